Background: an optimization exercise with open tools, aiming at small area. Do not read the settings as production practice.
Where RTL was checked, it was by simulation tests only, not by an equivalence proof against the original.
The runs stand in the order in which they began. Some may have run side by side, so a run need not build on the results above it, and the first need not be the original design.
The series may have gaps, and a smaller design here may also do less where the tests do not look.
Function not checked in runs 9 and 10: the RTL went through the layout flow alone.
The clock cells of runs 9 to 17 come from the design's own scripts or RTL, not from TritonCTS.
The clock port is modelled as an ideal driver, which makes a skipped or thinned clock tree look cheaper than it is; a real chip needs a root buffer or a tree.
Power and IR drop assume default switching activity.

[flow/run.sh]
#!/bin/bash
# synth_recipe.tcl (not shown) runs the flow's synth.tcl, then flattens the netlist and writes it again
# the make line also repeats each setting of config.mk as NAME=value (left out here)
make -C /OpenROAD-flow-scripts/flow DESIGN_CONFIG=/design/flow/config.mk WORK_HOME=/design/flow/orfs CLKGATE_MAP_FILE= SYNTH_SCRIPT=/design/flow/synth_recipe.tcl finish
[flow/config.mk]
export PLATFORM = sky130hd
export DESIGN_NAME = Security_Top
export DESIGN_NICKNAME = Security_Top
export VERILOG_FILES = /design/flow/design.v
export SDC_FILE = /design/flow/constraint.sdc
export NUM_CORES = 4
export LEC_CHECK = 0
export CAP_MARGIN = 20
export CORE_MARGIN = 2
export CORE_UTILIZATION = 40
export SLEW_MARGIN = 20
[flow/constraint.sdc]
create_clock -name core_clock -period 30.0 [get_ports {CLK}]
set_input_delay 6.0000 -clock core_clock [delete_from_list [all_inputs] [get_ports {CLK}]]
set_output_delay 6.0000 -clock core_clock [all_outputs]
set_load 0.01 [all_outputs]
[flow/design.v]
module BCD (input [3:0] BINARY,
				output reg [6:0] SEGMENTS);
always@(*)
	case(BINARY)
		0:SEGMENTS=7'b1000000;
		1:SEGMENTS=7'b1111001;
		2:SEGMENTS=7'b0100100;
		3:SEGMENTS=7'b0110000;
		4:SEGMENTS=7'b0011001;
		5:SEGMENTS=7'b0010010;
		6:SEGMENTS=7'b0000010;
		7:SEGMENTS=7'b1111000;
		8:SEGMENTS=7'b0000000;
		9:SEGMENTS=7'b0010000;
		10:SEGMENTS=7'b0001000;
		11:SEGMENTS=7'b0000011;
		12:SEGMENTS=7'b1000110;
		13:SEGMENTS=7'b0100001;
		14:SEGMENTS=7'b0000110;
		15:SEGMENTS=7'b0001110;
		default:SEGMENTS=7'b1111111;
	endcase
endmodule 
module Digit_Converter (input [7:0] Distance_Raw,		 
								output [13:0] Distance);		 
wire [3:0] Distance_Tens, Distance_Units;
assign Distance_Units = (Distance_Raw < 100) ? (Distance_Raw % 10) : 9;
assign Distance_Tens = (Distance_Raw < 100) ? ((Distance_Raw - Distance_Units) / 10) : 9;
BCD DUT1(.BINARY(Distance_Tens),
			.SEGMENTS(Distance[13:7]));
BCD DUT2(.BINARY(Distance_Units),
			.SEGMENTS(Distance[6:0]));
endmodule 
module CLK_Divider (input CLK,				 
						  input RST,				 
						  output reg T_CLK,		 
						  output T_Tick);			 
reg [11:0] Counter;
assign T_Tick = (Counter == 4) && !T_CLK;
always@(posedge CLK)
	if(!RST)
		begin
			T_CLK <= 0;
			Counter <= 0;
		end
	else
		if(Counter == 4)
			begin
				T_CLK <= !T_CLK;
				Counter <= 0;
			end
		else
			Counter <= Counter + 1;
endmodule
module Sensor_Controller (input CLK,							 
								  input EN,								 
								  input RST,							 
								  input Echo,							 
								  output reg Trigger,				 
								  output reg [7:0] Distance);		 
reg [19:0] Counter;
always@(posedge CLK)
	if(!RST)
		begin
			Counter <= 0;
			Trigger <= 0;
			Distance <= 0;
		end
	else if(EN)
		begin
			if(Counter == 99999)		 
				begin
					Counter <= 0;
					Trigger <= 1;
				end
			else
				begin
					Trigger <= 0;
					Counter <= Counter + 1;
				end
			if(Echo)						 
				Distance <= Counter * 10 / 58;
		end
endmodule
module Sound_Generator (input CLK,					 
								input RST,					 
								input [7:0] Distance,	 
								output Sound_Data,		 
								output XCLK,				 
								output BCLK,				 
								output DACLRCK);			 
reg [15:0] Counter;
always@(posedge CLK)
	if(!RST)
		Counter <= 0;
	else
		Counter <= Counter + 1;
assign Sound_Data = (Distance < 100) ? Counter[12] : 1'b0;		 
assign XCLK = Counter[1];
assign BCLK = Counter[3];
assign DACLRCK = Counter[8];
endmodule
module I2CTxLogic
(
	input CLK,
	input reset,
	input inTick,
	input [7:0] inData,
	input [1:0] mode,  
	output sdaLow,
	output sclLow,
	output reg ack,
	output reg ready
);
	reg sdaPullDown, sclPullDown;
	reg [3:0] state;
	reg [1:0] bitState;
	wire sda = ~sdaPullDown;
	assign sdaLow = sdaPullDown;
	assign sclLow = sclPullDown;
	always @(posedge CLK)
	begin
		if (reset)
		begin
			ack <= 1'b0;
			state <= 1'b0;
			ready <= 1'b0;
			bitState <= 1'b0;
			sclPullDown <= 1'b0;
			sdaPullDown <= 1'b0;
		end
		else if (inTick)
		begin
			case(mode)
				0: begin 
					case(state)
						0: begin
							sclPullDown <= 1'b0;
							ready <= 1'b0;
						end
						1: sdaPullDown <= 1'b1;
						2: begin
							sclPullDown <= 1'b1;
							ready <= 1'b1;
						end
					endcase
					if (state == 2'd2) state <= 1'b0;
					else state <= state + 1'b1;
				end
				1: begin
					if (state == 4'd0 && bitState == 2'd0)
					begin
						ready <= 1'b0;
						ack <= 1'b0;
					end
					if (state != 4'd8)
					begin
						case(bitState)
							0: sdaPullDown <= ~(inData >> (3'd7 - state));
							1: sclPullDown <= 1'b0;	
							3: begin
								sclPullDown <= 1'b1;
								state <= state + 1'b1;
							end
						endcase
					end
					else
					begin
						case(bitState)
							0: sdaPullDown <= 1'b0;
							1: sclPullDown <= 1'b0;
							2: ack <= ~sda;
							3: begin
								sclPullDown <= 1'b1;
								state <= 1'b0;
								ready <= 1'b1;
							end
						endcase
					end
					bitState <= bitState + 1'b1;
				end
				2: begin
					case(state)
						0: begin
							sdaPullDown <= 1'b1;
							ready <= 1'b0;
						end
						1: sclPullDown <= 1'b0;
						2: begin
							sdaPullDown <= 1'b0;
							ready <= 1'b1;
						end
					endcase
					if (state == 2'd2) state <= 1'b0;
					else state <= state + 1'b1;
				end
			endcase
		end
	end			
endmodule
module I2CMaster
(
	input CLK,
	input reset,
	input inTick,
	input [23:0] inData,
	output sdaLow,
	output sclLow,
	output reg ack,  
	output reg ready
);
	reg [1:0] txState, bytesCounter, ackNum;
	reg [7:0] txData;
	wire txReady, txAck;
	reg txReadyPrev;
	always @*
	begin
		case(bytesCounter)
			0: txData <= inData[23:16];
			1: txData <= inData[15:8];
			2: txData <= inData[7:0];
			default: txData <= 1'b0;
		endcase
	end
	always @(posedge CLK)
		if (reset) txReadyPrev <= 1'b0;
		else txReadyPrev <= txReady;
	always @(posedge CLK)
	begin
		if (reset)
		begin
			txState <= 1'b0;
			bytesCounter <= 1'b0;
			ready <= 1'b0;
			ackNum <= 1'b0;
			ack <= 1'b0;
		end
		else if (txReady && !txReadyPrev)
		begin
			case(txState)
				0: begin
					txState <= 2'd1;
					ready <= 1'b1;
					ackNum <= 1'b0;
				end
				1: begin
					if (bytesCounter == 2'd2)
					begin
						bytesCounter <= 1'b0;
						txState <= 2'd2;
					end
					else bytesCounter <= bytesCounter + 1'b1;
					ackNum = ackNum + txAck;
					ack <= (ackNum == 2'd3);
				end
				2: begin
					txState <= 2'd0;
					ready <= 1'b0;
				end
			endcase
		end
	end
	I2CTxLogic txLogic
	(
		.CLK(CLK),
		.reset(reset),
		.inTick(inTick),
		.inData(txData),
		.mode(txState),
		.sdaLow(sdaLow),
		.sclLow(sclLow),
		.ack(txAck),
		.ready(txReady)
	);
endmodule
module CodecConfigurator
(
	input CLK,
	input reset,
	input inTick,
	output sdaLow,
	output sclLow,
	output reg ready,
	output reg [3:0] ackNum
);
	localparam DEVICE_ADDR = 8'h35;
	reg i2cClockDisable;
	reg [23:0] data;
	reg [2:0] state;
	wire txReady, ack;
	reg txReadyPrev;
	I2CMaster i2cm1
	(
		.CLK(CLK),
		.reset(reset),
		.inTick(i2cClockDisable ? 1'b0 : inTick),
		.inData(data),
		.sdaLow(sdaLow),
		.sclLow(sclLow),
		.ready(txReady),
		.ack(ack)
	);
	always @(posedge CLK)
		if (reset) txReadyPrev <= 1'b0;
		else txReadyPrev <= txReady;
	always @(posedge CLK)
	begin
		if (reset)
		begin
			i2cClockDisable <= 1'b0;
			state <= 1'b0;
			ready <= 1'b0;
			data <= 8'h00;
			ackNum <= 1'b0;
		end
		else if (txReady && !txReadyPrev)
		begin
			case(state)	
				3'h0: data <= {DEVICE_ADDR, 7'h04, 9'b0_0000_0100};
				3'h1: data <= {DEVICE_ADDR, 7'h07, 9'b0_0100_0010};
				3'h2: data <= {DEVICE_ADDR, 7'h09, 9'b0_0000_0001};
				3'h3: data <= {DEVICE_ADDR, 7'h06, 9'b0_0011_1001};
				3'h4: data <= {DEVICE_ADDR, 7'h00, 9'b0_0001_0111};
				3'h5: data <= {DEVICE_ADDR, 7'h01, 9'b0_0001_0111};
			endcase
			if (state == 3'h6)
			begin
				ready <= 1'b1;
				i2cClockDisable <= 1'b1;
			end
			else state <= state + 1'b1;
			ackNum <= ackNum + ack; 
		end
	end
endmodule
module Security_Top (input CLK,						 
							input RST,						 
							output XCLK,					 
							output BCLK,					 
							output DACLRCK,				 
							input Echo_Sig,				 
							output Trigger_Sig,			 
							output [13:0] Distance,		 
							output Sound_Data,			 
							output I2C_Data_Low,			 
							output I2C_Clock_Low);		 
wire T_Tick;					 
wire [7:0] Distance_Raw;	 
CLK_Divider DUT1(.CLK(CLK),
					  .RST(RST),
					  .T_CLK(),
					  .T_Tick(T_Tick));
Sensor_Controller DUT2(.CLK(CLK),
							  .EN(T_Tick),
							  .RST(RST),
							  .Trigger(Trigger_Sig),
							  .Echo(Echo_Sig),
							  .Distance(Distance_Raw));
Digit_Converter DUT3(.Distance_Raw(Distance_Raw),
							.Distance(Distance));
Sound_Generator DUT5(.CLK(CLK),
							.RST(RST),
							.Distance(Distance_Raw),
							.Sound_Data(Sound_Data),
							.XCLK(XCLK),
							.BCLK(BCLK),
							.DACLRCK(DACLRCK));
CodecConfigurator DUT6(.CLK(CLK),
							  .reset(!RST),
							  .inTick((Distance_Raw < 100) ? T_Tick : 1'b0),
							  .sdaLow(I2C_Data_Low),
							  .sclLow(I2C_Clock_Low),
							  .ready(),
							  .ackNum());
endmodule
==> metrics.cfg, run 1 <==
[status]
status = timing/DRC/antenna clean

[run]
cap_violations = 0

[finish]
finalCoreUtilization_pct = 42.1
multi_input_area_um2 = 14800
final_common_cell = nor2_1
fin_area_um2 = 18100
nNetsFinal = 2439
drive_gt1_share_pct = 9.60
fill_cells = 4499
antennaDiodeCount = 0
syn2layout_area_growth_pct = 3.84
layout.cells.non_filler = 2949
regArea_um2 = 1720
layout_common_cells = nor2_1 (254), nand2_1 (238), a21oi_1 (170), xnor2_1 (129), o21ai_0 (118)

[power]
finalPower_mw = 0.273
powerDensity_nw_per_um2 = 15.1
seqPwrFrac_pct = 42.7
clkPwrFrac_pct = 42.8
vdd_ir_drop_max_uv = 25.8
switching_share_pct = 28.2
internal-power_mw = 0.196
switchingPower_mw = 0.0772
p_leak_nw = 6.66
power_frac_comb_pct = 14.5

[cts]
cts_buffer_depth = 2
post_cts_resized = 0
holdBufCountCts = 0
cts_made_buffers = 9
cts.clk_slew.worst_paths_ns = 0.07
cts_sinks = 86
root_buffer = clkbuf_16
cts_tree = built
clk-insertion-delay-late_ns = 0.34
htreeDepth = 3
postCtsSetupBuffers = 0

[place]
post-dp-hpwl_um = 42200
pre_cts_slack_ns = 8.02
dpl.cell_count = 2933
gp_congestion = 0.949
port-buffer-count = 23
post_dp_cell_area_um2 = 17800

[hold_path]
hp-class = reg2reg
worstHoldStart = DUT5.Counter[0]$_SDFF_PN0_
min_path_cells = 1

[sta]
tightest_slew_ns = 1.16
grt_setup_unrepaired = no
whs_ns = 0.435
worst_slack_ns = 7.44
finalSetupViolCount = 0
fin_crit_ns = 22.56
setup-tns-final_ns = 0
min_period_over_period_pct = 75.2
max_freq_mhz = 44.3
slew_violations = 0
hold_viol_final = 0
skew_ns = 0.0128
relSlewSlack_pct = 22.9

[critical_path]
cp_slowest_stage_delay_ns = 0.91
startpoint = DUT2.Counter[0]$_SDFFE_PN0P_
endpoint_kind = flop
critical_path.max_fanout = 18
r2r_cells = 62
critical_path_class = reg2reg
cp_slowest_cell = o221ai_1
arrival_ns = 22.75
startpoint_type = flop
required_ns = 30.19
r2r_start = DUT2.Counter[0]$_SDFFE_PN0P_

[logic_synthesis]
synth_edf_count = 0
synthesis.nets = 2499
synth-warning-count = 7
synthTopCellsByArea = dfxtp_1 (9.9%), xnor2_1 (6.5%), nor2_1 (5.5%)
synthFlopType = dfxtp_1
async_flop_share_pct = 0
ys_ff_latch = 86
synth.top_cell.area_share_pct = 9.89
synth_top_area_cell = dfxtp_1
yosysSeqAreaShare_pct = 9.89
yosysUniqueCellTypes = 162
synthCells = 2419
netlist_area_um2 = 17400
postSynthAreaPerCell_um2 = 7.20

[drt]
drtIter0Drc = 1732
wl_um = 53700
post_drt_wl_per_cell_um = 18.2
firstDrtPassIters = 6
drcViolationCount = 0
viasPerCell = 6.32
vias = 18600
ant_nets = 0

[floorplan]
fp.dieH_um = 213
die_x_um = 213
ioPinCount = 24
dieArea_um2 = 45200
rows = 76
initial_core_util_pct = 40.5
core_area_um2 = 43000

[global_routing]
antenna_found_initial = 0
grt_max_degree = 44
grt_remaining_overflow = 0
grt_pass1_wl_um = 87500
first_global_vias = 17100
grt_usage_pct = 22.9

## state kept, by name (all words and copies together) (netlist names), 2 cells and up
register	flops
DUT6.data	11
DUT2.Counter	20
DUT6.i2cm1.txLogic.bitState	2
DUT2.Distance	8
DUT5.Counter	13
DUT6.state	3
DUT6.i2cm1.txState	2
DUT1.Counter	12
DUT6.i2cm1.txLogic.state	4
DUT6.i2cm1.bytesCounter	2
## cell type report
type | instances | area share, %
Inverter | 58 | 1.23
Tap cell | 585 | 4.05
Timing Repair Buffer | 37 | 1.86
Clock buffer | 10 | 1.32
Multi-Input combinational cell | 2167 | 81.6
Sequential cell | 86 | 9.52
Clock inverter | 6 | 0.408
## path summary, 6_finish.rpt
check	endpoint	slack [ns]
setup / recovery	DUT2.Distance[0]$_SDFFE_PN0P_	7.44
hold / removal	DUT5.Counter[0]$_SDFF_PN0_	0.44
setup reg to reg	DUT2.Distance[0]$_SDFFE_PN0P_	7.44
hold reg to reg	DUT5.Counter[0]$_SDFF_PN0_	0.44
## metal layers
layer / track usage, % / part of all wire [%] / vias to the layer above
li1: - / - / 9061
met1: 31.9 / 47 / 8830
met2: 38.3 / 46 / 666
met3: 2.11 / 5.7 / 76
met4: 4.73 / 1.8 / 0
met5: 0 / 0 / -
## kinds of logic (layout without fill, tap and decap cells)
family | Yosys count | in the layout | share of synthesized area, %
XOR/XNOR | 199 | 199 | 10.8
buffers and inverters | 166 | 111 | 5.41
AND/OR/NAND/NOR | 1057 | 1057 | 31.8
flip-flops | 86 | 86 | 9.89
adder cells (fa/ha/maj) | 81 | 81 | 5.81
multiplexers | 38 | 38 | 2.39
AO/OA/AOI/OAI | 792 | 792 | 33.8
## critical path: cells and delay by family, from the launching register on
kind | cells | cell delay, ns
muxes | 3 | 0.91
xor gates and xnor gates | 4 | 1.45
and+or+nand+nor | 22 | 7.67
DFF | 1 | 0.50
AOI/OAI and AO/OA | 29 | 10.90
adders and majority gates | 3 | 0.84
buffers and inverters | 1 | 0.06
## cell usage after synthesis (30+ instances only)
library cell  number
nor2_1           254
nand2_1          238
a21oi_1          170
xnor2_1          129
o21ai_0          118
nand3_1          108
nor3_1            89
dfxtp_1           86
ha_1              76
xor2_1            56
inv_1             55
a31oi_1           45
and3_1            45
nand4_1           38
and2_1            36
clkbuf_1          35
a211oi_1          33
nor4_1            32
a21o_1            30
## power by group through the flow
stage	combinational (mW)	sequential, mW	clock, mW
CTS	0.0385	0.117	0.119
global route	0.0426	0.117	0.124
floorplan	0.0285	0.119	0
finish	0.0396	0.117	0.117
global placement	0.0379	0.119	0
detailed placement	0.0382	0.119	0
==> inputs of run 2 (changes only) <==
==> flow/design.v (replaced) <==
module BCD (input [3:0] BINARY,
				output reg [6:0] SEGMENTS);
always@(*)
	case(BINARY)
		0:SEGMENTS=7'b1000000;
		1:SEGMENTS=7'b1111001;
		2:SEGMENTS=7'b0100100;
		3:SEGMENTS=7'b0110000;
		4:SEGMENTS=7'b0011001;
		5:SEGMENTS=7'b0010010;
		6:SEGMENTS=7'b0000010;
		7:SEGMENTS=7'b1111000;
		8:SEGMENTS=7'b0000000;
		9:SEGMENTS=7'b0010000;
		default:SEGMENTS=7'bxxxxxxx;
	endcase
endmodule
module Digit_Converter (input Far,						 
								input [3:0] Tens,				 
								input [3:0] Units,			 
								output [13:0] Distance);		 
BCD DUT1(.BINARY(Far ? 4'd9 : Tens),
			.SEGMENTS(Distance[13:7]));
BCD DUT2(.BINARY(Far ? 4'd9 : Units),
			.SEGMENTS(Distance[6:0]));
endmodule
module CLK_Divider (input CLK,				 
						  input RST,				 
						  input Cycle_Odd,		 
						  output T_Tick);			 
reg [2:0] Counter;		 
assign T_Tick = Counter[2] && !Cycle_Odd;
always@(posedge CLK)
	if(!RST)
		Counter <= 0;
	else
		if(Counter[2])
			Counter <= 0;
		else
			Counter <= Counter + 1;
endmodule
module Sensor_Controller (input CLK,							 
								  input EN,								 
								  input RST,							 
								  input Echo,							 
								  output reg Trigger,				 
								  output reg Far,					 
								  output reg [3:0] Tens,			 
								  output reg [3:0] Units);		 
reg [4:0] R;
reg [6:0] Q_Hi;
reg [1:0] H;
reg [3:0] T, U;
wire Q_Inc   = R[4] & R[3];								 
wire U_Nine  = U[3] & U[0];
wire T_Nine  = T[3] & T[0];
wire Q_Wrap  = H[1] & T[2] & T[0] & U[2] & U[0];		 
wire C_Last  = Q_Hi[6] & Q_Hi[1] & Q_Hi[0] & T[3] & U[3] & U[0] & R[2];	 
always@(posedge CLK)
	if(!RST)
		begin
			R <= 0; Q_Hi <= 0; H <= 0; T <= 0; U <= 0;
			Trigger <= 0;
			Far <= 0; Tens <= 0; Units <= 0;
		end
	else if(EN)
		begin
			Trigger <= C_Last;
			if(Echo)
				begin
					Far <= H != 0;
					Tens <= T;
					Units <= U;
				end
			if(C_Last)
				begin
					R <= 0; Q_Hi <= 0; H <= 0; T <= 0; U <= 0;
				end
			else
				begin
					R <= Q_Inc ? {2'b00, R[2:0]} : R + 5'd5;
					if(Q_Inc)
						begin
							if(Q_Wrap)
								begin
									H <= 0; T <= 0; U <= 0;
									Q_Hi <= Q_Hi + 1;
								end
							else if(U_Nine)
								begin
									U <= 0;
									if(T_Nine)
										begin
											T <= 0;
											H <= H + 1;
										end
									else
										T <= T + 1;
								end
							else
								U <= U + 1;
						end
				end
		end
endmodule
module Sound_Generator (input CLK,					 
								input RST,					 
								input Far,					 
								output Sound_Data,		 
								output XCLK,				 
								output BCLK,				 
								output DACLRCK,			 
								output Cycle_Odd);		 
reg [12:0] Counter;
always@(posedge CLK)
	if(!RST)
		Counter <= 0;
	else
		Counter <= Counter + 1;
assign Sound_Data = Far ? 1'b0 : Counter[12];
assign XCLK = Counter[1];
assign BCLK = Counter[3];
assign DACLRCK = Counter[8];
assign Cycle_Odd = Counter[0];
endmodule
module CodecConfigurator
(
	input CLK,
	input RST,				 
	input inTick,
	output sdaLow,
	output sclLow
);
	reg [6:0] pos;			 
	reg [2:0] write;		 
	wire [4:0] slot = pos[6:2];
	wire [1:0] phase = pos[1:0];
	wire gapEnd = slot[4] & slot[3] & slot[2] & phase[0];		 
	wire bytesEnd = (pos == 7'd107);
	wire done = write[2] & write[1] & gapEnd;
	always @(posedge CLK)
		if (!RST)
		begin
			pos <= 7'd110;
			write <= 3'd0;
		end
		else if (inTick && !done)
		begin
			pos <= gapEnd ? 7'd0 : pos + 1'b1;
			if (bytesEnd) write <= write + 1'b1;
		end
	reg [26:0] lowBits;
	always @*
		case (write)
			3'd0: lowBits = 27'b011011111011101111001010011;
			3'd1: lowBits = 27'b010111101010001111001010011;
			3'd2: lowBits = 27'b001111111010110111001010011;
			3'd3: lowBits = 27'b001100011011001111001010011;
			3'd4: lowBits = 27'b000010111011111111001010011;
			3'd5: lowBits = 27'b000010111010111111001010011;
			default: lowBits = 27'bx;
		endcase
	wire inGap = slot[4] & slot[3] & (slot[2] | (slot[1] & slot[0]));	 
	assign sdaLow = inGap ? (~slot[0] | ~phase[1]) : lowBits[slot];
	assign sclLow = inGap ? ((slot[0] ^ phase[0]) & ~phase[1]) : ~(phase[0] ^ phase[1]);
endmodule
module Security_Top (input CLK,						 
							input RST,						 
							output XCLK,					 
							output BCLK,					 
							output DACLRCK,				 
							input Echo_Sig,				 
							output Trigger_Sig,			 
							output [13:0] Distance,		 
							output Sound_Data,			 
							output I2C_Data_Low,			 
							output I2C_Clock_Low);		 
wire T_Tick;					 
wire Cycle_Odd;				 
wire Far;						 
wire [3:0] Tens, Units;		 
Sound_Generator DUT5(.CLK(CLK),
							.RST(RST),
							.Far(Far),
							.Sound_Data(Sound_Data),
							.XCLK(XCLK),
							.BCLK(BCLK),
							.DACLRCK(DACLRCK),
							.Cycle_Odd(Cycle_Odd));
CLK_Divider DUT1(.CLK(CLK),
					  .RST(RST),
					  .Cycle_Odd(Cycle_Odd),
					  .T_Tick(T_Tick));
Sensor_Controller DUT2(.CLK(CLK),
							  .EN(T_Tick),
							  .RST(RST),
							  .Trigger(Trigger_Sig),
							  .Echo(Echo_Sig),
							  .Far(Far),
							  .Tens(Tens),
							  .Units(Units));
Digit_Converter DUT3(.Far(Far),
							.Tens(Tens),
							.Units(Units),
							.Distance(Distance));
CodecConfigurator DUT6(.CLK(CLK),
							  .RST(RST),
							  .inTick(T_Tick & ~Far),
							  .sdaLow(I2C_Data_Low),
							  .sclLow(I2C_Clock_Low));
endmodule
==> run 2 against run 1 <==
  * Still clean on timing, DRC and antenna
  * Sequential share of layout area up 21 points
  * Synthesized cell count down 84%
  * Worst setup slack improved by 14 ns
  * Register-to-register slack better by 20 ns
  * Utilization grew 4.9 points
  * Area after synthesis shrank 81%
==> metrics.cfg, run 2 <==
[status]
status = timing/DRC/antenna clean  ; unchanged

[critical_path]
startpoint = DUT6.write[1]$_SDFFE_PN0P_  ; was DUT2.Counter[0]$_SDFFE_PN0P_
r2r_cells = 5  ; was 62
required_ns = 24.00  ; was 30.19 ns
critical_path_class = reg2out  ; was reg2reg
startpoint_type = flop  ; unchanged
endpoint_kind = output pin  ; was flop
arrival_ns = 2.90  ; was 22.75 ns
critical_path.max_fanout = 8  ; was 18
r2r_start = DUT2.U[0]$_SDFFE_PN0P_  ; was DUT2.Counter[0]$_SDFFE_PN0P_

[finish]
antennaDiodeCount = 0  ; unchanged
drive_gt1_share_pct = 7.00  ; was 9.60%
largest_reg_flops = 13  ; was 20
fin_area_um2 = 3840  ; was 18,100 um2
layout_common_cells = dfxtp_1 (58), nand2_1 (40), nor2_1 (24), ha_1 (23), clkdlybuf4s50_1 (23)  ; was nor2_1 (254), nand2_1 (238), a21oi_1 (170), xnor2_1 (129), o21ai_0 (118)
syn2layout_area_growth_pct = 14.2  ; was 3.84%
nNetsFinal = 435  ; was 2,439
reg.largest.list = DUT5.Counter x13, DUT2.Q_Hi x7, DUT6.pos x7  ; was DUT2.Counter x20, DUT5.Counter x13, DUT1.Counter x12
final_common_cell = dfxtp_1  ; was nor2_1
top_register = DUT5.Counter  ; was DUT2.Counter

[drt]
drtIter0Drc = 98  ; was 1,732
firstDrtPassIters = 4  ; was 6
post_drt_wl_per_cell_um = 12.6  ; was 18.2 um
viasPerCell = 5.26  ; was 6.32
drcViolationCount = 0  ; unchanged
ant_nets = 0  ; unchanged
vias = 2731  ; was 18.6k
wl_um = 6560  ; was 53,700 um

[global_routing]
grt_usage_pct = 16.0  ; was 22.9%
grt_max_degree = 58  ; was 44
grt_pass1_wl_um = 11600  ; was 87,500 um
antenna_found_initial = 0  ; unchanged
first_global_vias = 2564  ; was 17.1k
grt_remaining_overflow = 0  ; unchanged

[sta]
finalSetupViolCount = 0  ; unchanged
slew_violations = 0  ; unchanged
worst_slack_ns = 21.10  ; was 7.44 ns
relSlewSlack_pct = 33.3  ; was 22.9%
grt_setup_unrepaired = no  ; unchanged
min_period_over_period_pct = 29.7  ; was 75.2%
tightest_slew_ns = 0.999  ; was 1.16 ns
hold_viol_final = 0  ; unchanged
fin_crit_ns = 8.90  ; was 22.56 ns
max_freq_mhz = 112  ; was 44.3 MHz
skew_ns = 0.00436  ; was 0.0128 ns
setup-tns-final_ns = 0  ; unchanged

[logic_synthesis]
synthFlopType = dfxtp_1  ; unchanged
synth.top_cell.area_share_pct = 34.6  ; was 9.89%
postSynthAreaPerCell_um2 = 8.46  ; was 7.20 um2
ys_ff_latch = 58  ; was 86
async_flop_share_pct = 0  ; unchanged
synthTopCellsByArea = dfxtp_1 (35%), ha_1 (8.6%), nand2_1 (4.5%)  ; was dfxtp_1 (9.9%), xnor2_1 (6.5%), nor2_1 (5.5%)
yosysUniqueCellTypes = 56  ; was 162
synthesis.nets = 423  ; was 2,499
netlist_area_um2 = 3360  ; was 17,400 um2
synth_edf_count = 0  ; unchanged
synth_top_area_cell = dfxtp_1  ; unchanged
synth-warning-count = 5  ; was 7
yosysSeqAreaShare_pct = 34.6  ; was 9.89%
synth_common_cells = dfxtp_1 (58), nand2_1 (40), nor2_1 (24)  ; was nor2_1 (254), nand2_1 (238), a21oi_1 (170)
synthCells = 397  ; was 2,419
synth_most_common_cell = dfxtp_1  ; was nor2_1

[power]
vdd_ir_drop_max_uv = 26.7  ; was 25.8 uV
p_leak_nw = 1.56  ; was 6.66 nW
seqPwrFrac_pct = 49.6  ; was 42.7%
powerDensity_nw_per_um2 = 41.4  ; was 15.1 nW/um2
power_frac_comb_pct = 3.5  ; was 14.5%
internal-power_mw = 0.123  ; was 0.196 mW
switching_share_pct = 22.3  ; was 28.2%
switchingPower_mw = 0.0354  ; was 0.0772 mW
clkPwrFrac_pct = 46.8  ; was 42.8%

[hold_path]
worstHoldStart = DUT1.Counter[0]$_SDFF_PP0_  ; was DUT5.Counter[0]$_SDFF_PN0_
hp-class = reg2reg  ; unchanged
min_path_cells = 1  ; unchanged

[place]
port-buffer-count = 23  ; unchanged
post_dp_cell_area_um2 = 3630  ; was 17,800 um2
post-dp-hpwl_um = 4520  ; was 42,200 um
pre_cts_slack_ns = 21.46  ; was 8.02 ns
gp_congestion = 0.793  ; was 0.949

[cts]
holdBufCountCts = 0  ; unchanged
cts.clk_slew.worst_paths_ns = 0.07  ; about the same
cts_buffer_depth = 2  ; unchanged
cts_tree = built  ; unchanged
root_buffer = clkbuf_8  ; was clkbuf_16
htreeDepth = 3  ; unchanged
post_cts_resized = 0  ; unchanged
cts_made_buffers = 9  ; unchanged
cts_sinks = 58  ; was 86
postCtsSetupBuffers = 0  ; unchanged
clk-insertion-delay-late_ns = 0.34  ; about the same

[floorplan]
dieArea_um2 = 9150  ; was 45,200 um2
rows = 33  ; was 76
core_area_um2 = 8180  ; was 43,000 um2
die_x_um = 95.6  ; was 213 um
initial_core_util_pct = 41.1  ; was 40.5%
fp.dieH_um = 95.6  ; was 213 um
ioPinCount = 24  ; unchanged

[run]
cap_violations = 0  ; unchanged

[run 2: critical path, cell delays in order, from the launching register on]
cell and delay, ns:
dfxtp_1 0.46, inv_1 0.13, ha_1 0.43, and3b_1 0.21
a311oi_1 0.28, a211oi_1 0.08, a211oi_1 0.28, o32a_1 0.17
clkdlybuf4s50_1 0.53
[run 2: metal layers]
metal	vias up	GRT usage (%)	wire [um]
li1	1418	-	-
met1	1261	20.7	3340
met2	42	25.8	2910
met3	10	5.06	239
met4	0	4.29	75
met5	-	0	0
[run 2: area by class of cell]
type	count	area, um2
fill	820	4340
multi-input combinational	302	2050
sequential	58	1160
timing repair buffer	24	238
clock buffer	12	155
tap	105	131
inverter	14	52.6
clock inverter	4	50.0
[run 2: cell families (layout without fill, tap and decap cells)]
| group | after synthesis | in the layout | synth area share, % |
|---|---|---|---|
| adder cells (fa/ha/maj) | 23 | 23 | 8.57 |
| buffers and inverters | 37 | 54 | 4.47 |
| multiplexers | 6 | 6 | 1.79 |
| AND/OR/NAND/NOR | 168 | 168 | 27.3 |
| flip-flops | 58 | 58 | 34.6 |
| AO/OA/AOI/OAI | 80 | 80 | 16.8 |
| XOR/XNOR | 25 | 25 | 6.52 |
[run 2: final timing paths]
path,to,slack (ns)
max,I2C_Data_Low,21.10
min reg2reg,DUT1.Counter[0]$_SDFF_PP0_,0.43
max reg2reg,DUT2.U[0]$_SDFFE_PN0P_,27.60
min,DUT1.Counter[0]$_SDFF_PP0_,0.43
[run 2: stage by stage]
step	power [mW]	hold WS [ns]	utilization, %	cells
finish	0.159	0.426	46.9	519
detailed placement	0.0861	0.420	44.4	503
floorplan	0.0840	0.405	-	397
global placement	0.0860	0.416	44.4	503
global route	0.165	0.454	46.9	519
CTS	0.161	0.430	46.9	519
[run 2: power groups by stage]
stage,logic (mW),registers (mW),clock network [mW]
after CTS,0.00571,0.0787,0.0768
after detailed placement,0.00566,0.0805,0
after global routing,0.00639,0.0788,0.0800
after floorplan,0.00378,0.0803,0
final,0.00563,0.0787,0.0743
after global placement,0.00559,0.0804,0
==> inputs of run 3 (changes only) <==
--- a/flow/config.mk
+++ b/flow/config.mk
@@ -5,7 +5,11 @@
 export SDC_FILE = /design/flow/constraint.sdc
 export NUM_CORES = 4
 export LEC_CHECK = 0
+export ABC_AREA = 1
 export CAP_MARGIN = 20
 export CORE_MARGIN = 2
 export CORE_UTILIZATION = 40
+export CTS_BUF_LIST = sky130_fd_sc_hd__clkbuf_8
+export CTS_CLUSTER_DIAMETER = 500
+export CTS_CLUSTER_SIZE = 60
 export SLEW_MARGIN = 20
==> run 3 against run 2 <==
  * Register-to-register slack better by 0.75 ns
  * Combinational power is 62% higher
  * Largest power group unchanged
  * Sequential power is 0.5% higher
  * Still clean
  * Highest routed layer unchanged
  * Global-route usage is 0.093 points lower
  * Critical endpoint unchanged
  * Routed wire length is 7.5% higher
  * Die area is 2.4% higher
==> metrics.cfg, run 3 <==
[status]
status = timing/DRC/antenna clean  ; unchanged

[critical_path]
endpoint_kind = output pin  ; unchanged
required_ns = 24.00  ; about the same
startpoint_type = flop  ; unchanged
critical_path.max_fanout = 7  ; was 8
critical_path_class = reg2out  ; unchanged
arrival_ns = 2.36  ; was 2.90 ns
r2r_cells = 8  ; was 5

[drt]
viasPerCell = 4.84  ; was 5.26
vias = 3089  ; was 2,731
post_drt_wl_per_cell_um = 11.1  ; was 12.6 um
wl_um = 7050  ; was 6560 um
ant_nets = 0  ; unchanged
drtIter0Drc = 100  ; was 98
firstDrtPassIters = 4  ; unchanged
drcViolationCount = 0  ; unchanged

[finish]
fill_cells = 874  ; was 820
regArea_um2 = 1160  ; unchanged
largest_reg_flops = 13  ; unchanged
drive_gt1_share_pct = 7.50  ; was 7.00%
antennaDiodeCount = 0  ; unchanged
nNetsFinal = 555  ; was 435
reg.largest.list = DUT5.Counter x13, DUT2.Q_Hi x7, DUT6.pos x7  ; unchanged
layout_common_cells = nand2_1 (120), inv_1 (66), dfxtp_1 (58), nor2_1 (58), a21oi_1 (52)  ; was dfxtp_1 (58), nand2_1 (40), nor2_1 (24), ha_1 (23), clkdlybuf4s50_1 (23)
finalCoreUtilization_pct = 47.6  ; was 46.9%
fin_area_um2 = 3950  ; was 3840 um2
layout.cells.non_filler = 638  ; was 519
final_common_cell = nand2_1  ; was dfxtp_1
syn2layout_area_growth_pct = 14.7  ; was 14.2%
multi_input_area_um2 = 1950  ; was 2050 um2
top_register = DUT5.Counter  ; unchanged

[place]
dpl.cell_count = 623  ; was 503
port-buffer-count = 23  ; unchanged
gp_congestion = 0.853  ; was 0.793
post_dp_cell_area_um2 = 3740  ; was 3630 um2
post-dp-hpwl_um = 5050  ; was 4520 um

[global_routing]
first_global_vias = 2898  ; was 2,564
grt_usage_pct = 15.9  ; was 16.0%
grt_pass1_wl_um = 12600  ; was 11,600 um
grt_remaining_overflow = 0  ; unchanged
antenna_found_initial = 0  ; unchanged
grt_max_degree = 31  ; was 58

[cts]
clk-insertion-delay-late_ns = 0.34  ; about the same
root_buffer = clkbuf_8  ; unchanged
cts_sinks = 58  ; unchanged
cts_tree = built  ; unchanged
cts_buffer_depth = 2  ; unchanged
cts.clk_slew.worst_paths_ns = 0.06  ; was 0.07 ns
htreeDepth = 3  ; unchanged
post_cts_resized = 0  ; unchanged
holdBufCountCts = 0  ; unchanged
postCtsSetupBuffers = 0  ; unchanged
cts_made_buffers = 9  ; unchanged

[floorplan]
fp.dieH_um = 96.8  ; was 95.6 um
ioPinCount = 24  ; unchanged
dieArea_um2 = 9360  ; was 9150 um2
initial_core_util_pct = 41.5  ; was 41.1%
die_x_um = 96.8  ; was 95.6 um
rows = 33  ; unchanged
core_area_um2 = 8300  ; was 8180 um2

[logic_synthesis]
synth_top_family_by_area = simple AND/OR/NAND/NOR gates  ; unchanged
ys_ff_latch = 58  ; unchanged
synth_common_cells = nand2_1 (120), inv_1 (65), dfxtp_1 (58), nor2_1 (58), a21oi_1 (52)  ; was dfxtp_1 (58), nand2_1 (40), nor2_1 (24)
synth.top_cell.area_share_pct = 33.7  ; was 34.6%
synth_compound_gate_area_share_pct = 12.4  ; was 16.8%
synth_most_common_cell = nand2_1  ; was dfxtp_1
async_flop_share_pct = 0  ; unchanged
yosysSeqAreaShare_pct = 33.7  ; was 34.6%
synth-warning-count = 5  ; unchanged
yosysUniqueCellTypes = 33  ; was 56
synthFlopType = dfxtp_1  ; unchanged
synth.area.mux_share_pct = 0  ; was 1.79%
postSynthAreaPerCell_um2 = 6.80  ; was 8.46 um2
netlist_area_um2 = 3440  ; was 3360 um2
synth_edf_count = 0  ; unchanged
synthXorXnorAreaFrac_pct = 2.29  ; was 6.52%
synth_top_area_cell = dfxtp_1  ; unchanged
yosys.area_share.adder_pct = 8.36  ; was 8.57%
synth_simple_gate_area_share_pct = 33.7  ; was 27.3%
synthTopCellsByArea = dfxtp_1 (34%), nand2_1 (13%), ha_1 (8.4%)  ; was dfxtp_1 (35%), ha_1 (8.6%), nand2_1 (4.5%)
synthesis.nets = 532  ; was 423
synthCells = 506  ; was 397

[sta]
setup-tns-final_ns = 0  ; unchanged
fin_crit_ns = 8.36  ; was 8.90 ns
finalSetupViolCount = 0  ; unchanged
relSlewSlack_pct = 49.2  ; was 33.3%
slew_violations = 0  ; unchanged
min_period_over_period_pct = 27.9  ; was 29.7%
hold_viol_final = 0  ; unchanged
grt_setup_unrepaired = no  ; unchanged
skew_ns = 0.00923  ; was 0.00436 ns
max_freq_mhz = 120  ; was 112 MHz
tightest_slew_ns = 0.757  ; was 0.999 ns

[power]
finalPower_mw = 0.162  ; was 0.159 mW
powerDensity_nw_per_um2 = 41.0  ; was 41.4 nW/um2
p_leak_nw = 1.73  ; was 1.56 nW
vdd_ir_drop_max_uv = 25.2  ; was 26.7 uV

[hold_path]
min_path_cells = 1  ; unchanged
hp-class = reg2reg  ; unchanged

[run]
cap_violations = 0  ; unchanged

## run 3: cell count changes in the layout (fill, tap and decap cells not counted), moves of 7 or more
cell      change
o21ai_0      +10
a21boi_0     -12
a21oi_1      +34
and3_1        -8
xnor2_1      -13
nor2b_1      -12
inv_1        +52
nor2_1       +34
nand2_1      +80
nand2b_1     -11
and2_1       -20
nor3_1        +7
nand3_1      +26
## run 3: layout make-up
type | count | area share, %
clock buffers | 12 | 4.18
clock inverters | 3 | 0.983
inverters | 69 | 6.56
multi-input cells | 367 | 49.5
flip-flops and latches | 58 | 29.4
well taps | 105 | 3.33
repair buffers | 24 | 6.02
## run 3: critical path: stages (launching register included)
cell             delay, ns
dfxtp_1               0.45
inv_1                 0.12
ha_1                  0.36
inv_1                 0.07
nand2_1               0.04
nand3_1               0.07
nand2_1               0.05
inv_1                 0.06
nand2_1               0.04
a21oi_1               0.11
nand2_1               0.07
nand2_1               0.06
clkdlybuf4s50_1       0.52
## run 3: cells by family after synthesis
logic type / count (synthesis)
compound gates: 80
xor+xnor: 9
fa+ha+maj: 23
buf+inv: 81
flops: 58
simple gates: 255
## run 3: per-layer routing
| layer | GRT usage (%) | vias up | routed length [um] |
|---|---|---|---|
| li1 | - | 1667 | - |
| met1 | 21.1 | 1368 | 3640 |
| met2 | 25.7 | 42 | 3070 |
| met3 | 2.38 | 12 | 193 |
| met4 | 7.26 | 0 | 151 |
| met5 | 0 | - | 0 |
## run 3: path summary, 6_finish.rpt
kind	startpoint	endpoint	slack, ns
hold / removal	DUT1.Counter[0]$_SDFF_PP0_	DUT1.Counter[0]$_SDFF_PP0_	0.42
hold reg to reg	DUT1.Counter[0]$_SDFF_PP0_	DUT1.Counter[0]$_SDFF_PP0_	0.42
setup / recovery	DUT6.write[1]$_SDFFE_PN0P_	I2C_Data_Low	21.64
setup reg to reg	DUT5.Counter[0]$_SDFF_PN0_	DUT5.Counter[12]$_SDFF_PN0_	28.35
## run 3: power breakdown
group | total, mW | internal, mW | switching [mW]
registers | 0.0791 | 0.0781 | 0.00103
logic | 0.00913 | 0.00374 | 0.00539
clock network | 0.0735 | 0.0442 | 0.0292
## run 3: per-stage QoR
step	worst slack (ns)	hold WS [ns]
detailed placement	22.01	0.421
global placement	22.04	0.408
CTS	21.63	0.430
floorplan	22.62	0.399
global route	21.41	0.448
finish	21.64	0.420
==> inputs of run 4 (changes only) <==
--- a/flow/config.mk
+++ b/flow/config.mk
@@ -9,7 +9,7 @@
 export CAP_MARGIN = 20
 export CORE_MARGIN = 2
 export CORE_UTILIZATION = 40
-export CTS_BUF_LIST = sky130_fd_sc_hd__clkbuf_8
+export CTS_BUF_LIST = sky130_fd_sc_hd__clkbuf_4
 export CTS_CLUSTER_DIAMETER = 500
 export CTS_CLUSTER_SIZE = 60
 export SLEW_MARGIN = 20
==> run 4 against run 3 <==
  * Power shrank 13%
  * Combinational power hardly changed
  * Area after synthesis unchanged
  * Synthesized cell count is the same
  * Sequential cell count did not move
  * Critical path depth is the same
  * Non-clock buffer count is the same
==> metrics.cfg, run 4 <==
[cts]
root_buffer = clkbuf_4  ; was clkbuf_8
post_cts_resized = 0  ; unchanged
cts_buffer_depth = 2  ; unchanged
cts_tree = built  ; unchanged
holdBufCountCts = 0  ; unchanged
clk-insertion-delay-late_ns = 0.39  ; was 0.34 ns
postCtsSetupBuffers = 0  ; unchanged
cts_sinks = 58  ; unchanged
htreeDepth = 3  ; unchanged
cts_made_buffers = 9  ; unchanged
cts.clk_slew.worst_paths_ns = 0.09  ; was 0.06 ns

[finish]
drive_gt1_share_pct = 7.13  ; was 7.50%
largest_reg_flops = 13  ; unchanged
top_register = DUT5.Counter  ; unchanged
final_common_cell = nand2_1  ; unchanged
layout_common_cells = nand2_1 (120), inv_1 (65), dfxtp_1 (58), nor2_1 (58), a21oi_1 (52)  ; was nand2_1 (120), inv_1 (66), dfxtp_1 (58), nor2_1 (58), a21oi_1 (52)
reg.largest.list = DUT5.Counter x13, DUT2.Q_Hi x7, DUT6.pos x7  ; unchanged
antennaDiodeCount = 0  ; unchanged
fin_area_um2 = 3860  ; was 3950 um2
syn2layout_area_growth_pct = 12.3  ; was 14.7%
fill_cells = 888  ; was 874
nNetsFinal = 555  ; unchanged

[logic_synthesis]
yosysSeqAreaShare_pct = 33.7  ; unchanged
synth_simple_gate_area_share_pct = 33.7  ; unchanged
ys_ff_latch = 58  ; unchanged
synth_top_family_by_area = simple AND/OR/NAND/NOR gates  ; unchanged
synth.area.mux_share_pct = 0  ; unchanged
synthesis.nets = 532  ; unchanged
synth.top_cell.area_share_pct = 33.7  ; unchanged
yosys.area_share.adder_pct = 8.36  ; unchanged
synth_most_common_cell = nand2_1  ; unchanged
synth_top_area_cell = dfxtp_1  ; unchanged
netlist_area_um2 = 3440  ; unchanged
async_flop_share_pct = 0  ; unchanged
synthCells = 506  ; unchanged
yosysUniqueCellTypes = 33  ; unchanged
synth_edf_count = 0  ; unchanged
synthXorXnorAreaFrac_pct = 2.29  ; unchanged
postSynthAreaPerCell_um2 = 6.80  ; unchanged
synth-warning-count = 5  ; unchanged
synthFlopType = dfxtp_1  ; unchanged
synth_compound_gate_area_share_pct = 12.4  ; unchanged
synthTopCellsByArea = dfxtp_1 (34%), nand2_1 (13%), ha_1 (8.4%)  ; unchanged
synth_common_cells = nand2_1 (120), inv_1 (65), dfxtp_1 (58), nor2_1 (58), a21oi_1 (52)  ; unchanged

[sta]
relSlewSlack_pct = 49.2  ; about the same
setup-tns-final_ns = 0  ; unchanged
skew_ns = 0.0142  ; was 0.00923 ns
hold_viol_final = 0  ; unchanged
worst_slack_ns = 21.57  ; was 21.64 ns
tightest_slew_ns = 0.757  ; about the same
min_period_over_period_pct = 28.1  ; was 27.9%
finalSetupViolCount = 0  ; unchanged
grt_setup_unrepaired = no  ; unchanged
whs_ns = 0.424  ; was 0.420 ns
fin_crit_ns = 8.43  ; was 8.36 ns
max_freq_mhz = 119  ; was 120 MHz
slew_violations = 0  ; unchanged

[drt]
drcViolationCount = 0  ; unchanged
ant_nets = 0  ; unchanged
vias = 3093  ; was 3,089
drtIter0Drc = 110  ; was 100
firstDrtPassIters = 5  ; was 4
wl_um = 6970  ; was 7050 um
viasPerCell = 4.85  ; was 4.84
post_drt_wl_per_cell_um = 10.9  ; was 11.1 um

[place]
gp_congestion = 0.853  ; unchanged
port-buffer-count = 23  ; unchanged
post_dp_cell_area_um2 = 3740  ; unchanged
post-dp-hpwl_um = 5050  ; unchanged
pre_cts_slack_ns = 22.01  ; unchanged

[critical_path]
arrival_ns = 2.43  ; was 2.36 ns
critical_path.max_fanout = 7  ; unchanged
critical_path_class = reg2out  ; unchanged
startpoint_type = flop  ; unchanged
startpoint = DUT6.write[1]$_SDFFE_PN0P_  ; unchanged
required_ns = 24.00  ; about the same
endpoint_kind = output pin  ; unchanged
r2r_start = DUT5.Counter[0]$_SDFF_PN0_  ; unchanged

[power]
vdd_ir_drop_max_uv = 22.5  ; was 25.2 uV
powerDensity_nw_per_um2 = 36.2  ; was 41.0 nW/um2
p_leak_nw = 1.68  ; was 1.73 nW

[global_routing]
grt_usage_pct = 15.8  ; was 15.9%
grt_pass1_wl_um = 12600  ; about the same
antenna_found_initial = 0  ; unchanged
first_global_vias = 2877  ; was 2,898
grt_remaining_overflow = 0  ; unchanged
grt_max_degree = 31  ; unchanged

[floorplan]
dieArea_um2 = 9360  ; unchanged
ioPinCount = 24  ; unchanged
fp.dieH_um = 96.8  ; unchanged
initial_core_util_pct = 41.5  ; unchanged
rows = 33  ; unchanged
core_area_um2 = 8300  ; unchanged
die_x_um = 96.8  ; unchanged

[run]
cap_violations = 0  ; unchanged

[hold_path]
hp-class = reg2reg  ; unchanged
worstHoldStart = DUT1.Counter[0]$_SDFF_PP0_  ; unchanged

[status]
status = timing/DRC/antenna clean  ; unchanged

run 4: cell counts after synthesis:
No cell type changed its count.
run 4: cell type report:
class / count / area (um2) / area share, %
flip-flops and latches: 58 / 1160 / 30.0
clock inverters: 5 / 46.3 / 1.20
inverters: 69 / 259 / 6.70
well taps: 105 / 131 / 3.40
repair buffers: 24 / 238 / 6.15
multi-input cells: 367 / 1950 / 50.6
clock buffers: 10 / 75.1 / 1.94
run 4: worst paths after layout:
| path | to | slack [ns] | depth (start not counted) |
|---|---|---|---|
| setup reg to reg | DUT2.U[2]$_SDFFE_PN0P_ | 28.34 | 6 |
| setup / recovery | I2C_Data_Low | 21.57 | 12 |
| hold / removal | DUT1.Counter[0]$_SDFF_PP0_ | 0.42 | 1 |
| hold reg to reg | DUT1.Counter[0]$_SDFF_PP0_ | 0.42 | 1 |
run 4: worst max-delay path, cell delays in order (launching register included):
cell	delay, ns
dfxtp_1	0.47
inv_1	0.12
ha_1	0.36
inv_1	0.07
nand2_1	0.04
nand3_1	0.07
nand2_1	0.05
inv_1	0.06
nand2_1	0.04
a21oi_1	0.11
nand2_1	0.07
nand2_1	0.06
clkdlybuf4s50_1	0.52
run 4: logic make-up after synthesis:
logic type                 Yosys count
buffers and inverters               81
xor gates and xnor gates             9
and+or+nand+nor                    255
DFF                                 58
adders and majority gates           23
AOI/OAI and AO/OA                   80
run 4: where the power goes:
group          leakage (nW)  internal, mW  switching [mW]
Sequential            0.469        0.0780         0.00102
Combinational          1.15       0.00374         0.00539
Clock                0.0688        0.0250          0.0268
run 4: layer usage:
layer  wire length, um  vias to the layer above  global-route usage, %
met5                 0                        -                      0
met4               101                        0                   6.18
met3               195                        9                   2.82
met2              3020                       48                   25.5
met1              3660                     1364                   21.0
li1                  -                     1672                      -
run 4: per-stage QoR:
stage | total power [mW] | util [%] | instances
3_5_place_dp | 0.0900 | 45.1 | 623
2_1_floorplan | 0.0867 | - | 506
6_report | 0.140 | 46.6 | 638
5_1_grt | 0.147 | 46.6 | 638
4_1_cts | 0.143 | 46.6 | 638
3_3_place_gp | 0.0899 | 45.1 | 623
==> inputs of run 5 (changes only) <==
==> flow/flow/run.sh (new file) <==
#!/bin/bash
# Own layout flow: the standard synthesis, then the combinational logic
# between the registers is mapped again by ABC for area (the registers, their
# names and cell types stay as the standard synthesis made them), then
# the standard layout steps from floorplan to finish.
set -euo pipefail
W=$PWD
R=$W/orfs/results/$FLOW_PLATFORM/Security_Top/base
YOSYS=yosys
if [[ -x $FLOW_HOME/../tools/install/yosys/bin/yosys ]]; then YOSYS=$FLOW_HOME/../tools/install/yosys/bin/yosys; fi
LIB=$FLOW_HOME/platforms/$FLOW_PLATFORM/lib/sky130_fd_sc_hd__tt_025C_1v80.lib

MAKE_VARS=(
  "BUFFER_PORTS_ARGS=-buffer_cell sky130_fd_sc_hd__buf_1"
  "CTS_ARGS=-sink_clustering_enable -repair_clock_nets -dont_use_dummy_load -buf_list sky130_fd_sc_hd__clkbuf_4"
)

# 1. standard synthesis (netlist only)
bash standard.sh "$R/1_2_yosys.v" > "$W/1_standard_synth.log" 2>&1
cp "$R/1_2_yosys.v" "$W/standard_netlist.v"

# 2. area re-mapping of the combinational logic
sed -e "s|@LIB@|$LIB|g" -e "s|@IN@|$W/standard_netlist.v|g" -e "s|@OUT@|$W/remapped_netlist.v|g" \
    -e "s|@SCRIPT@|$W/flow/area.abc|g" -e "s|@TOP@|$FLOW_TOP|g" "$W/flow/remap.ys" > "$W/remap.ys"
"$YOSYS" -s "$W/remap.ys" > "$W/2_remap.log" 2>&1
cp "$W/remapped_netlist.v" "$R/1_2_yosys.v"
touch "$R/1_2_yosys.v"

# 3. standard layout from the remapped netlist
bash standard.sh "${MAKE_VARS[@]}" finish > "$W/3_layout.log" 2>&1
==> flow/flow/area.abc (new file) <==
strash
&get -n
&deepsyn -T 20
&put
dch -f
map -a
topo
==> flow/flow/remap.ys (new file) <==
# Re-map the combinational cells of the standard netlist for area.
read_liberty -ignore_miss_func @LIB@
read_verilog @IN@
# registers and tie cells stay as they are
blackbox sky130_fd_sc_hd__dfxtp_1 sky130_fd_sc_hd__dfxtp_2 sky130_fd_sc_hd__dfxtp_4 sky130_fd_sc_hd__dfrtp_1 sky130_fd_sc_hd__dfstp_1 sky130_fd_sc_hd__edfxtp_1 sky130_fd_sc_hd__dfxbp_1 sky130_fd_sc_hd__dfrbp_1 sky130_fd_sc_hd__dfsbp_1 sky130_fd_sc_hd__conb_1
hierarchy -top @TOP@
flatten
opt_clean -purge
abc -liberty @LIB@ -script @SCRIPT@ -dont_use sky130_fd_sc_hd__lpflow* -dont_use sky130_fd_sc_hd__probe*
opt_clean -purge
hilomap -singleton -hicell sky130_fd_sc_hd__conb_1 HI -locell sky130_fd_sc_hd__conb_1 LO
splitnets
opt_clean -purge
insbuf -buf sky130_fd_sc_hd__buf_4 A X
opt_clean -purge
stat -liberty @LIB@
select @TOP@
write_verilog -noattr -noexpr -nohex -nodec -selected @OUT@
==> flow/standard.sh (new file) <==
#!/bin/bash
# synth_recipe.tcl (not shown) runs the flow's synth.tcl, then flattens the netlist and writes it again
# the make line also repeats each setting of config.mk as NAME=value (left out here)
make -C /OpenROAD-flow-scripts/flow DESIGN_CONFIG=/design/flow/config.mk WORK_HOME=/design/flow/orfs CLKGATE_MAP_FILE= SYNTH_SCRIPT=/design/flow/synth_recipe.tcl "${@:-finish}"
==> flow/config.mk (replaced) <==
export PLATFORM = sky130hd
export DESIGN_NAME = Security_Top
export DESIGN_NICKNAME = Security_Top
export VERILOG_FILES = /design/flow/design.v
export SDC_FILE = /design/flow/constraint.sdc
export NUM_CORES = 4
export LEC_CHECK = 0
export CAP_MARGIN = 20
export CORE_MARGIN = 2
export CORE_UTILIZATION = 40
export SLEW_MARGIN = 20
removed: flow/run.sh
==> run 5 against run 4 <==
  * Final cell count decreased by 26%
  * Global-route usage fell by 0.31 points
  * Clock skew increased by 0.024 ns
  * Sequential share of layout area grew 12 points
  * First-iteration DRC count is 0.91% lower
  * Routed wire length down 30%
  * Sequential power up 1%
  * Non-clock buffer count stayed put
  * Critical path type unchanged
==> metrics.cfg, run 5 <==
[cts]
root_buffer = clkbuf_4  ; unchanged
cts.clk_slew.worst_paths_ns = 0.11  ; was 0.09 ns
cts_made_buffers = 9  ; unchanged
clk-insertion-delay-late_ns = 0.41  ; was 0.39 ns
post_cts_resized = 0  ; unchanged
postCtsSetupBuffers = 0  ; unchanged
cts_sinks = 58  ; unchanged
holdBufCountCts = 0  ; unchanged
cts_buffer_depth = 2  ; unchanged
cts_tree = built  ; unchanged
htreeDepth = 3  ; unchanged

[finish]
nNetsFinal = 402  ; was 555
reg.largest.list = DUT5.Counter x13, DUT2.Q_Hi x7, DUT6.pos x7  ; unchanged
fill_cells = 614  ; was 888
finalCoreUtilization_pct = 46.1  ; was 46.6%
antennaDiodeCount = 0  ; unchanged
largest_reg_flops = 13  ; unchanged
final_common_cell = nor2_1  ; was nand2_1
drive_gt1_share_pct = 2.52  ; was 7.13%
syn2layout_area_growth_pct = 10.2  ; was 12.3%
layout_common_cells = nor2_1 (71), clkinv_1 (68), dfxtp_1 (58), nand2_1 (57), o21ai_0 (31)  ; was nand2_1 (120), inv_1 (65), dfxtp_1 (58), nor2_1 (58), a21oi_1 (52)
top_register = DUT5.Counter  ; unchanged

[critical_path]
critical_path_class = reg2out  ; unchanged
cp_slowest_cell = dfxtp_1  ; was clkdlybuf4s50_1
endpoint_kind = output pin  ; unchanged
cp_slowest_stage_delay_ns = 0.42  ; was 0.52 ns
path_delay_family = buffers and inverters  ; unchanged
worstPathCellList = clkinv_1 > nor2_1 > clkinv_1 > nor2_1 > a21oi_1 > xor2_1 > a31oi_1 > buf_1  ; was inv_1 > ha_1 > inv_1 > nand2_1 > nand3_1 > nand2_1 > inv_1 > nand2_1 > a21oi_1 > nand2_1 > nand2_1 > clkdlybuf4s50_1
critical_path.max_fanout = 5  ; was 7
startpoint_type = flop  ; unchanged
required_ns = 24.00  ; about the same
arrival_ns = 2.08  ; was 2.43 ns
path_buf_inv = 3  ; was 4

[drt]
firstDrtPassIters = 4  ; was 5
wl_um = 4890  ; was 6970 um
ant_nets = 0  ; unchanged
drtIter0Drc = 109  ; was 110
viasPerCell = 4.86  ; was 4.85
post_drt_wl_per_cell_um = 10.4  ; was 10.9 um
vias = 2293  ; was 3,093
drcViolationCount = 0  ; unchanged

[sta]
grt_setup_unrepaired = no  ; unchanged
slew_violations = 0  ; unchanged
skew_ns = 0.0382  ; was 0.0142 ns
finalSetupViolCount = 0  ; unchanged
fin_crit_ns = 8.08  ; was 8.43 ns
max_freq_mhz = 124  ; was 119 MHz
tightest_slew_ns = 0.629  ; was 0.757 ns
relSlewSlack_pct = 57.7  ; was 49.2%
setup-tns-final_ns = 0  ; unchanged
worst_slack_ns = 21.92  ; was 21.57 ns
min_period_over_period_pct = 26.9  ; was 28.1%
hold_viol_final = 0  ; unchanged

[logic_synthesis]
synthesis.nets = 367  ; was 532
postSynthAreaPerCell_um2 = 6.88  ; was 6.80 um2
synthCells = 364  ; was 506
synth-warning-count = 5  ; unchanged
netlist_area_um2 = 2500  ; was 3440 um2

[status]
status = timing/DRC/antenna clean  ; unchanged

[floorplan]
fp.dieH_um = 83.1  ; was 96.8 um
dieArea_um2 = 6910  ; was 9360 um2
core_area_um2 = 5990  ; was 8300 um2
initial_core_util_pct = 41.8  ; was 41.5%
die_x_um = 83.1  ; was 96.8 um
ioPinCount = 24  ; unchanged
rows = 28  ; was 33

[global_routing]
grt_usage_pct = 15.5  ; was 15.8%
grt_pass1_wl_um = 8830  ; was 12,600 um
antenna_found_initial = 0  ; unchanged
first_global_vias = 2050  ; was 2,877
grt_remaining_overflow = 0  ; unchanged
grt_max_degree = 31  ; unchanged

[place]
pre_cts_slack_ns = 22.30  ; was 22.01 ns
port-buffer-count = 23  ; unchanged
gp_congestion = 0.837  ; was 0.853
post-dp-hpwl_um = 3640  ; was 5050 um

[run]
cap_violations = 0  ; unchanged

[power]
p_leak_nw = 0.963  ; was 1.68 nW
powerDensity_nw_per_um2 = 44.3  ; was 36.2 nW/um2
vdd_ir_drop_max_uv = 19.2  ; was 22.5 uV
finalPower_mw = 0.122  ; was 0.140 mW

[hold_path]
hp-class = reg2reg  ; unchanged

==> run 5: cell types whose count changed in the layout (fill, tap and decap cells not counted), moves of 6 or more <==
cell,delta
nor3_1,+13
clkinv_1,+63
a21oi_1,-32
ha_1,-23
clkdlybuf4s50_1,-23
nand2_1,-63
nand3_2,-6
nor2_1,+13
buf_1,+23
o21ai_0,+9
inv_1,-65
nand3_1,-28
==> run 5: metrics by stage <==
step	hold WS [ns]	std cells	area [um2]
after floorplan	0.413	364	2500
after global placement	0.426	463	2690
after detailed placement	0.432	463	2690
after CTS	0.442	472	2760
after global routing	0.478	472	2760
final	0.443	472	2760
==> run 5: layout make-up <==
class | count | area, um2 | area share, %
Sequential cell | 58 | 1160 | 42.1
Clock buffer | 9 | 67.6 | 2.45
Inverter | 68 | 255 | 9.25
Timing Repair Buffer | 24 | 93.8 | 3.40
Multi-Input combinational cell | 238 | 1090 | 39.4
Tap cell | 75 | 93.8 | 3.40
==> run 5: power breakdown <==
group          switching, mW  internal (mW)
combinational        0.00353        0.00165
sequential           0.00129         0.0786
clock                 0.0234         0.0139
==> run 5: path summary, 6_finish.rpt <==
kind | from | endpoint | slack (ns) | cells past startpoint
worst max register to register | DUT5.Counter[0]$_SDFF_PN0_ | DUT6.write[2]$_SDFFE_PN0P_ | 27.13 | 11
worst max-delay path | DUT6.pos[5]$_SDFFE_PN1P_ | I2C_Clock_Low | 21.92 | 8
worst min-delay path | DUT1.Counter[0]$_SDFF_PP0_ | DUT1.Counter[0]$_SDFF_PP0_ | 0.44 | 1
worst min register to register | DUT1.Counter[0]$_SDFF_PP0_ | DUT1.Counter[0]$_SDFF_PP0_ | 0.44 | 1
==> run 5: per-layer routing <==
layer	part of all wire [%]	track usage (%)	vias to the layer above
met5	0	0	-
met4	1.6	6.71	0
met2	43	23.8	39
met1	51	20.1	992
met3	3.9	4.87	6
li1	-	-	1256
==> run 5: worst register-to-register path, stage by stage (launching register included) <==
cell and delay (ns):
dfxtp_1 0.35, nor2_1 0.40, clkinv_1 0.27, nor4_1 0.59, nand2_1 0.20, nor2_1 0.15, clkinv_1 0.09, nor3_1 0.26
nand2_1 0.12, nor2_1 0.18, o21ai_0 0.09, a21oi_1 0.12
==> inputs of run 6 (changes only) <==
--- a/flow/flow/run.sh
+++ b/flow/flow/run.sh
@@ -12,7 +12,7 @@
 
 MAKE_VARS=(
   "BUFFER_PORTS_ARGS=-buffer_cell sky130_fd_sc_hd__buf_1"
-  "CTS_ARGS=-sink_clustering_enable -repair_clock_nets -dont_use_dummy_load -buf_list sky130_fd_sc_hd__clkbuf_4"
+  "CTS_ARGS=-sink_clustering_enable -repair_clock_nets -dont_use_dummy_load -sink_clustering_size 64 -sink_clustering_max_diameter 1000 -buf_list sky130_fd_sc_hd__clkbuf_4"
 )
 
 # 1. standard synthesis (netlist only)
==> flow/flow/area.abc (replaced) <==
strash
&get -n
&deepsyn -T 20
&put
dch -f
amap
topo
==> run 6 against run 5 <==
  * Still clean
  * Clock skew down 0.0021 ns
  * Clock power is essentially flat
  * Critical path depth is 3 higher
  * Via count decreased by 5.1%
  * Die area down 2.8%
==> metrics.cfg, run 6 <==
[cts]
post_cts_resized = 0  ; unchanged
root_buffer = clkbuf_4  ; unchanged
cts.clk_slew.worst_paths_ns = 0.07  ; was 0.11 ns
postCtsSetupBuffers = 0  ; unchanged
cts_tree = built  ; unchanged
cts_made_buffers = 9  ; unchanged
clk-insertion-delay-late_ns = 0.40  ; was 0.41 ns
cts_buffer_depth = 2  ; unchanged
holdBufCountCts = 0  ; unchanged
cts_sinks = 58  ; unchanged
htreeDepth = 3  ; unchanged

[floorplan]
core_area_um2 = 5890  ; was 5990 um2
dieArea_um2 = 6720  ; was 6910 um2
ioPinCount = 24  ; unchanged
fp.dieH_um = 82.0  ; was 83.1 um
die_x_um = 82.0  ; was 83.1 um
rows = 28  ; unchanged
initial_core_util_pct = 41.3  ; was 41.8%

[power]
p_leak_nw = 0.956  ; was 0.963 nW
vdd_ir_drop_max_uv = 18.8  ; was 19.2 uV
powerDensity_nw_per_um2 = 45.8  ; was 44.3 nW/um2
finalPower_mw = 0.123  ; was 0.122 mW

[finish]
reg.largest.list = DUT5.Counter x13, DUT2.Q_Hi x7, DUT6.pos x7  ; unchanged
largest_reg_flops = 13  ; unchanged
drive_gt1_share_pct = 2.54  ; was 2.52%
antennaDiodeCount = 0  ; unchanged
layout_common_cells = nor2_1 (68), dfxtp_1 (58), clkinv_1 (45), nor3_1 (36), buf_1 (23)  ; was nor2_1 (71), clkinv_1 (68), dfxtp_1 (58), nand2_1 (57), o21ai_0 (31)
top_register = DUT5.Counter  ; unchanged
final_common_cell = nor2_1  ; unchanged
syn2layout_area_growth_pct = 10.2  ; about the same
nNetsFinal = 360  ; was 402

[logic_synthesis]
postSynthAreaPerCell_um2 = 7.53  ; was 6.88 um2
synth-warning-count = 5  ; unchanged
synthesis.nets = 326  ; was 367
synthCells = 323  ; was 364
netlist_area_um2 = 2430  ; was 2500 um2

[global_routing]
first_global_vias = 1972  ; was 2,050
grt_max_degree = 21  ; was 31
grt_pass1_wl_um = 8600  ; was 8830 um
grt_remaining_overflow = 0  ; unchanged
grt_usage_pct = 16.7  ; was 15.5%
antenna_found_initial = 0  ; unchanged

[critical_path]
r2r_cells = 10  ; was 11
cp_slowest_stage_delay_ns = 0.37  ; was 0.42 ns
endpoint_kind = output pin  ; unchanged
required_ns = 24.00  ; about the same
startpoint_type = flop  ; unchanged
worstPathCellList = clkinv_1 > nor2_1 > clkinv_1 > nor2_1 > nor2b_1 > a211oi_1 > nor4_1 > nor4_1 > a31oi_1 > a31oi_1 > buf_1  ; was clkinv_1 > nor2_1 > clkinv_1 > nor2_1 > a21oi_1 > xor2_1 > a31oi_1 > buf_1
arrival_ns = 2.50  ; was 2.08 ns
critical_path_class = reg2out  ; unchanged
cp_slowest_cell = dfxtp_1  ; unchanged
critical_path.max_fanout = 4  ; was 5

[drt]
wl_um = 4760  ; was 4890 um
ant_nets = 0  ; unchanged
viasPerCell = 5.06  ; was 4.86
firstDrtPassIters = 4  ; unchanged
drcViolationCount = 0  ; unchanged
vias = 2176  ; was 2,293
drtIter0Drc = 118  ; was 109
post_drt_wl_per_cell_um = 11.1  ; was 10.4 um

[sta]
finalSetupViolCount = 0  ; unchanged
tightest_slew_ns = 0.848  ; was 0.629 ns
slew_violations = 0  ; unchanged
grt_setup_unrepaired = no  ; unchanged
skew_ns = 0.0361  ; was 0.0382 ns
fin_crit_ns = 8.50  ; was 8.08 ns
min_period_over_period_pct = 28.3  ; was 26.9%
max_freq_mhz = 118  ; was 124 MHz
setup-tns-final_ns = 0  ; unchanged
hold_viol_final = 0  ; unchanged
relSlewSlack_pct = 42.8  ; was 57.7%

[status]
status = timing/DRC/antenna clean  ; unchanged

[hold_path]
min_path_cells = 1  ; unchanged
hp-class = reg2reg  ; unchanged

[run]
cap_violations = 0  ; unchanged

[place]
port-buffer-count = 23  ; unchanged
post-dp-hpwl_um = 3530  ; was 3640 um
gp_congestion = 0.828  ; was 0.837

run 6: cell types whose count changed in the layout (fill, tap and decap cells not counted), moves of 5 or more:
cell      delta
nor3_1      +14
and2_0       +5
and3_1      +10
o21ai_0     -10
or2_0        +5
clkinv_1    -23
nand2_1     -37
a211oi_1     +9
a21oi_1     -13
run 6: layout make-up:
cell class / instances / area [um2]
sequential: 58 / 1160
tap: 75 / 93.8
fill: 604 / 3210
inverter: 45 / 169
timing repair buffer: 23 / 86.3
clock buffer: 9 / 67.6
multi-input combinational: 220 / 1100
run 6: layer usage:
layer / part of all wire [%] / vias to the layer above / GRT usage, %
li1: - / 1186 / -
met1: 51 / 938 / 21.9
met2: 42 / 46 / 24.6
met3: 4.9 / 6 / 4.18
met4: 1.5 / 0 / 9.83
met5: 0 / - / 0
run 6: path summary, 6_finish.rpt:
| path | slack, ns | startpoint | to |
|---|---|---|---|
| setup reg to reg | 27.23 | DUT5.Counter[0]$_SDFF_PN0_ | DUT2.Q_Hi[6]$_SDFFE_PN0P_ |
| hold / removal | 0.46 | DUT2.Q_Hi[6]$_SDFFE_PN0P_ | DUT2.Q_Hi[6]$_SDFFE_PN0P_ |
| setup / recovery | 21.50 | DUT6.write[1]$_SDFFE_PN0P_ | I2C_Data_Low |
| hold reg to reg | 0.46 | DUT2.Q_Hi[6]$_SDFFE_PN0P_ | DUT2.Q_Hi[6]$_SDFFE_PN0P_ |
run 6: worst max-delay path, delay by kind of cell (launching register included):
family	cells	cell delay, ns
buffers and inverters	3	0.43
DFF	1	0.37
and+or+nand+nor	5	0.80
AOI/OAI and AO/OA	3	0.53
run 6: stage by stage:
stage	utilization, %	cell area [um2]	hold slack, ns	instances	setup WS [ns]
floorplan	-	2430	0.415	323	22.21
global placement	44.4	2610	0.433	421	22.04
detailed placement	44.4	2610	0.439	421	21.93
CTS	45.5	2680	0.461	430	21.51
global route	45.5	2680	0.483	430	21.17
finish	45.5	2680	0.457	430	21.50
run 6: where the power goes:
part / leakage (nW) / total (mW) / internal, mW / switching (mW)
clock network: 0.0414 / 0.0376 / 0.0139 / 0.0237
logic: 0.446 / 0.00540 / 0.00192 / 0.00348
registers: 0.469 / 0.0799 / 0.0786 / 0.00122
==> inputs of run 7 (changes only) <==
--- a/flow/flow/run.sh
+++ b/flow/flow/run.sh
@@ -12,7 +12,7 @@
 
 MAKE_VARS=(
   "BUFFER_PORTS_ARGS=-buffer_cell sky130_fd_sc_hd__buf_1"
-  "CTS_ARGS=-sink_clustering_enable -repair_clock_nets -dont_use_dummy_load -sink_clustering_size 64 -sink_clustering_max_diameter 1000 -buf_list sky130_fd_sc_hd__clkbuf_4"
+  "CTS_ARGS=-sink_clustering_enable -repair_clock_nets -dont_use_dummy_load -sink_clustering_size 64 -sink_clustering_max_diameter 1000 -buf_list sky130_fd_sc_hd__clkbuf_8 -root_buf sky130_fd_sc_hd__clkbuf_8"
 )
 
 # 1. standard synthesis (netlist only)
==> run 7 against run 6 <==
  * Die area grew 0.15%
  * Clock power grew 39%
  * Combinational power grew 1%
  * Worst setup slack gained 0.26 ns
==> metrics.cfg, run 7 <==
[cts]
cts_buffer_depth = 2  ; unchanged
cts_sinks = 58  ; unchanged
post_cts_resized = 0  ; unchanged
htreeDepth = 3  ; unchanged
root_buffer = clkbuf_8  ; was clkbuf_4
cts_tree = built  ; unchanged
postCtsSetupBuffers = 0  ; unchanged
cts.clk_slew.worst_paths_ns = 0.06  ; was 0.07 ns
cts_made_buffers = 9  ; unchanged
holdBufCountCts = 0  ; unchanged
clk-insertion-delay-late_ns = 0.33  ; was 0.40 ns

[critical_path]
cp_num_cells = 8  ; was 11
r2r_cells = 10  ; unchanged
critical_path.max_fanout = 23  ; was 4
path_delay_family = simple AND/OR/NAND/NOR gates  ; unchanged
cp_common_cell = nor2_1
worstPathCellList = buf_1 > clkinv_1 > or2_0 > nor2_1 > nand2_1 > o21ai_0 > nor2_1 > o22a_1  ; was clkinv_1 > nor2_1 > clkinv_1 > nor2_1 > nor2b_1 > a211oi_1 > nor4_1 > nor4_1 > a31oi_1 > a31oi_1 > buf_1
arrival_ns = 8.46  ; was 2.50 ns
startpoint_type = input pin  ; was flop
required_ns = 30.22  ; was 24.00 ns
path_buf_inv = 2  ; was 3
critical_path_class = in2reg  ; was reg2out
endpoint_kind = flop  ; was output pin
cp_slowest_stage_delay_ns = 0.61  ; was 0.37 ns
cp_slowest_cell = or2_0  ; was dfxtp_1

[power]
internal-power_mw = 0.107  ; was 0.0945 mW
seqPwrFrac_pct = 58.2  ; was 65.0%
switching_share_pct = 22.1  ; was 23.1%
vdd_ir_drop_max_uv = 33.0  ; was 18.8 uV
power_frac_comb_pct = 4.0  ; was 4.4%
powerDensity_nw_per_um2 = 50.2  ; was 45.8 nW/um2
switchingPower_mw = 0.0304  ; was 0.0284 mW
p_leak_nw = 0.975  ; was 0.956 nW
clkPwrFrac_pct = 37.9  ; was 30.6%

[sta]
grt_setup_unrepaired = no  ; unchanged
finalSetupViolCount = 0  ; unchanged
max_freq_mhz = 121  ; was 118 MHz
min_period_over_period_pct = 27.5  ; was 28.3%
hold_viol_final = 0  ; unchanged
skew_ns = 0.0170  ; was 0.0361 ns
relSlewSlack_pct = 40.8  ; was 42.8%
setup-tns-final_ns = 0  ; unchanged
tightest_slew_ns = 0.879  ; was 0.848 ns
slew_violations = 0  ; unchanged
fin_crit_ns = 8.24  ; was 8.50 ns
whs_ns = 0.449  ; was 0.457 ns

[place]
dpl.cell_count = 414  ; was 421
port-buffer-count = 23  ; unchanged
post-dp-hpwl_um = 3580  ; was 3530 um
gp_congestion = 0.756  ; was 0.828
post_dp_cell_area_um2 = 2620  ; was 2610 um2

[finish]
largest_reg_flops = 13  ; unchanged
finalCoreUtilization_pct = 46.3  ; was 45.5%
syn2layout_area_growth_pct = 12.5  ; was 10.2%
reg.largest.list = DUT5.Counter x13, DUT2.Q_Hi x7, DUT6.pos x7  ; unchanged
nNetsFinal = 353  ; was 360
antennaDiodeCount = 0  ; unchanged
final_common_cell = nor2_1  ; unchanged
fill_cells = 621  ; was 604
multi_input_area_um2 = 1130  ; was 1100 um2
layout_common_cells = nor2_1 (64), dfxtp_1 (58), clkinv_1 (39), nor3_1 (34), buf_1 (23)  ; was nor2_1 (68), dfxtp_1 (58), clkinv_1 (45), nor3_1 (36), buf_1 (23)
top_register = DUT5.Counter  ; unchanged
fin_area_um2 = 2740  ; was 2680 um2
regArea_um2 = 1160  ; unchanged
layout.cells.non_filler = 423  ; was 430
drive_gt1_share_pct = 2.59  ; was 2.54%

[global_routing]
grt_usage_pct = 16.4  ; was 16.7%
grt_pass1_wl_um = 8460  ; was 8600 um
grt_remaining_overflow = 0  ; unchanged
antenna_found_initial = 0  ; unchanged
grt_max_degree = 24  ; was 21
first_global_vias = 1938  ; was 1,972

[floorplan]
die_x_um = 82.0  ; about the same
initial_core_util_pct = 41.1  ; was 41.3%
dieArea_um2 = 6730  ; was 6720 um2
rows = 28  ; unchanged
ioPinCount = 24  ; unchanged
fp.dieH_um = 82.0  ; about the same
core_area_um2 = 5920  ; was 5890 um2

[logic_synthesis]
synth-warning-count = 5  ; unchanged
synthCells = 316  ; was 323
synthesis.nets = 319  ; was 326
netlist_area_um2 = 2440  ; was 2430 um2
postSynthAreaPerCell_um2 = 7.71  ; was 7.53 um2

[hold_path]
min_path_cells = 1  ; unchanged
hp-class = reg2reg  ; unchanged

[drt]
m1WireLength_um = 2510  ; was 2440 um
drcViolationCount = 0  ; unchanged
vias = 2187  ; was 2,176
wl_met3_um = 160  ; was 232 um
routed-wl-met2_um = 2170  ; was 2020 um
post_drt_wl_per_cell_um = 11.6  ; was 11.1 um
routed.top_layer = met4  ; unchanged
ant_nets = 0  ; unchanged
drtIter0Drc = 66  ; was 118
viasPerCell = 5.17  ; was 5.06
firstDrtPassIters = 4  ; unchanged
wl_um = 4920  ; was 4760 um

[run]
cap_violations = 0  ; unchanged

[status]
status = timing/DRC/antenna clean  ; unchanged

[run 7: final cells by class]
| cell class | instances | area share, % |
|---|---|---|
| Clock buffer | 9 | 4.52 |
| Sequential cell | 58 | 42.4 |
| Timing Repair Buffer | 23 | 3.15 |
| Multi-Input combinational cell | 219 | 41.2 |
| Tap cell | 75 | 3.42 |
| Inverter | 39 | 5.34 |
[run 7: power groups by stage]
stage	clock [mW]	sequential [mW]	combinational (mW)
after floorplan	0	0.0814	0.00411
after global placement	0	0.0816	0.00545
after detailed placement	0	0.0816	0.00551
after CTS	0.0540	0.0800	0.00553
after global routing	0.0574	0.0802	0.00645
final	0.0522	0.0801	0.00546
[run 7: worst paths after layout]
path	from	to	slack [ns]
worst max-delay path	RST	DUT2.U[2]$_SDFFE_PN0P_	21.76
worst min-delay path	DUT5.Counter[0]$_SDFF_PN0_	DUT5.Counter[0]$_SDFF_PN0_	0.45
worst max register to register	DUT5.Counter[0]$_SDFF_PN0_	DUT2.U[3]$_SDFFE_PN0P_	27.06
worst min register to register	DUT5.Counter[0]$_SDFF_PN0_	DUT5.Counter[0]$_SDFF_PN0_	0.45
[run 7: through the flow]
| stage | total power [mW] | setup slack (ns) |
|---|---|---|
| 2_1_floorplan | 0.0855 | 22.23 |
| 3_3_place_gp | 0.0871 | 21.53 |
| 3_5_place_dp | 0.0871 | 21.42 |
| 4_1_cts | 0.140 | 21.75 |
| 5_1_grt | 0.144 | 21.41 |
| 6_report | 0.138 | 21.76 |
[run 7: worst reg2reg max path: cells and delay by family (launching register included)]
family,cells,cell delay [ns]
AND/OR/NAND/NOR,7,1.82
AO/OA/AOI/OAI,2,0.46
flip-flops,1,0.33
buffers and inverters,1,0.25
[run 7: per-layer routing]
layer	vias up	track usage [%]
li1	1170	-
met1	980	20.6
met2	26	25.5
met3	11	4.62
met4	0	8.17
met5	-	0
==> inputs of run 8 (changes only) <==
--- a/flow/design.v
+++ b/flow/design.v
@@ -1,27 +1,20 @@
 module BCD (input [3:0] BINARY,
-				output reg [6:0] SEGMENTS);
-always@(*)
-	case(BINARY)
-		0:SEGMENTS=7'b1000000;
-		1:SEGMENTS=7'b1111001;
-		2:SEGMENTS=7'b0100100;
-		3:SEGMENTS=7'b0110000;
-		4:SEGMENTS=7'b0011001;
-		5:SEGMENTS=7'b0010010;
-		6:SEGMENTS=7'b0000010;
-		7:SEGMENTS=7'b1111000;
-		8:SEGMENTS=7'b0000000;
-		9:SEGMENTS=7'b0010000;
-		default:SEGMENTS=7'bxxxxxxx;
-	endcase
-endmodule
-module Digit_Converter (input Far,						 
-								input [3:0] Tens,				 
+				output [6:0] SEGMENTS);
+wire d0 = BINARY[0], d1 = BINARY[1], d2 = BINARY[2], d3 = BINARY[3];
+assign SEGMENTS[0] = (d2 & ~d1 & ~d0) | (~d3 & ~d2 & ~d1 & d0);
+assign SEGMENTS[1] = (d2 & ~d1 & d0) | (d2 & d1 & ~d0);
+assign SEGMENTS[2] = (~d2 & d1 & ~d0);
+assign SEGMENTS[3] = (d2 & ~d1 & ~d0) | (~d3 & ~d2 & ~d1 & d0) | (~d3 & d2 & d1 & d0);
+assign SEGMENTS[4] = (d0) | (d2 & ~d1);
+assign SEGMENTS[5] = (~d2 & d1) | (~d3 & ~d2 & d0) | (~d3 & d1 & d0);
+assign SEGMENTS[6] = (~d3 & ~d2 & ~d1) | (~d3 & d2 & d1 & d0);
+endmodule
+module Digit_Converter (input [3:0] Tens,				 
 								input [3:0] Units,			 
 								output [13:0] Distance);		 
-BCD DUT1(.BINARY(Far ? 4'd9 : Tens),
+BCD DUT1(.BINARY(Tens),
 			.SEGMENTS(Distance[13:7]));
-BCD DUT2(.BINARY(Far ? 4'd9 : Units),
+BCD DUT2(.BINARY(Units),
 			.SEGMENTS(Distance[6:0]));
 endmodule
 module CLK_Divider (input CLK,				 
@@ -44,8 +37,7 @@
 								  input RST,							 
 								  input Echo,							 
 								  output reg Trigger,				 
-								  output reg Far,					 
-								  output reg [3:0] Tens,			 
+								  								  output reg [3:0] Tens,			 
 								  output reg [3:0] Units);		 
 reg [4:0] R;
 reg [6:0] Q_Hi;
@@ -61,16 +53,15 @@
 		begin
 			R <= 0; Q_Hi <= 0; H <= 0; T <= 0; U <= 0;
 			Trigger <= 0;
-			Far <= 0; Tens <= 0; Units <= 0;
+			Tens <= 0; Units <= 0;
 		end
 	else if(EN)
 		begin
 			Trigger <= C_Last;
 			if(Echo)
 				begin
-					Far <= H != 0;
-					Tens <= T;
-					Units <= U;
+					Tens <= T | {4{H != 0}};
+					Units <= U | {4{H != 0}};
 				end
 			if(C_Last)
 				begin
@@ -196,11 +187,10 @@
 							  .RST(RST),
 							  .Trigger(Trigger_Sig),
 							  .Echo(Echo_Sig),
-							  .Far(Far),
 							  .Tens(Tens),
 							  .Units(Units));
-Digit_Converter DUT3(.Far(Far),
-							.Tens(Tens),
+assign Far = Tens[3] & Tens[2];
+Digit_Converter DUT3(.Tens(Tens),
 							.Units(Units),
 							.Distance(Distance));
 CodecConfigurator DUT6(.CLK(CLK),
--- a/flow/flow/run.sh
+++ b/flow/flow/run.sh
@@ -12,7 +12,7 @@
 
 MAKE_VARS=(
   "BUFFER_PORTS_ARGS=-buffer_cell sky130_fd_sc_hd__buf_1"
-  "CTS_ARGS=-sink_clustering_enable -repair_clock_nets -dont_use_dummy_load -sink_clustering_size 64 -sink_clustering_max_diameter 1000 -buf_list sky130_fd_sc_hd__clkbuf_8 -root_buf sky130_fd_sc_hd__clkbuf_8"
+  "CTS_ARGS=-sink_clustering_enable -repair_clock_nets -dont_use_dummy_load -sink_clustering_size 64 -sink_clustering_max_diameter 1000 -buf_list sky130_fd_sc_hd__clkbuf_4"
 )
 
 # 1. standard synthesis (netlist only)
==> run 8 against run 7 <==
  * Clock-buffer cell count unchanged
  * Worst hold slack better by 0.0032 ns
  * Area after synthesis down 1.8%
==> metrics.cfg, run 8 <==
[status]
status = timing/DRC/antenna clean  ; unchanged

[drt]
wl_um = 4770  ; was 4920 um
drtIter0Drc = 93  ; was 66
viasPerCell = 5.17  ; about the same
drcViolationCount = 0  ; unchanged
vias = 2150  ; was 2,187
post_drt_wl_per_cell_um = 11.5  ; was 11.6 um
ant_nets = 0  ; unchanged
firstDrtPassIters = 4  ; unchanged

[finish]
syn2layout_area_growth_pct = 10.4  ; was 12.5%
reg.largest.list = DUT5.Counter x13, DUT2.Q_Hi x7, DUT6.pos x7  ; unchanged
top_register = DUT5.Counter  ; unchanged
largest_reg_flops = 13  ; unchanged
layout_common_cells = nor2_1 (71), dfxtp_1 (57), clkinv_1 (27), nor3_1 (27), buf_1 (23)  ; was nor2_1 (64), dfxtp_1 (58), clkinv_1 (39), nor3_1 (34), buf_1 (23)
nNetsFinal = 346  ; was 353
fin_area_um2 = 2640  ; was 2740 um2
final_common_cell = nor2_1  ; unchanged
fill_cells = 593  ; was 621
drive_gt1_share_pct = 2.64  ; was 2.59%
antennaDiodeCount = 0  ; unchanged

[power]
seqPwrFrac_pct = 65.3  ; was 58.2%
power_frac_comb_pct = 3.5  ; was 4.0%
vdd_ir_drop_max_uv = 21.7  ; was 33.0 uV
p_leak_nw = 0.938  ; was 0.975 nW
internal-power_mw = 0.0917  ; was 0.107 mW
powerDensity_nw_per_um2 = 44.8  ; was 50.2 nW/um2
finalPower_mw = 0.118  ; was 0.138 mW
clkPwrFrac_pct = 31.2  ; was 37.9%
switchingPower_mw = 0.0264  ; was 0.0304 mW
switching_share_pct = 22.4  ; was 22.1%

[critical_path]
cp_slowest_cell = clkinv_1  ; was or2_0
arrival_ns = 8.44  ; was 8.46 ns
endpoint_kind = flop  ; unchanged
path_buf_inv = 2  ; unchanged
r2r_end = DUT2.Q_Hi[6]$_SDFFE_PN0P_  ; was DUT2.U[3]$_SDFFE_PN0P_
required_ns = 30.30  ; was 30.22 ns
critical_path_class = in2reg  ; unchanged
startpoint_type = input pin  ; unchanged
r2r_start = DUT5.Counter[0]$_SDFF_PN0_  ; unchanged
r2r_cells = 12  ; was 10
path_delay_family = simple AND/OR/NAND/NOR gates  ; unchanged
rrSetupSlack_ns = 27.05  ; was 27.06 ns
critical_path.max_fanout = 29  ; was 23
cp_slowest_stage_delay_ns = 0.76  ; was 0.61 ns
worstPathCellList = buf_1 > clkinv_1 > or2_0 > or3_1 > a211oi_1  ; was buf_1 > clkinv_1 > or2_0 > nor2_1 > nand2_1 > o21ai_0 > nor2_1 > o22a_1

[place]
gp_congestion = 0.815  ; was 0.756
post_dp_cell_area_um2 = 2570  ; was 2620 um2
port-buffer-count = 23  ; unchanged
post-dp-hpwl_um = 3470  ; was 3580 um

[cts]
cts_sinks = 57  ; was 58
post_cts_resized = 0  ; unchanged
cts_tree = built  ; unchanged
holdBufCountCts = 0  ; unchanged
root_buffer = clkbuf_4  ; was clkbuf_8
htreeDepth = 3  ; unchanged
cts.clk_slew.worst_paths_ns = 0.08  ; was 0.06 ns
cts_buffer_depth = 2  ; unchanged
clk-insertion-delay-late_ns = 0.38  ; was 0.33 ns
cts_made_buffers = 9  ; unchanged
postCtsSetupBuffers = 0  ; unchanged

[global_routing]
first_global_vias = 1864  ; was 1,938
grt_usage_pct = 16.2  ; was 16.4%
antenna_found_initial = 0  ; unchanged
grt_pass1_wl_um = 8050  ; was 8460 um
grt_max_degree = 30  ; was 24
grt_remaining_overflow = 0  ; unchanged

[run]
cap_violations = 0  ; unchanged

[logic_synthesis]
synth-warning-count = 4  ; was 5
postSynthAreaPerCell_um2 = 7.74  ; was 7.71 um2
synthCells = 309  ; was 316
netlist_area_um2 = 2390  ; was 2440 um2
synthesis.nets = 312  ; was 319

[sta]
relSlewSlack_pct = 47.1  ; was 40.8%
setup-tns-final_ns = 0  ; unchanged
slew_violations = 0  ; unchanged
grt_setup_unrepaired = no  ; unchanged
skew_ns = 0.0217  ; was 0.0170 ns
max_freq_mhz = 123  ; was 121 MHz
min_period_over_period_pct = 27.1  ; was 27.5%
fin_crit_ns = 8.14  ; was 8.24 ns
finalSetupViolCount = 0  ; unchanged
tightest_slew_ns = 0.789  ; was 0.879 ns
hold_viol_final = 0  ; unchanged

[floorplan]
ioPinCount = 24  ; unchanged
fp.dieH_um = 81.3  ; was 82.0 um
initial_core_util_pct = 40.9  ; was 41.1%
rows = 28  ; unchanged
core_area_um2 = 5850  ; was 5920 um2
dieArea_um2 = 6610  ; was 6730 um2
die_x_um = 81.3  ; was 82.0 um

[hold_path]
hold-path-endpoint = DUT1.Counter[2]$_SDFF_PP0_  ; was DUT5.Counter[0]$_SDFF_PN0_
min_path_cells = 2  ; was 1
hp-class = reg2reg  ; unchanged
worstHoldStart = DUT1.Counter[1]$_SDFF_PP0_  ; was DUT5.Counter[0]$_SDFF_PN0_

-- run 8: tightest hold or removal path, delay by kind of cell (launching register included) --
kind             cells  cell delay, ns
DFF                  1            0.32
and+or+nand+nor      2            0.09
-- run 8: power groups by stage --
stage               combinational, mW  sequential [mW]  clock [mW]
floorplan                     0.00287           0.0788           0
global placement              0.00422           0.0788           0
detailed placement            0.00430           0.0789           0
CTS                           0.00430           0.0771      0.0390
global route                  0.00483           0.0772      0.0424
finish                        0.00419           0.0771      0.0368
-- run 8: how the worst max path moves through the flow --
| stage | startpoint | slack, ns | endpoint | cells after the start |
|---|---|---|---|---|
| 2_1_floorplan | RST | 22.41 | DUT2.U[2]$_SDFFE_PN0P_ | 4 |
| 3_3_place_gp | RST | 21.40 | DUT2.U[2]$_SDFFE_PN0P_ | 5 |
| 3_5_place_dp | RST | 21.36 | DUT2.U[2]$_SDFFE_PN0P_ | 5 |
| 4_1_cts | RST | 21.79 | DUT2.U[2]$_SDFFE_PN0P_ | 5 |
| 5_1_grt | RST | 21.65 | DUT2.U[2]$_SDFFE_PN0P_ | 5 |
| 6_report | RST | 21.86 | DUT2.U[2]$_SDFFE_PN0P_ | 5 |
-- run 8: cell type report --
cell class	count	area, um2	share of cell area (%)
clock buffer	9	67.6	2.56
timing repair buffer	23	86.3	3.27
inverter	27	101	3.84
sequential	57	1140	43.2
multi-input combinational	225	1150	43.5
tap	75	93.8	3.56
-- run 8: stage by stage --
| step | hold slack, ns | setup WS, ns | util (%) | cells |
|---|---|---|---|---|
| 2_1_floorplan | 0.415 | 22.41 | - | 309 |
| 3_3_place_gp | 0.434 | 21.40 | 43.9 | 407 |
| 3_5_place_dp | 0.444 | 21.36 | 43.9 | 407 |
| 4_1_cts | 0.457 | 21.79 | 45.1 | 416 |
| 5_1_grt | 0.481 | 21.65 | 45.1 | 416 |
| 6_report | 0.453 | 21.86 | 45.1 | 416 |
-- run 8: metal layers --
metal	up-vias	GRT usage (%)	routed length [um]
li1	1144	-	-
met4	0	6.10	57
met2	21	26.1	2260
met1	981	18.9	2310
met5	-	0	0
met3	4	7.33	145
==> inputs of run 9 (changes only) <==
--- a/flow/design.v
+++ b/flow/design.v
@@ -48,10 +48,40 @@
 wire T_Nine  = T[3] & T[0];
 wire Q_Wrap  = H[1] & T[2] & T[0] & U[2] & U[0];		 
 wire C_Last  = Q_Hi[6] & Q_Hi[1] & Q_Hi[0] & T[3] & U[3] & U[0] & R[2];	 
+wire Clr = !RST | (EN & C_Last);
+always@(posedge CLK)
+	if(Clr)
+		begin
+			R <= 0; Q_Hi <= 0; H <= 0; T <= 0; U <= 0;
+		end
+	else if(EN)
+		begin
+			R <= Q_Inc ? {2'b00, R[2:0]} : R + 5'd5;
+			if(Q_Inc)
+				begin
+					if(Q_Wrap)
+						begin
+							H <= 0; T <= 0; U <= 0;
+							Q_Hi <= Q_Hi + 1;
+						end
+					else if(U_Nine)
+						begin
+							U <= 0;
+							if(T_Nine)
+								begin
+									T <= 0;
+									H <= H + 1;
+								end
+							else
+								T <= T + 1;
+						end
+					else
+						U <= U + 1;
+				end
+		end
 always@(posedge CLK)
 	if(!RST)
 		begin
-			R <= 0; Q_Hi <= 0; H <= 0; T <= 0; U <= 0;
 			Trigger <= 0;
 			Tens <= 0; Units <= 0;
 		end
@@ -62,35 +92,6 @@
 				begin
 					Tens <= T | {4{H != 0}};
 					Units <= U | {4{H != 0}};
-				end
-			if(C_Last)
-				begin
-					R <= 0; Q_Hi <= 0; H <= 0; T <= 0; U <= 0;
-				end
-			else
-				begin
-					R <= Q_Inc ? {2'b00, R[2:0]} : R + 5'd5;
-					if(Q_Inc)
-						begin
-							if(Q_Wrap)
-								begin
-									H <= 0; T <= 0; U <= 0;
-									Q_Hi <= Q_Hi + 1;
-								end
-							else if(U_Nine)
-								begin
-									U <= 0;
-									if(T_Nine)
-										begin
-											T <= 0;
-											H <= H + 1;
-										end
-									else
-										T <= T + 1;
-								end
-							else
-								U <= U + 1;
-						end
 				end
 		end
 endmodule
@@ -127,7 +128,6 @@
 	wire [4:0] slot = pos[6:2];
 	wire [1:0] phase = pos[1:0];
 	wire gapEnd = slot[4] & slot[3] & slot[2] & phase[0];		 
-	wire bytesEnd = (pos == 7'd107);
 	wire done = write[2] & write[1] & gapEnd;
 	always @(posedge CLK)
 		if (!RST)
@@ -138,17 +138,17 @@
 		else if (inTick && !done)
 		begin
 			pos <= gapEnd ? 7'd0 : pos + 1'b1;
-			if (bytesEnd) write <= write + 1'b1;
+			if (gapEnd) write <= write + 1'b1;
 		end
 	reg [26:0] lowBits;
 	always @*
 		case (write)
-			3'd0: lowBits = 27'b011011111011101111001010011;
-			3'd1: lowBits = 27'b010111101010001111001010011;
-			3'd2: lowBits = 27'b001111111010110111001010011;
-			3'd3: lowBits = 27'b001100011011001111001010011;
-			3'd4: lowBits = 27'b000010111011111111001010011;
-			3'd5: lowBits = 27'b000010111010111111001010011;
+			3'd1: lowBits = 27'b011011111011101111001010011;
+			3'd2: lowBits = 27'b010111101010001111001010011;
+			3'd3: lowBits = 27'b001111111010110111001010011;
+			3'd4: lowBits = 27'b001100011011001111001010011;
+			3'd5: lowBits = 27'b000010111011111111001010011;
+			3'd6: lowBits = 27'b000010111010111111001010011;
 			default: lowBits = 27'bx;
 		endcase
 	wire inGap = slot[4] & slot[3] & (slot[2] | (slot[1] & slot[0]));	 
--- a/flow/flow/run.sh
+++ b/flow/flow/run.sh
@@ -12,18 +12,44 @@
 
 MAKE_VARS=(
   "BUFFER_PORTS_ARGS=-buffer_cell sky130_fd_sc_hd__buf_1"
-  "CTS_ARGS=-sink_clustering_enable -repair_clock_nets -dont_use_dummy_load -sink_clustering_size 64 -sink_clustering_max_diameter 1000 -buf_list sky130_fd_sc_hd__clkbuf_4"
+  "PRE_CTS_TCL=$W/flow/manual_cts.tcl"
+  "MANUAL_CTS_NET=CLK"
+  "MANUAL_CTS_BUF=sky130_fd_sc_hd__clkbuf_8"
+  "MANUAL_CTS_N=4"
 )
 
 # 1. standard synthesis (netlist only)
 bash standard.sh "$R/1_2_yosys.v" > "$W/1_standard_synth.log" 2>&1
 cp "$R/1_2_yosys.v" "$W/standard_netlist.v"
 
-# 2. area re-mapping of the combinational logic
-sed -e "s|@LIB@|$LIB|g" -e "s|@IN@|$W/standard_netlist.v|g" -e "s|@OUT@|$W/remapped_netlist.v|g" \
-    -e "s|@SCRIPT@|$W/flow/area.abc|g" -e "s|@TOP@|$FLOW_TOP|g" "$W/flow/remap.ys" > "$W/remap.ys"
-"$YOSYS" -s "$W/remap.ys" > "$W/2_remap.log" 2>&1
-cp "$W/remapped_netlist.v" "$R/1_2_yosys.v"
+# 2. area re-mapping of the combinational logic: several ABC runs (two
+#    mappers, four seeds), keeping the smallest result
+best=""
+best_area=""
+for batch in "1 2" "3 4"; do
+  for seed in $batch; do
+    for mapper in amap nf; do
+      tag=${mapper}_$seed
+      sed -e "s|@SEED@|$seed|g" "$W/flow/area_$mapper.abc" > "$W/area_$tag.abc"
+      sed -e "s|@LIB@|$LIB|g" -e "s|@IN@|$W/standard_netlist.v|g" -e "s|@OUT@|$W/remapped_$tag.v|g" \
+          -e "s|@SCRIPT@|$W/area_$tag.abc|g" -e "s|@TOP@|$FLOW_TOP|g" "$W/flow/remap.ys" > "$W/remap_$tag.ys"
+      "$YOSYS" -s "$W/remap_$tag.ys" > "$W/2_remap_$tag.log" 2>&1 &
+    done
+  done
+  wait
+done
+for log in "$W"/2_remap_*.log; do
+  tag=${log##*/2_remap_}
+  tag=${tag%.log}
+  area=$(grep "Chip area for module" "$log" | tail -1 | awk '{print $NF}')
+  [[ -n $area && -s $W/remapped_$tag.v ]] || continue
+  if [[ -z $best_area ]] || awk -v a="$area" -v b="$best_area" 'BEGIN { exit !(a < b) }'; then
+    best=$tag
+    best_area=$area
+  fi
+done
+echo "remap: kept $best, area $best_area" > "$W/2_remap_choice.log"
+cp "$W/remapped_$best.v" "$R/1_2_yosys.v"
 touch "$R/1_2_yosys.v"
 
 # 3. standard layout from the remapped netlist
==> flow/flow/area_amap.abc (new file) <==
strash
&get -n
&deepsyn -T 20 -S @SEED@
&put
dch -f
amap
topo
==> flow/flow/area_nf.abc (new file) <==
strash
&get -n
&deepsyn -T 20 -S @SEED@
&put
&get -n
&dch -f
&nf -R 1000
&put
topo
==> flow/flow/manual_cts.tcl (new file) <==
set block [ord::get_db_block]
set db [ord::get_db]
set clk_net [$block findNet $::env(MANUAL_CTS_NET)]
set master [$db findMaster $::env(MANUAL_CTS_BUF)]
set k $::env(MANUAL_CTS_N)

set sinks {}
foreach it [$clk_net getITerms] {
  set loc [[$it getInst] getLocation]
  lappend sinks [list $it [lindex $loc 0] [lindex $loc 1]]
}
set n [llength $sinks]
# initial centres: sinks spread along the sorted x order
set sorted [lsort -integer -index 1 $sinks]
set cx {}
set cy {}
for {set c 0} {$c < $k} {incr c} {
  set s [lindex $sorted [expr {int(($c + 0.5) * $n / $k)}]]
  lappend cx [lindex $s 1]
  lappend cy [lindex $s 2]
}
for {set iter 0} {$iter < 50} {incr iter} {
  set sumx [lrepeat $k 0]
  set sumy [lrepeat $k 0]
  set cnt [lrepeat $k 0]
  set assign {}
  foreach s $sinks {
    set best 0
    set bd -1
    for {set c 0} {$c < $k} {incr c} {
      set d [expr {abs([lindex $s 1] - [lindex $cx $c]) + abs([lindex $s 2] - [lindex $cy $c])}]
      if {$bd < 0 || $d < $bd} { set bd $d; set best $c }
    }
    lappend assign $best
    lset sumx $best [expr {[lindex $sumx $best] + [lindex $s 1]}]
    lset sumy $best [expr {[lindex $sumy $best] + [lindex $s 2]}]
    lset cnt $best [expr {[lindex $cnt $best] + 1}]
  }
  for {set c 0} {$c < $k} {incr c} {
    if {[lindex $cnt $c] > 0} {
      lset cx $c [expr {[lindex $sumx $c] / [lindex $cnt $c]}]
      lset cy $c [expr {[lindex $sumy $c] / [lindex $cnt $c]}]
    }
  }
}
set nets {}
for {set c 0} {$c < $k} {incr c} {
  set buf [odb::dbInst_create $block $master clkbuf_0_$c]
  set net [odb::dbNet_create $block clknet_0_$c]
  $net setSigType CLOCK
  [$buf findITerm X] connect $net
  $buf setLocation [lindex $cx $c] [lindex $cy $c]
  $buf setPlacementStatus PLACED
  lappend nets $net
  lappend bufs $buf
}
foreach s $sinks c $assign {
  set it [lindex $s 0]
  $it disconnect
  $it connect [lindex $nets $c]
}
foreach buf $bufs {
  [$buf findITerm A] connect $clk_net
}
global_connect
puts "manual CTS: $n clock sinks on $k [$master getName], cluster sizes $cnt"
proc clock_tree_synthesis { args } {
  set_propagated_clock [all_clocks]
}
removed: flow/flow/area.abc
==> run 9 against run 8 <==
  * Utilization down 0.30 points
  * Highest routed layer unchanged
  * Power shrank 5.5%
  * Die area is 0.20% lower
  * Critical path type is now reg2out
  * First-iteration DRC count is 25% higher
  * Critical path depth increased by 4
  * Maximum frequency up 1.8%
  * Still clean on timing, DRC and antenna
  * Register-to-register slack got worse by 0.04 ns
  * Final cell count down 0.48%
  * Sequential cell count did not move
==> metrics.cfg, run 9 <==
[place]
gp_congestion = 0.774  ; was 0.815
dpl.cell_count = 410  ; was 407
pre_cts_slack_ns = 22.21  ; was 21.36 ns
post-dp-hpwl_um = 3470  ; about the same
port-buffer-count = 23  ; unchanged

[floorplan]
dieArea_um2 = 6600  ; was 6610 um2
ioPinCount = 24  ; unchanged
fp.dieH_um = 81.2  ; was 81.3 um
initial_core_util_pct = 40.8  ; was 40.9%
die_x_um = 81.2  ; was 81.3 um
core_area_um2 = 5850  ; unchanged
rows = 28  ; unchanged

[power]
clkPwrFrac_pct = 27.2  ; was 31.2%
power_frac_comb_pct = 3.7  ; was 3.5%
p_leak_nw = 0.935  ; was 0.938 nW
switchingPower_mw = 0.0217  ; was 0.0264 mW
powerDensity_nw_per_um2 = 42.6  ; was 44.8 nW/um2
seqPwrFrac_pct = 69.0  ; was 65.3%
switching_share_pct = 19.4  ; was 22.4%
vdd_ir_drop_max_uv = 18.9  ; was 21.7 uV
internal-power_mw = 0.0900  ; was 0.0917 mW

[critical_path]
required_ns = 24.00  ; was 30.30 ns
critical_path.max_fanout = 7  ; was 29
startpoint_type = flop  ; was input pin
cp_slowest_stage_delay_ns = 0.44  ; was 0.76 ns
cp_slowest_cell = dfxtp_1  ; was clkinv_1
path_delay_family = compound AO/OA/AOI/OAI gates  ; was simple AND/OR/NAND/NOR gates
worstPathCellList = clkinv_1 > nor2_1 > o21ai_0 > a31oi_1 > nor2_1 > a221oi_1 > o21ai_0 > o22ai_1 > buf_1  ; was buf_1 > clkinv_1 > or2_0 > or3_1 > a211oi_1
path_buf_inv = 2  ; unchanged
arrival_ns = 2.00  ; was 8.44 ns
endpoint_kind = output pin  ; was flop
critical_path_class = reg2out  ; was in2reg

[global_routing]
grt_remaining_overflow = 0  ; unchanged
grt_pass1_wl_um = 8040  ; was 8050 um
antenna_found_initial = 0  ; unchanged
grt_max_degree = 29  ; was 30
first_global_vias = 1863  ; was 1,864
grt_usage_pct = 14.5  ; was 16.2%

[cts]
holdBufCountCts = 0  ; unchanged
post_cts_resized = 0  ; unchanged
clk-insertion-delay-late_ns = 0.15  ; was 0.38 ns
cts.clk_slew.worst_paths_ns = 0.09  ; was 0.08 ns
postCtsSetupBuffers = 0  ; unchanged

[sta]
hold_viol_final = 0  ; unchanged
finalSetupViolCount = 0  ; unchanged
max_freq_mhz = 125  ; was 123 MHz
tightest_slew_ns = 0.723  ; was 0.789 ns
setup-tns-final_ns = 0  ; unchanged
relSlewSlack_pct = 51.5  ; was 47.1%
worst_slack_ns = 22.00  ; was 21.86 ns
min_period_over_period_pct = 26.7  ; was 27.1%
fin_crit_ns = 8.00  ; was 8.14 ns
skew_ns = 0.0178  ; was 0.0217 ns
slew_violations = 0  ; unchanged
grt_setup_unrepaired = no  ; unchanged

[drt]
ant_nets = 0  ; unchanged
wl_um = 4620  ; was 4770 um
post_drt_wl_per_cell_um = 11.2  ; was 11.5 um
drcViolationCount = 0  ; unchanged
vias = 2117  ; was 2,150
firstDrtPassIters = 6  ; was 4
viasPerCell = 5.11  ; was 5.17
drtIter0Drc = 116  ; was 93

[logic_synthesis]
netlist_area_um2 = 2390  ; about the same
synthesis.nets = 315  ; was 312
synth-warning-count = 4  ; unchanged
synthCells = 312  ; was 309
postSynthAreaPerCell_um2 = 7.65  ; was 7.74 um2

[finish]
largest_reg_flops = 13  ; unchanged
layout_common_cells = nor2_1 (84), dfxtp_1 (57), nor3_1 (31), clkinv_1 (30), buf_1 (23)  ; was nor2_1 (71), dfxtp_1 (57), clkinv_1 (27), nor3_1 (27), buf_1 (23)
antennaDiodeCount = 0  ; unchanged
syn2layout_area_growth_pct = 9.86  ; was 10.4%
nNetsFinal = 344  ; was 346
final_common_cell = nor2_1  ; unchanged
drive_gt1_share_pct = 1.18  ; was 2.64%
top_register = DUT5.Counter  ; unchanged
fill_cells = 617  ; was 593
layout.cells.non_filler = 414  ; was 416
reg.largest.list = DUT5.Counter x13, DUT2.Q_Hi x7, DUT6.pos x7  ; unchanged

[status]
status = timing/DRC/antenna clean  ; unchanged

[hold_path]
hp-class = reg2reg  ; unchanged

[run]
cap_violations = 0  ; unchanged

run 9: through the flow:
step | instance area [um2] | hold WS [ns] | util, % | total power, mW
4_1_cts | 2620 | 0.451 | 44.8 | 0.113
6_report | 2620 | 0.451 | 44.8 | 0.112
2_1_floorplan | 2390 | 0.415 | - | 0.0817
3_5_place_dp | 2570 | 0.439 | 43.9 | 0.0831
5_1_grt | 2620 | 0.473 | 44.8 | 0.118
3_3_place_gp | 2570 | 0.436 | 43.9 | 0.0831
run 9: layout make-up:
| cell class | count | area [um2] | area share [%] |
|---|---|---|---|
| Inverter | 30 | 113 | 4.30 |
| Tap cell | 75 | 93.8 | 3.58 |
| Buffer | 4 | 55.1 | 2.10 |
| Sequential cell | 57 | 1140 | 43.5 |
| Multi-Input combinational cell | 225 | 1130 | 43.2 |
| Timing Repair Buffer | 23 | 86.3 | 3.29 |
run 9: worst min-delay path, cell delays in order, from the launching register on:
cell	delay (ns)
dfxtp_1	0.31
clkinv_1	0.05
a21oi_1	0.05
run 9: power by group through the flow:
stage	clock network, mW	logic [mW]	registers (mW)
CTS	0.0319	0.00426	0.0771
global route	0.0354	0.00491	0.0773
finish	0.0304	0.00416	0.0771
floorplan	0	0.00286	0.0788
detailed placement	0	0.00423	0.0789
global placement	0	0.00422	0.0788
run 9: final timing paths:
path,start,to,slack [ns],cells after the start
hold reg to reg,DUT2.Units[3]$_SDFFE_PN0P_,DUT2.Units[3]$_SDFFE_PN0P_,0.45,2
setup / recovery,DUT6.pos[4]$_SDFFE_PN0P_,I2C_Data_Low,22.00,9
hold / removal,DUT2.Units[3]$_SDFFE_PN0P_,DUT2.Units[3]$_SDFFE_PN0P_,0.45,2
setup reg to reg,DUT5.Counter[0]$_SDFF_PN0_,DUT2.Q_Hi[6]$_SDFFE_PP0P_,27.01,12
run 9: layer usage:
| layer | track usage [%] | routed length, um | vias up |
|---|---|---|---|
| li1 | - | - | 1142 |
| met2 | 25.1 | 1990 | 41 |
| met4 | 2.03 | 88 | 0 |
| met1 | 20.4 | 2390 | 926 |
| met3 | 0.778 | 149 | 8 |
| met5 | 0 | 0 | - |
==> inputs of run 10 (changes only) <==
--- a/flow/flow/run.sh
+++ b/flow/flow/run.sh
@@ -15,7 +15,7 @@
   "PRE_CTS_TCL=$W/flow/manual_cts.tcl"
   "MANUAL_CTS_NET=CLK"
   "MANUAL_CTS_BUF=sky130_fd_sc_hd__clkbuf_8"
-  "MANUAL_CTS_N=4"
+  "MANUAL_CTS_N=3"
 )
 
 # 1. standard synthesis (netlist only)
==> run 10 against run 9 <==
  * Clock power down 7.9%
  * Power is 2.1% lower
  * Global-route usage about the same
  * Sequential power about the same
  * Highest routed layer unchanged
  * Design area shrank 0.52%
  * Register-to-register slack lost 0.02 ns
  * Sequential share of layout area up 0.23 points
  * Via count increased by 0.14%
  * Worst setup slack got worse by 0.048 ns
  * Die area is the same
==> metrics.cfg, run 10 <==
[drt]
vias = 2120  ; was 2,117
routed.top_layer = met4  ; unchanged
firstDrtPassIters = 5  ; was 6
routed-wl-met2_um = 2030  ; was 1990 um
drcViolationCount = 0  ; unchanged
wl_um = 4640  ; was 4620 um
drtIter0Drc = 105  ; was 116
ant_nets = 0  ; unchanged
viasPerCell = 5.13  ; was 5.11
post_drt_wl_per_cell_um = 11.2  ; about the same
wl_met3_um = 141  ; was 149 um
m1WireLength_um = 2410  ; was 2390 um

[finish]
drive_gt1_share_pct = 0.888  ; was 1.18%
layout_common_cells = nor2_1 (84), dfxtp_1 (57), nor3_1 (31), clkinv_1 (30), buf_1 (23)  ; unchanged
reg.largest.list = DUT5.Counter x13, DUT2.Q_Hi x7, DUT6.pos x7  ; unchanged
top_register = DUT5.Counter  ; unchanged
syn2layout_area_growth_pct = 9.28  ; was 9.86%
fin_area_um2 = 2610  ; was 2620 um2
finalCoreUtilization_pct = 44.6  ; was 44.8%
layout.cells.non_filler = 413  ; was 414
final_common_cell = nor2_1  ; unchanged
antennaDiodeCount = 0  ; unchanged
fill_cells = 622  ; was 617
largest_reg_flops = 13  ; unchanged
nNetsFinal = 343  ; was 344

[power]
finalPower_mw = 0.109  ; was 0.112 mW
p_leak_nw = 0.927  ; was 0.935 nW
seqPwrFrac_pct = 70.6  ; was 69.0%
vdd_ir_drop_max_uv = 27.5  ; was 18.9 uV
power_frac_comb_pct = 3.8  ; was 3.7%
switchingPower_mw = 0.0222  ; was 0.0217 mW
powerDensity_nw_per_um2 = 41.9  ; was 42.6 nW/um2
internal-power_mw = 0.0871  ; was 0.0900 mW
clkPwrFrac_pct = 25.6  ; was 27.2%
switching_share_pct = 20.3  ; was 19.4%

[floorplan]
initial_core_util_pct = 40.8  ; unchanged
rows = 28  ; unchanged
fp.dieH_um = 81.2  ; unchanged
ioPinCount = 24  ; unchanged
die_x_um = 81.2  ; unchanged
core_area_um2 = 5850  ; unchanged
dieArea_um2 = 6600  ; unchanged

[sta]
skew_ns = 0.0103  ; was 0.0178 ns
slew_violations = 0  ; unchanged
finalSetupViolCount = 0  ; unchanged
fin_crit_ns = 8.04  ; was 8.00 ns
grt_setup_unrepaired = no  ; unchanged
max_freq_mhz = 124  ; was 125 MHz
setup-tns-final_ns = 0  ; unchanged
tightest_slew_ns = 0.734  ; was 0.723 ns
relSlewSlack_pct = 50.8  ; was 51.5%
hold_viol_final = 0  ; unchanged
min_period_over_period_pct = 26.8  ; was 26.7%

[global_routing]
antenna_found_initial = 0  ; unchanged
grt_max_degree = 29  ; unchanged
first_global_vias = 1876  ; was 1,863
grt_usage_pct = 14.5  ; about the same
grt_remaining_overflow = 0  ; unchanged
grt_pass1_wl_um = 8040  ; unchanged

[cts]
postCtsSetupBuffers = 0  ; unchanged
cts.clk_slew.worst_paths_ns = 0.11  ; was 0.09 ns
clk-insertion-delay-late_ns = 0.17  ; was 0.15 ns
holdBufCountCts = 0  ; unchanged
post_cts_resized = 0  ; unchanged

[critical_path]
critical_path.max_fanout = 7  ; unchanged
arrival_ns = 2.04  ; was 2.00 ns
startpoint_type = flop  ; unchanged
required_ns = 24.00  ; about the same
critical_path_class = reg2out  ; unchanged
endpoint_kind = output pin  ; unchanged
rrSetupSlack_ns = 26.99  ; was 27.01 ns

[place]
gp_congestion = 0.774  ; unchanged
port-buffer-count = 23  ; unchanged
post_dp_cell_area_um2 = 2570  ; unchanged
post-dp-hpwl_um = 3470  ; unchanged
dpl.cell_count = 410  ; unchanged

[run]
cap_violations = 0  ; unchanged

[logic_synthesis]
synth-warning-count = 4  ; unchanged
netlist_area_um2 = 2390  ; unchanged
postSynthAreaPerCell_um2 = 7.65  ; unchanged
synthesis.nets = 315  ; unchanged
synthCells = 312  ; unchanged

[status]
status = timing/DRC/antenna clean  ; unchanged

[hold_path]
hp-class = reg2reg  ; unchanged

## run 10: layer usage
metal	up-vias	global-route usage, %
met5	-	0
met4	0	1.36
met3	3	1.00
met2	32	25.6
met1	944	20.1
li1	1141	-
## run 10: power by group through the flow
stage                     clock, mW  combinational [mW]  sequential (mW)
after floorplan                   0             0.00286           0.0788
after global placement            0             0.00422           0.0788
after detailed placement          0             0.00423           0.0789
after CTS                    0.0293             0.00426           0.0772
after global routing         0.0320             0.00491           0.0773
final                        0.0280             0.00416           0.0771
## run 10: worst max-delay path, cell delays in order, from the launching register on
cell	delay (ns)
dfxtp_1	0.44
clkinv_1	0.19
nor2_1	0.20
o21ai_0	0.18
a31oi_1	0.25
nor2_1	0.06
a221oi_1	0.19
o21ai_0	0.10
o22ai_1	0.11
buf_1	0.16
## run 10: worst paths after layout
kind,endpoint,depth (start not counted),from
hold / removal,DUT2.Units[3]$_SDFFE_PN0P_,2,DUT2.Units[3]$_SDFFE_PN0P_
setup reg to reg,DUT2.Q_Hi[6]$_SDFFE_PP0P_,12,DUT5.Counter[0]$_SDFF_PN0_
setup / recovery,I2C_Data_Low,9,DUT6.pos[4]$_SDFFE_PN0P_
hold reg to reg,DUT2.Units[3]$_SDFFE_PN0P_,2,DUT2.Units[3]$_SDFFE_PN0P_
## run 10: per-stage QoR
step | setup WS [ns] | hold slack, ns
6_report | 21.96 | 0.456
5_1_grt | 21.79 | 0.478
4_1_cts | 22.01 | 0.456
3_5_place_dp | 22.21 | 0.439
3_3_place_gp | 22.24 | 0.436
2_1_floorplan | 22.44 | 0.415
## run 10: final cells by class
cell class	instances	area (um2)	area share (%)
buffer	3	41.3	1.58
inverter	30	113	4.32
multi-input combinational	225	1130	43.4
sequential	57	1140	43.8
tap	75	93.8	3.60
timing repair buffer	23	86.3	3.31
==> inputs of run 11 (changes only) <==
--- a/flow/design.v
+++ b/flow/design.v
@@ -1,13 +1,13 @@
 module BCD (input [3:0] BINARY,
 				output [6:0] SEGMENTS);
-wire d0 = BINARY[0], d1 = BINARY[1], d2 = BINARY[2], d3 = BINARY[3];
-assign SEGMENTS[0] = (d2 & ~d1 & ~d0) | (~d3 & ~d2 & ~d1 & d0);
-assign SEGMENTS[1] = (d2 & ~d1 & d0) | (d2 & d1 & ~d0);
-assign SEGMENTS[2] = (~d2 & d1 & ~d0);
-assign SEGMENTS[3] = (d2 & ~d1 & ~d0) | (~d3 & ~d2 & ~d1 & d0) | (~d3 & d2 & d1 & d0);
-assign SEGMENTS[4] = (d0) | (d2 & ~d1);
-assign SEGMENTS[5] = (~d2 & d1) | (~d3 & ~d2 & d0) | (~d3 & d1 & d0);
-assign SEGMENTS[6] = (~d3 & ~d2 & ~d1) | (~d3 & d2 & d1 & d0);
+wire [3:0] d = BINARY;
+assign SEGMENTS[0] = (d[2] & ~d[1] & ~d[0]) | (~d[3] & ~d[2] & ~d[1] & d[0]);
+assign SEGMENTS[1] = (d[2] & ~d[1] & d[0]) | (d[2] & d[1] & ~d[0]);
+assign SEGMENTS[2] = (~d[2] & d[1] & ~d[0]);
+assign SEGMENTS[3] = (d[2] & ~d[1] & ~d[0]) | (~d[3] & ~d[2] & ~d[1] & d[0]) | (~d[3] & d[2] & d[1] & d[0]);
+assign SEGMENTS[4] = (d[0]) | (d[2] & ~d[1]);
+assign SEGMENTS[5] = (~d[2] & d[1]) | (~d[3] & ~d[2] & d[0]) | (~d[3] & d[1] & d[0]);
+assign SEGMENTS[6] = (~d[3] & ~d[2] & ~d[1]) | (~d[3] & d[2] & d[1] & d[0]);
 endmodule
 module Digit_Converter (input [3:0] Tens,				 
 								input [3:0] Units,			 
@@ -37,17 +37,23 @@
 								  input RST,							 
 								  input Echo,							 
 								  output reg Trigger,				 
-								  								  output reg [3:0] Tens,			 
+								  output reg [3:0] Tens,			 
 								  output reg [3:0] Units);		 
 reg [4:0] R;
 reg [6:0] Q_Hi;
-reg [1:0] H;
+reg [1:0] H;			 
 reg [3:0] T, U;
+wire [3:0] U_Inc = {(U[3]) | (U[2] & U[1] & U[0]), (U[2] & ~U[0]) | (U[2] & ~U[1]) | (~U[2] & U[1] & U[0]), (~U[1] & U[0]) | (U[1] & ~U[0]), (~U[0])};	 
+wire [3:0] T_Inc = {(T[3]) | (T[2] & T[1] & T[0]), (T[2] & ~T[0]) | (T[2] & ~T[1]) | (~T[2] & T[1] & T[0]), (~T[1] & T[0]) | (T[1] & ~T[0]), (~T[0])};	 
+wire U_Nine  = (U[3] & U[0]);
+wire T_Nine  = (T[3] & T[0]);
+wire U_Five  = U[2] & U[0];				 
+wire T_Five  = T[2] & T[0];				 
+wire T_Eight = T[3];						 
 wire Q_Inc   = R[4] & R[3];								 
-wire U_Nine  = U[3] & U[0];
-wire T_Nine  = T[3] & T[0];
-wire Q_Wrap  = H[1] & T[2] & T[0] & U[2] & U[0];		 
-wire C_Last  = Q_Hi[6] & Q_Hi[1] & Q_Hi[0] & T[3] & U[3] & U[0] & R[2];	 
+wire Q_Wrap  = H[1] & T_Five & U_Five;					 
+wire C_Last  = Q_Hi[6] & Q_Hi[1] & Q_Hi[0] & T_Eight & U_Nine & R[2];	 
+wire Far_Now = H[0];
 wire Clr = !RST | (EN & C_Last);
 always@(posedge CLK)
 	if(Clr)
@@ -70,13 +76,13 @@
 							if(T_Nine)
 								begin
 									T <= 0;
-									H <= H + 1;
+									H <= {H[0], 1'b1};
 								end
 							else
-								T <= T + 1;
+								T <= T_Inc;
 						end
 					else
-						U <= U + 1;
+						U <= U_Inc;
 				end
 		end
 always@(posedge CLK)
@@ -90,8 +96,8 @@
 			Trigger <= C_Last;
 			if(Echo)
 				begin
-					Tens <= T | {4{H != 0}};
-					Units <= U | {4{H != 0}};
+					Tens <= T | {4{Far_Now}};
+					Units <= U | {4{Far_Now}};
 				end
 		end
 endmodule
@@ -140,19 +146,9 @@
 			pos <= gapEnd ? 7'd0 : pos + 1'b1;
 			if (gapEnd) write <= write + 1'b1;
 		end
-	reg [26:0] lowBits;
-	always @*
-		case (write)
-			3'd1: lowBits = 27'b011011111011101111001010011;
-			3'd2: lowBits = 27'b010111101010001111001010011;
-			3'd3: lowBits = 27'b001111111010110111001010011;
-			3'd4: lowBits = 27'b001100011011001111001010011;
-			3'd5: lowBits = 27'b000010111011111111001010011;
-			3'd6: lowBits = 27'b000010111010111111001010011;
-			default: lowBits = 27'bx;
-		endcase
+	wire romLow = (~slot[4] & ~slot[3] & ~slot[2] & ~slot[1]) | (~write[2] & slot[4] & ~slot[3] & ~slot[0]) | (~slot[4] & slot[3] & ~slot[2] & slot[1]) | (~slot[4] & ~slot[3] & slot[2] & ~slot[0]) | (~slot[4] & ~slot[2] & ~slot[1] & slot[0]) | (slot[4] & ~slot[3] & ~slot[2] & ~slot[0]) | (~write[1] & write[0] & slot[2] & ~slot[0]) | (~write[2] & write[1] & slot[4] & slot[2]) | (write[2] & write[1] & slot[2] & ~slot[0]) | (~write[1] & slot[3] & slot[1] & slot[0]) | (~write[1] & slot[4] & ~slot[2] & slot[1] & slot[0]) | (~write[0] & slot[3] & slot[2] & ~slot[1] & ~slot[0]) | (~write[2] & write[0] & slot[4] & ~slot[1] & ~slot[0]) | (~write[2] & slot[4] & slot[2] & ~slot[1]) | (write[2] & write[0] & slot[3] & slot[2]) | (write[0] & slot[2] & slot[1] & ~slot[0]) | (write[2] & write[1] & slot[3] & slot[2] & ~slot[1]) | (~write[2] & ~write[1] & slot[4] & slot[3] & slot[0]) | (~write[1] & ~write[0] & slot[4] & slot[1] & slot[0]) | (write[1] & write[0] & slot[4] & ~slot[3] & slot[1]) | (~write[2] & ~write[0] & slot[4] & slot[3] & slot[0]) | (write[2] & slot[4] & ~slot[3] & ~slot[2] & slot[1]) | (write[1] & write[0] & slot[3] & slot[2] & ~slot[1] & slot[0]) | (~write[1] & ~write[0] & slot[4] & slot[3] & ~slot[1] & ~slot[0]);
 	wire inGap = slot[4] & slot[3] & (slot[2] | (slot[1] & slot[0]));	 
-	assign sdaLow = inGap ? (~slot[0] | ~phase[1]) : lowBits[slot];
+	assign sdaLow = inGap ? (~slot[0] | ~phase[1]) : romLow;
 	assign sclLow = inGap ? ((slot[0] ^ phase[0]) & ~phase[1]) : ~(phase[0] ^ phase[1]);
 endmodule
 module Security_Top (input CLK,						 
--- a/flow/flow/run.sh
+++ b/flow/flow/run.sh
@@ -15,7 +15,7 @@
   "PRE_CTS_TCL=$W/flow/manual_cts.tcl"
   "MANUAL_CTS_NET=CLK"
   "MANUAL_CTS_BUF=sky130_fd_sc_hd__clkbuf_8"
-  "MANUAL_CTS_N=3"
+  "MANUAL_CTS_N=4"
 )
 
 # 1. standard synthesis (netlist only)
==> run 11 against run 10 <==
  * Still clean
  * Design area decreased by 1.4%
  * Utilization increased by 1.6 points
  * Synthesized cell count decreased by 11%
  * Sequential share of layout area increased by 0.62 points
  * Via count decreased by 6.7%
  * Critical path depth decreased by 2
  * Clock skew increased by 0.011 ns
  * Area after synthesis decreased by 2.3%
  * Global-route usage decreased by 0.15 points
  * Critical path type unchanged
==> metrics.cfg, run 11 <==
[drt]
post_drt_wl_per_cell_um = 11.7  ; was 11.2 um
vias = 1978  ; was 2,120
wl_um = 4420  ; was 4640 um
firstDrtPassIters = 4  ; was 5
viasPerCell = 5.25  ; was 5.13
drcViolationCount = 0  ; unchanged
ant_nets = 0  ; unchanged
drtIter0Drc = 89  ; was 105

[critical_path]
endpoint_kind = output pin  ; unchanged
critical_path_class = reg2out  ; unchanged
critical_path.max_fanout = 8  ; was 7
r2r_start = DUT5.Counter[0]$_SDFF_PN0_  ; unchanged
required_ns = 24.00  ; about the same
arrival_ns = 1.77  ; was 2.04 ns
startpoint_type = flop  ; unchanged
r2r_cells = 8  ; was 12
rrSetupSlack_ns = 27.49  ; was 26.99 ns
startpoint = DUT6.write[0]$_SDFFE_PN0P_  ; was DUT6.pos[4]$_SDFFE_PN0P_

[sta]
hold_viol_final = 0  ; unchanged
finalSetupViolCount = 0  ; unchanged
min_period_over_period_pct = 25.9  ; was 26.8%
max_freq_mhz = 129  ; was 124 MHz
fin_crit_ns = 7.77  ; was 8.04 ns
slew_violations = 0  ; unchanged
tightest_slew_ns = 0.559  ; was 0.734 ns
skew_ns = 0.0209  ; was 0.0103 ns
grt_setup_unrepaired = no  ; unchanged
relSlewSlack_pct = 62.7  ; was 50.8%
worst_slack_ns = 22.23  ; was 21.96 ns
setup-tns-final_ns = 0  ; unchanged

[power]
finalPower_mw = 0.113  ; was 0.109 mW
powerDensity_nw_per_um2 = 43.8  ; was 41.9 nW/um2
p_leak_nw = 0.958  ; was 0.927 nW
power_frac_comb_pct = 3.8  ; about the same
vdd_ir_drop_max_uv = 25.2  ; was 27.5 uV
internal-power_mw = 0.0901  ; was 0.0871 mW
clkPwrFrac_pct = 27.6  ; was 25.6%
switchingPower_mw = 0.0224  ; was 0.0222 mW
switching_share_pct = 19.9  ; was 20.3%
seqPwrFrac_pct = 68.6  ; was 70.6%

[logic_synthesis]
synthCells = 277  ; was 312
netlist_area_um2 = 2330  ; was 2390 um2
synth-warning-count = 4  ; unchanged
postSynthAreaPerCell_um2 = 8.42  ; was 7.65 um2
synthesis.nets = 280  ; was 315

[global_routing]
antenna_found_initial = 0  ; unchanged
grt_remaining_overflow = 0  ; unchanged
grt_pass1_wl_um = 7850  ; was 8040 um
grt_max_degree = 25  ; was 29
first_global_vias = 1725  ; was 1,876
grt_usage_pct = 14.3  ; was 14.5%

[floorplan]
rows = 27  ; was 28
dieArea_um2 = 6460  ; was 6600 um2
core_area_um2 = 5570  ; was 5850 um2
fp.dieH_um = 80.4  ; was 81.2 um
ioPinCount = 24  ; unchanged
initial_core_util_pct = 41.8  ; was 40.8%
die_x_um = 80.4  ; was 81.2 um

[hold_path]
min_path_cells = 2  ; unchanged
hp-class = reg2reg  ; unchanged
worstHoldStart = DUT1.Counter[0]$_SDFF_PP0_  ; was DUT2.Units[3]$_SDFFE_PN0P_

[finish]
drive_gt1_share_pct = 1.64  ; was 0.888%
final_common_cell = dfxtp_1  ; was nor2_1
antennaDiodeCount = 0  ; unchanged
top_register = DUT5.Counter  ; unchanged
nNetsFinal = 310  ; was 343
multi_input_area_um2 = 1170  ; was 1130 um2
finalCoreUtilization_pct = 46.1  ; was 44.6%
layout_common_cells = dfxtp_1 (57), nor2_1 (38), a21oi_1 (35), nand2_1 (32), buf_1 (23)  ; was nor2_1 (84), dfxtp_1 (57), nor3_1 (31), clkinv_1 (30), buf_1 (23)
fill_cells = 565  ; was 622
regArea_um2 = 1140  ; unchanged
layout.cells.non_filler = 377  ; was 413
reg.largest.list = DUT5.Counter x13, DUT2.Q_Hi x7, DUT6.pos x7  ; unchanged
syn2layout_area_growth_pct = 10.2  ; was 9.28%
largest_reg_flops = 13  ; unchanged

[status]
status = timing/DRC/antenna clean  ; unchanged

[place]
port-buffer-count = 23  ; unchanged
dpl.cell_count = 373  ; was 410
post-dp-hpwl_um = 3150  ; was 3470 um
gp_congestion = 0.896  ; was 0.774
pre_cts_slack_ns = 22.42  ; was 22.21 ns

[cts]
post_cts_resized = 0  ; unchanged
holdBufCountCts = 0  ; unchanged
postCtsSetupBuffers = 0  ; unchanged
clk-insertion-delay-late_ns = 0.16  ; was 0.17 ns
cts.clk_slew.worst_paths_ns = 0.10  ; was 0.11 ns

[run]
cap_violations = 0  ; unchanged

[run 11: power groups by stage]
stage	Clock, mW	Combinational [mW]	Sequential [mW]
2_1_floorplan	0	0.00261	0.0789
3_3_place_gp	0	0.00423	0.0789
3_5_place_dp	0	0.00428	0.0789
4_1_cts	0.0327	0.00429	0.0772
5_1_grt	0.0355	0.00484	0.0774
6_report	0.0311	0.00422	0.0772
[run 11: metal layers]
metal  wire length, um  share of wire [%]  vias to the layer above  global-route usage (%)
met2              1840                 42                       40                    23.2
met4                95                2.2                        0                    2.88
met1              2320                 53                      881                    21.0
li1                  -                  -                     1050                       -
met3               158                3.6                        7                    1.01
met5                 0                  0                        -                       0
[run 11: critical path: stages, from the launching register on]
cell      delay, ns
dfxtp_1        0.49
nor2_1         0.09
o311ai_0       0.37
o21ai_0        0.14
o21ai_0        0.09
a211oi_1       0.09
o21ai_0        0.17
buf_1          0.17
[run 11: worst paths after layout]
path | end
worst min-delay path | DUT1.Counter[2]$_SDFF_PP0_
worst max register to register | DUT2.Q_Hi[6]$_SDFFE_PP0P_
worst max-delay path | I2C_Data_Low
worst min register to register | DUT1.Counter[2]$_SDFF_PP0_
[run 11: area by class of cell]
class,instances,share of cell area (%)
Timing Repair Buffer,24,3.65
Multi-Input combinational cell,214,45.5
Tap cell,72,3.50
Sequential cell,57,44.4
Inverter,6,0.876
Buffer,4,2.14
[run 11: metrics by stage]
step                instance area, um2  hold slack [ns]
floorplan                         2330            0.414
global placement                  2520            0.423
detailed placement                2520            0.436
CTS                               2570            0.441
global route                      2570            0.461
finish                            2570            0.438
==> inputs of run 12 (changes only) <==
--- a/flow/design.v
+++ b/flow/design.v
@@ -40,7 +40,7 @@
 								  output reg [3:0] Tens,			 
 								  output reg [3:0] Units);		 
 reg [4:0] R;
-reg [6:0] Q_Hi;
+reg [3:0] E;
 reg [1:0] H;			 
 reg [3:0] T, U;
 wire [3:0] U_Inc = {(U[3]) | (U[2] & U[1] & U[0]), (U[2] & ~U[0]) | (U[2] & ~U[1]) | (~U[2] & U[1] & U[0]), (~U[1] & U[0]) | (U[1] & ~U[0]), (~U[0])};	 
@@ -49,16 +49,16 @@
 wire T_Nine  = (T[3] & T[0]);
 wire U_Five  = U[2] & U[0];				 
 wire T_Five  = T[2] & T[0];				 
-wire T_Eight = T[3];						 
 wire Q_Inc   = R[4] & R[3];								 
 wire Q_Wrap  = H[1] & T_Five & U_Five;					 
-wire C_Last  = Q_Hi[6] & Q_Hi[1] & Q_Hi[0] & T_Eight & U_Nine & R[2];	 
+wire E_Last  = ~R[2] & ~R[1] & ~R[0];					 
+wire C_Last  = E[3] & E[2] & E[0] & T[3] & U_Nine & ~R[3] & R[2] & R[1];
 wire Far_Now = H[0];
 wire Clr = !RST | (EN & C_Last);
 always@(posedge CLK)
 	if(Clr)
 		begin
-			R <= 0; Q_Hi <= 0; H <= 0; T <= 0; U <= 0;
+			R <= 0; E <= 0; H <= 0; T <= 0; U <= 0;
 		end
 	else if(EN)
 		begin
@@ -68,7 +68,8 @@
 					if(Q_Wrap)
 						begin
 							H <= 0; T <= 0; U <= 0;
-							Q_Hi <= Q_Hi + 1;
+							if(E_Last)
+								E <= E + 1;
 						end
 					else if(U_Nine)
 						begin
==> run 12 against run 11 <==
  * Still clean on timing, DRC and antenna
  * Die area fell by 2.4%
  * Register-to-register slack better by 0.27 ns
  * Utilization fell by 0.52 points
  * Clock skew rose by 0.012 ns
  * Sequential share of layout area shrank 1.3 points
  * First-iteration DRC count up 7.9%
  * Final cell count fell by 3.4%
  * Via count down 5.0%
  * Worst hold slack better by 0.0079 ns
  * Synthesized cell count fell by 4.7%
  * Sequential power decreased by 5.2%
  * Design area is 2.3% lower
  * Largest cell class unchanged
==> metrics.cfg, run 12 <==
[run]
cap_violations = 0  ; unchanged

[sta]
skew_ns = 0.0333  ; was 0.0209 ns
max_freq_mhz = 130  ; was 129 MHz
grt_setup_unrepaired = no  ; unchanged
min_period_over_period_pct = 25.6  ; was 25.9%
hold_viol_final = 0  ; unchanged
finalSetupViolCount = 0  ; unchanged
tightest_slew_ns = 0.461  ; was 0.559 ns
setup-tns-final_ns = 0  ; unchanged
relSlewSlack_pct = 69.2  ; was 62.7%
slew_violations = 0  ; unchanged
fin_crit_ns = 7.67  ; was 7.77 ns

[power]
powerDensity_nw_per_um2 = 42.5  ; was 43.8 nW/um2
switching_share_pct = 19.1  ; was 19.9%
vdd_ir_drop_max_uv = 28.0  ; was 25.2 uV
p_leak_nw = 0.913  ; was 0.958 nW
seqPwrFrac_pct = 68.7  ; was 68.6%
clkPwrFrac_pct = 27.6  ; about the same
power_frac_comb_pct = 3.7  ; was 3.8%
internal-power_mw = 0.0863  ; was 0.0901 mW
switchingPower_mw = 0.0204  ; was 0.0224 mW

[cts]
postCtsSetupBuffers = 0  ; unchanged
holdBufCountCts = 0  ; unchanged
cts.clk_slew.worst_paths_ns = 0.11  ; was 0.10 ns
clk-insertion-delay-late_ns = 0.16  ; about the same
post_cts_resized = 0  ; unchanged

[place]
port-buffer-count = 23  ; unchanged
gp_congestion = 0.825  ; was 0.896
post-dp-hpwl_um = 2960  ; was 3150 um
dpl.cell_count = 360  ; was 373

[critical_path]
r2r_start = DUT5.Counter[0]$_SDFF_PN0_  ; unchanged
required_ns = 24.00  ; about the same
startpoint_type = flop  ; unchanged
r2r_end = DUT6.pos[5]$_SDFFE_PN1P_  ; was DUT2.Q_Hi[6]$_SDFFE_PP0P_
r2r_cells = 10  ; was 8
rrSetupSlack_ns = 27.76  ; was 27.49 ns
arrival_ns = 1.67  ; was 1.77 ns
critical_path.max_fanout = 11  ; was 8
endpoint_kind = output pin  ; unchanged
critical_path_class = reg2out  ; unchanged

[logic_synthesis]
synthesis.nets = 267  ; was 280
netlist_area_um2 = 2270  ; was 2330 um2
synth-warning-count = 4  ; unchanged
synthCells = 264  ; was 277
postSynthAreaPerCell_um2 = 8.61  ; was 8.42 um2

[drt]
drtIter0Drc = 96  ; was 89
ant_nets = 0  ; unchanged
firstDrtPassIters = 4  ; unchanged
vias = 1880  ; was 1,978
wl_um = 4230  ; was 4420 um
post_drt_wl_per_cell_um = 11.6  ; was 11.7 um
drcViolationCount = 0  ; unchanged
viasPerCell = 5.16  ; was 5.25

[finish]
largest_reg_flops = 13  ; unchanged
layout_common_cells = dfxtp_1 (54), a21oi_1 (37), nor2_1 (29), nand2_1 (23), buf_1 (23)  ; was dfxtp_1 (57), nor2_1 (38), a21oi_1 (35), nand2_1 (32), buf_1 (23)
syn2layout_area_growth_pct = 10.5  ; was 10.2%
antennaDiodeCount = 0  ; unchanged
final_common_cell = dfxtp_1  ; unchanged
nNetsFinal = 297  ; was 310
multi_input_area_um2 = 1170  ; unchanged
fill_cells = 572  ; was 565
top_register = DUT5.Counter  ; unchanged
regArea_um2 = 1080  ; was 1140 um2
drive_gt1_share_pct = 1.71  ; was 1.64%
reg.largest.list = DUT5.Counter x13, DUT6.pos x7, DUT2.R x5  ; was DUT5.Counter x13, DUT2.Q_Hi x7, DUT6.pos x7
layout.cells.non_filler = 364  ; was 377

[hold_path]
min_path_cells = 1  ; was 2
hp-class = reg2reg  ; unchanged
worstHoldStart = DUT1.Counter[0]$_SDFF_PP0_  ; unchanged
hold-path-endpoint = DUT1.Counter[0]$_SDFF_PP0_  ; was DUT1.Counter[2]$_SDFF_PP0_

[floorplan]
ioPinCount = 24  ; unchanged
fp.dieH_um = 79.4  ; was 80.4 um
initial_core_util_pct = 41.3  ; was 41.8%
dieArea_um2 = 6300  ; was 6460 um2
rows = 27  ; unchanged
die_x_um = 79.4  ; was 80.4 um
core_area_um2 = 5510  ; was 5570 um2

[global_routing]
first_global_vias = 1724  ; was 1,725
grt_max_degree = 35  ; was 25
gr-usage-met3_pct = 1.24  ; was 1.01%
met2_usage_pct = 22.8  ; was 23.2%
grt_busiest_layer = met2  ; unchanged
antenna_found_initial = 0  ; unchanged
grt_pass1_wl_um = 7450  ; was 7850 um
grt_usage_pct = 13.7  ; was 14.3%
use_met1_pct = 19.5  ; was 21.0%
grt_remaining_overflow = 0  ; unchanged

[status]
status = timing/DRC/antenna clean  ; unchanged

[run 12: area by class of cell]
type,count,area share [%]
multi-input cells,204,46.5
repair buffers,24,3.74
well taps,72,3.59
inverters,6,0.897
plain buffers,4,2.19
flip-flops and latches,54,43.0
[run 12: worst max path at each step]
stage | start | endpoint | slack, ns | cells after the start
6_report | DUT6.write[1]$_SDFFE_PN0P_ | I2C_Data_Low | 22.33 | 7
5_1_grt | DUT6.write[1]$_SDFFE_PN0P_ | I2C_Data_Low | 22.13 | 7
4_1_cts | DUT6.write[1]$_SDFFE_PN0P_ | I2C_Data_Low | 22.33 | 7
3_5_place_dp | DUT6.pos[3]$_SDFFE_PN1P_ | I2C_Data_Low | 22.49 | 8
3_3_place_gp | DUT6.write[1]$_SDFFE_PN0P_ | I2C_Data_Low | 22.56 | 7
2_1_floorplan | DUT2.Units[1]$_SDFFE_PN0P_ | Distance[0] | 22.62 | 6
[run 12: power by group through the flow]
stage          Sequential, mW  Combinational, mW  Clock [mW]
2_1_floorplan          0.0748            0.00243           0
3_3_place_gp           0.0749            0.00395           0
3_5_place_dp           0.0749            0.00400           0
4_1_cts                0.0732            0.00403      0.0310
5_1_grt                0.0734            0.00453      0.0336
6_report               0.0732            0.00398      0.0295
[run 12: critical path: stages (launching register included)]
cell	delay, ns
dfxtp_1	0.54
o21ai_0	0.15
o211ai_1	0.18
a21oi_1	0.09
a31oi_1	0.16
o22ai_1	0.09
a21oi_1	0.15
buf_1	0.16
[run 12: per-stage QoR]
step	util, %	worst slack [ns]	hold WS [ns]	total power, mW	cell area (um2)
after floorplan	-	22.62	0.414	0.0772	2270
after global placement	44.6	22.56	0.424	0.0788	2460
after detailed placement	44.6	22.49	0.432	0.0789	2460
after CTS	45.6	22.33	0.446	0.108	2510
after global routing	45.6	22.13	0.466	0.112	2510
final	45.6	22.33	0.446	0.107	2510
[run 12: metal layers]
| metal | up-vias | part of all wire (%) |
|---|---|---|
| met2 | 33 | 43 |
| met1 | 816 | 52 |
| li1 | 1024 | - |
| met5 | - | 0 |
| met4 | 0 | 1.7 |
| met3 | 7 | 3.5 |
==> inputs of run 13 (changes only) <==
--- a/flow/design.v
+++ b/flow/design.v
@@ -41,24 +41,21 @@
 								  output reg [3:0] Units);		 
 reg [4:0] R;
 reg [3:0] E;
-reg [1:0] H;			 
-reg [3:0] T, U;
+reg [4:0] T;			 
+reg [3:0] U;			 
 wire [3:0] U_Inc = {(U[3]) | (U[2] & U[1] & U[0]), (U[2] & ~U[0]) | (U[2] & ~U[1]) | (~U[2] & U[1] & U[0]), (~U[1] & U[0]) | (U[1] & ~U[0]), (~U[0])};	 
-wire [3:0] T_Inc = {(T[3]) | (T[2] & T[1] & T[0]), (T[2] & ~T[0]) | (T[2] & ~T[1]) | (~T[2] & T[1] & T[0]), (~T[1] & T[0]) | (T[1] & ~T[0]), (~T[0])};	 
 wire U_Nine  = (U[3] & U[0]);
-wire T_Nine  = (T[3] & T[0]);
 wire U_Five  = U[2] & U[0];				 
-wire T_Five  = T[2] & T[0];				 
 wire Q_Inc   = R[4] & R[3];								 
-wire Q_Wrap  = H[1] & T_Five & U_Five;					 
+wire Q_Wrap  = T[4] & T[3] & T[0] & U_Five;				 
 wire E_Last  = ~R[2] & ~R[1] & ~R[0];					 
-wire C_Last  = E[3] & E[2] & E[0] & T[3] & U_Nine & ~R[3] & R[2] & R[1];
-wire Far_Now = H[0];
+wire C_Last  = E[3] & E[2] & E[0] & T[3] & U[3] & ~R[3] & R[2] & R[1] & ~R[0];
+wire Far_Now = T[4] | (T[3] & (T[2] | T[1]));			 
 wire Clr = !RST | (EN & C_Last);
 always@(posedge CLK)
 	if(Clr)
 		begin
-			R <= 0; E <= 0; H <= 0; T <= 0; U <= 0;
+			R <= 0; E <= 0; T <= 0; U <= 0;
 		end
 	else if(EN)
 		begin
@@ -67,20 +64,14 @@
 				begin
 					if(Q_Wrap)
 						begin
-							H <= 0; T <= 0; U <= 0;
+							T <= 0; U <= 0;
 							if(E_Last)
 								E <= E + 1;
 						end
 					else if(U_Nine)
 						begin
 							U <= 0;
-							if(T_Nine)
-								begin
-									T <= 0;
-									H <= {H[0], 1'b1};
-								end
-							else
-								T <= T_Inc;
+							T <= T + 1;
 						end
 					else
 						U <= U_Inc;
@@ -97,7 +88,7 @@
 			Trigger <= C_Last;
 			if(Echo)
 				begin
-					Tens <= T | {4{Far_Now}};
+					Tens <= T[3:0] | {4{Far_Now}};
 					Units <= U | {4{Far_Now}};
 				end
 		end
==> run 13 against run 12 <==
  * First-iteration DRC count rose by 4.2%
  * Sequential power fell by 2%
  * Largest power group unchanged
  * Combinational power barely moved
  * Worst hold slack improved by 0.0061 ns
  * Still clean
  * Clock skew fell by 0.014 ns
  * Critical path depth did not move
==> metrics.cfg, run 13 <==
[logic_synthesis]
netlist_area_um2 = 2250  ; was 2270 um2
postSynthAreaPerCell_um2 = 8.68  ; was 8.61 um2
synthesis.nets = 262  ; was 267
synthCells = 259  ; was 264
synth-warning-count = 4  ; unchanged

[drt]
drtIter0Drc = 100  ; was 96
firstDrtPassIters = 4  ; unchanged
drcViolationCount = 0  ; unchanged
ant_nets = 0  ; unchanged
vias = 1893  ; was 1,880
viasPerCell = 5.27  ; was 5.16
wl_um = 4230  ; about the same
post_drt_wl_per_cell_um = 11.8  ; was 11.6 um

[critical_path]
path_buf_inv = 1  ; unchanged
startpoint = DUT6.write[0]$_SDFFE_PN0P_  ; was DUT6.write[1]$_SDFFE_PN0P_
r2r_start = DUT5.Counter[0]$_SDFF_PN0_  ; unchanged
r2r_end = DUT2.E[3]$_SDFFE_PP0P_  ; was DUT6.pos[5]$_SDFFE_PN1P_
crit_path_end = I2C_Data_Low  ; unchanged
startpoint_type = flop  ; unchanged
required_ns = 24.00  ; about the same
worstPathCellList = a21oi_1 > and3b_1 > o21ai_0 > a21boi_0 > a2111oi_0 > a21oi_1 > buf_1  ; was o21ai_0 > o211ai_1 > a21oi_1 > a31oi_1 > o22ai_1 > a21oi_1 > buf_1
critical_path_class = reg2out  ; unchanged
endpoint_kind = output pin  ; unchanged
critical_path.max_fanout = 10  ; was 11
cp_slowest_stage_delay_ns = 0.39  ; was 0.54 ns
path_delay_family = compound AO/OA/AOI/OAI gates  ; unchanged
r2r_cells = 8  ; was 10
cp_num_cells = 7  ; unchanged
arrival_ns = 1.78  ; was 1.67 ns
cp_common_cell = a21oi_1  ; unchanged
cp_slowest_cell = dfxtp_1  ; unchanged
rrSetupSlack_ns = 27.63  ; was 27.76 ns

[status]
status = timing/DRC/antenna clean  ; unchanged

[finish]
drive_gt1_share_pct = 1.74  ; was 1.71%
fill_cells = 567  ; was 572
nNetsFinal = 292  ; was 297
antennaDiodeCount = 0  ; unchanged
syn2layout_area_growth_pct = 10.6  ; was 10.5%
fin_area_um2 = 2490  ; was 2510 um2
top_register = DUT5.Counter  ; unchanged
final_common_cell = dfxtp_1  ; unchanged
layout_common_cells = dfxtp_1 (53), a21oi_1 (31), nor2_1 (27), o21ai_0 (23), buf_1 (23)  ; was dfxtp_1 (54), a21oi_1 (37), nor2_1 (29), nand2_1 (23), buf_1 (23)
layout.cells.non_filler = 359  ; was 364
reg.largest.list = DUT5.Counter x13, DUT6.pos x7  ; was DUT5.Counter x13, DUT6.pos x7, DUT2.R x5
largest_reg_flops = 13  ; unchanged

[global_routing]
grt_max_degree = 36  ; was 35
grt_remaining_overflow = 0  ; unchanged
antenna_found_initial = 0  ; unchanged
grt_pass1_wl_um = 7450  ; unchanged
grt_usage_pct = 13.6  ; was 13.7%
first_global_vias = 1662  ; was 1,724

[power]
vdd_ir_drop_max_uv = 21.4  ; was 28.0 uV
p_leak_nw = 0.912  ; was 0.913 nW
internal-power_mw = 0.0849  ; was 0.0863 mW
switching_share_pct = 19.1  ; about the same
seqPwrFrac_pct = 68.5  ; was 68.7%
switchingPower_mw = 0.0200  ; was 0.0204 mW
powerDensity_nw_per_um2 = 42.2  ; was 42.5 nW/um2
clkPwrFrac_pct = 27.7  ; was 27.6%
power_frac_comb_pct = 3.8  ; was 3.7%
finalPower_mw = 0.105  ; was 0.107 mW

[sta]
relSlewSlack_pct = 67.6  ; was 69.2%
finalSetupViolCount = 0  ; unchanged
skew_ns = 0.0191  ; was 0.0333 ns
min_period_over_period_pct = 25.9  ; was 25.6%
grt_setup_unrepaired = no  ; unchanged
setup-tns-final_ns = 0  ; unchanged
fin_crit_ns = 7.78  ; was 7.67 ns
tightest_slew_ns = 0.485  ; was 0.461 ns
hold_viol_final = 0  ; unchanged
slew_violations = 0  ; unchanged
max_freq_mhz = 129  ; was 130 MHz

[place]
gp_congestion = 0.777  ; was 0.825
post_dp_cell_area_um2 = 2430  ; was 2460 um2
post-dp-hpwl_um = 2940  ; was 2960 um
dpl.cell_count = 355  ; was 360
port-buffer-count = 23  ; unchanged

[cts]
cts.clk_slew.worst_paths_ns = 0.10  ; was 0.11 ns
holdBufCountCts = 0  ; unchanged
clk-insertion-delay-late_ns = 0.15  ; was 0.16 ns
post_cts_resized = 0  ; unchanged
postCtsSetupBuffers = 0  ; unchanged

[hold_path]
hp-class = reg2reg  ; unchanged
min_path_cells = 1  ; unchanged

[floorplan]
dieArea_um2 = 6240  ; was 6300 um2
fp.dieH_um = 79.0  ; was 79.4 um
core_area_um2 = 5470  ; was 5510 um2
initial_core_util_pct = 41.1  ; was 41.3%
rows = 27  ; unchanged
ioPinCount = 24  ; unchanged
die_x_um = 79.0  ; was 79.4 um

[run]
cap_violations = 0  ; unchanged

run 13: cell count changes in the layout (fill, tap and decap cells not counted), moves of 3 or more:
cell      previous run  this run
a21oi_1             37        31
nand2b_1             9         5
and2_0              10         7
nor2b_1              8        11
o22ai_1              3         0
xnor2_1              1         4
run 13: power by group through the flow:
stage	Sequential [mW]	Combinational [mW]	Clock [mW]
final	0.0719	0.00401	0.0290
after global routing	0.0721	0.00455	0.0336
after CTS	0.0719	0.00408	0.0304
after floorplan	0.0734	0.00246	0
after detailed placement	0.0735	0.00405	0
after global placement	0.0735	0.00403	0
run 13: how the worst min path moves through the flow:
stage | from | end | slack [ns]
final | DUT1.Counter[0]$_SDFF_PP0_ | DUT1.Counter[0]$_SDFF_PP0_ | 0.45
after global routing | DUT1.Counter[0]$_SDFF_PP0_ | DUT1.Counter[0]$_SDFF_PP0_ | 0.46
after CTS | DUT1.Counter[0]$_SDFF_PP0_ | DUT1.Counter[0]$_SDFF_PP0_ | 0.46
after detailed placement | DUT1.Counter[0]$_SDFF_PP0_ | DUT1.Counter[0]$_SDFF_PP0_ | 0.44
after global placement | DUT1.Counter[0]$_SDFF_PP0_ | DUT1.Counter[0]$_SDFF_PP0_ | 0.43
after floorplan | DUT1.Counter[0]$_SDFF_PP0_ | DUT1.Counter[0]$_SDFF_PP0_ | 0.41
run 13: metal layers:
metal	vias up	global-route usage, %	routed length, um
li1	1008	-	-
met2	30	21.1	1730
met3	6	0.795	132
met4	0	2.07	66
met1	849	21.2	2300
met5	-	0	0
run 13: worst register-to-register path, stage by stage (launching register included):
cell	delay [ns]
dfxtp_1	0.37
nor2b_1	0.32
and4_1	0.40
nand3_1	0.15
nor4_1	0.31
and2_0	0.30
and3_1	0.23
xnor2_1	0.13
nor2_1	0.05
run 13: final cells by class:
class	instances	area, um2	share of cell area, %
plain buffers	4	55.1	2.21
repair buffers	24	93.8	3.77
well taps	72	90.1	3.62
flip-flops and latches	53	1060	42.7
multi-input cells	202	1170	47.1
inverters	4	15.0	0.604
run 13: per-stage QoR:
| step | setup slack, ns | hold WS [ns] | util [%] |
|---|---|---|---|
| 6_report | 22.22 | 0.452 | 45.5 |
| 5_1_grt | 21.80 | 0.461 | 45.5 |
| 4_1_cts | 22.19 | 0.458 | 45.5 |
| 3_5_place_dp | 22.37 | 0.439 | 44.4 |
| 3_3_place_gp | 22.39 | 0.430 | 44.4 |
| 2_1_floorplan | 22.59 | 0.414 | - |
==> inputs of run 14 (changes only) <==
--- a/flow/flow/run.sh
+++ b/flow/flow/run.sh
@@ -23,10 +23,10 @@
 cp "$R/1_2_yosys.v" "$W/standard_netlist.v"
 
 # 2. area re-mapping of the combinational logic: several ABC runs (two
-#    mappers, four seeds), keeping the smallest result
+#    mappers, eight seeds), keeping the smallest result
 best=""
 best_area=""
-for batch in "1 2" "3 4"; do
+for batch in "1 2" "3 4" "5 6" "7 8"; do
   for seed in $batch; do
     for mapper in amap nf; do
       tag=${mapper}_$seed
==> run 14 against run 13 <==
  * Sequential share of layout area is 0.13 points higher
  * First-iteration DRC count is 23% lower
  * Maximum frequency is 3.4% lower
  * Highest routed layer unchanged
  * Final cell count is 2.2% higher
  * Largest cell class unchanged
  * Utilization is 0.14 points lower
  * Still clean
  * Area after synthesis is 0.33% lower
==> metrics.cfg, run 14 <==
[cts]
cts.clk_slew.worst_paths_ns = 0.10  ; about the same
clk-insertion-delay-late_ns = 0.16  ; was 0.15 ns
postCtsSetupBuffers = 0  ; unchanged
holdBufCountCts = 0  ; unchanged
post_cts_resized = 0  ; unchanged

[critical_path]
r2r_end = DUT2.E[3]$_SDFFE_PP0P_  ; unchanged
required_ns = 24.00  ; about the same
critical_path_class = reg2out  ; unchanged
endpoint_kind = output pin  ; unchanged
rrSetupSlack_ns = 27.65  ; was 27.63 ns
r2r_cells = 9  ; was 8
critical_path.max_fanout = 7  ; was 10
startpoint = DUT6.write[1]$_SDFFE_PN0P_  ; was DUT6.write[0]$_SDFFE_PN0P_
startpoint_type = flop  ; unchanged
arrival_ns = 2.06  ; was 1.78 ns
r2r_start = DUT5.Counter[0]$_SDFF_PN0_  ; unchanged
crit_path_end = I2C_Data_Low  ; unchanged

[floorplan]
ioPinCount = 24  ; unchanged
dieArea_um2 = 6220  ; was 6240 um2
fp.dieH_um = 78.9  ; was 79.0 um
rows = 27  ; unchanged
die_x_um = 78.9  ; was 79.0 um
core_area_um2 = 5470  ; unchanged
initial_core_util_pct = 40.9  ; was 41.1%

[drt]
viasPerCell = 5.22  ; was 5.27
drcViolationCount = 0  ; unchanged
wl_um = 4210  ; was 4230 um
firstDrtPassIters = 4  ; unchanged
drtIter0Drc = 77  ; was 100
post_drt_wl_per_cell_um = 11.5  ; was 11.8 um
vias = 1915  ; was 1,893
ant_nets = 0  ; unchanged

[finish]
syn2layout_area_growth_pct = 10.7  ; was 10.6%
top_register = DUT5.Counter  ; unchanged
antennaDiodeCount = 0  ; unchanged
fin_area_um2 = 2480  ; was 2490 um2
nNetsFinal = 300  ; was 292
fill_cells = 564  ; was 567
reg.largest.list = DUT5.Counter x13, DUT6.pos x7  ; unchanged
layout_common_cells = dfxtp_1 (53), nor2_1 (36), a21oi_1 (32), o21ai_0 (29), buf_1 (23)  ; was dfxtp_1 (53), a21oi_1 (31), nor2_1 (27), o21ai_0 (23), buf_1 (23)
finalCoreUtilization_pct = 45.3  ; was 45.5%
layout.cells.non_filler = 367  ; was 359
final_common_cell = dfxtp_1  ; unchanged
drive_gt1_share_pct = 1.69  ; was 1.74%
largest_reg_flops = 13  ; unchanged

[place]
gp_congestion = 0.813  ; was 0.777
dpl.cell_count = 363  ; was 355
post_dp_cell_area_um2 = 2420  ; was 2430 um2
post-dp-hpwl_um = 3020  ; was 2940 um
port-buffer-count = 23  ; unchanged
pre_cts_slack_ns = 22.09  ; was 22.37 ns

[power]
finalPower_mw = 0.109  ; was 0.105 mW
vdd_ir_drop_max_uv = 23.7  ; was 21.4 uV
powerDensity_nw_per_um2 = 43.9  ; was 42.2 nW/um2
p_leak_nw = 0.949  ; was 0.912 nW

[global_routing]
grt_pass1_wl_um = 7330  ; was 7450 um
first_global_vias = 1704  ; was 1,662
grt_usage_pct = 13.5  ; was 13.6%
grt_remaining_overflow = 0  ; unchanged
antenna_found_initial = 0  ; unchanged
grt_max_degree = 34  ; was 36

[sta]
relSlewSlack_pct = 67.0  ; was 67.6%
grt_setup_unrepaired = no  ; unchanged
whs_ns = 0.443  ; was 0.452 ns
setup-tns-final_ns = 0  ; unchanged
hold_viol_final = 0  ; unchanged
slew_violations = 0  ; unchanged
worst_slack_ns = 21.94  ; was 22.22 ns
min_period_over_period_pct = 26.9  ; was 25.9%
max_freq_mhz = 124  ; was 129 MHz
tightest_slew_ns = 0.489  ; was 0.485 ns
skew_ns = 0.0281  ; was 0.0191 ns
fin_crit_ns = 8.06  ; was 7.78 ns
finalSetupViolCount = 0  ; unchanged

[logic_synthesis]
netlist_area_um2 = 2240  ; was 2250 um2
synthCells = 267  ; was 259
synth-warning-count = 4  ; unchanged
postSynthAreaPerCell_um2 = 8.39  ; was 8.68 um2
synthesis.nets = 270  ; was 262

[run]
cap_violations = 0  ; unchanged

[hold_path]
hp-class = reg2reg  ; unchanged
min_path_cells = 1  ; unchanged

[status]
status = timing/DRC/antenna clean  ; unchanged

-- run 14: worst max-delay path, cell delays in order (launching register included) --
cell       delay [ns]
dfxtp_1          0.45
clkinv_1         0.16
o311ai_0         0.49
a22oi_1          0.17
a311oi_1         0.26
a2111oi_0        0.11
a21oi_1          0.14
buf_1            0.16
-- run 14: how the worst min path moves through the flow --
stage	slack [ns]	start	end
CTS	0.45	DUT1.Counter[0]$_SDFF_PP0_	DUT1.Counter[0]$_SDFF_PP0_
finish	0.44	DUT1.Counter[0]$_SDFF_PP0_	DUT1.Counter[0]$_SDFF_PP0_
global route	0.46	DUT1.Counter[0]$_SDFF_PP0_	DUT1.Counter[0]$_SDFF_PP0_
floorplan	0.41	DUT1.Counter[0]$_SDFF_PP0_	DUT1.Counter[0]$_SDFF_PP0_
detailed placement	0.43	DUT1.Counter[0]$_SDFF_PP0_	DUT1.Counter[0]$_SDFF_PP0_
global placement	0.43	DUT1.Counter[0]$_SDFF_PP0_	DUT1.Counter[0]$_SDFF_PP0_
-- run 14: per-layer routing --
metal  part of all wire (%)  global-route usage, %  vias up  routed length, um
li1                       -                      -     1026                  -
met1                     53                   18.6      861               2210
met2                     44                   23.7       26               1830
met3                    2.9                   1.25        2                123
met4                   0.97                   1.55        0                 41
met5                      0                      0        -                  0
-- run 14: final cells by class --
class	instances	area, um2	share of cell area (%)
buffer	4	55.1	2.22
tap	72	90.1	3.63
timing repair buffer	24	93.8	3.78
multi-input combinational	206	1150	46.4
sequential	53	1060	42.8
inverter	8	30.0	1.21
-- run 14: where the power goes --
group	switching [mW]	total, mW	internal [mW]
Sequential	0.00215	0.0743	0.0722
Clock	0.0171	0.0293	0.0122
Combinational	0.00303	0.00516	0.00212
Total	0.0223	0.109	0.0865
==> inputs of run 15 (changes only) <==
--- a/flow/flow/run.sh
+++ b/flow/flow/run.sh
@@ -15,7 +15,7 @@
   "PRE_CTS_TCL=$W/flow/manual_cts.tcl"
   "MANUAL_CTS_NET=CLK"
   "MANUAL_CTS_BUF=sky130_fd_sc_hd__clkbuf_8"
-  "MANUAL_CTS_N=4"
+  "MANUAL_CTS_N=3"
 )
 
 # 1. standard synthesis (netlist only)
--- a/flow/flow/manual_cts.tcl
+++ b/flow/flow/manual_cts.tcl
@@ -19,22 +19,42 @@
   lappend cx [lindex $s 1]
   lappend cy [lindex $s 2]
 }
+# balanced k-means: each cluster takes at most ceil(n / k) sinks, the
+# sinks with the strongest preference choosing first
+set cap [expr {($n + $k - 1) / $k}]
 for {set iter 0} {$iter < 50} {incr iter} {
+  set order {}
+  set si 0
+  foreach s $sinks {
+    set ds {}
+    for {set c 0} {$c < $k} {incr c} {
+      lappend ds [expr {abs([lindex $s 1] - [lindex $cx $c]) + abs([lindex $s 2] - [lindex $cy $c])}]
+    }
+    set sd [lsort -integer $ds]
+    lappend order [list $si [expr {[lindex $sd 1] - [lindex $sd 0]}] $ds]
+    incr si
+  }
+  set order [lsort -integer -decreasing -index 1 $order]
+  set assign [lrepeat $n 0]
+  set cnt [lrepeat $k 0]
+  foreach o $order {
+    set si [lindex $o 0]
+    set ds [lindex $o 2]
+    set best -1
+    set bd -1
+    for {set c 0} {$c < $k} {incr c} {
+      if {[lindex $cnt $c] >= $cap} { continue }
+      set d [lindex $ds $c]
+      if {$bd < 0 || $d < $bd} { set bd $d; set best $c }
+    }
+    lset assign $si $best
+    lset cnt $best [expr {[lindex $cnt $best] + 1}]
+  }
   set sumx [lrepeat $k 0]
   set sumy [lrepeat $k 0]
-  set cnt [lrepeat $k 0]
-  set assign {}
-  foreach s $sinks {
-    set best 0
-    set bd -1
-    for {set c 0} {$c < $k} {incr c} {
-      set d [expr {abs([lindex $s 1] - [lindex $cx $c]) + abs([lindex $s 2] - [lindex $cy $c])}]
-      if {$bd < 0 || $d < $bd} { set bd $d; set best $c }
-    }
-    lappend assign $best
-    lset sumx $best [expr {[lindex $sumx $best] + [lindex $s 1]}]
-    lset sumy $best [expr {[lindex $sumy $best] + [lindex $s 2]}]
-    lset cnt $best [expr {[lindex $cnt $best] + 1}]
+  foreach s $sinks c $assign {
+    lset sumx $c [expr {[lindex $sumx $c] + [lindex $s 1]}]
+    lset sumy $c [expr {[lindex $sumy $c] + [lindex $s 2]}]
   }
   for {set c 0} {$c < $k} {incr c} {
     if {[lindex $cnt $c] > 0} {
==> run 15 against run 14 <==
  * Worst hold slack gained 0.0010 ns
  * Final cell count is 0.27% lower
  * Clock skew fell by 0.026 ns
  * First-iteration DRC count up 5.2%
  * Worst setup slack worse by 0.062 ns
  * Clock power fell by 8.2%
  * Sequential power about the same
  * Largest cell class unchanged
==> metrics.cfg, run 15 <==
[sta]
whs_ns = 0.444  ; was 0.443 ns
tightest_slew_ns = 0.506  ; was 0.489 ns
fin_crit_ns = 8.12  ; was 8.06 ns
slew_violations = 0  ; unchanged
setup-tns-final_ns = 0  ; unchanged
skew_ns = 0.00192  ; was 0.0281 ns
grt_setup_unrepaired = no  ; unchanged
max_freq_mhz = 123  ; was 124 MHz
hold_viol_final = 0  ; unchanged
relSlewSlack_pct = 65.8  ; was 67.0%
finalSetupViolCount = 0  ; unchanged
min_period_over_period_pct = 27.1  ; was 26.9%

[critical_path]
critical_path_class = reg2out  ; unchanged
path_delay_family = compound AO/OA/AOI/OAI gates  ; unchanged
required_ns = 24.00  ; about the same
cp_slowest_cell = o311ai_0  ; unchanged
critical_path.max_fanout = 7  ; unchanged
worstPathCellList = clkinv_1 > o311ai_0 > a311oi_1 > a2111oi_0 > a21oi_1 > buf_1  ; was clkinv_1 > o311ai_0 > a22oi_1 > a311oi_1 > a2111oi_0 > a21oi_1 > buf_1
cp_slowest_stage_delay_ns = 0.51  ; was 0.49 ns
arrival_ns = 2.12  ; was 2.06 ns
endpoint_kind = output pin  ; unchanged
startpoint_type = flop  ; unchanged
path_buf_inv = 2  ; unchanged

[drt]
post_drt_wl_per_cell_um = 11.4  ; was 11.5 um
firstDrtPassIters = 4  ; unchanged
drcViolationCount = 0  ; unchanged
vias = 1906  ; was 1,915
viasPerCell = 5.21  ; was 5.22
wl_um = 4190  ; was 4210 um
drtIter0Drc = 81  ; was 77
ant_nets = 0  ; unchanged

[finish]
final_common_cell = dfxtp_1  ; unchanged
multi_input_area_um2 = 1150  ; unchanged
largest_reg_flops = 13  ; unchanged
reg.largest.list = DUT5.Counter x13, DUT6.pos x7  ; unchanged
antennaDiodeCount = 0  ; unchanged
nNetsFinal = 299  ; was 300
fill_cells = 569  ; was 564
regArea_um2 = 1060  ; unchanged
layout_common_cells = dfxtp_1 (53), nor2_1 (36), a21oi_1 (32), o21ai_0 (29), buf_1 (23)  ; unchanged
layout.cells.non_filler = 366  ; was 367
syn2layout_area_growth_pct = 10.1  ; was 10.7%
top_register = DUT5.Counter  ; unchanged
drive_gt1_share_pct = 1.36  ; was 1.69%
finalCoreUtilization_pct = 45.1  ; was 45.3%

[power]
internal-power_mw = 0.0836  ; was 0.0865 mW
seqPwrFrac_pct = 69.9  ; was 68.3%
p_leak_nw = 0.942  ; was 0.949 nW
power_frac_comb_pct = 4.8  ; was 4.7%
switching_share_pct = 21.4  ; was 20.5%
clkPwrFrac_pct = 25.3  ; was 27.0%
vdd_ir_drop_max_uv = 23.5  ; was 23.7 uV
finalPower_mw = 0.106  ; was 0.109 mW
powerDensity_nw_per_um2 = 43.1  ; was 43.9 nW/um2
switchingPower_mw = 0.0227  ; was 0.0223 mW

[place]
post-dp-hpwl_um = 3020  ; unchanged
gp_congestion = 0.813  ; unchanged
dpl.cell_count = 363  ; unchanged
port-buffer-count = 23  ; unchanged

[logic_synthesis]
postSynthAreaPerCell_um2 = 8.39  ; unchanged
synthCells = 267  ; unchanged
synthesis.nets = 270  ; unchanged
netlist_area_um2 = 2240  ; unchanged
synth-warning-count = 4  ; unchanged

[global_routing]
grt_busiest_layer = met2  ; unchanged
grt_usage_pct = 13.5  ; about the same
grt_max_degree = 34  ; unchanged
met2_usage_pct = 23.6  ; was 23.7%
use_met1_pct = 18.8  ; was 18.6%
gr-usage-met3_pct = 0.909  ; was 1.25%
grt_remaining_overflow = 0  ; unchanged
grt_pass1_wl_um = 7300  ; was 7330 um
antenna_found_initial = 0  ; unchanged
first_global_vias = 1703  ; was 1,704

[floorplan]
ioPinCount = 24  ; unchanged
die_x_um = 78.9  ; unchanged
core_area_um2 = 5470  ; unchanged
fp.dieH_um = 78.9  ; unchanged
initial_core_util_pct = 40.9  ; unchanged
dieArea_um2 = 6220  ; unchanged
rows = 27  ; unchanged

[status]
status = timing/DRC/antenna clean  ; unchanged

[cts]
postCtsSetupBuffers = 0  ; unchanged
holdBufCountCts = 0  ; unchanged
post_cts_resized = 0  ; unchanged
cts.clk_slew.worst_paths_ns = 0.10  ; about the same
clk-insertion-delay-late_ns = 0.16  ; about the same

[hold_path]
hp-class = reg2reg  ; unchanged

[run]
cap_violations = 0  ; unchanged

[run 15: metal layers]
layer / routed length, um / up-vias
li1: - / 1027
met1: 2220 / 854
met2: 1810 / 21
met3: 99 / 4
met4: 53 / 0
met5: 0 / -
[run 15: power groups by stage]
stage | sequential [mW] | combinational [mW] | clock (mW)
6_report | 0.0743 | 0.00515 | 0.0269
5_1_grt | 0.0746 | 0.00591 | 0.0313
4_1_cts | 0.0743 | 0.00523 | 0.0283
3_5_place_dp | 0.0759 | 0.00522 | 0
3_3_place_gp | 0.0760 | 0.00522 | 0
2_1_floorplan | 0.0754 | 0.00352 | 0
[run 15: worst paths after layout]
check,startpoint,endpoint,slack [ns],depth (start not counted)
max,DUT6.write[1]$_SDFFE_PN0P_,I2C_Data_Low,21.88,6
min reg2reg,DUT1.Counter[0]$_SDFF_PP0_,DUT1.Counter[0]$_SDFF_PP0_,0.44,1
max reg2reg,DUT5.Counter[0]$_SDFF_PN0_,DUT2.E[3]$_SDFFE_PP0P_,27.71,9
min,DUT1.Counter[0]$_SDFF_PP0_,DUT1.Counter[0]$_SDFF_PP0_,0.44,1
[run 15: area by class of cell]
cell class / instances / share of cell area [%]
well taps: 72 / 3.65
repair buffers: 24 / 3.81
plain buffers: 3 / 1.67
multi-input cells: 206 / 46.6
inverters: 8 / 1.22
flip-flops and latches: 53 / 43.0
[run 15: worst reg2reg max path, delay by kind of cell, from the launching register on]
family                    cells  cell delay, ns
DFF                           1            0.37
xor gates and xnor gates      1            0.12
and+or+nand+nor               8            1.70
[run 15: through the flow]
| stage | setup WS [ns] | area (um2) |
|---|---|---|
| finish | 21.88 | 2470 |
| global route | 21.64 | 2470 |
| CTS | 21.89 | 2470 |
| detailed placement | 22.09 | 2420 |
| global placement | 22.21 | 2420 |
| floorplan | 22.40 | 2240 |
==> inputs of run 16 (changes only) <==
--- a/flow/flow/run.sh
+++ b/flow/flow/run.sh
@@ -15,7 +15,7 @@
   "PRE_CTS_TCL=$W/flow/manual_cts.tcl"
   "MANUAL_CTS_NET=CLK"
   "MANUAL_CTS_BUF=sky130_fd_sc_hd__clkbuf_8"
-  "MANUAL_CTS_N=3"
+  "MANUAL_CTS_N=4"
 )
 
 # 1. standard synthesis (netlist only)
==> run 16 against run 15 <==
  * Power is 2.4% higher
  * Maximum frequency is 0.45% higher
  * Combinational power hardly changed
  * Clock power is 9.7% higher
  * Via count is 1.4% higher
  * Still clean on timing, DRC and antenna
  * Critical path depth is 1 higher
  * Worst setup slack better by 0.036 ns
  * Final cell count is 0.27% higher
  * Sequential share of layout area is 0.24 points lower
==> metrics.cfg, run 16 <==
[cts]
post_cts_resized = 0  ; unchanged
cts.clk_slew.worst_paths_ns = 0.08  ; was 0.10 ns
holdBufCountCts = 0  ; unchanged
clk-insertion-delay-late_ns = 0.14  ; was 0.16 ns
postCtsSetupBuffers = 0  ; unchanged

[drt]
viasPerCell = 5.26  ; was 5.21
firstDrtPassIters = 4  ; unchanged
drcViolationCount = 0  ; unchanged
post_drt_wl_per_cell_um = 11.5  ; was 11.4 um
vias = 1932  ; was 1,906
wl_um = 4210  ; was 4190 um
ant_nets = 0  ; unchanged
drtIter0Drc = 56  ; was 81

[run]
cap_violations = 0  ; unchanged

[sta]
worst_slack_ns = 21.92  ; was 21.88 ns
slew_violations = 0  ; unchanged
setup-tns-final_ns = 0  ; unchanged
min_period_over_period_pct = 26.9  ; was 27.1%
max_freq_mhz = 124  ; was 123 MHz
finalSetupViolCount = 0  ; unchanged
fin_crit_ns = 8.08  ; was 8.12 ns
hold_viol_final = 0  ; unchanged
grt_setup_unrepaired = no  ; unchanged
skew_ns = 0.00860  ; was 0.00192 ns
tightest_slew_ns = 0.500  ; was 0.506 ns
relSlewSlack_pct = 66.3  ; was 65.8%

[logic_synthesis]
netlist_area_um2 = 2240  ; unchanged
synth-warning-count = 4  ; unchanged
synthCells = 267  ; unchanged
synthesis.nets = 270  ; unchanged
postSynthAreaPerCell_um2 = 8.39  ; unchanged

[finish]
top_register = DUT5.Counter  ; unchanged
antennaDiodeCount = 0  ; unchanged
largest_reg_flops = 13  ; unchanged
reg.largest.list = DUT5.Counter x13, DUT6.pos x7  ; unchanged
drive_gt1_share_pct = 1.69  ; was 1.36%
final_common_cell = dfxtp_1  ; unchanged
layout_common_cells = dfxtp_1 (53), nor2_1 (36), a21oi_1 (32), o21ai_0 (29), buf_1 (23)  ; unchanged
multi_input_area_um2 = 1150  ; unchanged
fill_cells = 566  ; was 569
nNetsFinal = 300  ; was 299
syn2layout_area_growth_pct = 10.7  ; was 10.1%
regArea_um2 = 1060  ; unchanged

[power]
power_frac_comb_pct = 4.7  ; was 4.8%
p_leak_nw = 0.949  ; was 0.942 nW
seqPwrFrac_pct = 68.2  ; was 69.9%
clkPwrFrac_pct = 27.1  ; was 25.3%
vdd_ir_drop_max_uv = 18.5  ; was 23.5 uV
switching_share_pct = 20.6  ; was 21.4%
switchingPower_mw = 0.0224  ; was 0.0227 mW
internal-power_mw = 0.0865  ; was 0.0836 mW
powerDensity_nw_per_um2 = 43.9  ; was 43.1 nW/um2

[critical_path]
critical_path.max_fanout = 7  ; unchanged
rrSetupSlack_ns = 27.67  ; was 27.71 ns
required_ns = 24.00  ; about the same
critical_path_class = reg2out  ; unchanged
endpoint_kind = output pin  ; unchanged
arrival_ns = 2.08  ; was 2.12 ns
startpoint_type = flop  ; unchanged

[global_routing]
grt_pass1_wl_um = 7330  ; was 7300 um
antenna_found_initial = 0  ; unchanged
first_global_vias = 1714  ; was 1,703
grt_remaining_overflow = 0  ; unchanged
grt_usage_pct = 13.4  ; was 13.5%
grt_max_degree = 34  ; unchanged

[place]
post-dp-hpwl_um = 3020  ; unchanged
pre_cts_slack_ns = 22.09  ; unchanged
gp_congestion = 0.813  ; unchanged
port-buffer-count = 23  ; unchanged

[floorplan]
core_area_um2 = 5470  ; unchanged
initial_core_util_pct = 40.9  ; unchanged
ioPinCount = 24  ; unchanged
die_x_um = 78.9  ; unchanged
fp.dieH_um = 78.9  ; unchanged
rows = 27  ; unchanged
dieArea_um2 = 6220  ; unchanged

[hold_path]
hp-class = reg2reg  ; unchanged

[status]
status = timing/DRC/antenna clean  ; unchanged

-- run 16: power groups by stage --
stage	clock [mW]	sequential, mW	combinational (mW)
floorplan	0	0.0754	0.00352
global placement	0	0.0760	0.00522
detailed placement	0	0.0759	0.00522
CTS	0.0308	0.0743	0.00523
global route	0.0338	0.0746	0.00591
finish	0.0295	0.0742	0.00517
-- run 16: path summary, 6_finish.rpt --
kind	startpoint	endpoint	cells after the start
worst max register to register	DUT5.Counter[0]$_SDFF_PN0_	DUT2.E[3]$_SDFFE_PP0P_	9
worst max-delay path	DUT6.write[1]$_SDFFE_PN0P_	I2C_Data_Low	7
worst min register to register	DUT1.Counter[0]$_SDFF_PP0_	DUT1.Counter[0]$_SDFF_PP0_	1
worst min-delay path	DUT1.Counter[0]$_SDFF_PP0_	DUT1.Counter[0]$_SDFF_PP0_	1
-- run 16: cell type report --
| cell class | count | area share [%] |
|---|---|---|
| Multi-Input combinational cell | 206 | 46.4 |
| Sequential cell | 53 | 42.8 |
| Tap cell | 72 | 3.63 |
| Timing Repair Buffer | 24 | 3.78 |
| Buffer | 4 | 2.22 |
| Inverter | 8 | 1.21 |
-- run 16: per-layer routing --
layer	vias to the layer above	GRT usage, %	share of wire (%)
met5	-	0	0
met4	0	1.38	1.4
met3	5	1.25	3.3
met2	28	23.9	43
met1	868	18.3	52
li1	1031	-	-
-- run 16: through the flow --
stage | util, % | hold slack, ns | cells | power (mW) | area [um2]
detailed placement | 44.3 | 0.431 | 363 | 0.0812 | 2420
finish | 45.3 | 0.440 | 367 | 0.109 | 2480
CTS | 45.3 | 0.445 | 367 | 0.110 | 2480
global route | 45.3 | 0.461 | 367 | 0.114 | 2480
floorplan | - | 0.414 | 267 | 0.0789 | 2240
global placement | 44.3 | 0.429 | 363 | 0.0812 | 2420
-- run 16: worst max-delay path: stages, from the launching register on --
cell       delay [ns]
dfxtp_1          0.46
clkinv_1         0.16
o311ai_0         0.50
a22oi_1          0.16
a311oi_1         0.25
a2111oi_0        0.11
a21oi_1          0.14
buf_1            0.16
==> inputs of run 17 (changes only) <==
--- a/flow/flow/run.sh
+++ b/flow/flow/run.sh
@@ -15,7 +15,7 @@
   "PRE_CTS_TCL=$W/flow/manual_cts.tcl"
   "MANUAL_CTS_NET=CLK"
   "MANUAL_CTS_BUF=sky130_fd_sc_hd__clkbuf_8"
-  "MANUAL_CTS_N=4"
+  "MANUAL_CTS_N=3"
 )
 
 # 1. standard synthesis (netlist only)
==> run 17 against run 16 <==
  * Sequential cell count did not move
  * Clock power fell by 8.8%
  * Global-route usage barely moved
==> metrics.cfg, run 17 <==
[finish]
nNetsFinal = 299  ; was 300
fin_area_um2 = 2470  ; was 2480 um2
layout_common_cells = dfxtp_1 (53), nor2_1 (36), a21oi_1 (32), o21ai_0 (29), buf_1 (23)  ; unchanged
fill_cells = 569  ; was 566
syn2layout_area_growth_pct = 10.1  ; was 10.7%
antennaDiodeCount = 0  ; unchanged
drive_gt1_share_pct = 1.36  ; was 1.69%
regArea_um2 = 1060  ; unchanged
reg.largest.list = DUT5.Counter x13, DUT6.pos x7  ; unchanged
multi_input_area_um2 = 1150  ; unchanged
top_register = DUT5.Counter  ; unchanged
final_common_cell = dfxtp_1  ; unchanged
largest_reg_flops = 13  ; unchanged

[floorplan]
core_area_um2 = 5470  ; unchanged
ioPinCount = 24  ; unchanged
rows = 27  ; unchanged
die_x_um = 78.9  ; unchanged
fp.dieH_um = 78.9  ; unchanged
dieArea_um2 = 6220  ; unchanged
initial_core_util_pct = 40.9  ; unchanged

[sta]
max_freq_mhz = 123  ; was 124 MHz
tightest_slew_ns = 0.506  ; was 0.500 ns
setup-tns-final_ns = 0  ; unchanged
hold_viol_final = 0  ; unchanged
slew_violations = 0  ; unchanged
relSlewSlack_pct = 65.8  ; was 66.3%
fin_crit_ns = 8.12  ; was 8.08 ns
skew_ns = 0.00192  ; was 0.00860 ns
finalSetupViolCount = 0  ; unchanged
whs_ns = 0.444  ; was 0.440 ns
min_period_over_period_pct = 27.1  ; was 26.9%
grt_setup_unrepaired = no  ; unchanged

[place]
post-dp-hpwl_um = 3020  ; unchanged
port-buffer-count = 23  ; unchanged
gp_congestion = 0.813  ; unchanged
post_dp_cell_area_um2 = 2420  ; unchanged

[cts]
holdBufCountCts = 0  ; unchanged
post_cts_resized = 0  ; unchanged
clk-insertion-delay-late_ns = 0.16  ; was 0.14 ns
postCtsSetupBuffers = 0  ; unchanged
cts.clk_slew.worst_paths_ns = 0.10  ; was 0.08 ns

[power]
power_frac_comb_pct = 4.8  ; was 4.7%
p_leak_nw = 0.942  ; was 0.949 nW
seqPwrFrac_pct = 69.9  ; was 68.2%
powerDensity_nw_per_um2 = 43.1  ; was 43.9 nW/um2
internal-power_mw = 0.0836  ; was 0.0865 mW
switching_share_pct = 21.4  ; was 20.6%
switchingPower_mw = 0.0227  ; was 0.0224 mW
clkPwrFrac_pct = 25.3  ; was 27.1%
vdd_ir_drop_max_uv = 23.5  ; was 18.5 uV

[logic_synthesis]
synth-warning-count = 4  ; unchanged
synthCells = 267  ; unchanged
synthesis.nets = 270  ; unchanged
postSynthAreaPerCell_um2 = 8.39  ; unchanged
netlist_area_um2 = 2240  ; unchanged

[global_routing]
antenna_found_initial = 0  ; unchanged
grt_remaining_overflow = 0  ; unchanged
first_global_vias = 1703  ; was 1,714
grt_pass1_wl_um = 7300  ; was 7330 um
grt_usage_pct = 13.5  ; was 13.4%
grt_max_degree = 34  ; unchanged

[critical_path]
r2r_start = DUT5.Counter[0]$_SDFF_PN0_  ; unchanged
rrSetupSlack_ns = 27.71  ; was 27.67 ns
critical_path_class = reg2out  ; unchanged
endpoint_kind = output pin  ; unchanged
startpoint_type = flop  ; unchanged
r2r_end = DUT2.E[3]$_SDFFE_PP0P_  ; unchanged
required_ns = 24.00  ; about the same
critical_path.max_fanout = 7  ; unchanged
arrival_ns = 2.12  ; was 2.08 ns
r2r_cells = 9  ; unchanged

[drt]
firstDrtPassIters = 4  ; unchanged
drtIter0Drc = 81  ; was 56
ant_nets = 0  ; unchanged
post_drt_wl_per_cell_um = 11.4  ; was 11.5 um
viasPerCell = 5.21  ; was 5.26
vias = 1906  ; was 1,932
drcViolationCount = 0  ; unchanged
wl_um = 4190  ; was 4210 um

[hold_path]
worstHoldStart = DUT1.Counter[0]$_SDFF_PP0_  ; unchanged
hold-path-endpoint = DUT1.Counter[0]$_SDFF_PP0_  ; unchanged
min_path_cells = 1  ; unchanged
hp-class = reg2reg  ; unchanged

[run]
cap_violations = 0  ; unchanged

[status]
status = timing/DRC/antenna clean  ; unchanged

-- run 17: how the worst max path moves through the flow --
stage                                           from           end  slack (ns)
after CTS                 DUT6.write[1]$_SDFFE_PN0P_  I2C_Data_Low       21.89
after global routing      DUT6.write[1]$_SDFFE_PN0P_  I2C_Data_Low       21.64
after global placement    DUT6.write[1]$_SDFFE_PN0P_  I2C_Data_Low       22.21
final                     DUT6.write[1]$_SDFFE_PN0P_  I2C_Data_Low       21.88
after detailed placement  DUT6.write[1]$_SDFFE_PN0P_  I2C_Data_Low       22.09
after floorplan           DUT6.write[1]$_SDFFE_PN0P_  I2C_Data_Low       22.40
-- run 17: cell type report --
| cell class | instances | area share, % |
|---|---|---|
| plain buffers | 3 | 1.67 |
| inverters | 8 | 1.22 |
| multi-input cells | 206 | 46.6 |
| flip-flops and latches | 53 | 43.0 |
| well taps | 72 | 3.65 |
| repair buffers | 24 | 3.81 |
-- run 17: routing by layer --
metal / global-route usage (%) / up-vias / routed length, um / share of wire [%]
met1: 18.8 / 854 / 2220 / 53
li1: - / 1027 / - / -
met4: 1.55 / 0 / 53 / 1.3
met3: 0.909 / 4 / 99 / 2.4
met2: 23.6 / 21 / 1810 / 43
met5: 0 / - / 0 / 0
-- run 17: worst max-delay path: stages, from the launching register on --
cell and delay, ns:
dfxtp_1 0.47, clkinv_1 0.16, o311ai_0 0.51, a311oi_1 0.16
a2111oi_0 0.45, a21oi_1 0.07, buf_1 0.14
-- run 17: power by group through the flow --
stage	Combinational [mW]	Sequential, mW	Clock, mW
finish	0.00515	0.0743	0.0269
global route	0.00591	0.0746	0.0313
CTS	0.00523	0.0743	0.0283
detailed placement	0.00522	0.0759	0
global placement	0.00522	0.0760	0
floorplan	0.00352	0.0754	0
-- run 17: stage by stage --
step	cells	worst slack, ns	total power [mW]	utilization [%]
2_1_floorplan	267	22.40	0.0789	-
3_3_place_gp	363	22.21	0.0812	44.3
3_5_place_dp	363	22.09	0.0812	44.3
4_1_cts	366	21.89	0.108	45.1
5_1_grt	366	21.64	0.112	45.1
6_report	366	21.88	0.106	45.1

==> re-timing with driven ports <==
In the flow no input, the clock included, has a driving cell. The finished layouts below were timed again as built, in two steps. Step 1 (the two cells are an assumption about what drives the block):
set clk [get_ports {CLK}]
set_driving_cell -lib_cell sky130_fd_sc_hd__clkbuf_16 $clk
set_driving_cell -lib_cell sky130_fd_sc_hd__buf_2 [delete_from_list [all_inputs] $clk]
Step 2 times the ports against the registers' clock, not the clock port: input delays grow and output delays shrink by t, the midpoint of the rising clock arrivals with the driver on. Slacks: no drivers / after step 1 / after step 2; pairs: no drivers / after step 1.
| run | shift t [ns] | setup slack, ns | hold slack, ns | latest minus earliest clock arrival (ns) | cell pins on the clock port's net |
|---|---|---|---|---|---|
| run 1 | 0.372 | 7.444 / 7.444 / 7.444 | 0.435 / 0.435 / 0.435 | 0.014 / 0.014 | 1 |
| run 2 | 0.365 | 21.100 / 21.071 / 21.436 | 0.426 / 0.426 / 0.426 | 0.004 / 0.005 | 1 |
| run 3 | 0.363 | 21.638 / 21.608 / 21.971 | 0.420 / 0.420 / 0.420 | 0.009 / 0.009 | 1 |
| run 4 | 0.412 | 21.569 / 21.542 / 21.954 | 0.423 / 0.423 / 0.423 | 0.014 / 0.014 | 1 |
| run 5 | 0.412 | 21.920 / 21.895 / 22.287 | 0.443 / 0.443 / 0.443 | 0.038 / 0.038 | 1 |
| run 6 | 0.405 | 21.502 / 21.475 / 21.880 | 0.457 / 0.457 / 0.457 | 0.036 / 0.036 | 1 |
| run 7 | 0.352 | 21.759 / 21.764 / 21.412 | 0.449 / 0.449 / 0.449 | 0.017 / 0.018 | 1 |
| run 8 | 0.398 | 21.860 / 21.862 / 21.464 | 0.453 / 0.453 / 0.453 | 0.023 / 0.022 | 1 |
| run 9 | 0.204 | 22.004 / 21.944 / 22.148 | 0.451 / 0.451 / 0.451 | 0.018 / 0.018 | 4 |
| run 10 | 0.215 | 21.955 / 21.906 / 22.121 | 0.456 / 0.456 / 0.456 | 0.011 / 0.010 | 3 |
| run 11 | 0.199 | 22.230 / 22.176 / 22.375 | 0.438 / 0.438 / 0.438 | 0.022 / 0.022 | 4 |
| run 12 | 0.202 | 22.335 / 22.280 / 22.482 | 0.446 / 0.446 / 0.446 | 0.034 / 0.034 | 4 |
| run 13 | 0.199 | 22.218 / 22.163 / 22.362 | 0.452 / 0.452 / 0.452 | 0.019 / 0.019 | 4 |
| run 14 | 0.199 | 21.942 / 21.886 / 22.085 | 0.443 / 0.443 / 0.443 | 0.028 / 0.028 | 4 |
| run 15 | 0.205 | 21.880 / 21.834 / 22.040 | 0.444 / 0.444 / 0.444 | 0.003 / 0.003 | 3 |
| run 16 | 0.195 | 21.916 / 21.862 / 22.057 | 0.440 / 0.440 / 0.440 | 0.010 / 0.009 | 4 |
| run 17 | 0.205 | 21.880 / 21.834 / 22.040 | 0.444 / 0.444 / 0.444 | 0.003 / 0.003 | 3 |
After both steps setup and hold are still met in every run listed. The setup slack of run 8, which loses most, moves by +0.002 ns with the drivers and by -0.396 ns with both steps.
